Context: an optimization exercise on an open-source flow, tuned for small area. The choices shown serve that exercise and are no tape-out recipe.
At most, simulation tests tie the RTL to the original design; equivalence was not proved.
Order is by start time. A run may have started before the one above it ended, and the first run may already hold edits.
Not every run is shown, and edits may drop behaviour that the tests do not exercise.
The RTL of runs 1, 3 and 15 was laid out without a check of its function.
The clock cells of runs 9 to 12 and 14 to 21 come from the design's own scripts or RTL, not from TritonCTS.
No driver is modelled on the clock port, so clock power and skew are understated where the tree is cut down; a real chip needs a root buffer or a tree.
Power is estimated from default activity; no workload was simulated.

### flow/config.mk
export PLATFORM = sky130hd
export DESIGN_NAME = flash_dri
export DESIGN_NICKNAME = flash_dri
export VERILOG_FILES = /design/flow/design.v
export SDC_FILE = /design/flow/constraint.sdc
export NUM_CORES = 4
export LEC_CHECK = 0
export CAP_MARGIN = 20
export CORE_MARGIN = 2
export CORE_UTILIZATION = 40
export PLACE_DENSITY = 0.6
export SLEW_MARGIN = 20
### flow/constraint.sdc
create_clock -name core_clock -period 5.0 [get_ports {clk}]
set_input_delay 1.0000 -clock core_clock [delete_from_list [all_inputs] [get_ports {clk}]]
set_output_delay 1.0000 -clock core_clock [all_outputs]
set_load 0.01 [all_outputs]
### flow/design.v
`timescale 1ns / 1ps
module flash_write_enable
(
    input   wire    clk,
    input   wire    rst_n,
    output  reg     fls_sck,
    output  reg     fls_ncs,
    output  reg     fls_sdo,
    input   wire    fls_sdi,
    input   wire    start,
    output  reg     busy
);
reg [9:0] cnt;
reg [6:0] cycle_cnt; 
reg [2:0] phase_cnt;
reg [7:0] tx_reg;
reg sft_wen;
reg byte_flag;
always@(posedge clk)
begin
    if(!rst_n) begin
        cnt <= 0;
    end else begin
        if(busy)
            cnt <= cnt + 1;
        else
            cnt <= 0;
    end
end
always@(posedge clk)
begin
    if(!rst_n) begin
        cycle_cnt <= 0;
    end else begin
        cycle_cnt <= cnt[9:3];
    end
end
always@(posedge clk)
begin
    if(!rst_n) begin
        phase_cnt <= 0;
    end else begin
        phase_cnt <= cnt[2:0];
    end
end
always@(posedge clk)
begin
    if(!rst_n) begin
        fls_sck <= 0;
    end else begin
        fls_sck <= cnt[2];
    end
end
always@(posedge clk)
begin
    if(!rst_n) begin
        fls_ncs <= 1;
    end else begin
        if(busy)
            fls_ncs <= 0;
        else
            fls_ncs <= 1;
    end
end
always@(posedge clk)
begin
    if(!rst_n) begin
        tx_reg <= 0;
    end else begin
        if(start)
            tx_reg <= {8'h06};  
        else if(sft_wen)
            tx_reg <= {tx_reg[6:0],1'b0};
    end
end
always@(posedge clk)
begin
    if(!rst_n) begin
        sft_wen <= 0;
    end else begin
        sft_wen <= (phase_cnt == 6);
    end
end
always@(posedge clk)
begin
    if(!rst_n) begin
        byte_flag <= 0;
    end else begin
        byte_flag <= (cycle_cnt[2:0] == 7) && (phase_cnt == 5);
    end
end
always@(posedge clk)
begin
    if(!rst_n) begin
        fls_sdo <= 0;
    end else begin
        fls_sdo <= tx_reg[7];
    end
end
always@(posedge clk)
begin
    if(!rst_n) begin
        busy <= 0;
    end else begin
        if(start)
            busy <= 1;
        else if(cycle_cnt == 8)
            busy <= 0;
    end
end
endmodule
`timescale 1ns / 1ps
module flash_wait_free
(
    input   wire    clk,
    input   wire    rst_n,
    output  reg     fls_sck,
    output  reg     fls_ncs,
    output  reg     fls_sdo,
    input   wire    fls_sdi,
    input   wire    start,
    output  reg     busy
);
reg [31:0] cnt;
reg [28:0] cycle_cnt; 
reg [2:0] phase_cnt;
reg [7:0] tx_reg;
reg [7:0] rx_reg;
reg sft_wen;
reg sft_ren;
reg byte_flag;
reg fls_busy;
always@(posedge clk)
begin
    if(!rst_n) begin
        cnt <= 0;
    end else begin
        if(busy)
            cnt <= cnt + 1;
        else
            cnt <= 0;
    end
end
always@(posedge clk)
begin
    if(!rst_n) begin
        cycle_cnt <= 0;
    end else begin
        cycle_cnt <= cnt[31:3];
    end
end
always@(posedge clk)
begin
    if(!rst_n) begin
        phase_cnt <= 0;
    end else begin
        phase_cnt <= cnt[2:0];
    end
end
always@(posedge clk)
begin
    if(!rst_n) begin
        fls_sck <= 0;
    end else begin
        fls_sck <= cnt[2];
    end
end
always@(posedge clk)
begin
    if(!rst_n) begin
        fls_ncs <= 1;
    end else begin
        if(busy)
            fls_ncs <= 0;
        else
            fls_ncs <= 1;
    end
end
always@(posedge clk)
begin
    if(!rst_n) begin
        tx_reg <= 0;
    end else begin
        if(start)
            tx_reg <= {8'h05};  
        else if(sft_wen)
            tx_reg <= {tx_reg[6:0],1'b0};
    end
end
always@(posedge clk)
begin
    if(!rst_n) begin
        sft_wen <= 0;
    end else begin
        sft_wen <= (phase_cnt == 6);
    end
end
always@(posedge clk)
begin
    if(!rst_n) begin
        sft_ren <= 0;
    end else begin
        sft_ren <= (phase_cnt == 3) && (cycle_cnt > 7);
    end
end
always@(posedge clk)
begin
    if(!rst_n) begin
        byte_flag <= 0;
    end else begin
        byte_flag <= (cycle_cnt > 7) && (cycle_cnt[2:0] == 7) && (phase_cnt == 5);
    end
end
always@(posedge clk)
begin
    if(!rst_n) begin
        fls_sdo <= 0;
    end else begin
        fls_sdo <= tx_reg[7];
    end
end
always@(posedge clk)
begin
    if(!rst_n) begin
        rx_reg <= 0;
    end else begin
        if(sft_ren)
            rx_reg <= {rx_reg[6:0],fls_sdi};
    end
end
always@(posedge clk)
begin
    if(!rst_n) begin
        fls_busy <= 1'b1;
    end else begin
        if(start)
            fls_busy <= 1;
        else if(byte_flag)
            fls_busy <= rx_reg[0];  
    end
end
always@(posedge clk)
begin
    if(!rst_n) begin
        busy <= 0;
    end else begin
        if(start)
            busy <= 1;
        else if((fls_busy == 0) && (phase_cnt == 0))
            busy <= 0;
    end
end
endmodule
`timescale 1ns / 1ps
module flash_erase
(
    input   wire    clk,
    input   wire    rst_n,
    output  reg     fls_sck,
    output  reg     fls_ncs,
    output  reg     fls_sdo,
    input   wire    fls_sdi,
    input   wire    start,
    output  reg     busy
);
reg [9:0] cnt;
reg [6:0] cycle_cnt; 
reg [2:0] phase_cnt;
reg [7:0] tx_reg;
reg sft_wen;
reg byte_flag;
always@(posedge clk)
begin
    if(!rst_n) begin
        cnt <= 0;
    end else begin
        if(busy)
            cnt <= cnt + 1;
        else
            cnt <= 0;
    end
end
always@(posedge clk)
begin
    if(!rst_n) begin
        cycle_cnt <= 0;
    end else begin
        cycle_cnt <= cnt[9:3];
    end
end
always@(posedge clk)
begin
    if(!rst_n) begin
        phase_cnt <= 0;
    end else begin
        phase_cnt <= cnt[2:0];
    end
end
always@(posedge clk)
begin
    if(!rst_n) begin
        fls_sck <= 0;
    end else begin
        fls_sck <= cnt[2];
    end
end
always@(posedge clk)
begin
    if(!rst_n) begin
        fls_ncs <= 1;
    end else begin
        if(busy)
            fls_ncs <= 0;
        else
            fls_ncs <= 1;
    end
end
always@(posedge clk)
begin
    if(!rst_n) begin
        tx_reg <= 0;
    end else begin
        if(start)
            tx_reg <= {8'hc7};  
        else if(sft_wen)
            tx_reg <= {tx_reg[6:0],1'b0};
    end
end
always@(posedge clk)
begin
    if(!rst_n) begin
        sft_wen <= 0;
    end else begin
        sft_wen <= (phase_cnt == 6);
    end
end
always@(posedge clk)
begin
    if(!rst_n) begin
        byte_flag <= 0;
    end else begin
        byte_flag <= (cycle_cnt[2:0] == 7) && (phase_cnt == 5);
    end
end
always@(posedge clk)
begin
    if(!rst_n) begin
        fls_sdo <= 0;
    end else begin
        fls_sdo <= tx_reg[7];
    end
end
always@(posedge clk)
begin
    if(!rst_n) begin
        busy <= 0;
    end else begin
        if(start)
            busy <= 1;
        else if(cycle_cnt == 8)
            busy <= 0;
    end
end
endmodule
`timescale 1ns / 1ps
module flash_sector_erase
(
    input   wire        clk,
    input   wire        rst_n,
    output  reg         fls_sck,
    output  reg         fls_ncs,
    output  reg         fls_sdo,
    input   wire        fls_sdi,
    input   wire        start,
    input   wire [23:0] addr,
    output  reg         busy
);
reg [9:0] cnt;
reg [6:0] cycle_cnt; 
reg [2:0] phase_cnt;
reg [31:0] tx_reg;
reg sft_wen;
always@(posedge clk)
begin
    if(!rst_n) begin
        cnt <= 0;
    end else begin
        if(busy)
            cnt <= cnt + 1;
        else
            cnt <= 0;
    end
end
always@(posedge clk)
begin
    if(!rst_n) begin
        cycle_cnt <= 0;
    end else begin
        cycle_cnt <= cnt[9:3];
    end
end
always@(posedge clk)
begin
    if(!rst_n) begin
        phase_cnt <= 0;
    end else begin
        phase_cnt <= cnt[2:0];
    end
end
always@(posedge clk)
begin
    if(!rst_n) begin
        fls_sck <= 0;
    end else begin
        fls_sck <= cnt[2];
    end
end
always@(posedge clk)
begin
    if(!rst_n) begin
        fls_ncs <= 1;
    end else begin
        if(busy)
            fls_ncs <= 0;
        else
            fls_ncs <= 1;
    end
end
always@(posedge clk)
begin
    if(!rst_n) begin
        tx_reg <= 0;
    end else begin
        if(start)
            tx_reg <= {8'h20,addr};  
        else if(sft_wen)
            tx_reg <= {tx_reg[30:0],1'b0};
    end
end
always@(posedge clk)
begin
    if(!rst_n) begin
        sft_wen <= 0;
    end else begin
        sft_wen <= (phase_cnt == 6);
    end
end
always@(posedge clk)
begin
    if(!rst_n) begin
        fls_sdo <= 0;
    end else begin
        fls_sdo <= tx_reg[31];
    end
end
always@(posedge clk)
begin
    if(!rst_n) begin
        busy <= 0;
    end else begin
        if(start)
            busy <= 1;
        else if(cycle_cnt == 32)
            busy <= 0;
    end
end
endmodule
`timescale 1ns / 1ps
module flash_write
(
    input   wire        clk,
    input   wire        rst_n,
    output  reg         fls_sck,
    output  reg         fls_ncs,
    output  reg         fls_sdo,
    input   wire        fls_sdi,
    input   wire        start,
    input   wire [23:0] addr,
    input   wire [7:0]  din,
    output  reg         busy
);
reg [9:0] cnt;
reg [6:0] cycle_cnt; 
reg [2:0] phase_cnt;
reg [39:0] tx_reg;
reg sft_wen;
reg byte_flag;
always@(posedge clk)
begin
    if(!rst_n) begin
        cnt <= 0;
    end else begin
        if(busy)
            cnt <= cnt + 1;
        else
            cnt <= 0;
    end
end
always@(posedge clk)
begin
    if(!rst_n) begin
        cycle_cnt <= 0;
    end else begin
        cycle_cnt <= cnt[9:3];
    end
end
always@(posedge clk)
begin
    if(!rst_n) begin
        phase_cnt <= 0;
    end else begin
        phase_cnt <= cnt[2:0];
    end
end
always@(posedge clk)
begin
    if(!rst_n) begin
        fls_sck <= 0;
    end else begin
        fls_sck <= cnt[2];
    end
end
always@(posedge clk)
begin
    if(!rst_n) begin
        fls_ncs <= 1;
    end else begin
        if(busy)
            fls_ncs <= 0;
        else
            fls_ncs <= 1;
    end
end
always@(posedge clk)
begin
    if(!rst_n) begin
        tx_reg <= 0;
    end else begin
        if(start)
            tx_reg <= {8'h02,addr,din};
        else if(sft_wen)
            tx_reg <= {tx_reg[38:0],1'b0};
    end
end
always@(posedge clk)
begin
    if(!rst_n) begin
        sft_wen <= 0;
    end else begin
        sft_wen <= (phase_cnt == 6);
    end
end
always@(posedge clk)
begin
    if(!rst_n) begin
        byte_flag <= 0;
    end else begin
        byte_flag <= (cycle_cnt[2:0] == 7) && (phase_cnt == 5);
    end
end
always@(posedge clk)
begin
    if(!rst_n) begin
        fls_sdo <= 0;
    end else begin
        fls_sdo <= tx_reg[39];
    end
end
always@(posedge clk)
begin
    if(!rst_n) begin
        busy <= 0;
    end else begin
        if(start)
            busy <= 1;
        else if(cycle_cnt == 40)
            busy <= 0;
    end
end
endmodule
`timescale 1ns / 1ps
module flash_read
(
    input   wire        clk,
    input   wire        rst_n,
    output  reg         fls_sck,
    output  reg         fls_ncs,
    output  reg         fls_sdo,
    input   wire        fls_sdi,
    input   wire        start,
    input   wire [23:0] addr,
    output  reg         dout_en,
    output  reg  [7:0]  dout,
    output  reg         busy
);
reg [9:0] cnt;
reg [6:0] cycle_cnt; 
reg [2:0] phase_cnt;
reg [31:0] tx_reg;
reg [7:0] rx_reg;
reg sft_wen;
reg sft_ren;
reg byte_flag;
always@(posedge clk)
begin
    if(!rst_n) begin
        cnt <= 0;
    end else begin
        if(busy)
            cnt <= cnt + 1;
        else
            cnt <= 0;
    end
end
always@(posedge clk)
begin
    if(!rst_n) begin
        cycle_cnt <= 0;
    end else begin
        cycle_cnt <= cnt[9:3];
    end
end
always@(posedge clk)
begin
    if(!rst_n) begin
        phase_cnt <= 0;
    end else begin
        phase_cnt <= cnt[2:0];
    end
end
always@(posedge clk)
begin
    if(!rst_n) begin
        fls_sck <= 0;
    end else begin
        fls_sck <= cnt[2];
    end
end
always@(posedge clk)
begin
    if(!rst_n) begin
        fls_ncs <= 1;
    end else begin
        if(busy)
            fls_ncs <= 0;
        else
            fls_ncs <= 1;
    end
end
always@(posedge clk)
begin
    if(!rst_n) begin
        tx_reg <= 0;
    end else begin
        if(start)
            tx_reg <= {8'h03,addr};  
        else if(sft_wen)
            tx_reg <= {tx_reg[30:0],1'b0};
    end
end
always@(posedge clk)
begin
    if(!rst_n) begin
        sft_wen <= 0;
    end else begin
        sft_wen <= (phase_cnt == 6);
    end
end
always@(posedge clk)
begin
    if(!rst_n) begin
        sft_ren <= 0;
    end else begin
        sft_ren <= (phase_cnt == 3) && (cycle_cnt > 31);
    end
end
always@(posedge clk)
begin
    if(!rst_n) begin
        byte_flag <= 0;
    end else begin
        byte_flag <= (cycle_cnt > 31) && (cycle_cnt[2:0] == 7) && (phase_cnt == 5);
    end
end
always@(posedge clk)
begin
    if(!rst_n) begin
        fls_sdo <= 0;
    end else begin
        fls_sdo <= tx_reg[31];
    end
end
always@(posedge clk)
begin
    if(!rst_n) begin
        rx_reg <= 0;
    end else begin
        if(sft_ren)
            rx_reg <= {rx_reg[6:0],fls_sdi};
    end
end
always@(posedge clk)
begin
    if(!rst_n) begin
        dout_en <= 0;
    end else begin
        dout_en <= byte_flag;
    end
end
always@(posedge clk)
begin
    if(!rst_n) begin
        dout <= 0;
    end else begin
        if(byte_flag)
            dout <= rx_reg;
    end
end
always@(posedge clk)
begin
    if(!rst_n) begin
        busy <= 0;
    end else begin
        if(start)
            busy <= 1;
        else if(cycle_cnt == 40)
            busy <= 0;
    end
end
endmodule
`timescale 1ns / 1ps
module flash_fast_read
(
    input   wire        clk,
    input   wire        rst_n,
    output  reg         fls_sck,
    output  reg         fls_ncs,
    output  reg         fls_sdo,
    input   wire        fls_sdi,
    input   wire        start,
    output  reg         dout_en,
    output  reg [23:0]  addr,
    output  reg [7:0]   dout,
    output  reg         busy
);
reg [31:0] cnt;
reg [28:0] cycle_cnt; 
reg [2:0] phase_cnt;
reg [31:0] tx_reg;
reg [7:0] rx_reg;
reg sft_wen;
reg sft_ren;
reg byte_flag;
always@(posedge clk)
begin
    if(!rst_n) begin
        cnt <= 0;
    end else begin
        if(busy)
            cnt <= cnt + 1;
        else
            cnt <= 0;
    end
end
always@(posedge clk)
begin
    if(!rst_n) begin
        cycle_cnt <= 0;
    end else begin
        cycle_cnt <= cnt[31:3];
    end
end
always@(posedge clk)
begin
    if(!rst_n) begin
        phase_cnt <= 0;
    end else begin
        phase_cnt <= cnt[2:0];
    end
end
always@(posedge clk)
begin
    if(!rst_n) begin
        fls_sck <= 0;
    end else begin
        fls_sck <= cnt[2];
    end
end
always@(posedge clk)
begin
    if(!rst_n) begin
        fls_ncs <= 1;
    end else begin
        if(busy)
            fls_ncs <= 0;
        else
            fls_ncs <= 1;
    end
end
always@(posedge clk)
begin
    if(!rst_n) begin
        tx_reg <= 0;
    end else begin
        if(start)
            tx_reg <= {8'h0b,8'h00,8'h00,8'h00};  
        else if(sft_wen)
            tx_reg <= {tx_reg[30:0],1'b0};
    end
end
always@(posedge clk)
begin
    if(!rst_n) begin
        sft_wen <= 0;
    end else begin
        sft_wen <= (phase_cnt == 6);
    end
end
always@(posedge clk)
begin
    if(!rst_n) begin
        sft_ren <= 0;
    end else begin
        sft_ren <= (phase_cnt == 3) && (cycle_cnt > 39);
    end
end
always@(posedge clk)
begin
    if(!rst_n) begin
        byte_flag <= 0;
    end else begin
        byte_flag <= (cycle_cnt > 39) && (cycle_cnt[2:0] == 7) && (phase_cnt == 5);
    end
end
always@(posedge clk)
begin
    if(!rst_n) begin
        fls_sdo <= 0;
    end else begin
        fls_sdo <= tx_reg[31];
    end
end
always@(posedge clk)
begin
    if(!rst_n) begin
        rx_reg <= 0;
    end else begin
        if(sft_ren)
            rx_reg <= {rx_reg[6:0],fls_sdi};
    end
end
always@(posedge clk)
begin
    if(!rst_n) begin
        dout_en <= 0;
    end else begin
        dout_en <= byte_flag;
    end
end
always@(posedge clk)
begin
    if(!rst_n) begin
        dout <= 0;
    end else begin
        if(byte_flag)
            dout <= rx_reg;
    end
end
always@(posedge clk)
begin
    if(!rst_n) begin
        addr <= 0;
    end else begin
        if(start)
            addr <= 24'hFF_FFFF;
        else if(byte_flag)
            addr <= addr + 1;
    end
end
always@(posedge clk)
begin
    if(!rst_n) begin
        busy <= 0;
    end else begin
        if(start)
            busy <= 1;
        else if(cycle_cnt == 28'h800_0028)
            busy <= 0;
    end
end
endmodule
`timescale 1ns / 1ps
module flash_id
(
    input   wire        clk,
    input   wire        rst_n,
    output  reg         fls_sck,
    output  reg         fls_ncs,
    output  reg         fls_sdo,
    input   wire        fls_sdi,
    input   wire        start,
    output  reg [15:0]  fls_id,
    output  reg         busy
);
reg [9:0] cnt;
reg [6:0] cycle_cnt; 
reg [2:0] phase_cnt;
reg [31:0] tx_reg;
reg [7:0] rx_reg;
reg sft_wen;
reg sft_ren;
reg byte_flag;
always@(posedge clk)
begin
    if(!rst_n) begin
        cnt <= 0;
    end else begin
        if(busy)
            cnt <= cnt + 1;
        else
            cnt <= 0;
    end
end
always@(posedge clk)
begin
    if(!rst_n) begin
        cycle_cnt <= 0;
    end else begin
        cycle_cnt <= cnt[9:3];
    end
end
always@(posedge clk)
begin
    if(!rst_n) begin
        phase_cnt <= 0;
    end else begin
        phase_cnt <= cnt[2:0];
    end
end
always@(posedge clk)
begin
    if(!rst_n) begin
        fls_sck <= 0;
    end else begin
        fls_sck <= cnt[2];
    end
end
always@(posedge clk)
begin
    if(!rst_n) begin
        fls_ncs <= 1;
    end else begin
        if(busy)
            fls_ncs <= 0;
        else
            fls_ncs <= 1;
    end
end
always@(posedge clk)
begin
    if(!rst_n) begin
        tx_reg <= 0;
    end else begin
        if(start)
            tx_reg <= {8'h90,8'h00,8'h00,8'h00};  
        else if(sft_wen)
            tx_reg <= {tx_reg[30:0],1'b0};
    end
end
always@(posedge clk)
begin
    if(!rst_n) begin
        sft_wen <= 0;
    end else begin
        sft_wen <= (phase_cnt == 6);
    end
end
always@(posedge clk)
begin
    if(!rst_n) begin
        sft_ren <= 0;
    end else begin
        sft_ren <= (phase_cnt == 3) && (cycle_cnt > 31) && (cycle_cnt < 48);
    end
end
always@(posedge clk)
begin
    if(!rst_n) begin
        byte_flag <= 0;
    end else begin
        byte_flag <= (cycle_cnt > 31) && (cycle_cnt[2:0] == 7) && (phase_cnt == 5);
    end
end
always@(posedge clk)
begin
    if(!rst_n) begin
        fls_sdo <= 0;
    end else begin
        fls_sdo <= tx_reg[31];
    end
end
always@(posedge clk)
begin
    if(!rst_n) begin
        rx_reg <= 0;
    end else begin
        if(sft_ren)
            rx_reg <= {rx_reg[6:0],fls_sdi};
    end
end
always@(posedge clk)
begin
    if(!rst_n) begin
        fls_id <= 0;
    end else begin
        if(byte_flag)
            fls_id <= {fls_id[7:0],rx_reg};
    end
end
always@(posedge clk)
begin
    if(!rst_n) begin
        busy <= 0;
    end else begin
        if(start)
            busy <= 1;
        else if(cycle_cnt == 48)
            busy <= 0;
    end
end
endmodule
`timescale 1ns / 1ps
module flash_dri
(
    input   wire        clk,
    input   wire        rst_n,
    output  reg         fls_sck,
    output  reg         fls_ncs,
    output  reg         fls_sdo,
    input   wire        fls_sdi,
    input   wire        start,
    input   wire [2:0]  mod_sel,  
    input   wire [23:0] fls_addr,
    input   wire [7:0]  fls_write,
    output  wire [7:0]  fls_read,
    output  wire        frd_en,
    output  wire [23:0] frd_addr,
    output  wire [7:0]  frd_data,
    output  wire [15:0] id,
    output  reg         busy
);
wire fls_sck_wen;
wire fls_sck_wfree;
wire fls_sck_erase;
wire fls_sck_sector;
wire fls_sck_wr;
wire fls_sck_rd;
wire fls_sck_frd;
wire fls_sck_id;
wire fls_ncs_wen;
wire fls_ncs_wfree;
wire fls_ncs_erase;
wire fls_ncs_sector;
wire fls_ncs_wr;
wire fls_ncs_rd;
wire fls_ncs_frd;
wire fls_ncs_id;
wire fls_sdo_wen;
wire fls_sdo_wfree;
wire fls_sdo_erase;
wire fls_sdo_sector;
wire fls_sdo_wr;
wire fls_sdo_rd;
wire fls_sdo_frd;
wire fls_sdo_id;
reg fls_sdi_wen;
reg fls_sdi_wfree;
reg fls_sdi_erase;
reg fls_sdi_sector;
reg fls_sdi_wr;
reg fls_sdi_rd;
reg fls_sdi_frd;
reg fls_sdi_id;
reg start_wen;
reg start_wfree;
reg start_erase;
reg start_sector;
reg start_wr;
reg start_rd;
reg start_frd;
reg start_id;
wire busy_wen;
wire busy_wfree;
wire busy_erase;
wire busy_sector;
wire busy_wr;
wire busy_rd;
wire busy_frd;
wire busy_id;
flash_write_enable u_flash_write_enable
(
    .clk        (clk            ),
    .rst_n      (rst_n            ),
    .fls_sck    (fls_sck_wen    ),
    .fls_ncs    (fls_ncs_wen    ),
    .fls_sdo    (fls_sdo_wen    ),
    .fls_sdi    (fls_sdi_wen    ),
    .start      (start_wen      ),
    .busy       (busy_wen       )
);
flash_wait_free u_flash_wait_free
(
    .clk        (clk            ),
    .rst_n      (rst_n            ),
    .fls_sck    (fls_sck_wfree  ),
    .fls_ncs    (fls_ncs_wfree  ),
    .fls_sdo    (fls_sdo_wfree  ),
    .fls_sdi    (fls_sdi_wfree  ),
    .start      (start_wfree    ),
    .busy       (busy_wfree     )
);
flash_erase u_flash_erase
(
    .clk        (clk            ),
    .rst_n      (rst_n            ),
    .fls_sck    (fls_sck_erase  ),
    .fls_ncs    (fls_ncs_erase  ),
    .fls_sdo    (fls_sdo_erase  ),
    .fls_sdi    (fls_sdi_erase  ),
    .start      (start_erase    ),
    .busy       (busy_erase     )
);
flash_sector_erase u_flash_sector_erase
(
    .clk        (clk            ),
    .rst_n      (rst_n            ),
    .fls_sck    (fls_sck_sector ),
    .fls_ncs    (fls_ncs_sector ),
    .fls_sdo    (fls_sdo_sector ),
    .fls_sdi    (fls_sdi_sector ),
    .start      (start_sector   ),
    .addr       (fls_addr       ),
    .busy       (busy_sector    )
);
flash_write u_flash_write
(
    .clk        (clk            ),
    .rst_n      (rst_n            ),
    .fls_sck    (fls_sck_wr     ),
    .fls_ncs    (fls_ncs_wr     ),
    .fls_sdo    (fls_sdo_wr     ),
    .fls_sdi    (fls_sdi_wr     ),
    .start      (start_wr       ),
    .addr       (fls_addr       ),
    .din        (fls_write      ),
    .busy       (busy_wr        )
);
flash_read u_flash_read
(
    .clk        (clk            ),
    .rst_n      (rst_n            ),
    .fls_sck    (fls_sck_rd     ),
    .fls_ncs    (fls_ncs_rd     ),
    .fls_sdo    (fls_sdo_rd     ),
    .fls_sdi    (fls_sdi_rd     ),
    .start      (start_rd       ),
    .addr       (fls_addr       ),
    .dout       (fls_read       ),
    .busy       (busy_rd        )
);
flash_fast_read u_flash_fast_read
(
    .clk        (clk            ),
    .rst_n      (rst_n            ),
    .fls_sck    (fls_sck_frd    ),
    .fls_ncs    (fls_ncs_frd    ),
    .fls_sdo    (fls_sdo_frd    ),
    .fls_sdi    (fls_sdi_frd    ),
    .start      (start_frd      ),
    .dout_en    (frd_en         ),
    .addr       (frd_addr       ),
    .dout       (frd_data       ),
    .busy       (busy_frd       )
);
flash_id u_flash_id
(
    .clk        (clk            ),
    .rst_n      (rst_n            ),
    .fls_sck    (fls_sck_id     ),
    .fls_ncs    (fls_ncs_id     ),
    .fls_sdo    (fls_sdo_id     ),
    .fls_sdi    (fls_sdi_id     ),
    .start      (start_id       ),
    .fls_id     (id             ),
    .busy       (busy_id        )
);
always@(posedge clk)
begin
    if(!rst_n) begin
        start_wfree <= 0;
        start_wen <= 0;
        start_erase <= 0;
        start_wr <= 0;
        start_rd <= 0;
        start_frd <= 0;
        start_id <= 0;
        start_sector <= 0;
    end else begin
        start_wfree  <= start && (mod_sel == 0);
        start_wen    <= start && (mod_sel == 1);
        start_erase  <= start && (mod_sel == 2);
        start_wr     <= start && (mod_sel == 3);
        start_rd     <= start && (mod_sel == 4);
        start_frd    <= start && (mod_sel == 5);
        start_id     <= start && (mod_sel == 6);
        start_sector <= start && (mod_sel == 7);
    end
end
always@(posedge clk)
begin
    if(!rst_n) begin
        fls_sdi_wfree <= 0;
        fls_sdi_wen <= 0;
        fls_sdi_erase <= 0;
        fls_sdi_wr <= 0;
        fls_sdi_rd <= 0;
        fls_sdi_frd <= 0;
        fls_sdi_id <= 0;
        fls_sdi_sector <= 0;
    end else begin
        fls_sdi_wfree <= fls_sdi && (mod_sel == 0);
        fls_sdi_wen   <= fls_sdi && (mod_sel == 1);
        fls_sdi_erase <= fls_sdi && (mod_sel == 2);
        fls_sdi_wr    <= fls_sdi && (mod_sel == 3);
        fls_sdi_rd    <= fls_sdi && (mod_sel == 4);
        fls_sdi_frd   <= fls_sdi && (mod_sel == 5);
        fls_sdi_id    <= fls_sdi && (mod_sel == 6);
        fls_sdi_sector<= fls_sdi && (mod_sel == 7);
    end
end
always@(posedge clk)
begin
    if(!rst_n) begin
        fls_sck <= 0;
    end else begin
        case(mod_sel)
         0: fls_sck <= fls_sck_wfree;
         1: fls_sck <= fls_sck_wen;
         2: fls_sck <= fls_sck_erase;
         3: fls_sck <= fls_sck_wr;
         4: fls_sck <= fls_sck_rd;
         5: fls_sck <= fls_sck_frd;
         6: fls_sck <= fls_sck_id;
         7: fls_sck <= fls_sck_sector;
        endcase
    end
end
always@(posedge clk)
begin
    if(!rst_n) begin
        fls_ncs <= 1;
    end else begin
        case(mod_sel)
         0: fls_ncs <= fls_ncs_wfree;
         1: fls_ncs <= fls_ncs_wen;
         2: fls_ncs <= fls_ncs_erase;
         3: fls_ncs <= fls_ncs_wr;
         4: fls_ncs <= fls_ncs_rd;
         5: fls_ncs <= fls_ncs_frd;
         6: fls_ncs <= fls_ncs_id;
         7: fls_ncs <= fls_ncs_sector;
        endcase
    end
end
always@(posedge clk)
begin
    if(!rst_n) begin
        fls_sdo <= 0;
    end else begin
        case(mod_sel)
         0: fls_sdo <= fls_sdo_wfree;
         1: fls_sdo <= fls_sdo_wen;
         2: fls_sdo <= fls_sdo_erase;
         3: fls_sdo <= fls_sdo_wr;
         4: fls_sdo <= fls_sdo_rd;
         5: fls_sdo <= fls_sdo_frd;
         6: fls_sdo <= fls_sdo_id;
         7: fls_sdo <= fls_sdo_sector;
        endcase
    end
end
always@(posedge clk)
begin
    if(!rst_n) begin
        busy <= 0;
    end else begin
        busy <= busy_wfree | busy_wen | busy_erase | busy_wr | busy_rd | busy_frd | busy_id | busy_sector;
    end
end
endmodule
### flow/run.sh
#!/bin/bash
# synth_recipe.tcl (not shown) runs the flow's synth.tcl, then flattens the netlist and writes it again
# the make line also repeats each setting of config.mk as NAME=value (left out here)
make -C /OpenROAD-flow-scripts/flow DESIGN_CONFIG=/design/flow/config.mk WORK_HOME=/design/flow/orfs CLKGATE_MAP_FILE= SYNTH_SCRIPT=/design/flow/synth_recipe.tcl finish
==> results of run 1 <==
[final timing paths]
kind | from | to | slack, ns | depth (start not counted)
max | u_flash_fast_read.addr[0]$_SDFFE_PN0P_ | frd_addr[0] | 2.33 | 1
min | u_flash_write_enable.phase_cnt[0]$_SDFF_PN0_ | u_flash_write_enable.sft_wen$_SDFF_PN0_ | 0.39 | 1
max reg2reg | u_flash_fast_read.byte_flag$_SDFF_PN0_ | u_flash_fast_read.addr[13]$_SDFFE_PN0P_ | 2.53 | 4
min reg2reg | u_flash_write_enable.phase_cnt[0]$_SDFF_PN0_ | u_flash_write_enable.sft_wen$_SDFF_PN0_ | 0.39 | 1
[cells by family after synthesis]
group,Yosys count,share of synthesized area (%)
xor+xnor,76,3.45
simple gates,813,21.3
fa+ha+maj,9,0.583
flops,526,54.5
buf+inv,133,2.68
mux,197,10.3
compound gates,249,7.18
[placed cells by master (no fill, tap or decap), types with 4 or more instances in the layout]
cell and n:
or3_1 24, a21oi_1 161, inv_1 19, buf_4 7
nand2_1 64, o41ai_1 6, clkdlybuf4s50_1 98, or4_1 33
and2_1 128, a31oi_1 13, xor2_1 52, dfxtp_1 522
bufinv_16 5, nor4_1 18, clkinv_2 7, nor2_1 353
and4b_1 6, nor3_1 15, ha_1 9, clkbuf_8 13
and3_1 23, xnor2_1 24, clkbuf_16 56, o21ai_0 28
nand2b_1 9, nand4b_1 4, o31ai_1 30, nand4_1 45
mux2i_1 195, and4_1 17, clkbuf_1 16, nand3_1 51
nor3b_1 5
[synth_stat cells, types with 2 or more instances]
library cell,instances,area [sq um]
dfxtp_1,526,10500
nor2_1,353,1330
mux2i_1,195,1950
a21oi_1,161,806
and2_1,128,801
clkbuf_1,87,327
nand2_1,65,244
xor2_1,52,455
nand3_1,51,255
nand4_1,45,282
or4_1,33,248
o31ai_1,30,225
o21ai_0,28,140
or3_1,24,150
xnor2_1,24,210
and3_1,23,144
buf_1,20,75.1
inv_1,19,71.3
nor4_1,18,113
and4_1,17,149
nor3_1,15,75.1
a31oi_1,13,81.3
ha_1,9,113
nand2b_1,9,56.3
and4b_1,6,60.1
o41ai_1,6,52.6
nor3b_1,5,37.5
nand4b_1,4,35.0
buf_2,3,15.0
nor2b_1,3,18.8
or2_2,3,18.8
or4b_2,3,30.0
a221oi_1,2,17.5
a22oi_1,2,15.0
buf_6,2,22.5
inv_2,2,7.51
nand4bb_1,2,22.5
nor4b_1,2,17.5
o21ai_1,2,10.0
[layout make-up]
| class | count | area share (%) |
|---|---|---|
| clock buffers | 85 | 7.26 |
| well taps | 615 | 3.41 |
| flip-flops and latches | 526 | 46.6 |
| repair buffers | 106 | 4.66 |
| inverters | 21 | 0.371 |
| multi-input cells | 1344 | 36.6 |
| clock inverters | 15 | 1.08 |
[power by group through the flow]
| stage | clock [mW] | combinational [mW] | sequential [mW] |
|---|---|---|---|
| global placement | 0 | 0.163 | 4.33 |
| detailed placement | 0 | 0.165 | 4.33 |
| global route | 4.44 | 0.183 | 4.23 |
| CTS | 4.27 | 0.166 | 4.23 |
| floorplan | 0 | 0.0880 | 4.32 |
| finish | 4.14 | 0.164 | 4.23 |
[stage by stage]
| step | std cells | total power, mW | setup slack (ns) | util (%) | cell area (sq um) |
|---|---|---|---|---|---|
| floorplan | 2003 | 4.41 | 2.95 | - | 19300 |
| global placement | 2612 | 4.49 | 1.93 | 43.4 | 20700 |
| detailed placement | 2612 | 4.49 | 1.89 | 43.4 | 20700 |
| CTS | 2712 | 8.67 | 2.28 | 47.3 | 22600 |
| global route | 2712 | 8.86 | 2.27 | 47.3 | 22600 |
| finish | 2712 | 8.54 | 2.33 | 47.3 | 22600 |
[layer usage]
layer	GRT usage [%]	vias to the layer above	part of all wire (%)
li1	-	7013	-
met1	19.7	6449	48
met2	25.2	164	46
met3	3.25	54	3.9
met4	4.26	4	1.9
met5	0	-	0.076
==> flow_summary.ini, run 1 <==
[yosys]
syn-cell-area_sq_mm = 0.0193
synth_edf_count = 0
yosys_warnings = 9
netlist_instances = 2003
avgSynthCellArea_sq_um = 9.64
synthDistinctLibCells = 50
synth_fp_nets = 2051
ys_ff_latch = 526
ys_async_sr_fraction_pct = 0
synth_flop_cell = dfxtp_1
ys_seq_area_share_pct = 54.5

[floorplanning]
ios = 100
core_sq_mm = 0.0477
die_area_sq_mm = 0.0501
rows = 80
die_w_um = 224
die_h_um = 224
start_util_pct = 40.5

[place]
routabilityCongestion = 0.759
place.detailed.hpwl_um = 24400
port_buffers = 99

[final_layout]
multiInputGateArea_sq_mm = 0.00827
antenna_cells = 0
syn_to_final_growth_pct = 17.0
drive_gt1_share_pct = 5.20
nets = 2102
ff_latch_area_sq_mm = 0.0105
n_fill_cell = 4472
largest_register_ffs = 40

[setup_path]
cp_slowest_cell = clkdlybuf4s50_1
critPathBufInv = 1
max_stage_delay_ns = 0.59
path_cells = clkdlybuf4s50_1
critPathTopFamily = buffers and inverters
timing_worst_setup_path_type = flop to output port
critPathLaunchType = flop
cp.required_ns = 4.00
arrival_ns = 1.67
worstSetupEndpointType = output port
crit_fanout = 6

[clocking]
clock_sinks = 526
postCtsSetupBuffers = 0
htree_levels = 2
clockRootBuffer = clkbuf_16
clk_latency_ns = 0.61
path_clk_slew_ns = 0.06
clockBufferDepth = 3
ctsHoldBuffers = 0
cts_resized = 0
cts_made_buffers = 55
tritoncts = done

[drt]
drtIter0Drc = 735
num_vias = 13700
wire_per_inst_um = 14.1
drt-total-wl_um = 38200
ant_nets = 0
route.detailed.drc = 0
drtPass1Iterations = 5
vias_per_cell = 5.05

[sta]
whs_ns = 0.389
tns_ns = 0
slew_headroom_pct = 34.3
fmax_ghz = 0.375
min_period_ns = 2.67
post-route-period-util_pct = 53.4
worstMarginPinSlew_ns = 0.984
fin_worst_skew_ns = 0.0242
hold_viol = 0
rsz0062_at_grt = false
drv_slew = 0
finalSetupViolCount = 0

[run_status]
outcome = no timing/DRC/antenna violations

[pwr]
p_leak_nw = 7.80
combPwrFrac_pct = 1.9
p_sw_share_pct = 20.5
peakVddDrop_mv = 0.268
power_switching_mw = 1.75
pwr_density_cell_mw_per_mm2 = 378
p_seq_share_pct = 49.6
clockPowerShare_pct = 48.5
p_int_mw = 6.79

[grt]
grt_max_degree = 106
antenna_found_initial = 2
grt_use_total_pct = 15.1
grt_pass1_vias = 13100
grt_pass1_wl_um = 63600
gr-total-overflow = 0

[min_path]
hold_class = flop to flop

[run]
maxCapViolCount = 0
==> run 2, diff against run 1 <==
==> flow/design.v (replaced) <==
module flash_dri
(
    input   wire        clk,
    input   wire        rst_n,
    output  reg         fls_sck,
    output  reg         fls_ncs,
    output  reg         fls_sdo,
    input   wire        fls_sdi,
    input   wire        start,
    input   wire [2:0]  mod_sel,
    input   wire [23:0] fls_addr,
    input   wire [7:0]  fls_write,
    output  reg  [7:0]  fls_read,
    output  reg         frd_en,
    output  reg  [23:0] frd_addr,
    output  reg  [7:0]  frd_data,
    output  reg  [15:0] id,
    output  reg         busy
);
localparam C_WFREE  = 3'd0;
localparam C_WEN    = 3'd1;
localparam C_ERASE  = 3'd2;
localparam C_WR     = 3'd3;
localparam C_RD     = 3'd4;
localparam C_FRD    = 3'd5;
localparam C_ID     = 3'd6;
localparam C_SECTOR = 3'd7;
reg  [8:0] f;
reg  [7:0] rx;
wire [2:0] fbyte = f[8:6];
wire [2:0] fbit  = f[5:3];
wire is_wfree = (mod_sel == C_WFREE);
wire is_frd   = (mod_sel == C_FRD);
wire is_rd    = (mod_sel == C_RD);
wire is_id    = (mod_sel == C_ID);
localparam [63:0] OPS   = {8'h20, 8'h90, 8'h0b, 8'h03, 8'h02, 8'hc7, 8'h06, 8'h05};
localparam [23:0] LASTS = {3'd5, 3'd7, 3'd7, 3'd6, 3'd6, 3'd2, 3'd2, 3'd3};
wire [7:0] op   = OPS[{mod_sel, 3'b000} +: 8];
wire [2:0] last = LASTS[mod_sel * 3 +: 3];
wire has_addr = (mod_sel == C_WR) | (mod_sel == C_RD) | (mod_sel == C_SECTOR);
wire has_data = (mod_sel == C_WR);
wire [7:0] addr_byte = (fbyte == 3'd2) ? fls_addr[23:16] :
                       (fbyte == 3'd3) ? fls_addr[15:8]  : fls_addr[7:0];
wire tx_bit = (fbyte == 3'd0) ? op[7] :
              (fbyte == 3'd1) ? op[~fbit] :
              (fbyte == 3'd5) ? (has_data & fls_write[~fbit]) :
              (fbyte[2:1] == 2'b11) ? 1'b0 :
              (has_addr & addr_byte[~fbit]);
wire idle    = (f == 9'd0);
wire f_pre   = (fbyte == 3'd0) & (f[5:0] == 6'd62);       
wire at_cap  = (f[5:0] == 6'd61);                        
wire at_end  = (f[5:0] == 6'd0) & (fbyte == last) &
               (is_wfree ? ~rx[0] : is_frd ? (&frd_addr) : 1'b1);
wire hold_hi = (is_wfree & (fbyte == 3'd3)) | (is_frd & (fbyte == 3'd7));
wire frd_load = is_frd & at_cap & (fbyte == 3'd0);
wire frd_cap  = is_frd & at_cap & fbyte[2] & fbyte[1];
wire rd_cap   = is_rd  & at_cap & (fbyte == 3'd5);
wire id_cap   = is_id  & at_cap & ((fbyte == 3'd5) | (fbyte == 3'd6));
always @(posedge clk) begin
    if (!rst_n)
        f <= 9'd0;
    else if (start)
        f <= 9'd61;
    else if (idle | at_end)
        f <= 9'd0;
    else begin
        f[5:0] <= f[5:0] + 6'd1;
        if ((&f[5:0]) & ~hold_hi)
            f[8:6] <= f[8:6] + 3'd1;
    end
end
always @(posedge clk) begin
    if (f[2:0] == 3'd2)
        rx <= {rx[6:0], fls_sdi};
end
always @(posedge clk) begin
    if (!rst_n) begin
        busy     <= 1'b0;
        fls_ncs  <= 1'b1;
        fls_sck  <= 1'b0;
        fls_sdo  <= 1'b0;
        frd_en   <= 1'b0;
        fls_read <= 8'd0;
        frd_data <= 8'd0;
        frd_addr <= 24'd0;
        id       <= 16'd0;
    end else begin
        busy    <= f_pre | (busy & ~at_end);
        fls_ncs <= ~busy;
        fls_sck <= busy & (f[2] ^ (f[1] & f[0]));
        fls_sdo <= busy & tx_bit;
        frd_en  <= frd_cap;
        if (rd_cap)
            fls_read <= rx;
        if (id_cap)
            id <= {id[7:0], rx};
        if (frd_cap)
            frd_data <= rx;
        if (frd_load)
            frd_addr <= 24'hff_ffff;
        else if (frd_cap)
            frd_addr <= frd_addr + 24'd1;
    end
end
endmodule
==> run 2 against run 1 <==
Setup slack worse by 0.39 ns. Final cell count shrank 76%. Largest power group unchanged. Sequential power shrank 85%. Highest routed layer is now met4.
==> flow_summary.ini, run 2 <==
[run_status]
outcome = no timing/DRC/antenna violations

[clocking]
tritoncts = done
clockBufferDepth = 2
path_clk_slew_ns = 0.08
htree_levels = 3
cts_made_buffers = 9
ctsHoldBuffers = 0
clk_latency_ns = 0.35
clockRootBuffer = clkbuf_8
clock_sinks = 78
cts_resized = 0
postCtsSetupBuffers = 0

[setup_path]
reg2reg_to = id[11]$_SDFFE_PN0P_
crit_fanout = 17
cp_slowest_cell = clkdlybuf4s50_1
path_depth = 6
arrival_ns = 3.26
reg2reg_depth = 5
critPathTopFamily = simple AND/OR/NAND/NOR gates
critPathBufInv = 1
max_stage_delay_ns = 0.70
critPathLaunchType = primary input
worstSetupEndpointType = flop
path_cells = clkdlybuf4s50_1, nand3b_2, nor3_1, nand3_1, xnor2_1, a21oi_1
worstReg2RegStart = f[3]$_SDFF_PN0_
crit_path_end = frd_addr[14]$_SDFFE_PN0P_
timing.reg2reg.setup_slack_ns = 2.08
cp.required_ns = 5.21
timing_worst_setup_path_type = primary input to flop
startpoint = mod_sel[1]

[pwr]
p_int_mw = 0.926
p_seq_share_pct = 52.4
power_switching_mw = 0.316
peakVddDrop_mv = 0.153
combPwrFrac_pct = 7.4
pwr_density_cell_mw_per_mm2 = 238
clockPowerShare_pct = 40.2
p_leak_nw = 1.79
p_sw_share_pct = 25.4

[sta]
hold_viol = 0
min_period_ns = 3.05
rsz0062_at_grt = false
drv_slew = 0
slew_headroom_pct = 35.4
whs_ns = 0.458
fmax_ghz = 0.327
fin_worst_skew_ns = 0.0111
tns_ns = 0
post-route-period-util_pct = 61.1
finalSetupViolCount = 0
worstMarginPinSlew_ns = 0.969

[yosys]
synth_fp_nets = 465
synthDistinctLibCells = 58
synth_top_area_share_pct = 35.1
yosys_warnings = 1
ys_ff_latch = 78
avgSynthCellArea_sq_um = 9.61
synth_xor_area_share_pct = 5.49
synth_common_cells = 70 x dfxtp_1, 38 x a21oi_1, 33 x nor2_1
ys_async_sr_fraction_pct = 0
yosys.area_share.simple_pct = 20.9
synth_top_cell_by_area = dfxtp_1
muxShareOfSynthArea_pct = 11.7
synthAdderAreaFrac_pct = 3.45
synth_flop_cell = dfxtp_1
synth_compound_area_share_pct = 13.0
synth_most_common_cell = dfxtp_1
synth_top_family_by_area = simple AND/OR/NAND/NOR gates
netlist_top_cells_area = dfxtp_1 35%, mux2i_1 7.5%, edfxtp_1 6.0%, a21oi_1 4.8%, ha_1 3.5%
synth_edf_count = 8
netlist_instances = 415
syn-cell-area_sq_mm = 0.00399
ys_seq_area_share_pct = 41.2

[grt]
gr-total-overflow = 0
grt_use_total_pct = 18.9
grt_max_degree = 61
grt_pass1_wl_um = 16800
grt_pass1_vias = 3299
antenna_found_initial = 0

[place]
routabilityCongestion = 0.765
place.detailed.hpwl_um = 7260
port_buffers = 99

[drt]
ant_nets = 0
wire_per_inst_um = 15.8
drtPass1Iterations = 4
vias_per_cell = 5.33
num_vias = 3405
drtIter0Drc = 176
drt-total-wl_um = 10100
route.detailed.drc = 0

[final_layout]
nets = 551
multiInputGateArea_sq_mm = 0.00217
utilization_pct = 53.7
ff_latch_area_sq_mm = 0.00164
largest_register_ffs = 24
syn_to_final_growth_pct = 31.0
layout_commonest_cell = clkdlybuf4s50_1
n_fill_cell = 899
drive_gt1_share_pct = 6.52
reg_top3 = frd_addr x24, id x16, f x9
layout_common_cells = 99 x clkdlybuf4s50_1, 70 x dfxtp_1, 38 x a21oi_1
antenna_cells = 0

[floorplanning]
die_w_um = 104
core_sq_mm = 0.00973
die_h_um = 104
start_util_pct = 41.0
die_area_sq_mm = 0.0108
ios = 100
rows = 36

[run]
maxCapViolCount = 0

[min_path]
hold_class = flop to flop
[run 2: worst min-delay path, stage by stage (launching register included)]
cell and delay, ns:
dfxtp_1 0.32, nand2_1 0.05, a21oi_1 0.05
[run 2: final cells by class]
| type | count | share of cell area, % |
|---|---|---|
| clock inverters | 7 | 1.53 |
| inverters | 10 | 0.718 |
| flip-flops and latches | 78 | 31.4 |
| repair buffers | 101 | 19.2 |
| multi-input cells | 301 | 41.5 |
| well taps | 133 | 3.18 |
| clock buffers | 9 | 2.37 |
[run 2: metrics by stage]
| stage | setup WS (ns) | area [sq um] | std cells | total power, mW |
|---|---|---|---|---|
| 5_1_grt | 1.74 | 5230 | 639 | 1.29 |
| 2_1_floorplan | 2.54 | 3990 | 415 | 0.715 |
| 6_report | 1.95 | 5230 | 639 | 1.24 |
| 3_3_place_gp | 1.64 | 5020 | 623 | 0.755 |
| 3_5_place_dp | 1.62 | 5020 | 623 | 0.757 |
| 4_1_cts | 2.00 | 5230 | 639 | 1.26 |
[run 2: cells by family after synthesis]
kind of cell / Yosys count
AND/OR/NAND/NOR: 146
buffers and inverters: 36
flip-flops: 78
AO/OA/AOI/OAI: 82
adder cells (fa/ha/maj): 11
multiplexers: 37
XOR/XNOR: 25
[run 2: worst min-delay path by stage]
stage                                        start                       end  slack [ns]  cells after the start
after global routing      frd_data[4]$_SDFFE_PN0P_  frd_data[4]$_SDFFE_PN0P_        0.47                      2
after detailed placement  frd_data[6]$_SDFFE_PN0P_  frd_data[6]$_SDFFE_PN0P_        0.45                      2
final                     frd_data[6]$_SDFFE_PN0P_  frd_data[6]$_SDFFE_PN0P_        0.46                      2
after global placement    frd_data[6]$_SDFFE_PN0P_  frd_data[6]$_SDFFE_PN0P_        0.44                      2
after floorplan                    busy$_SDFF_PN0_        fls_ncs$_SDFF_PN1_        0.45                      1
after CTS                 frd_data[6]$_SDFFE_PN0P_  frd_data[6]$_SDFFE_PN0P_        0.46                      2
[run 2: routing by layer]
layer | track usage (%) | up-vias | wire length [um]
met5 | 0 | - | 0
met4 | 5.79 | 0 | 121
met3 | 3.70 | 14 | 390
met2 | 31.3 | 76 | 4860
met1 | 25.0 | 1627 | 4700
li1 | - | 1688 | -
[run 2: power by group through the flow]
| stage | Clock (mW) | Combinational (mW) | Sequential, mW |
|---|---|---|---|
| after global placement | 0 | 0.0902 | 0.665 |
| after detailed placement | 0 | 0.0919 | 0.665 |
| after CTS | 0.514 | 0.0921 | 0.650 |
| after floorplan | 0 | 0.0603 | 0.655 |
| after global routing | 0.538 | 0.0995 | 0.652 |
| final | 0.500 | 0.0917 | 0.650 |
==> run 3, diff against run 2 <==
--- a/flow/design.v
+++ b/flow/design.v
@@ -40,11 +40,16 @@
 wire has_addr = (mod_sel == C_WR) | (mod_sel == C_RD) | (mod_sel == C_SECTOR);
 wire has_data = (mod_sel == C_WR);
-wire [7:0] addr_byte = (fbyte == 3'd2) ? fls_addr[23:16] :
-                       (fbyte == 3'd3) ? fls_addr[15:8]  : fls_addr[7:0];
-wire tx_bit = (fbyte == 3'd0) ? op[7] :
-              (fbyte == 3'd1) ? op[~fbit] :
-              (fbyte == 3'd5) ? (has_data & fls_write[~fbit]) :
-              (fbyte[2:1] == 2'b11) ? 1'b0 :
-              (has_addr & addr_byte[~fbit]);
+wire [7:0] pay_byte;
+genvar bi;
+generate
+    for (bi = 0; bi < 8; bi = bi + 1) begin : g_pay
+        wire [3:0] col = {fls_write[bi], fls_addr[bi], fls_addr[8+bi], fls_addr[16+bi]};
+        assign pay_byte[bi] = col[{fbyte[2], fbyte[0]}];
+    end
+endgenerate
+wire pay_bit = pay_byte[~fbit];
+wire pay_ok  = (fbyte[2] ? ~fbyte[1] : fbyte[1]) &
+               (fbyte[2] & fbyte[0] ? has_data : has_addr);
+wire tx_bit  = (fbyte[2:1] == 2'b00) ? op[fbyte[0] ? ~fbit : 3'd7] : (pay_ok & pay_bit);
 wire idle    = (f == 9'd0);
 wire f_pre   = (fbyte == 3'd0) & (f[5:0] == 6'd62);       
@@ -81,8 +86,4 @@
         fls_sdo  <= 1'b0;
         frd_en   <= 1'b0;
-        fls_read <= 8'd0;
-        frd_data <= 8'd0;
-        frd_addr <= 24'd0;
-        id       <= 16'd0;
     end else begin
         busy    <= f_pre | (busy & ~at_end);
@@ -91,15 +92,28 @@
         fls_sdo <= busy & tx_bit;
         frd_en  <= frd_cap;
-        if (rd_cap)
-            fls_read <= rx;
-        if (id_cap)
-            id <= {id[7:0], rx};
-        if (frd_cap)
-            frd_data <= rx;
-        if (frd_load)
-            frd_addr <= 24'hff_ffff;
-        else if (frd_cap)
-            frd_addr <= frd_addr + 24'd1;
     end
 end
+wire       rd_en  = rd_cap  | ~rst_n;
+wire       id_en  = id_cap  | ~rst_n;
+wire       frd_en_w = frd_cap | ~rst_n;
+wire [7:0] rx_r   = rx & {8{rst_n}};
+wire [7:0] idl_r  = id[7:0] & {8{rst_n}};
+always @(posedge clk) begin
+    if (rd_en)
+        fls_read <= rx_r;
+    if (frd_en_w)
+        frd_data <= rx_r;
+    if (id_en)
+        id <= {idl_r, rx_r};
+end
+wire [24:0] addr_c;
+assign addr_c[0] = frd_cap;
+genvar gi;
+generate
+    for (gi = 0; gi < 24; gi = gi + 1) begin : g_addr
+        assign addr_c[gi+1] = addr_c[gi] & frd_addr[gi];
+        always @(posedge clk)
+            frd_addr[gi] <= rst_n & (frd_load | (frd_addr[gi] ^ addr_c[gi]));
+    end
+endgenerate
 endmodule
==> flow/flow/run.sh (new file) <==
#!/bin/bash
# Own layout flow: the standard layout (standard.sh), with two changes:
#  - synthesis is the standard synthesis script, except that ABC maps the
#    logic with an area-oriented script (flow/abc_area.script);
#  - the port buffers that global placement inserts are buf_1 cells.
set -euo pipefail
W=$(pwd)
FL=$W/flow

# standard synthesis script, with the ABC mapping script swapped
{
  cat <<'TCL'
proc abc {args} {
  set i [lsearch -exact $args -script]
  if { $i >= 0 } { lset args [expr {$i + 1}] $::env(MY_ABC_SCRIPT) }
  yosys abc {*}$args
}
TCL
  cat "$W/synth_recipe.tcl"
} > "$W/own_synth.tcl"

export MY_ABC_SCRIPT="$FL/abc_area.script"
export BUFFER_PORTS_ARGS="-buffer_cell sky130_fd_sc_hd__buf_1"

bash "$W/standard.sh" SYNTH_SCRIPT="$W/own_synth.tcl" finish > "$W/flow_make.log" 2>&1
==> flow/flow/abc_area.script (new file) <==
strash
dch
amap
topo
==> flow/standard.sh (new file) <==
#!/bin/bash
# synth_recipe.tcl (not shown) runs the flow's synth.tcl, then flattens the netlist and writes it again
# the make line also repeats each setting of config.mk as NAME=value (left out here)
make -C /OpenROAD-flow-scripts/flow DESIGN_CONFIG=/design/flow/config.mk WORK_HOME=/design/flow/orfs CLKGATE_MAP_FILE= SYNTH_SCRIPT=/design/flow/synth_recipe.tcl "${@:-finish}"
removed: flow/run.sh
==> run 3 against run 2 <==
The layout now fails its checks (negative setup slack). Global-route usage down 1.9 points. Synthesized cell count down 22%. Count of clock-buffer cells in the layout unchanged. Cell area down 11%. Total power up 7.4%. Clock power up 5.6%. First-iteration DRC count down 28%. Critical endpoint is now frd_addr[23]$_DFF_P_. Largest power group unchanged. Highest routed layer unchanged.
==> flow_summary.ini, run 3 <==
[floorplanning]
core_sq_mm = 0.00830
die_area_sq_mm = 0.00941
die_w_um = 97
rows = 33
start_util_pct = 41.7
ios = 100
die_h_um = 97

[sta]
hold_viol = 0
drv_slew = 0
fin_worst_skew_ns = 0.00904
finalSetupViolCount = 1
worstMarginPinSlew_ns = 0.899
slew_headroom_pct = 40.0
rsz0062_at_grt = true
setup_slack_ns = -0.0244
post-route-period-util_pct = 100
min_period_ns = 5.02
fmax_ghz = 0.199
tns_ns = -0.0244

[final_layout]
multiInputGateArea_sq_mm = 0.00174
syn_to_final_growth_pct = 34.6
largest_register_ffs = 24
n_fill_cell = 745
reg_top3 = frd_addr x24, id x16, f x9
layout_common_cells = 97 x buf_1, 70 x nor2_1, 40 x edfxtp_1
antenna_cells = 0
layout_commonest_cell = buf_1
drive_gt1_share_pct = 13.6
nets = 517
postLayoutCellArea_sq_mm = 0.00466
ff_latch_area_sq_mm = 0.00196
stdcell_count = 554

[clocking]
tritoncts = done
clk_latency_ns = 0.35
clockBufferDepth = 2
clockRootBuffer = clkbuf_8
htree_levels = 3
clock_sinks = 78
cts_made_buffers = 9
path_clk_slew_ns = 0.08
ctsHoldBuffers = 0

[yosys]
ys_seq_area_share_pct = 56.7
synth_top_area_share_pct = 34.7
avgSynthCellArea_sq_um = 10.7
ys_async_sr_fraction_pct = 0
netlist_instances = 322
synth_common_cells = 71 x nor2_1, 40 x edfxtp_1, 38 x dfxtp_1
synth_most_common_cell = nor2_1
yosys_warnings = 1
syn-cell-area_sq_mm = 0.00346
netlist_top_cells_area = edfxtp_1 35%, dfxtp_1 22%, ha_1 12%, nor2_1 7.7%, a22oi_1 4.8%
ys_ff_latch = 78
synthDistinctLibCells = 30
synth_fp_nets = 395
synth_edf_count = 40
synth_flop_cell = edfxtp_1
synth_top_cell_by_area = edfxtp_1

[grt]
use_met1_pct = 20.9
grt_use_total_pct = 17.0
met3_usage_pct = 4.19
antenna_found_initial = 0
met2_usage_pct = 28.8
busiest_layer = met2
grt_pass1_wl_um = 13000
grt_max_degree = 44
grt_pass1_vias = 2742
gr-total-overflow = 0

[drt]
num_vias = 2813
ant_nets = 0
wire_per_inst_um = 14.0
vias_per_cell = 5.08
drtIter0Drc = 126
route.detailed.drc = 0
drt-total-wl_um = 7730
drtPass1Iterations = 4

[setup_path]
arrival_ns = 5.24
crit_fanout = 2
critPathBufInv = 3
cp_slowest_cell = ha_2
critPathLaunchType = primary input
timing_worst_setup_path_type = primary input to flop
max_stage_delay_ns = 0.19
cpMostUsedCell = ha_4
cp.required_ns = 5.22
critPathTopFamily = adder cells
worstSetupEndpointType = flop

[run_status]
outcome = complete, but fails checks
failed_checks = negative setup slack

[pwr]
peakVddDrop_mv = 0.152
pwr_density_cell_mw_per_mm2 = 286
p_leak_nw = 1.71
p_total_mw = 1.33

[min_path]
hold_class = flop to flop

[place]
place.detailed.hpwl_um = 5710
port_buffers = 99
dp.cells = 537
routabilityCongestion = 0.828
place_ws_ns = -0.588
place_area_sq_mm = 0.00438

[run]
maxCapViolCount = 0
==> run 3: area by class of cell <==
| cell class | count | area share (%) |
|---|---|---|
| well taps | 105 | 2.82 |
| clock inverters | 7 | 2.26 |
| repair buffers | 111 | 10.3 |
| multi-input cells | 221 | 37.3 |
| inverters | 23 | 2.47 |
| clock buffers | 9 | 2.66 |
| flip-flops and latches | 78 | 42.1 |
==> run 3: cells by family after synthesis <==
| family | Yosys count | synth area share [%] |
|---|---|---|
| AND/OR/NAND/NOR | 126 | 16.4 |
| flip-flops | 78 | 56.7 |
| AO/OA/AOI/OAI | 60 | 11.8 |
| adder cells (fa/ha/maj) | 34 | 12.3 |
| buffers and inverters | 23 | 2.50 |
| XOR/XNOR | 1 | 0.253 |
==> run 3: worst paths after layout <==
kind	start	to	slack, ns	depth (start not counted)
worst min-delay path	rx[5]$_DFFE_PN_	rx[6]$_DFFE_PN_	0.45	0
worst max-delay path	mod_sel[2]	frd_addr[23]$_DFF_P_	-0.02	33
worst min register to register	rx[5]$_DFFE_PN_	rx[6]$_DFFE_PN_	0.45	0
worst max register to register	f[1]$_SDFF_PP0_	frd_addr[23]$_DFF_P_	0.10	31
==> run 3: per-layer routing <==
| metal | vias to the layer above | wire length, um |
|---|---|---|
| met2 | 74 | 3810 |
| met5 | - | 0 |
| met3 | 18 | 344 |
| met4 | 0 | 156 |
| li1 | 1427 | - |
| met1 | 1294 | 3420 |
==> run 3: timing repair <==
action	CTS	global route
pin swaps	1	4
buffers inserted	1	0
gates resized for setup	4	8
setup endpoints to repair	2	2
==> run 3: through the flow <==
stage	hold slack (ns)	util [%]
final	0.454	56.1
after global routing	0.464	56.1
after CTS	0.455	55.8
after detailed placement	0.427	52.8
after global placement	0.425	52.8
after floorplan	0.418	-
==> run 3: where the power goes <==
group | internal, mW | switching (mW) | total, mW
sequential | 0.693 | 0.0111 | 0.704
combinational | 0.0395 | 0.0613 | 0.101
clock | 0.288 | 0.240 | 0.528
total | 1.02 | 0.313 | 1.33
==> run 4, diff against run 3 <==
--- a/flow/design.v
+++ b/flow/design.v
@@ -107,12 +107,21 @@
         id <= {idl_r, rx_r};
 end
+wire [2:0] blk_c;
+assign blk_c[0] = frd_cap;
+assign blk_c[1] = blk_c[0] & (&frd_addr[7:0]);
+assign blk_c[2] = blk_c[1] & (&frd_addr[15:8]);
 wire [24:0] addr_c;
-assign addr_c[0] = frd_cap;
 genvar gi;
 generate
     for (gi = 0; gi < 24; gi = gi + 1) begin : g_addr
-        assign addr_c[gi+1] = addr_c[gi] & frd_addr[gi];
-        always @(posedge clk)
-            frd_addr[gi] <= rst_n & (frd_load | (frd_addr[gi] ^ addr_c[gi]));
+        if (gi % 8 == 0) begin : g_blk
+            assign addr_c[gi+1] = blk_c[gi/8] & frd_addr[gi];
+            always @(posedge clk)
+                frd_addr[gi] <= rst_n & (frd_load | (frd_addr[gi] ^ blk_c[gi/8]));
+        end else begin : g_rip
+            assign addr_c[gi+1] = addr_c[gi] & frd_addr[gi];
+            always @(posedge clk)
+                frd_addr[gi] <= rst_n & (frd_load | (frd_addr[gi] ^ addr_c[gi]));
+        end
     end
 endgenerate
==> run 4 against run 3 <==
Cell area shrank 10%. Setup slack improved by 1.4 ns. Area after synthesis fell by 0.36%. Combinational power shrank 16%. Fmax up 40%. The run now finishes clean. Clock power decreased by 9.7%. Sequential power about the same. Global-route usage shrank 0.89 points. Largest power group unchanged. Clock skew barely moved.
==> flow_summary.ini, run 4 <==
[run_status]
outcome = no timing/DRC/antenna violations

[clocking]
cts_made_buffers = 9
htree_levels = 3
ctsHoldBuffers = 0
path_clk_slew_ns = 0.08
clockRootBuffer = clkbuf_8
clock_sinks = 78
tritoncts = done
postCtsSetupBuffers = 0
clk_latency_ns = 0.35
cts_resized = 0
clockBufferDepth = 2

[setup_path]
timing.reg2reg.setup_slack_ns = 1.90
cp_slowest_cell = nor3_1
timing_worst_setup_path_type = primary input to flop
critPathBufInv = 2
crit_fanout = 8
critPathLaunchType = primary input
cpMostUsedCell = ha_1
cp.required_ns = 5.28
worstSetupEndpointType = flop
critPathTopFamily = simple AND/OR/NAND/NOR gates
arrival_ns = 3.87
worstReg2RegStart = f[3]$_SDFF_PN0_
startpoint = mod_sel[2]
max_stage_delay_ns = 0.33
path_cells = buf_1, clkinv_1, nor2_1, and2_0, nand2_1, nor3_1, nand2_1, nor3_1, ha_1, ha_1, ha_1, ha_1, ha_1, ha_1, ha_1, xor2_1, nor2_1, nor2_1

[grt]
grt_use_total_pct = 16.1
grt_pass1_vias = 2594
antenna_found_initial = 0
gr-total-overflow = 0
grt_pass1_wl_um = 12100
grt_max_degree = 44

[final_layout]
antenna_cells = 0
reg_top3 = frd_addr x24, id x16, f x9
utilization_pct = 50.3
largest_register_ffs = 24
layout_commonest_cell = buf_1
postLayoutCellArea_sq_mm = 0.00418
layout_common_cells = 99 x buf_1, 75 x nor2_1, 40 x edfxtp_1
syn_to_final_growth_pct = 21.2
nets = 517
drive_gt1_share_pct = 4.21

[drt]
ant_nets = 0
drtPass1Iterations = 4
drtIter0Drc = 97
drt-total-wl_um = 7370
wire_per_inst_um = 13.3
route.detailed.drc = 0
num_vias = 2753
vias_per_cell = 4.95

[sta]
tns_ns = 0
finalSetupViolCount = 0
fmax_ghz = 0.279
min_period_ns = 3.58
worstMarginPinSlew_ns = 0.850
drv_slew = 0
fin_worst_skew_ns = 0.00904
setup_slack_ns = 1.42
post-route-period-util_pct = 71.7
rsz0062_at_grt = false
hold_viol = 0
slew_headroom_pct = 41.9

[floorplanning]
die_w_um = 96.8
core_sq_mm = 0.00830
start_util_pct = 41.5
ios = 100
die_h_um = 96.8
rows = 33
die_area_sq_mm = 0.00938

[pwr]
p_leak_nw = 1.62
pwr_density_cell_mw_per_mm2 = 303
p_total_mw = 1.27
peakVddDrop_mv = 0.113

[min_path]
hold_start = rx[2]$_DFFE_PN_
hold_class = flop to flop

[yosys]
synth_top_cell_by_area = edfxtp_1
synth_edf_count = 40
ys_async_sr_fraction_pct = 0
synthDistinctLibCells = 28
ys_ff_latch = 78
synth_most_common_cell = nor2_1
synth_common_cells = 75 x nor2_1, 40 x edfxtp_1, 38 x dfxtp_1
synth_fp_nets = 404
synth_top_area_share_pct = 34.8
yosys_warnings = 1
netlist_instances = 333
netlist_top_cells_area = edfxtp_1 35%, dfxtp_1 22%, ha_1 12%, nor2_1 8.2%, nand2_1 3.2%
avgSynthCellArea_sq_um = 10.4
syn-cell-area_sq_mm = 0.00345
ys_seq_area_share_pct = 56.9
synth_flop_cell = edfxtp_1

[place]
routabilityCongestion = 0.908
place_area_sq_mm = 0.00397
place_ws_ns = 1.07
port_buffers = 99
place.detailed.hpwl_um = 5410

[run]
maxCapViolCount = 0
## run 4: final cells by class
type,instances,area [sq um]
Clock inverter,7,81.3
Timing Repair Buffer,102,394
Inverter,23,86.3
Multi-Input combinational cell,232,1400
Sequential cell,78,1960
Tap cell,105,131
Fill cell,784,4120
Clock buffer,9,124
## run 4: power by group
part	switching [mW]	internal (mW)	total [mW]
Clock	0.241	0.236	0.477
Combinational	0.0540	0.0309	0.0849
Sequential	0.0114	0.693	0.704
## run 4: per-layer routing
layer,wire length [um],vias up,track usage [%]
met5,0,-,0
met2,3480,85,26.4
met1,3310,1237,19.7
met4,164,0,6.83
met3,412,14,4.77
li1,-,1417,-
## run 4: path summary, 6_finish.rpt
path	endpoint	cells past startpoint
worst max-delay path	frd_addr[23]$_DFF_P_	18
worst min-delay path	rx[3]$_DFFE_PN_	0
worst max register to register	frd_addr[23]$_DFF_P_	16
worst min register to register	rx[3]$_DFFE_PN_	0
## run 4: stage by stage
step	instances	hold slack, ns
floorplan	333	0.418
global placement	540	0.425
detailed placement	540	0.427
CTS	556	0.449
global route	556	0.460
finish	556	0.451
## run 4: worst register-to-register path, stage by stage, from the launching register on
cell and delay (ns):
dfxtp_1 0.49, nand4_1 0.24, nor2b_1 0.27, nand2_1 0.11, nor3_1 0.33, nand2_1 0.13
nor3_1 0.17, ha_1 0.18, ha_1 0.14, ha_1 0.14, ha_1 0.14, ha_1 0.15
ha_1 0.14, ha_1 0.15, xor2_1 0.14, nor2_1 0.05, nor2_1 0.08
## run 4: cells by family (layout without fill, tap and decap cells)
logic type               count (synthesis)  count (layout)  share of synthesized area [%]
AO/OA/AOI/OAI                           51              51                           9.66
flip-flops                              78              78                           56.9
adder cells (fa/ha/maj)                 32              32                           11.6
AND/OR/NAND/NOR                        146             146                           18.5
buffers and inverters                   23             141                           2.50
XOR/XNOR                                 3               3                          0.762
==> run 5, diff against run 4 <==
--- a/flow/flow/run.sh
+++ b/flow/flow/run.sh
@@ -22,4 +22,5 @@
 export MY_ABC_SCRIPT="$FL/abc_area.script"
 export BUFFER_PORTS_ARGS="-buffer_cell sky130_fd_sc_hd__buf_1"
+export CTS_ARGS="-sink_clustering_enable -repair_clock_nets -dont_use_dummy_load -buf_list sky130_fd_sc_hd__clkbuf_16 -sink_clustering_size 100 -sink_clustering_max_diameter 500"
 
 bash "$W/standard.sh" SYNTH_SCRIPT="$W/own_synth.tcl" finish > "$W/flow_make.log" 2>&1
==> run 5 against run 4 <==
Register-to-register slack barely moved. Hold slack got worse by 0.013 ns. Setup slack lost 0.026 ns. Clock skew rose by 0.0039 ns. Critical path depth is the same. Combinational power barely moved. Global-route usage fell by 0.15 points. Sequential share of layout area decreased by 0.22 points. Highest routed layer unchanged.
==> flow_summary.ini, run 5 <==
[run_status]
outcome = no timing/DRC/antenna violations

[clocking]
tritoncts = done
postCtsSetupBuffers = 0
clock_sinks = 78
cts_resized = 0
ctsHoldBuffers = 0
clockBufferDepth = 2
cts_made_buffers = 9
htree_levels = 3
clk_latency_ns = 0.33
clockRootBuffer = clkbuf_16
path_clk_slew_ns = 0.05

[sta]
setup_slack_ns = 1.39
min_period_ns = 3.61
slew_headroom_pct = 41.8
tns_ns = 0
whs_ns = 0.438
fmax_ghz = 0.277
post-route-period-util_pct = 72.2
rsz0062_at_grt = false
worstMarginPinSlew_ns = 0.851
hold_viol = 0
fin_worst_skew_ns = 0.0130
finalSetupViolCount = 0
drv_slew = 0

[setup_path]
arrival_ns = 3.86
worstSetupEndpointType = flop
crit_fanout = 8
cp.required_ns = 5.25
critPathLaunchType = primary input
timing_worst_setup_path_type = primary input to flop

[drt]
drt-total-wl_um = 7370
route.detailed.drc = 0
wire_per_inst_um = 13.4
drtIter0Drc = 98
vias_per_cell = 4.97
ant_nets = 0
route.met3.wl_um = 396
num_vias = 2727
drtPass1Iterations = 4
wl_met1_um = 3350
top_layer = met4
wl_met2_um = 3470

[final_layout]
layout_commonest_cell = buf_1
reg_top3 = frd_addr x24, id x16, f x9
largest_register_ffs = 24
antenna_cells = 0
drive_gt1_share_pct = 2.70
syn_to_final_growth_pct = 21.8
layout_common_cells = 99 x buf_1, 75 x nor2_1, 40 x edfxtp_1
nets = 517
utilization_pct = 50.6

[min_path]
hold_class = flop to flop

[run]
maxCapViolCount = 0

[yosys]
synth_common_cells = 75 x nor2_1, 40 x edfxtp_1, 38 x dfxtp_1
synth_top_cell_by_area = edfxtp_1
netlist_top_cells_area = edfxtp_1 35%, dfxtp_1 22%, ha_1 12%, nor2_1 8.2%, nand2_1 3.2%
ys_ff_latch = 78
synth_fp_nets = 404
synthDistinctLibCells = 28
avgSynthCellArea_sq_um = 10.4
ys_async_sr_fraction_pct = 0
synth_top_area_share_pct = 34.8
synth_edf_count = 40
yosys_warnings = 1
synth_most_common_cell = nor2_1
ys_seq_area_share_pct = 56.9
synth_flop_cell = edfxtp_1
syn-cell-area_sq_mm = 0.00345
netlist_instances = 333

[floorplanning]
die_h_um = 96.8
ios = 100
rows = 33
core_sq_mm = 0.00830
start_util_pct = 41.5
die_area_sq_mm = 0.00938
die_w_um = 96.8

[place]
routabilityCongestion = 0.908
place.detailed.hpwl_um = 5410
place_ws_ns = 1.07
port_buffers = 99

[grt]
grt_pass1_wl_um = 12000
antenna_found_initial = 0
grt_pass1_vias = 2592
grt_max_degree = 44
gr-total-overflow = 0
grt_use_total_pct = 15.9

[pwr]
peakVddDrop_mv = 0.162
p_total_mw = 1.31
p_leak_nw = 1.63
pwr_density_cell_mw_per_mm2 = 313
run 5: cell counts after synthesis:
No cell type changed its count.
run 5: power by group:
part           leakage [nW]  internal (mW)  switching, mW
registers             0.706          0.695         0.0114
logic                 0.811         0.0309         0.0542
clock network         0.111          0.315          0.207
total                  1.63           1.04          0.272
run 5: routing by layer:
metal	GRT usage (%)	up-vias
met3	4.55	12
met4	6.50	0
met1	19.5	1225
met2	26.5	80
li1	-	1410
met5	0	-
run 5: path summary, 6_finish.rpt:
| path | startpoint | endpoint | slack [ns] | cells after the start |
|---|---|---|---|---|
| worst max-delay path | mod_sel[2] | frd_addr[23]$_DFF_P_ | 1.39 | 18 |
| worst min-delay path | rx[2]$_DFFE_PN_ | rx[3]$_DFFE_PN_ | 0.44 | 0 |
| worst max register to register | f[3]$_SDFF_PN0_ | frd_addr[23]$_DFF_P_ | 1.91 | 16 |
| worst min register to register | rx[2]$_DFFE_PN_ | rx[3]$_DFFE_PN_ | 0.44 | 0 |
run 5: worst max-delay path, cell delays in order:
cell and delay (ns):
buf_1 0.16, clkinv_1 0.23, nor2_1 0.18, and2_0 0.25, nand2_1 0.10, nor3_1 0.33
nand2_1 0.13, nor3_1 0.17, ha_1 0.18, ha_1 0.14, ha_1 0.14, ha_1 0.14
ha_1 0.15, ha_1 0.14, ha_1 0.15, xor2_1 0.14, nor2_1 0.05, nor2_1 0.08
run 5: cell families after synthesis:
group           share of synthesized area (%)
fa+ha+maj                                11.6
xor+xnor                                0.762
simple gates                             18.5
buf+inv                                  2.50
compound gates                           9.66
flops                                    56.9
run 5: area by class of cell:
type | count | area [sq um]
Fill cell | 784 | 4100
Timing Repair Buffer | 102 | 394
Inverter | 23 | 86.3
Clock buffer | 9 | 225
Tap cell | 105 | 131
Sequential cell | 78 | 1960
Multi-Input combinational cell | 232 | 1400
run 5: stage by stage:
step,instances,instance area [sq um]
3_3_place_gp,540,3970
6_report,549,4200
2_1_floorplan,333,3450
5_1_grt,549,4200
3_5_place_dp,540,3970
4_1_cts,549,4200
==> run 6, diff against run 5 <==
--- a/flow/flow/run.sh
+++ b/flow/flow/run.sh
@@ -22,5 +22,5 @@
 export MY_ABC_SCRIPT="$FL/abc_area.script"
 export BUFFER_PORTS_ARGS="-buffer_cell sky130_fd_sc_hd__buf_1"
-export CTS_ARGS="-sink_clustering_enable -repair_clock_nets -dont_use_dummy_load -buf_list sky130_fd_sc_hd__clkbuf_16 -sink_clustering_size 100 -sink_clustering_max_diameter 500"
+export CTS_ARGS="-sink_clustering_enable -repair_clock_nets -dont_use_dummy_load"
 
 bash "$W/standard.sh" SYNTH_SCRIPT="$W/own_synth.tcl" finish > "$W/flow_make.log" 2>&1
==> run 6 against run 5 <==
Clock skew up 0.0079 ns. Register-to-register slack is essentially flat. Fmax up 0.42%. Sequential power is essentially flat. Combinational power about the same. First-iteration DRC count is 20% lower. Global-route usage is 0.12 points higher. Core utilization is 1.2 points lower. Area after synthesis unchanged.
==> flow_summary.ini, run 6 <==
[drt]
drt-total-wl_um = 7400
route.detailed.drc = 0
drtIter0Drc = 78
ant_nets = 0
vias_per_cell = 4.97
drtPass1Iterations = 5
num_vias = 2729
wire_per_inst_um = 13.5

[yosys]
ys_ff_latch = 78
yosys_warnings = 1
avgSynthCellArea_sq_um = 10.4
synthDistinctLibCells = 28
synth_top_cell_by_area = edfxtp_1
ys_seq_area_share_pct = 56.9
synth_most_common_cell = nor2_1
syn-cell-area_sq_mm = 0.00345
synth_edf_count = 40
synth_flop_cell = edfxtp_1
synth_fp_nets = 404
synth_common_cells = 75 x nor2_1, 40 x edfxtp_1, 38 x dfxtp_1
netlist_instances = 333
netlist_top_cells_area = edfxtp_1 35%, dfxtp_1 22%, ha_1 12%, nor2_1 8.2%, nand2_1 3.2%
ys_async_sr_fraction_pct = 0
synth_top_area_share_pct = 34.8

[clocking]
cts_made_buffers = 9
clockRootBuffer = clkbuf_8
clock_sinks = 78
postCtsSetupBuffers = 0
htree_levels = 3
clk_latency_ns = 0.35
tritoncts = done
clockBufferDepth = 2
cts_resized = 0
ctsHoldBuffers = 0
path_clk_slew_ns = 0.09

[final_layout]
syn_to_final_growth_pct = 18.8
n_fill_cell = 792
nets = 517
ff_latch_area_sq_mm = 0.00196
stdcell_count = 549
utilization_pct = 49.4
multiInputGateArea_sq_mm = 0.00140
drive_gt1_share_pct = 2.70
reg_top3 = frd_addr x24, id x16, f x9
largest_register_ffs = 24
antenna_cells = 0
layout_common_cells = 99 x buf_1, 75 x nor2_1, 40 x edfxtp_1
layout_commonest_cell = buf_1

[place]
port_buffers = 99
dp.cells = 540
place.detailed.hpwl_um = 5410
place_ws_ns = 1.07
routabilityCongestion = 0.908

[setup_path]
critPathLaunchType = primary input
worstSetupEndpointType = flop
timing_worst_setup_path_type = primary input to flop
arrival_ns = 3.86
crit_fanout = 8
cp.required_ns = 5.27

[sta]
finalSetupViolCount = 0
rsz0062_at_grt = false
slew_headroom_pct = 41.8
fmax_ghz = 0.278
worstMarginPinSlew_ns = 0.851
setup_slack_ns = 1.41
fin_worst_skew_ns = 0.0209
tns_ns = 0
drv_slew = 0
post-route-period-util_pct = 71.9
min_period_ns = 3.59
hold_viol = 0

[grt]
grt_max_degree = 44
grt_use_total_pct = 16.1
grt_pass1_wl_um = 12100
gr-total-overflow = 0
antenna_found_initial = 0
grt_pass1_vias = 2597

[min_path]
hold_class = flop to flop

[floorplanning]
die_area_sq_mm = 0.00938
rows = 33
ios = 100
die_h_um = 96.8
die_w_um = 96.8
start_util_pct = 41.5
core_sq_mm = 0.00830

[run]
maxCapViolCount = 0

[run_status]
outcome = no timing/DRC/antenna violations

[pwr]
p_leak_nw = 1.58
peakVddDrop_mv = 0.118
pwr_density_cell_mw_per_mm2 = 278
## run 6: cell counts after synthesis
No cell type changed its count.
## run 6: per-layer routing
metal,vias to the layer above,global-route usage [%],wire [um]
li1,1410,-,-
met5,-,0,0
met3,8,4.70,400
met2,82,26.9,3570
met4,0,6.28,110
met1,1229,19.5,3320
## run 6: report_power, final
group	switching [mW]	leakage, nW	internal [mW]	total (mW)
logic	0.0542	0.811	0.0309	0.0851
registers	0.0114	0.706	0.694	0.705
clock network	0.189	0.0647	0.161	0.349
## run 6: logic make-up (layout without fill, tap and decap cells)
logic type,after synthesis,after routing,share of synthesized area [%]
buffers and inverters,23,134,2.50
xor gates and xnor gates,3,3,0.762
DFF,78,78,56.9
and+or+nand+nor,146,146,18.5
adders and majority gates,32,32,11.6
AOI/OAI and AO/OA,51,51,9.66
## run 6: final cells by class
class                           count  area share (%)
Timing Repair Buffer              102            9.62
Inverter                           23            2.11
Sequential cell                    78            47.9
Tap cell                          105            3.21
Multi-Input combinational cell    232            34.1
Clock buffer                        9            3.02
## run 6: final timing paths
path | startpoint | cells past startpoint | slack (ns) | end
worst max register to register | f[3]$_SDFF_PN0_ | 16 | 1.91 | frd_addr[23]$_DFF_P_
worst min register to register | rx[3]$_DFFE_PN_ | 0 | 0.44 | rx[4]$_DFFE_PN_
worst max-delay path | mod_sel[2] | 18 | 1.41 | frd_addr[23]$_DFF_P_
worst min-delay path | rx[3]$_DFFE_PN_ | 0 | 0.44 | rx[4]$_DFFE_PN_
## run 6: critical path: stages
cell and delay, ns:
buf_1 0.16, clkinv_1 0.24, nor2_1 0.19, and2_0 0.25
nand2_1 0.10, nor3_1 0.33, nand2_1 0.13, nor3_1 0.17
ha_1 0.18, ha_1 0.14, ha_1 0.14, ha_1 0.14
ha_1 0.15, ha_1 0.14, ha_1 0.15, xor2_1 0.14
nor2_1 0.05, nor2_1 0.08
## run 6: metrics by stage
stage	area, sq um	hold WS, ns	power (mW)
2_1_floorplan	3450	0.418	0.767
3_3_place_gp	3970	0.425	0.804
3_5_place_dp	3970	0.427	0.805
4_1_cts	4100	0.431	1.16
5_1_grt	4100	0.449	1.20
6_report	4100	0.437	1.14
==> run 7, diff against run 6 <==
--- a/flow/config.mk
+++ b/flow/config.mk
@@ -6,7 +6,7 @@
 export NUM_CORES = 4
 export LEC_CHECK = 0
-export CAP_MARGIN = 20
+export CAP_MARGIN = 0
 export CORE_MARGIN = 2
 export CORE_UTILIZATION = 40
 export PLACE_DENSITY = 0.6
-export SLEW_MARGIN = 20
+export SLEW_MARGIN = 0
==> run 7 against run 6 <==
Clock skew stayed put. Register-to-register slack hardly changed. Area after synthesis stayed put. Via count stayed put. Synthesized cell count stayed put. Hold slack stayed put. Largest cell class unchanged. Still clean. Critical endpoint unchanged. Die area stayed put.
==> flow_summary.ini, run 7 <==
[run_status]
outcome = no timing/DRC/antenna violations

[final_layout]
utilization_pct = 49.4
drive_gt1_share_pct = 2.70
ff_latch_area_sq_mm = 0.00196
layout_common_cells = 99 x buf_1, 75 x nor2_1, 40 x edfxtp_1
n_fill_cell = 792
nets = 517
postLayoutCellArea_sq_mm = 0.00410
antenna_cells = 0
layout_commonest_cell = buf_1
largest_register_ffs = 24
multiInputGateArea_sq_mm = 0.00140
stdcell_count = 549
syn_to_final_growth_pct = 18.8
reg_top3 = frd_addr x24, id x16, f x9

[yosys]
synth_fp_nets = 404
ys_async_sr_fraction_pct = 0
synth_flop_cell = edfxtp_1
synth_top_area_share_pct = 34.8
synth_common_cells = 75 x nor2_1, 40 x edfxtp_1, 38 x dfxtp_1
synth_most_common_cell = nor2_1
yosys_warnings = 1
synth_edf_count = 40
ys_ff_latch = 78
synthDistinctLibCells = 28
synth_top_cell_by_area = edfxtp_1
syn-cell-area_sq_mm = 0.00345
netlist_top_cells_area = edfxtp_1 35%, dfxtp_1 22%, ha_1 12%, nor2_1 8.2%, nand2_1 3.2%
netlist_instances = 333
avgSynthCellArea_sq_um = 10.4
ys_seq_area_share_pct = 56.9

[sta]
setup_slack_ns = 1.41
rsz0062_at_grt = false
post-route-period-util_pct = 71.9
min_period_ns = 3.59
hold_viol = 0
worstMarginPinSlew_ns = 0.851
drv_slew = 0
tns_ns = 0
fmax_ghz = 0.278
finalSetupViolCount = 0
whs_ns = 0.437
fin_worst_skew_ns = 0.0209
slew_headroom_pct = 41.8

[grt]
grt_pass1_vias = 2597
antenna_found_initial = 0
grt_max_degree = 44
gr-total-overflow = 0
grt_use_total_pct = 16.1
grt_pass1_wl_um = 12100

[clocking]
cts_resized = 0
tritoncts = done
clock_sinks = 78
postCtsSetupBuffers = 0
ctsHoldBuffers = 0
path_clk_slew_ns = 0.09
clockRootBuffer = clkbuf_8
htree_levels = 3
cts_made_buffers = 9
clk_latency_ns = 0.35
clockBufferDepth = 2

[floorplanning]
ios = 100
die_h_um = 96.8
die_w_um = 96.8
die_area_sq_mm = 0.00938
rows = 33
core_sq_mm = 0.00830
start_util_pct = 41.5

[pwr]
p_int_mw = 0.885
p_total_mw = 1.14
p_sw_share_pct = 22.3
peakVddDrop_mv = 0.118
clockPowerShare_pct = 30.7
pwr_density_cell_mw_per_mm2 = 278
combPwrFrac_pct = 7.5
p_leak_nw = 1.58
power_switching_mw = 0.254
p_seq_share_pct = 61.9

[drt]
ant_nets = 0
num_vias = 2729
route.detailed.drc = 0
wire_per_inst_um = 13.5
vias_per_cell = 4.97
drtIter0Drc = 78
drtPass1Iterations = 5
drt-total-wl_um = 7400

[min_path]
hold_class = flop to flop

[setup_path]
timing_worst_setup_path_type = primary input to flop
reg2reg_depth = 16
critPathLaunchType = primary input
startpoint = mod_sel[2]
crit_fanout = 8
worstSetupEndpointType = flop
crit_path_end = frd_addr[23]$_DFF_P_
timing.reg2reg.setup_slack_ns = 1.91
cp.required_ns = 5.27
arrival_ns = 3.86
worstReg2RegStart = f[3]$_SDFF_PN0_
reg2reg_to = frd_addr[23]$_DFF_P_

[place]
place_ws_ns = 1.07
routabilityCongestion = 0.908
dp.cells = 540
port_buffers = 99
place_area_sq_mm = 0.00397
place.detailed.hpwl_um = 5410

[run]
maxCapViolCount = 0
run 7: cell counts in the layout (fill, tap and decap cells not counted):
No cell type changed its count.
run 7: final cells by class:
class,instances,area share [%]
clock buffers,9,3.02
inverters,23,2.11
multi-input cells,232,34.1
flip-flops and latches,78,47.9
well taps,105,3.21
repair buffers,102,9.62
run 7: logic make-up after synthesis:
family | Yosys count | synth area share, %
AO/OA/AOI/OAI | 51 | 9.66
XOR/XNOR | 3 | 0.762
adder cells (fa/ha/maj) | 32 | 11.6
buffers and inverters | 23 | 2.50
flip-flops | 78 | 56.9
AND/OR/NAND/NOR | 146 | 18.5
run 7: power groups by stage:
stage          clock network [mW]  logic (mW)  registers [mW]
4_1_cts                     0.368      0.0862           0.705
2_1_floorplan                   0      0.0420           0.725
5_1_grt                     0.394      0.0966           0.708
3_3_place_gp                    0      0.0846           0.719
6_report                    0.349      0.0851           0.705
3_5_place_dp                    0      0.0858           0.719
run 7: critical path, stage by stage:
cell and delay (ns):
buf_1 0.16, clkinv_1 0.24, nor2_1 0.19, and2_0 0.25, nand2_1 0.10, nor3_1 0.33, nand2_1 0.13, nor3_1 0.17
ha_1 0.18, ha_1 0.14, ha_1 0.14, ha_1 0.14, ha_1 0.15, ha_1 0.14, ha_1 0.15, xor2_1 0.14
nor2_1 0.05, nor2_1 0.08
run 7: routing by layer:
layer,part of all wire (%),global-route usage (%),up-vias
li1,-,-,1410
met1,45,19.5,1229
met2,48,26.9,82
met3,5.4,4.70,8
met4,1.5,6.28,0
met5,0,0,-
run 7: how the worst min path moves through the flow:
stage	slack, ns	startpoint	to	cells past startpoint
2_1_floorplan	0.42	rx[1]$_DFFE_PN_	rx[2]$_DFFE_PN_	0
4_1_cts	0.43	rx[3]$_DFFE_PN_	rx[4]$_DFFE_PN_	0
3_3_place_gp	0.43	rx[2]$_DFFE_PN_	rx[3]$_DFFE_PN_	0
6_report	0.44	rx[3]$_DFFE_PN_	rx[4]$_DFFE_PN_	0
5_1_grt	0.45	rx[3]$_DFFE_PN_	rx[4]$_DFFE_PN_	0
3_5_place_dp	0.43	rx[2]$_DFFE_PN_	rx[3]$_DFFE_PN_	0
==> run 8, diff against run 7 <==
--- a/flow/flow/run.sh
+++ b/flow/flow/run.sh
@@ -3,5 +3,6 @@
 #  - synthesis is the standard synthesis script, except that ABC maps the
 #    logic with an area-oriented script (flow/abc_area.script);
-#  - the port buffers that global placement inserts are buf_1 cells.
+#  - the port buffers that global placement inserts are buf_1 cells;
+#  - the clock tree is a single clock buffer (flow/cts_single_buffer.tcl).
 set -euo pipefail
 W=$(pwd)
@@ -22,5 +23,8 @@
 export MY_ABC_SCRIPT="$FL/abc_area.script"
 export BUFFER_PORTS_ARGS="-buffer_cell sky130_fd_sc_hd__buf_1"
-export CTS_ARGS="-sink_clustering_enable -repair_clock_nets -dont_use_dummy_load"
+# clock tree: one clock buffer from the clock port to all registers
+export PRE_CTS_TCL="$FL/cts_single_buffer.tcl"
+export SINGLE_CLKBUF=sky130_fd_sc_hd__clkbuf_16
+export CLOCK_PORT_NET=clk
 
 bash "$W/standard.sh" SYNTH_SCRIPT="$W/own_synth.tcl" finish > "$W/flow_make.log" 2>&1
==> flow/flow/cts_single_buffer.tcl (new file) <==
# PRE_CTS hook: the clock tree is a single clock buffer between the clock
# port and every register, placed at the registers' centroid.
proc clock_tree_synthesis {args} {
  set block [ord::get_db_block]
  set n 0
  set sx 0
  set sy 0
  foreach inst [$block getInsts] {
    set m [[$inst getMaster] getName]
    if { [string match "*df*" $m] } {
      set box [$inst getBBox]
      set sx [expr { $sx + ([$box xMin] + [$box xMax]) / 2.0 }]
      set sy [expr { $sy + ([$box yMin] + [$box yMax]) / 2.0 }]
      incr n
    }
  }
  set dbu [$block getDbUnitsPerMicron]
  set x [expr { $sx / $n / $dbu }]
  set y [expr { $sy / $n / $dbu }]
  puts "single clock buffer at ($x, $y) for $n registers"
  insert_buffer -buffer_cell $::env(SINGLE_CLKBUF) -net [get_nets $::env(CLOCK_PORT_NET)] \
    -location [list $x $y] -buffer_name clkbuf_0_clk -net_name clknet_0_clk
  set net [$block findNet clknet_0_clk]
  $net setSigType CLOCK
  set_propagated_clock [all_clocks]
}
--- a/flow/config.mk
+++ b/flow/config.mk
@@ -6,7 +6,7 @@
 export NUM_CORES = 4
 export LEC_CHECK = 0
-export CAP_MARGIN = 0
+export CAP_MARGIN = 20
 export CORE_MARGIN = 2
 export CORE_UTILIZATION = 40
 export PLACE_DENSITY = 0.6
-export SLEW_MARGIN = 0
+export SLEW_MARGIN = 20
==> run 8 against run 7 <==
The flow now stops in clock tree synthesis. Area after synthesis did not move. Synthesized cell count stayed put.
==> flow_summary.ini, run 8 <==
[yosys]
netlist_instances = 333
netlist_top_cells_area = edfxtp_1 35%, dfxtp_1 22%, ha_1 12%, nor2_1 8.2%, nand2_1 3.2%
synth_flop_cell = edfxtp_1
synth_top_cell_by_area = edfxtp_1
synth_common_cells = 75 x nor2_1, 40 x edfxtp_1, 38 x dfxtp_1
avgSynthCellArea_sq_um = 10.4
synth_top_area_share_pct = 34.8
yosys_warnings = 1
syn-cell-area_sq_mm = 0.00345
synthDistinctLibCells = 28
synth_fp_nets = 404
ys_seq_area_share_pct = 56.9
ys_async_sr_fraction_pct = 0
synth_most_common_cell = nor2_1
synth_edf_count = 40
ys_ff_latch = 78

[place]
place_area_sq_mm = 0.00397
place_ws_ns = 1.07
port_buffers = 99
place.detailed.hpwl_um = 5410
routabilityCongestion = 0.908
dp.cells = 540

[run_status]
error = Error: cts.tcl, 36 invalid command name "NULL"
outcome = did not finish
haltStage = clock tree synthesis

[floorplanning]
rows = 33
ios = 100
start_util_pct = 41.5
die_h_um = 96.8
die_w_um = 96.8
-- run 8: cell counts after synthesis --
No cell type changed its count.
-- run 8: worst max-delay path by stage --
stage,start,endpoint,slack (ns)
2_1_floorplan,mod_sel[2],frd_addr[23]$_DFF_P_,1.66
3_3_place_gp,mod_sel[2],frd_addr[22]$_DFF_P_,1.28
3_5_place_dp,mod_sel[2],frd_addr[22]$_DFF_P_,1.07
-- run 8: cells by family after synthesis --
group	synth area share, %
AOI/OAI and AO/OA	9.66
xor gates and xnor gates	0.762
buffers and inverters	2.50
and+or+nand+nor	18.5
DFF	56.9
adders and majority gates	11.6
-- run 8: power by group through the flow --
stage               registers, mW  clock network, mW  logic (mW)
detailed placement          0.719                  0      0.0858
global placement            0.719                  0      0.0846
floorplan                   0.725                  0      0.0420
==> run 9, diff against run 8 <==
--- a/flow/flow/run.sh
+++ b/flow/flow/run.sh
@@ -4,5 +4,6 @@
 #    logic with an area-oriented script (flow/abc_area.script);
 #  - the port buffers that global placement inserts are buf_1 cells;
-#  - the clock tree is a single clock buffer (flow/cts_single_buffer.tcl).
+#  - the clock tree is a few clock buffers fed by the clock port
+#    (flow/cts_groups.tcl).
 set -euo pipefail
 W=$(pwd)
@@ -23,7 +24,8 @@
 export MY_ABC_SCRIPT="$FL/abc_area.script"
 export BUFFER_PORTS_ARGS="-buffer_cell sky130_fd_sc_hd__buf_1"
-# clock tree: one clock buffer from the clock port to all registers
-export PRE_CTS_TCL="$FL/cts_single_buffer.tcl"
-export SINGLE_CLKBUF=sky130_fd_sc_hd__clkbuf_16
+# clock tree: a few clock buffers, each fed by the clock port
+export PRE_CTS_TCL="$FL/cts_groups.tcl"
+export CLKBUF_CELL=${CLKBUF_CELL:-sky130_fd_sc_hd__clkbuf_16}
+export CLKBUF_GROUPS=${CLKBUF_GROUPS:-3}
 export CLOCK_PORT_NET=clk
 
==> flow/flow/cts_groups.tcl (new file) <==
# PRE_CTS hook: the clock tree is CLKBUF_GROUPS clock buffers, each driven
# directly by the clock port and each driving one group of registers.  The
# groups are balanced: the registers are split recursively across their
# wider spread, in proportion to the number of groups on each side.  Each
# buffer sits at its group's centroid.
proc cts_groups { pts k } {
  if { $k <= 1 } { return [list $pts] }
  set xs [lsort -real [lmap p $pts { lindex $p 1 }]]
  set ys [lsort -real [lmap p $pts { lindex $p 2 }]]
  set axis [expr { ([lindex $xs end] - [lindex $xs 0]) >= ([lindex $ys end] - [lindex $ys 0]) ? 1 : 2 }]
  set pts [lsort -real -index $axis $pts]
  set k1 [expr { $k / 2 }]
  set n1 [expr { round([llength $pts] * double($k1) / $k) }]
  return [concat [cts_groups [lrange $pts 0 [expr { $n1 - 1 }]] $k1] \
    [cts_groups [lrange $pts $n1 end] [expr { $k - $k1 }]]]
}
proc clock_tree_synthesis {args} {
  set block [ord::get_db_block]
  set dbu [$block getDbUnitsPerMicron]
  set pts {}
  foreach inst [$block getInsts] {
    if { [string match "*df*" [[$inst getMaster] getName]] } {
      set box [$inst getBBox]
      lappend pts [list [$inst getName] [expr { ([$box xMin] + [$box xMax]) / 2.0 / $dbu }] \
        [expr { ([$box yMin] + [$box yMax]) / 2.0 / $dbu }]]
    }
  }
  set c 0
  foreach g [cts_groups $pts $::env(CLKBUF_GROUPS)] {
    set sx 0.0
    set sy 0.0
    set pins {}
    foreach p $g {
      set sx [expr { $sx + [lindex $p 1] }]
      set sy [expr { $sy + [lindex $p 2] }]
      lappend pins [get_pins "[lindex $p 0]/CLK"]
    }
    set x [expr { $sx / [llength $g] }]
    set y [expr { $sy / [llength $g] }]
    puts "clock buffer $c at ($x, $y) for [llength $g] registers"
    insert_buffer -buffer_cell $::env(CLKBUF_CELL) -net [get_nets $::env(CLOCK_PORT_NET)] \
      -load_pins $pins -location [list $x $y] -buffer_name clkbuf_${c}_clk -net_name clknet_${c}_clk
    incr c
  }
  set_propagated_clock [all_clocks]
}
removed: flow/flow/cts_single_buffer.tcl
==> run 9 against run 8 <==
Area after synthesis unchanged. Synthesized cell count unchanged. Now clean on timing, DRC and antenna.
==> flow_summary.ini, run 9 <==
[run_status]
outcome = no timing/DRC/antenna violations

[setup_path]
crit_fanout = 8
timing.reg2reg.setup_slack_ns = 1.92
reg2reg_depth = 16
arrival_ns = 3.85
critPathLaunchType = primary input
worstSetupEndpointType = flop
timing_worst_setup_path_type = primary input to flop
cp.required_ns = 5.11

[drt]
ant_nets = 0
drtPass1Iterations = 4
num_vias = 2738
vias_per_cell = 5.04
wire_per_inst_um = 13.4
drt-total-wl_um = 7260
drtIter0Drc = 113
route.detailed.drc = 0

[yosys]
synth_flop_cell = edfxtp_1
avgSynthCellArea_sq_um = 10.4
syn-cell-area_sq_mm = 0.00345
synth_edf_count = 40
synthDistinctLibCells = 28
ys_async_sr_fraction_pct = 0
ys_ff_latch = 78
yosys_warnings = 1
synth_common_cells = 75 x nor2_1, 40 x edfxtp_1, 38 x dfxtp_1
synth_top_cell_by_area = edfxtp_1
synth_fp_nets = 404
ys_seq_area_share_pct = 56.9
netlist_instances = 333
synth_top_area_share_pct = 34.8
netlist_top_cells_area = edfxtp_1 35%, dfxtp_1 22%, ha_1 12%, nor2_1 8.2%, nand2_1 3.2%
synth_most_common_cell = nor2_1

[floorplanning]
rows = 33
core_sq_mm = 0.00830
die_h_um = 96.8
die_area_sq_mm = 0.00938
die_w_um = 96.8
ios = 100
start_util_pct = 41.5

[grt]
grt_use_total_pct = 14.7
grt_pass1_vias = 2548
antenna_found_initial = 0
gr-total-overflow = 0
grt_max_degree = 44
grt_pass1_wl_um = 11900

[sta]
post-route-period-util_pct = 74.9
slew_headroom_pct = 42.0
fin_worst_skew_ns = 0.0113
setup_slack_ns = 1.25
hold_viol = 0
drv_slew = 0
rsz0062_at_grt = false
worstMarginPinSlew_ns = 0.848
tns_ns = 0
fmax_ghz = 0.267
min_period_ns = 3.75
finalSetupViolCount = 0

[final_layout]
reg_top3 = frd_addr x24, id x16, f x9
layout_commonest_cell = buf_1
postLayoutCellArea_sq_mm = 0.00405
layout_common_cells = 99 x buf_1, 75 x nor2_1, 40 x edfxtp_1
multiInputGateArea_sq_mm = 0.00140
n_fill_cell = 799
drive_gt1_share_pct = 1.37
nets = 511
antenna_cells = 0
largest_register_ffs = 24
ff_latch_area_sq_mm = 0.00196
utilization_pct = 48.8
syn_to_final_growth_pct = 17.4

[pwr]
p_int_mw = 0.834
power_switching_mw = 0.219
p_sw_share_pct = 20.8
combPwrFrac_pct = 8.1
peakVddDrop_mv = 0.138
p_total_mw = 1.05
pwr_density_cell_mw_per_mm2 = 260
p_seq_share_pct = 66.9
p_leak_nw = 1.55
clockPowerShare_pct = 25.1

[clocking]
ctsHoldBuffers = 0
postCtsSetupBuffers = 0
path_clk_slew_ns = 0.10
clk_latency_ns = 0.16
cts_resized = 0

[place]
port_buffers = 99
place.detailed.hpwl_um = 5410
place_ws_ns = 1.07
routabilityCongestion = 0.908
place_area_sq_mm = 0.00397

[min_path]
hold_class = flop to flop
hold_depth = 0

[run]
maxCapViolCount = 0
-- run 9: cell counts after synthesis --
Identical to the previous run, type by type.
-- run 9: path summary, 6_finish.rpt --
kind                                             end       startpoint
worst max-delay path            frd_addr[23]$_DFF_P_       mod_sel[2]
worst min-delay path                 rx[3]$_DFFE_PN_  rx[2]$_DFFE_PN_
worst max register to register  frd_addr[23]$_DFF_P_  f[3]$_SDFF_PN0_
worst min register to register       rx[3]$_DFFE_PN_  rx[2]$_DFFE_PN_
-- run 9: routing by layer --
layer | up-vias | track usage (%) | routed length [um]
li1 | 1398 | - | -
met1 | 1251 | 19.5 | 3320
met2 | 83 | 26.8 | 3480
met3 | 6 | 1.52 | 385
met4 | 0 | 1.73 | 87
met5 | - | 0 | 0
-- run 9: cell type report, clock buffers not listed --
type | instances | share of cell area [%]
Sequential cell | 78 | 48.5
Multi-Input combinational cell | 232 | 34.6
Timing Repair Buffer | 102 | 9.74
Tap cell | 105 | 3.25
Inverter | 23 | 2.13
-- run 9: power by group through the flow --
| stage | Combinational (mW) | Clock [mW] | Sequential, mW |
|---|---|---|---|
| 2_1_floorplan | 0.0420 | 0 | 0.725 |
| 3_3_place_gp | 0.0846 | 0 | 0.719 |
| 3_5_place_dp | 0.0858 | 0 | 0.719 |
| 4_1_cts | 0.0862 | 0.272 | 0.705 |
| 5_1_grt | 0.0966 | 0.296 | 0.708 |
| 6_report | 0.0851 | 0.264 | 0.704 |
-- run 9: per-stage QoR --
step	cells	hold WS, ns
finish	543	0.450
global route	543	0.465
CTS	543	0.452
detailed placement	540	0.427
global placement	540	0.425
floorplan	333	0.418
-- run 9: worst max-delay path: stages --
cell	delay, ns
buf_1	0.16
clkinv_1	0.23
nor2_1	0.19
and2_0	0.26
nand2_1	0.10
nor3_1	0.32
nand2_1	0.13
nor3_1	0.17
ha_1	0.18
ha_1	0.14
ha_1	0.14
ha_1	0.14
ha_1	0.15
ha_1	0.14
ha_1	0.15
xor2_1	0.14
nor2_1	0.05
nor2_1	0.08
-- run 9: cell families (layout without fill, tap and decap cells) --
family / after synthesis / in the layout / share of synthesized area, %
XOR/XNOR: 3 / 3 / 0.762
buffers and inverters: 23 / 128 / 2.50
AND/OR/NAND/NOR: 146 / 146 / 18.5
adder cells (fa/ha/maj): 32 / 32 / 11.6
AO/OA/AOI/OAI: 51 / 51 / 9.66
flip-flops: 78 / 78 / 56.9
==> run 10, diff against run 9 <==
--- a/flow/flow/run.sh
+++ b/flow/flow/run.sh
@@ -26,6 +26,6 @@
 # clock tree: a few clock buffers, each fed by the clock port
 export PRE_CTS_TCL="$FL/cts_groups.tcl"
-export CLKBUF_CELL=${CLKBUF_CELL:-sky130_fd_sc_hd__clkbuf_16}
-export CLKBUF_GROUPS=${CLKBUF_GROUPS:-3}
+export CLKBUF_CELL=${CLKBUF_CELL:-sky130_fd_sc_hd__clkbuf_8}
+export CLKBUF_GROUPS=${CLKBUF_GROUPS:-4}
 export CLOCK_PORT_NET=clk
 
--- a/flow/config.mk
+++ b/flow/config.mk
@@ -8,5 +8,5 @@
 export CAP_MARGIN = 20
 export CORE_MARGIN = 2
-export CORE_UTILIZATION = 40
-export PLACE_DENSITY = 0.6
+export CORE_UTILIZATION = 70
+export PLACE_DENSITY = 0.85
 export SLEW_MARGIN = 20
==> run 10 against run 9 <==
Synthesized cell count is the same. Fmax grew 1.9%. Sequential share of layout area grew 0.82 points. Combinational power grew 2%. Flip-flop and latch count is the same.
==> flow_summary.ini, run 10 <==
[setup_path]
worstReg2RegStart = f[3]$_SDFF_PN0_
critPathLaunchType = primary input
crit_fanout = 8
reg2reg_depth = 16
worstSetupEndpointType = flop
reg2reg_to = frd_addr[23]$_DFF_P_
cp.required_ns = 5.11
arrival_ns = 3.79
crit_path_end = frd_addr[23]$_DFF_P_
startpoint = mod_sel[2]
timing_worst_setup_path_type = primary input to flop
timing.reg2reg.setup_slack_ns = 1.94

[floorplanning]
core_sq_mm = 0.00472
start_util_pct = 73.0
die_h_um = 74.2
die_area_sq_mm = 0.00550
rows = 25
die_w_um = 74.2
ios = 100

[sta]
slew_headroom_pct = 41.4
fin_worst_skew_ns = 0.0159
min_period_ns = 3.68
finalSetupViolCount = 0
fmax_ghz = 0.272
whs_ns = 0.452
hold_viol = 0
drv_slew = 0
worstMarginPinSlew_ns = 0.858
tns_ns = 0
post-route-period-util_pct = 73.6
rsz0062_at_grt = false

[yosys]
synthDistinctLibCells = 28
synth_edf_count = 40
ys_ff_latch = 78
netlist_instances = 333
synth_top_area_share_pct = 34.8
synth_top_cell_by_area = edfxtp_1
ys_seq_area_share_pct = 56.9
synth_common_cells = 75 x nor2_1, 40 x edfxtp_1, 38 x dfxtp_1
avgSynthCellArea_sq_um = 10.4
synth_most_common_cell = nor2_1
yosys_warnings = 1
synth_flop_cell = edfxtp_1
netlist_top_cells_area = edfxtp_1 35%, dfxtp_1 22%, ha_1 12%, nor2_1 8.2%, nand2_1 3.2%
synth_fp_nets = 404
ys_async_sr_fraction_pct = 0
syn-cell-area_sq_mm = 0.00345

[clocking]
clk_latency_ns = 0.17
ctsHoldBuffers = 0
postCtsSetupBuffers = 0
path_clk_slew_ns = 0.11
cts_resized = 0

[final_layout]
antenna_cells = 0
syn_to_final_growth_pct = 15.5
reg_top3 = frd_addr x24, id x16, f x9
n_fill_cell = 284
utilization_pct = 84.3
nets = 512
layout_commonest_cell = buf_1
largest_register_ffs = 24
ff_latch_area_sq_mm = 0.00196
multiInputGateArea_sq_mm = 0.00140
drive_gt1_share_pct = 1.59
layout_common_cells = 99 x buf_1, 75 x nor2_1, 40 x edfxtp_1

[place]
place.detailed.hpwl_um = 5480
routabilityCongestion = 1.07
port_buffers = 99

[drt]
drtIter0Drc = 255
drtPass1Iterations = 4
route.detailed.drc = 0
num_vias = 2863
ant_nets = 0
vias_per_cell = 5.66
drt-total-wl_um = 7490
wire_per_inst_um = 14.8

[grt]
grt_max_degree = 44
use_met1_pct = 35.8
grt_pass1_vias = 2670
met3_usage_pct = 1.76
grt_use_total_pct = 27.4
grt_pass1_wl_um = 11800
met2_usage_pct = 50.1
gr-total-overflow = 0
antenna_found_initial = 0
busiest_layer = met2

[pwr]
p_leak_nw = 1.55
peakVddDrop_mv = 0.218
pwr_density_cell_mw_per_mm2 = 255

[min_path]
hold_depth = 0
hold_class = flop to flop

[run]
maxCapViolCount = 0

[run_status]
outcome = no timing/DRC/antenna violations
-- run 10: cell counts after synthesis --
Identical to the previous run, type by type.
-- run 10: how the worst min path moves through the flow --
stage	end	start
final	rx[4]$_DFFE_PN_	rx[3]$_DFFE_PN_
after global routing	rx[3]$_DFFE_PN_	rx[2]$_DFFE_PN_
after CTS	rx[4]$_DFFE_PN_	rx[3]$_DFFE_PN_
after detailed placement	rx[4]$_DFFE_PN_	rx[3]$_DFFE_PN_
after global placement	rx[3]$_DFFE_PN_	rx[2]$_DFFE_PN_
after floorplan	rx[2]$_DFFE_PN_	rx[1]$_DFFE_PN_
-- run 10: worst max-delay path, cell delays in order --
cell      delay [ns]
buf_1           0.14
clkinv_1        0.21
nor2_1          0.17
and2_0          0.25
nand2_1         0.10
nor3_1          0.29
nand2_1         0.13
nor3_1          0.16
ha_1            0.17
ha_1            0.14
ha_1            0.14
ha_1            0.14
ha_1            0.15
ha_1            0.16
ha_1            0.16
xor2_1          0.15
nor2_1          0.05
nor2_1          0.08
-- run 10: power breakdown --
part / total (mW) / internal [mW] / switching [mW]
Clock: 0.221 / 0.0748 / 0.146
Sequential: 0.706 / 0.693 / 0.0128
Combinational: 0.0867 / 0.0312 / 0.0555
Total: 1.01 / 0.799 / 0.214
-- run 10: kinds of logic (layout without fill, tap and decap cells) --
logic type / Yosys count / count (layout) / share of synthesized area [%]
simple gates: 146 / 146 / 18.5
fa+ha+maj: 32 / 32 / 11.6
compound gates: 51 / 51 / 9.66
buf+inv: 23 / 129 / 2.50
flops: 78 / 78 / 56.9
xor+xnor: 3 / 3 / 0.762
-- run 10: area by class of cell, clock buffers not listed --
cell class	instances	share of cell area [%]
Multi-Input combinational cell	232	35.1
Tap cell	67	2.11
Timing Repair Buffer	102	9.90
Sequential cell	78	49.3
Inverter	23	2.17
-- run 10: per-layer routing --
metal,routed length (um),share of wire [%],up-vias
met5,0,0,-
met4,165,2.2,0
met3,403,5.4,21
met2,3870,52,112
met1,3050,41,1336
li1,-,-,1394
-- run 10: stage by stage --
| stage | setup slack, ns | std cells | area (sq um) | total power [mW] |
|---|---|---|---|---|
| after floorplan | 1.66 | 333 | 3450 | 0.767 |
| after detailed placement | 1.21 | 502 | 3930 | 0.805 |
| after global routing | 1.01 | 506 | 3980 | 1.05 |
| after global placement | 1.35 | 502 | 3930 | 0.801 |
| final | 1.32 | 506 | 3980 | 1.01 |
| after CTS | 1.35 | 506 | 3980 | 1.01 |
==> run 11, diff against run 10 <==
--- a/flow/design.v
+++ b/flow/design.v
@@ -52,14 +52,14 @@
                (fbyte[2] & fbyte[0] ? has_data : has_addr);
 wire tx_bit  = (fbyte[2:1] == 2'b00) ? op[fbyte[0] ? ~fbit : 3'd7] : (pay_ok & pay_bit);
-wire idle    = (f == 9'd0);
-wire f_pre   = (fbyte == 3'd0) & (f[5:0] == 6'd62);       
+wire pre     = ~busy & f[5];
+wire f_pre   = pre & f[1];                                
 wire at_cap  = (f[5:0] == 6'd61);                        
-wire at_end  = (f[5:0] == 6'd0) & (fbyte == last) &
+wire at_end  = (f[5:0] == 6'd0) & (fbyte >= last) &
                (is_wfree ? ~rx[0] : is_frd ? (&frd_addr) : 1'b1);
-wire hold_hi = (is_wfree & (fbyte == 3'd3)) | (is_frd & (fbyte == 3'd7));
-wire frd_load = is_frd & at_cap & (fbyte == 3'd0);
+wire hold_hi = &fbyte;
+wire frd_load = is_frd & pre & f[0];                     
 wire frd_cap  = is_frd & at_cap & fbyte[2] & fbyte[1];
-wire rd_cap   = is_rd  & at_cap & (fbyte == 3'd5);
-wire id_cap   = is_id  & at_cap & ((fbyte == 3'd5) | (fbyte == 3'd6));
+wire rd_cap   = is_rd  & at_cap & fbyte[2] & fbyte[0];
+wire id_cap   = is_id  & at_cap & fbyte[2] & (fbyte[1] | fbyte[0]);
 always @(posedge clk) begin
     if (!rst_n)
@@ -67,5 +67,5 @@
     else if (start)
         f <= 9'd61;
-    else if (idle | at_end)
+    else if (at_end | ~(busy | f[5]))
         f <= 9'd0;
     else begin
--- a/flow/flow/run.sh
+++ b/flow/flow/run.sh
@@ -26,6 +26,6 @@
 # clock tree: a few clock buffers, each fed by the clock port
 export PRE_CTS_TCL="$FL/cts_groups.tcl"
-export CLKBUF_CELL=${CLKBUF_CELL:-sky130_fd_sc_hd__clkbuf_8}
-export CLKBUF_GROUPS=${CLKBUF_GROUPS:-4}
+export CLKBUF_CELL=${CLKBUF_CELL:-sky130_fd_sc_hd__clkbuf_16}
+export CLKBUF_GROUPS=${CLKBUF_GROUPS:-3}
 export CLOCK_PORT_NET=clk
 
==> flow/flow/abc_area.script (replaced) <==
strash
balance
rewrite
refactor
balance
rewrite
rewrite -z
balance
refactor -z
rewrite -z
balance
dch
amap
topo
==> run 11 against run 10 <==
First-iteration DRC count down 23%. Critical path depth down 9. Clock power up 16%. Fmax up 5.7%. Wire length down 3.3%. Setup slack better by 0.20 ns. Via count down 2.9%. Hold slack worse by 0.0045 ns. Critical path type is now flop to flop.
==> flow_summary.ini, run 11 <==
[run_status]
outcome = no timing/DRC/antenna violations

[clocking]
postCtsSetupBuffers = 0
clk_latency_ns = 0.16
cts_resized = 0
path_clk_slew_ns = 0.10
ctsHoldBuffers = 0

[final_layout]
syn_to_final_growth_pct = 16.1
n_fill_cell = 286
reg_top3 = frd_addr x24, id x16, f x9
multiInputGateArea_sq_mm = 0.00138
drive_gt1_share_pct = 1.92
largest_register_ffs = 24
nets = 490
ff_latch_area_sq_mm = 0.00196
postLayoutCellArea_sq_mm = 0.00395
layout_commonest_cell = buf_1
antenna_cells = 0
layout_common_cells = 99 x buf_1, 67 x nor2_1, 40 x edfxtp_1

[sta]
fin_worst_skew_ns = 0.0162
rsz0062_at_grt = false
fmax_ghz = 0.287
worstMarginPinSlew_ns = 0.683
tns_ns = 0
min_period_ns = 3.48
hold_viol = 0
slew_headroom_pct = 54.4
drv_slew = 0
finalSetupViolCount = 0
post-route-period-util_pct = 69.6

[min_path]
hold_class = flop to flop

[pwr]
p_int_mw = 0.831
p_leak_nw = 1.50
pwr_density_cell_mw_per_mm2 = 264
combPwrFrac_pct = 8.1
p_sw_share_pct = 20.3
p_seq_share_pct = 67.3
power_switching_mw = 0.212
clockPowerShare_pct = 24.6
peakVddDrop_mv = 0.277

[setup_path]
path_cells = clkinv_1, ha_1, o21a_1, o21a_1, o221a_1, nor2_1, o21ai_0, or2_0, a221oi_1
crit_fanout = 23
worstSetupEndpointType = flop
timing_worst_setup_path_type = flop to flop
cp_slowest_cell = dfxtp_1
max_stage_delay_ns = 0.72
cp.required_ns = 5.07
critPathTopFamily = compound AO/OA/AOI/OAI gates
arrival_ns = 3.56
critPathLaunchType = flop
cpMostUsedCell = o21a_1
critPathBufInv = 1

[yosys]
synthDistinctLibCells = 26
netlist_instances = 312
synth_most_common_cell = nor2_1
synth_top_area_share_pct = 35.3
ys_ff_latch = 78
syn-cell-area_sq_mm = 0.00340
synth_fp_nets = 383
synth_top_cell_by_area = edfxtp_1
yosys_warnings = 1
netlist_top_cells_area = edfxtp_1 35%, dfxtp_1 22%, ha_1 12%, nor2_1 7.4%, o221ai_1 4.1%
ys_async_sr_fraction_pct = 0
synth_common_cells = 67 x nor2_1, 40 x edfxtp_1, 38 x dfxtp_1
synth_flop_cell = edfxtp_1
ys_seq_area_share_pct = 57.6
synth_edf_count = 40
avgSynthCellArea_sq_um = 10.9

[drt]
drt-total-wl_um = 7240
route.detailed.drc = 0
drtIter0Drc = 196
wire_per_inst_um = 15.4
num_vias = 2780
ant_nets = 0
drtPass1Iterations = 4
vias_per_cell = 5.90

[floorplanning]
die_w_um = 73.7
core_sq_mm = 0.00469
ios = 100
rows = 25
start_util_pct = 72.5
die_area_sq_mm = 0.00544
die_h_um = 73.7

[place]
place_area_sq_mm = 0.00388
port_buffers = 99
routabilityCongestion = 0.961
place.detailed.hpwl_um = 5390

[grt]
antenna_found_initial = 0
grt_max_degree = 38
grt_use_total_pct = 25.9
grt_pass1_wl_um = 11200
grt_pass1_vias = 2446
gr-total-overflow = 0

[run]
maxCapViolCount = 0
==> run 11: cell types whose count changed in the layout (fill, tap and decap cells not counted), sizes merged, moves of 3 or more <==
cell / previous run / this run
nand2: 29 / 12
o22ai: 15 / 5
o221ai: 2 / 16
o21ai: 8 / 13
nand3: 3 / 9
a31oi: 9 / 3
or3: 3 / 0
nor2: 75 / 67
nor4: 0 / 3
==> run 11: cell families (layout without fill, tap and decap cells) <==
group	count (synthesis)	count (layout)	synth area share (%)
xor gates and xnor gates	3	3	0.772
DFF	78	78	57.6
adders and majority gates	32	32	11.8
AOI/OAI and AO/OA	50	50	10.4
buffers and inverters	21	126	2.32
and+or+nand+nor	128	128	17.1
==> run 11: path summary, 6_finish.rpt <==
check / from / to / slack, ns / cells after the start
hold / removal: rx[4]$_DFFE_PN_ / rx[5]$_DFFE_PN_ / 0.45 / 0
hold reg to reg: rx[4]$_DFFE_PN_ / rx[5]$_DFFE_PN_ / 0.45 / 0
setup reg to reg: f[6]$_SDFFE_PP0P_ / f[6]$_SDFFE_PP0P_ / 1.52 / 9
setup / recovery: f[6]$_SDFFE_PP0P_ / f[6]$_SDFFE_PP0P_ / 1.52 / 9
==> run 11: layout make-up, clock buffers not listed <==
| cell class | instances | share of cell area (%) |
|---|---|---|
| inverters | 21 | 1.99 |
| repair buffers | 102 | 9.97 |
| well taps | 54 | 1.71 |
| flip-flops and latches | 78 | 49.6 |
| multi-input cells | 213 | 34.8 |
==> run 11: worst reg2reg max path, cell delays in order, from the launching register on <==
cell and delay, ns:
dfxtp_1 0.72, clkinv_1 0.71, ha_1 0.52, o21a_1 0.18
o21a_1 0.16, o221a_1 0.25, nor2_1 0.11, o21ai_0 0.19
or2_0 0.34, a221oi_1 0.21
==> run 11: power by group through the flow <==
| stage | registers (mW) | clock network, mW | logic [mW] |
|---|---|---|---|
| after floorplan | 0.722 | 0 | 0.0389 |
| after global placement | 0.715 | 0 | 0.0811 |
| after detailed placement | 0.716 | 0 | 0.0838 |
| after CTS | 0.701 | 0.259 | 0.0845 |
| after global routing | 0.703 | 0.279 | 0.0939 |
| final | 0.701 | 0.257 | 0.0844 |
==> run 11: metrics by stage <==
stage	util (%)	power, mW	cells	hold slack (ns)	worst slack (ns)
finish	84.2	1.04	471	0.448	1.52
global route	84.2	1.08	471	0.468	1.23
CTS	84.2	1.04	471	0.448	1.55
detailed placement	82.6	0.800	468	0.431	1.46
global placement	82.6	0.796	468	0.426	1.56
floorplan	-	0.761	312	0.418	1.34
==> run 11: routing by layer <==
| metal | track usage (%) | part of all wire [%] | vias to the layer above |
|---|---|---|---|
| met2 | 49.0 | 53 | 90 |
| met5 | 0 | 0 | - |
| met3 | 1.51 | 4.4 | 8 |
| met4 | 3.64 | 1.1 | 0 |
| li1 | - | - | 1351 |
| met1 | 33.4 | 42 | 1331 |
==> run 12, diff against run 11 <==
--- a/flow/config.mk
+++ b/flow/config.mk
@@ -9,4 +9,5 @@
 export CORE_MARGIN = 2
 export CORE_UTILIZATION = 70
+export GPL_TIMING_DRIVEN = 0
 export PLACE_DENSITY = 0.85
 export SLEW_MARGIN = 20
==> run 12 against run 11 <==
Register-to-register slack about the same. Sequential share of layout area decreased by 0.078 points. Largest power group unchanged. Combinational power shrank 0.8%. Clock power about the same. Flip-flop and latch count is the same. Sequential power hardly changed. Critical path depth unchanged. Clock skew down 0.0052 ns. Die area unchanged. Total power is essentially flat. Critical endpoint unchanged. Global-route usage shrank 1.1 points.
==> flow_summary.ini, run 12 <==
[run]
maxCapViolCount = 0

[yosys]
synth_top_cell_by_area = edfxtp_1
yosys_warnings = 1
synth_edf_count = 40
synth_fp_nets = 383
ys_async_sr_fraction_pct = 0
ys_ff_latch = 78
synth_flop_cell = edfxtp_1
synth_top_area_share_pct = 35.3
netlist_instances = 312
netlist_top_cells_area = edfxtp_1 35%, dfxtp_1 22%, ha_1 12%, nor2_1 7.4%, o221ai_1 4.1%
avgSynthCellArea_sq_um = 10.9
synth_most_common_cell = nor2_1
ys_seq_area_share_pct = 57.6
synth_common_cells = 67 x nor2_1, 40 x edfxtp_1, 38 x dfxtp_1
synthDistinctLibCells = 26
syn-cell-area_sq_mm = 0.00340

[sta]
tns_ns = 0
finalSetupViolCount = 0
fin_worst_skew_ns = 0.0111
slew_headroom_pct = 49.3
hold_viol = 0
rsz0062_at_grt = false
post-route-period-util_pct = 69.8
whs_ns = 0.442
min_period_ns = 3.49
worstMarginPinSlew_ns = 0.759
drv_slew = 0
fmax_ghz = 0.287

[pwr]
peakVddDrop_mv = 0.207
p_leak_nw = 1.51
pwr_density_cell_mw_per_mm2 = 263

[final_layout]
antenna_cells = 0
layout_commonest_cell = buf_1
stdcell_count = 472
largest_register_ffs = 24
reg_top3 = frd_addr x24, id x16, f x9
layout_common_cells = 99 x buf_1, 67 x nor2_1, 40 x edfxtp_1
drive_gt1_share_pct = 2.39
nets = 491
syn_to_final_growth_pct = 16.3

[floorplanning]
rows = 25
die_h_um = 73.7
start_util_pct = 72.5
core_sq_mm = 0.00469
ios = 100
die_area_sq_mm = 0.00544
die_w_um = 73.7

[clocking]
postCtsSetupBuffers = 0
path_clk_slew_ns = 0.10
clk_latency_ns = 0.16
cts_resized = 0
ctsHoldBuffers = 0

[drt]
route.detailed.drc = 0
drtPass1Iterations = 4
ant_nets = 0
wire_per_inst_um = 15.0
drtIter0Drc = 169
num_vias = 2744
drt-total-wl_um = 7080
vias_per_cell = 5.81

[grt]
antenna_found_initial = 0
gr-total-overflow = 0
grt_pass1_wl_um = 10700
grt_max_degree = 43
grt_use_total_pct = 24.8
grt_pass1_vias = 2445

[min_path]
hold_class = flop to flop

[setup_path]
arrival_ns = 3.56
crit_fanout = 23
worstSetupEndpointType = flop
timing_worst_setup_path_type = flop to flop
cp.required_ns = 5.07
critPathLaunchType = flop

[place]
place.detailed.hpwl_um = 5290
routabilityCongestion = 0.890
dp.cells = 469
port_buffers = 99

[run_status]
outcome = no timing/DRC/antenna violations
-- run 12: cell type report, clock buffers not listed --
class / instances / area [sq um]
fill: 235 / 733
tap: 54 / 67.6
inverter: 21 / 80.1
timing repair buffer: 103 / 399
sequential: 78 / 1960
multi-input combinational: 213 / 1380
-- run 12: final timing paths --
path,slack [ns],start,cells past startpoint,to
worst min register to register,0.44,rx[6]$_DFFE_PN_,0,rx[7]$_DFFE_PN_
worst max-delay path,1.51,f[6]$_SDFFE_PP0P_,9,f[6]$_SDFFE_PP0P_
worst max register to register,1.51,f[6]$_SDFFE_PP0P_,9,f[6]$_SDFFE_PP0P_
worst min-delay path,0.44,rx[6]$_DFFE_PN_,0,rx[7]$_DFFE_PN_
-- run 12: where the power goes --
group | internal [mW] | leakage [nW] | switching (mW)
Combinational | 0.0298 | 0.767 | 0.0539
Clock | 0.110 | 0.0370 | 0.147
Sequential | 0.690 | 0.706 | 0.0104
Total | 0.831 | 1.51 | 0.212
-- run 12: kinds of logic (layout without fill, tap and decap cells) --
family	count (synthesis)	after routing	synth area share (%)
AOI/OAI and AO/OA	50	50	10.4
xor gates and xnor gates	3	3	0.772
adders and majority gates	32	32	11.8
buffers and inverters	21	127	2.32
DFF	78	78	57.6
and+or+nand+nor	128	128	17.1
-- run 12: worst max-delay path, stage by stage, from the launching register on --
cell      delay (ns)
dfxtp_1         0.71
clkinv_1        0.70
ha_1            0.50
o21a_1          0.18
o21a_1          0.16
o221a_1         0.26
nor2_1          0.09
o21ai_0         0.20
or2_0           0.36
a221oi_1        0.22
-- run 12: routing by layer --
layer	vias to the layer above	GRT usage, %	share of wire, %
met1	1280	32.1	42
li1	1353	-	-
met4	0	4.65	1.5
met2	99	45.9	52
met3	12	1.51	5.0
met5	-	0	0
-- run 12: stage by stage --
stage	setup slack [ns]	power [mW]	instance area [sq um]	utilization (%)
after global placement	0.138	0.794	3840	81.9
final	1.51	1.04	3960	84.4
after detailed placement	1.46	0.799	3880	82.8
after floorplan	1.34	0.761	3400	-
after CTS	1.57	1.04	3960	84.4
after global routing	1.19	1.08	3960	84.4
==> run 13, diff against run 12 <==
--- a/flow/flow/run.sh
+++ b/flow/flow/run.sh
@@ -26,6 +26,6 @@
 # clock tree: a few clock buffers, each fed by the clock port
 export PRE_CTS_TCL="$FL/cts_groups.tcl"
-export CLKBUF_CELL=${CLKBUF_CELL:-sky130_fd_sc_hd__clkbuf_16}
-export CLKBUF_GROUPS=${CLKBUF_GROUPS:-3}
+export CLKBUF_CELL=${CLKBUF_CELL:-sky130_fd_sc_hd__clkbuf_8}
+export CLKBUF_GROUPS=${CLKBUF_GROUPS:-4}
 export CLOCK_PORT_NET=clk
 
--- a/flow/config.mk
+++ b/flow/config.mk
@@ -8,6 +8,5 @@
 export CAP_MARGIN = 20
 export CORE_MARGIN = 2
-export CORE_UTILIZATION = 70
-export GPL_TIMING_DRIVEN = 0
-export PLACE_DENSITY = 0.85
+export CORE_UTILIZATION = 85
+export PLACE_DENSITY = 0.92
 export SLEW_MARGIN = 20
==> run 13 against run 12 <==
The run now fails in global placement. Synthesized cell count unchanged. Area after synthesis unchanged.
==> flow_summary.ini, run 13 <==
[run_status]
outcome = did not finish
haltStage = global placement
error = [ERROR GPL-0301] Utilization 107.195 % exceeds 100%.

[yosys]
synth_fp_nets = 383
netlist_top_cells_area = edfxtp_1 35%, dfxtp_1 22%, ha_1 12%, nor2_1 7.4%, o221ai_1 4.1%
ys_seq_area_share_pct = 57.6
yosys_warnings = 1
synth_edf_count = 40
synth_top_cell_by_area = edfxtp_1
synth_most_common_cell = nor2_1
synthDistinctLibCells = 26
synth_flop_cell = edfxtp_1
netlist_instances = 312
ys_ff_latch = 78
synth_common_cells = 67 x nor2_1, 40 x edfxtp_1, 38 x dfxtp_1
synth_top_area_share_pct = 35.3
syn-cell-area_sq_mm = 0.00340
ys_async_sr_fraction_pct = 0
avgSynthCellArea_sq_um = 10.9

[floorplanning]
die_h_um = 67.3
die_w_um = 67.3
start_util_pct = 90.9
ios = 100
rows = 22

[place]
port_buffers = 99
## run 13: cells by family after synthesis
group	Yosys count	synth area share [%]
flops	78	57.6
buf+inv	21	2.32
compound gates	50	10.4
simple gates	128	17.1
xor+xnor	3	0.772
fa+ha+maj	32	11.8
==> run 14, diff against run 13 <==
--- a/flow/config.mk
+++ b/flow/config.mk
@@ -8,5 +8,5 @@
 export CAP_MARGIN = 20
 export CORE_MARGIN = 2
-export CORE_UTILIZATION = 85
-export PLACE_DENSITY = 0.92
+export CORE_UTILIZATION = 75
+export PLACE_DENSITY = 0.88
 export SLEW_MARGIN = 20
==> run 14 against run 13 <==
Now clean on timing, DRC and antenna. Synthesized cell count stayed put. Area after synthesis unchanged.
==> flow_summary.ini, run 14 <==
[yosys]
avgSynthCellArea_sq_um = 10.9
synth_flop_cell = edfxtp_1
netlist_top_cells_area = edfxtp_1 35%, dfxtp_1 22%, ha_1 12%, nor2_1 7.4%, o221ai_1 4.1%
yosys.area_share.simple_pct = 17.1
synth_top_family_by_area = simple AND/OR/NAND/NOR gates
synth_top_cell_by_area = edfxtp_1
synth_xor_area_share_pct = 0.772
synth_edf_count = 40
ys_async_sr_fraction_pct = 0
syn-cell-area_sq_mm = 0.00340
synth_fp_nets = 383
synth_most_common_cell = nor2_1
yosys_warnings = 1
muxShareOfSynthArea_pct = 0
ys_seq_area_share_pct = 57.6
synthDistinctLibCells = 26
synthAdderAreaFrac_pct = 11.8
synth_compound_area_share_pct = 10.4
synth_common_cells = 67 x nor2_1, 40 x edfxtp_1, 38 x dfxtp_1
ys_ff_latch = 78
netlist_instances = 312
synth_top_area_share_pct = 35.3

[grt]
grt_pass1_wl_um = 12400
grt_use_total_pct = 30.2
gr-total-overflow = 0
grt_max_degree = 38
grt_pass1_vias = 2630
antenna_found_initial = 0

[clocking]
postCtsSetupBuffers = 0
ctsHoldBuffers = 0
clk_latency_ns = 0.17
path_clk_slew_ns = 0.11
cts_resized = 0

[floorplanning]
start_util_pct = 78.2
die_w_um = 71.4
core_sq_mm = 0.00435
ios = 100
rows = 24
die_h_um = 71.4
die_area_sq_mm = 0.00509

[sta]
drv_slew = 0
fmax_ghz = 0.284
setup_slack_ns = 1.48
post-route-period-util_pct = 70.4
tns_ns = 0
fin_worst_skew_ns = 0.0151
slew_headroom_pct = 52.5
min_period_ns = 3.52
finalSetupViolCount = 0
hold_viol = 0
worstMarginPinSlew_ns = 0.711
rsz0062_at_grt = false

[final_layout]
layout_commonest_cell = buf_1
reg_top3 = frd_addr x24, id x16, f x9
nets = 491
stdcell_count = 470
largest_register_ffs = 24
n_fill_cell = 202
postLayoutCellArea_sq_mm = 0.00393
drive_gt1_share_pct = 2.15
layout_common_cells = 99 x buf_1, 67 x nor2_1, 40 x edfxtp_1
antenna_cells = 0
syn_to_final_growth_pct = 15.5

[place]
port_buffers = 99
dp.cells = 466
place.detailed.hpwl_um = 5770
place_ws_ns = 1.40
place_area_sq_mm = 0.00387
routabilityCongestion = 0.982

[drt]
route.detailed.drc = 0
vias_per_cell = 6.08
ant_nets = 0
drtPass1Iterations = 5
num_vias = 2857
wire_per_inst_um = 16.8
drt-total-wl_um = 7880
drtIter0Drc = 240

[setup_path]
cp.required_ns = 5.11
path_cells = buf_1, nand3_1, nor3_1, nand2_1, nor3_1, ha_1, ha_1, ha_1, ha_1, ha_1, ha_1, ha_1, xor2_1, nor2_1, nor2_1
cp_slowest_cell = nor3_1
cpMostUsedCell = ha_1
critPathLaunchType = primary input
max_stage_delay_ns = 0.28
critPathBufInv = 1
timing_worst_setup_path_type = primary input to flop
crit_fanout = 5
critPathTopFamily = adder cells
arrival_ns = 3.63
worstSetupEndpointType = flop

[run_status]
outcome = no timing/DRC/antenna violations

[min_path]
hold_class = flop to flop

[pwr]
pwr_density_cell_mw_per_mm2 = 257
peakVddDrop_mv = 0.215
p_leak_nw = 1.49

[run]
maxCapViolCount = 0
[run 14: cell counts after synthesis]
No cell type changed its count.
[run 14: final timing paths]
check                    start              endpoint  slack (ns)  cells after the start
min reg2reg    rx[4]$_DFFE_PN_       rx[5]$_DFFE_PN_        0.45                      0
min            rx[4]$_DFFE_PN_       rx[5]$_DFFE_PN_        0.45                      0
max reg2reg  f[6]$_SDFFE_PP0P_     f[6]$_SDFFE_PP0P_        1.51                      9
max                 mod_sel[0]  frd_addr[23]$_DFF_P_        1.48                     15
[run 14: cell families after synthesis]
| group | count (synthesis) |
|---|---|
| AOI/OAI and AO/OA | 50 |
| xor gates and xnor gates | 3 |
| adders and majority gates | 32 |
| buffers and inverters | 21 |
| DFF | 78 |
| and+or+nand+nor | 128 |
[run 14: power by group]
| group | internal [mW] | leakage (nW) | switching (mW) | total, mW |
|---|---|---|---|---|
| sequential | 0.691 | 0.706 | 0.0108 | 0.701 |
| combinational | 0.0299 | 0.760 | 0.0560 | 0.0859 |
| clock | 0.0748 | 0.0288 | 0.148 | 0.222 |
| total | 0.795 | 1.49 | 0.214 | 1.01 |
[run 14: final cells by class, clock buffers not listed]
type                       count  area, sq um  area share [%]
inverter                      21         78.8            2.01
multi-input combinational    213         1380            35.0
sequential                    78         1960            49.9
tap                           52         65.1            1.66
timing repair buffer         102          394            10.0
[run 14: through the flow]
stage,total power [mW],util (%),hold slack [ns]
floorplan,0.761,-,0.418
global placement,0.795,89.0,0.423
detailed placement,0.799,89.0,0.432
CTS,1.01,90.3,0.457
global route,1.04,90.3,0.472
finish,1.01,90.3,0.452
[run 14: per-layer routing]
layer  GRT usage [%]  vias to the layer above  share of wire (%)  wire [um]
li1                -                     1353                  -          -
met1            37.4                     1308                 37       2900
met2            57.1                      161                 52       4120
met3            2.25                       35                7.0        554
met4            7.97                        0                3.9        306
met5               0                        -                  0          0
==> run 15, diff against run 14 <==
--- a/flow/design.v
+++ b/flow/design.v
@@ -35,7 +35,15 @@
 wire is_id    = (mod_sel == C_ID);
 localparam [63:0] OPS   = {8'h20, 8'h90, 8'h0b, 8'h03, 8'h02, 8'hc7, 8'h06, 8'h05};
-localparam [23:0] LASTS = {3'd5, 3'd7, 3'd7, 3'd6, 3'd6, 3'd2, 3'd2, 3'd3};
 wire [7:0] op   = OPS[{mod_sel, 3'b000} +: 8];
-wire [2:0] last = LASTS[mod_sel * 3 +: 3];
+wire [7:0] end_byte = {
+    fbyte[2] & fbyte[0],                 
+    &fbyte,                              
+    &fbyte,                              
+    fbyte[2] & fbyte[1],                 
+    fbyte[2] & fbyte[1],                 
+    fbyte[1],                            
+    fbyte[1],                            
+    fbyte[2] | (fbyte[1] & fbyte[0])     
+};
 wire has_addr = (mod_sel == C_WR) | (mod_sel == C_RD) | (mod_sel == C_SECTOR);
 wire has_data = (mod_sel == C_WR);
@@ -55,6 +63,9 @@
 wire f_pre   = pre & f[1];                                
 wire at_cap  = (f[5:0] == 6'd61);                        
-wire at_end  = (f[5:0] == 6'd0) & (fbyte >= last) &
-               (is_wfree ? ~rx[0] : is_frd ? (&frd_addr) : 1'b1);
+wire addr_g0 = &frd_addr[7:0];
+wire addr_g1 = &frd_addr[15:8];
+wire addr_g2 = &frd_addr[23:16];
+wire at_end  = (f[5:0] == 6'd0) & end_byte[mod_sel] &
+               (is_wfree ? ~rx[0] : is_frd ? (addr_g0 & addr_g1 & addr_g2) : 1'b1);
 wire hold_hi = &fbyte;
 wire frd_load = is_frd & pre & f[0];                     
@@ -94,21 +105,19 @@
     end
 end
-wire       rd_en  = rd_cap  | ~rst_n;
-wire       id_en  = id_cap  | ~rst_n;
-wire       frd_en_w = frd_cap | ~rst_n;
-wire [7:0] rx_r   = rx & {8{rst_n}};
-wire [7:0] idl_r  = id[7:0] & {8{rst_n}};
+wire       rd_ld  = rst_n & rd_cap;
+wire       rd_hd  = rst_n & ~rd_cap;
+wire       id_ld  = rst_n & id_cap;
+wire       id_hd  = rst_n & ~id_cap;
+wire       frd_ld = rst_n & frd_cap;
+wire       frd_hd = rst_n & ~frd_cap;
 always @(posedge clk) begin
-    if (rd_en)
-        fls_read <= rx_r;
-    if (frd_en_w)
-        frd_data <= rx_r;
-    if (id_en)
-        id <= {idl_r, rx_r};
+    fls_read <= ({8{rd_ld}}  & rx) | ({8{rd_hd}}  & fls_read);
+    frd_data <= ({8{frd_ld}} & rx) | ({8{frd_hd}} & frd_data);
+    id       <= ({16{id_ld}} & {id[7:0], rx}) | ({16{id_hd}} & id);
 end
 wire [2:0] blk_c;
 assign blk_c[0] = frd_cap;
-assign blk_c[1] = blk_c[0] & (&frd_addr[7:0]);
-assign blk_c[2] = blk_c[1] & (&frd_addr[15:8]);
+assign blk_c[1] = blk_c[0] & addr_g0;
+assign blk_c[2] = blk_c[1] & addr_g1;
 wire [24:0] addr_c;
 genvar gi;
==> flow/flow/abc_area.script (replaced) <==
&get -n
&st
&dch -x
&nf -R 1000 -C 32 -F 20 -A 20 -E 100 -Q 100 -p
&put
==> run 15 against run 14 <==
Hold slack better by 0.042 ns. Total power fell by 8.1%. Register-to-register slack better by 0.12 ns. Fmax shrank 2.4%. Synthesized cell count shrank 13%. Setup slack got worse by 0.086 ns. Clock skew barely moved. Die area decreased by 2.9%. Critical path type unchanged. Critical endpoint is now frd_addr[22]$_DFF_P_. Largest cell class unchanged. Highest routed layer unchanged.
==> flow_summary.ini, run 15 <==
[sta]
rsz0062_at_grt = false
post-route-period-util_pct = 72.2
setup_slack_ns = 1.39
finalSetupViolCount = 0
tns_ns = 0
min_period_ns = 3.61
fin_worst_skew_ns = 0.0153
worstMarginPinSlew_ns = 0.883
slew_headroom_pct = 41.1
fmax_ghz = 0.277
whs_ns = 0.494
hold_viol = 0
drv_slew = 0

[clocking]
path_clk_slew_ns = 0.12
clk_latency_ns = 0.17
cts_resized = 0
ctsHoldBuffers = 0
postCtsSetupBuffers = 0

[final_layout]
syn_to_final_growth_pct = 15.6
postLayoutCellArea_sq_mm = 0.00381
multiInputGateArea_sq_mm = 0.00163
largest_register_ffs = 24
n_fill_cell = 220
reg_top3 = frd_addr x24, id x16, f x9
ff_latch_area_sq_mm = 0.00164
nets = 449
antenna_cells = 0
stdcell_count = 429
utilization_pct = 88.8
layout_common_cells = 99 x buf_1, 70 x dfxtp_1, 32 x a22o_1
layout_commonest_cell = buf_1
drive_gt1_share_pct = 4.77

[setup_path]
timing.reg2reg.setup_slack_ns = 1.63
worstReg2RegStart = f[8]$_SDFFE_PP0P_
reg2reg_to = frd_addr[22]$_DFF_P_
crit_fanout = 10
startpoint = mod_sel[2]
timing_worst_setup_path_type = primary input to flop
reg2reg_depth = 11
worstSetupEndpointType = flop
critPathLaunchType = primary input
arrival_ns = 3.69
cp.required_ns = 5.08

[yosys]
yosys_warnings = 1
synth_top_cell_by_area = dfxtp_1
ys_async_sr_fraction_pct = 0
synth_most_common_cell = dfxtp_1
synth_fp_nets = 342
netlist_top_cells_area = dfxtp_1 43%, ha_1 12%, a22o_1 8.5%, edfxtp_1 7.3%, mux4_2 6.8%
synth_top_area_share_pct = 42.5
netlist_instances = 272
avgSynthCellArea_sq_um = 12.1
syn-cell-area_sq_mm = 0.00330
synthDistinctLibCells = 38
synth_flop_cell = dfxtp_1
ys_ff_latch = 78
synth_common_cells = 70 x dfxtp_1, 32 x a22o_1, 31 x ha_1
ys_seq_area_share_pct = 49.8
synth_edf_count = 8

[place]
place_area_sq_mm = 0.00375
dp.cells = 425
port_buffers = 99
routabilityCongestion = 0.912
place.detailed.hpwl_um = 5370
place_ws_ns = 1.24

[min_path]
whs_endpoint = id[8]$_DFF_P_
hold_class = flop to flop
hold_depth = 1
hold_start = id[8]$_DFF_P_

[grt]
grt_pass1_wl_um = 11700
grt_max_degree = 35
gr-total-overflow = 0
antenna_found_initial = 0
grt_pass1_vias = 2539
grt_use_total_pct = 28.7

[pwr]
p_total_mw = 0.928
pwr_density_cell_mw_per_mm2 = 243
peakVddDrop_mv = 0.221
p_leak_nw = 1.51

[drt]
drtPass1Iterations = 5
drt-total-wl_um = 7210
drtIter0Drc = 154
num_vias = 2638
route.detailed.drc = 0
vias_per_cell = 6.15
ant_nets = 0
wire_per_inst_um = 16.8

[floorplanning]
rows = 24
die_h_um = 70.3
start_util_pct = 76.8
die_w_um = 70.3
ios = 100
die_area_sq_mm = 0.00494
core_sq_mm = 0.00429

[run]
maxCapViolCount = 0

[run_status]
outcome = no timing/DRC/antenna violations
==> run 15: routing by layer <==
layer	wire (um)	track usage, %	vias up
met5	0	0	-
met4	133	6.20	0
met3	402	3.32	14
met2	3710	51.6	112
met1	2960	37.2	1250
li1	-	-	1262
==> run 15: worst max path at each step <==
stage / depth (start not counted) / end
after global routing: 13 / frd_addr[23]$_DFF_P_
after detailed placement: 12 / frd_addr[22]$_DFF_P_
after global placement: 12 / frd_addr[22]$_DFF_P_
final: 12 / frd_addr[22]$_DFF_P_
after CTS: 12 / frd_addr[22]$_DFF_P_
after floorplan: 4 / frd_addr[15]$_DFF_P_
==> run 15: layout make-up, clock buffers not listed <==
class	count	share of cell area, %
Multi-Input combinational cell	186	42.9
Timing Repair Buffer	101	10.1
Tap cell	52	1.71
Sequential cell	78	43.1
Inverter	8	0.788
==> run 15: kinds of logic (layout without fill, tap and decap cells) <==
kind of cell	count (synthesis)	count (layout)	share of synthesized area [%]
AO/OA/AOI/OAI	80	80	18.7
XOR/XNOR	9	9	2.39
adder cells (fa/ha/maj)	31	31	11.8
flip-flops	78	78	49.8
AND/OR/NAND/NOR	53	53	8.65
multiplexers	13	13	7.78
buffers and inverters	8	113	0.911
==> run 15: worst max-delay path: stages <==
cell,delay [ns]
buf_1,0.30
nand3_1,0.24
nor4_1,0.56
and3_1,0.28
ha_1,0.15
ha_1,0.15
ha_1,0.16
ha_1,0.15
ha_1,0.14
ha_1,0.16
ha_1,0.23
o21a_1,0.18
==> run 15: where the power goes <==
part	switching, mW	total, mW	internal, mW
logic	0.0307	0.0573	0.0266
clock network	0.150	0.225	0.0748
registers	0.00975	0.646	0.636
total	0.190	0.928	0.737
==> run 16, diff against run 15 <==
--- a/flow/design.v
+++ b/flow/design.v
@@ -48,16 +48,14 @@
 wire has_addr = (mod_sel == C_WR) | (mod_sel == C_RD) | (mod_sel == C_SECTOR);
 wire has_data = (mod_sel == C_WR);
-wire [7:0] pay_byte;
-genvar bi;
-generate
-    for (bi = 0; bi < 8; bi = bi + 1) begin : g_pay
-        wire [3:0] col = {fls_write[bi], fls_addr[bi], fls_addr[8+bi], fls_addr[16+bi]};
-        assign pay_byte[bi] = col[{fbyte[2], fbyte[0]}];
-    end
-endgenerate
-wire pay_bit = pay_byte[~fbit];
-wire pay_ok  = (fbyte[2] ? ~fbyte[1] : fbyte[1]) &
-               (fbyte[2] & fbyte[0] ? has_data : has_addr);
-wire tx_bit  = (fbyte[2:1] == 2'b00) ? op[fbyte[0] ? ~fbit : 3'd7] : (pay_ok & pay_bit);
+wire [7:0] bsel = 8'd1 << (~fbit);
+wire y_f  = (fbyte == 3'd0);
+wire y_op = (fbyte == 3'd1);
+wire y_a2 = (fbyte == 3'd2) & has_addr;
+wire y_a1 = (fbyte == 3'd3) & has_addr;
+wire y_a0 = (fbyte == 3'd4) & has_addr;
+wire y_d  = (fbyte == 3'd5) & has_data;
+wire [7:0] col = ({8{y_op}} & op) | ({8{y_a2}} & fls_addr[23:16]) | ({8{y_a1}} & fls_addr[15:8]) |
+                 ({8{y_a0}} & fls_addr[7:0]) | ({8{y_d}} & fls_write);
+wire tx_bit = (y_f & op[7]) | (|(bsel & col));
 wire pre     = ~busy & f[5];
 wire f_pre   = pre & f[1];                                
@@ -73,17 +71,10 @@
 wire rd_cap   = is_rd  & at_cap & fbyte[2] & fbyte[0];
 wire id_cap   = is_id  & at_cap & fbyte[2] & (fbyte[1] | fbyte[0]);
-always @(posedge clk) begin
-    if (!rst_n)
-        f <= 9'd0;
-    else if (start)
-        f <= 9'd61;
-    else if (at_end | ~(busy | f[5]))
-        f <= 9'd0;
-    else begin
-        f[5:0] <= f[5:0] + 6'd1;
-        if ((&f[5:0]) & ~hold_hi)
-            f[8:6] <= f[8:6] + 3'd1;
-    end
-end
+wire       f_ld   = rst_n & start;
+wire       f_keep = rst_n & ~start & ~at_end & (busy | f[5]);
+wire [5:0] f_lo   = f[5:0] + 6'd1;
+wire [2:0] f_hi   = f[8:6] + {2'd0, (&f[5:0]) & ~hold_hi};
+always @(posedge clk)
+    f <= ({9{f_keep}} & {f_hi, f_lo}) | ({9{f_ld}} & 9'd61);
 always @(posedge clk) begin
     if (f[2:0] == 3'd2)
@@ -91,17 +82,9 @@
 end
 always @(posedge clk) begin
-    if (!rst_n) begin
-        busy     <= 1'b0;
-        fls_ncs  <= 1'b1;
-        fls_sck  <= 1'b0;
-        fls_sdo  <= 1'b0;
-        frd_en   <= 1'b0;
-    end else begin
-        busy    <= f_pre | (busy & ~at_end);
-        fls_ncs <= ~busy;
-        fls_sck <= busy & (f[2] ^ (f[1] & f[0]));
-        fls_sdo <= busy & tx_bit;
-        frd_en  <= frd_cap;
-    end
+    busy    <= rst_n & (f_pre | (busy & ~at_end));
+    fls_ncs <= ~(rst_n & busy);
+    fls_sck <= rst_n & busy & (f[2] ^ (f[1] & f[0]));
+    fls_sdo <= rst_n & busy & tx_bit;
+    frd_en  <= rst_n & frd_cap;
 end
 wire       rd_ld  = rst_n & rd_cap;
==> run 16 against run 15 <==
Largest cell class unchanged. Cell area down 1.8%. Register-to-register slack better by 0.18 ns. Fmax up 1.4%. Still clean. Clock skew fell by 0.0046 ns. Critical path depth unchanged. Hold slack worse by 0.0042 ns. Final cell count up 3.0%.
==> flow_summary.ini, run 16 <==
[pwr]
p_seq_share_pct = 70.3
peakVddDrop_mv = 0.249
p_sw_share_pct = 20.5
clockPowerShare_pct = 24.7
pwr_density_cell_mw_per_mm2 = 244
p_leak_nw = 1.44
power_switching_mw = 0.188
combPwrFrac_pct = 5.0
p_total_mw = 0.916
p_int_mw = 0.728

[yosys]
synth_top_area_share_pct = 43.5
synth_top_cell_by_area = dfxtp_1
synth_compound_area_share_pct = 22.6
synthAdderAreaFrac_pct = 10.5
ys_ff_latch = 78
netlist_top_cells_area = dfxtp_1 44%, ha_1 10%, a22o_1 8.7%, edfxtp_1 7.5%, o21a_1 5.6%
synth_flop_cell = dfxtp_1
synth_fp_nets = 352
yosys.area_share.simple_pct = 13.3
yosys_warnings = 1
synth_xor_area_share_pct = 2.18
netlist_instances = 286
synth_most_common_cell = dfxtp_1
synth_edf_count = 8
ys_async_sr_fraction_pct = 0
avgSynthCellArea_sq_um = 11.3
synth_common_cells = 70 x dfxtp_1, 32 x a22o_1, 27 x ha_1
synthDistinctLibCells = 35
syn-cell-area_sq_mm = 0.00322
muxShareOfSynthArea_pct = 0
ys_seq_area_share_pct = 51.0
synth_top_family_by_area = compound AO/OA/AOI/OAI gates

[clocking]
cts_resized = 0
ctsHoldBuffers = 0
path_clk_slew_ns = 0.11
clk_latency_ns = 0.17
postCtsSetupBuffers = 0

[floorplanning]
die_h_um = 69.5
core_sq_mm = 0.00406
ios = 100
start_util_pct = 79.4
die_w_um = 69.5
die_area_sq_mm = 0.00483
rows = 23

[final_layout]
ff_latch_area_sq_mm = 0.00164
postLayoutCellArea_sq_mm = 0.00374
layout_common_cells = 99 x buf_1, 70 x dfxtp_1, 32 x a22o_1
n_fill_cell = 155
nets = 460
largest_register_ffs = 24
layout_commonest_cell = buf_1
antenna_cells = 0
multiInputGateArea_sq_mm = 0.00158
stdcell_count = 442
syn_to_final_growth_pct = 16.3
reg_top3 = frd_addr x24, id x16, f x9
drive_gt1_share_pct = 2.30

[setup_path]
worstReg2RegStart = f[5]$_DFF_P_
worstSetupEndpointType = flop
arrival_ns = 3.63
cp.required_ns = 5.07
cp_slowest_cell = nor3_1
path_depth = 12
crit_fanout = 11
critPathBufInv = 1
reg2reg_to = frd_addr[22]$_DFF_P_
critPathLaunchType = primary input
critPathTopFamily = adder cells
max_stage_delay_ns = 0.45
timing.reg2reg.setup_slack_ns = 1.81
crit_path_end = frd_addr[22]$_DFF_P_
timing_worst_setup_path_type = primary input to flop
cpMostUsedCell = ha_1
path_cells = buf_1, nand3b_1, nor3_1, and3_1, ha_1, ha_1, ha_1, ha_1, ha_1, ha_1, ha_1, o21a_1
startpoint = mod_sel[2]
reg2reg_depth = 12

[drt]
drtPass1Iterations = 5
route.detailed.drc = 0
drt-total-wl_um = 8300
vias_per_cell = 6.50
ant_nets = 0
wire_per_inst_um = 18.8
drtIter0Drc = 294
num_vias = 2875

[sta]
fmax_ghz = 0.281
finalSetupViolCount = 0
drv_slew = 0
post-route-period-util_pct = 71.2
tns_ns = 0
rsz0062_at_grt = false
hold_viol = 0
whs_ns = 0.490
worstMarginPinSlew_ns = 1.08
slew_headroom_pct = 28.2
min_period_ns = 3.56
fin_worst_skew_ns = 0.0107

[grt]
antenna_found_initial = 0
gr-total-overflow = 0
grt_pass1_vias = 2834
grt_max_degree = 33
grt_use_total_pct = 33.8
grt_pass1_wl_um = 13600

[place]
place_area_sq_mm = 0.00368
place.detailed.hpwl_um = 6110
routabilityCongestion = 0.952
dp.cells = 438
port_buffers = 99

[min_path]
hold_class = flop to flop

[run_status]
outcome = no timing/DRC/antenna violations

[run]
maxCapViolCount = 0
-- run 16: changes by cell type after synthesis, moves of 3 or more --
cell / delta
clkinv_1: -4
mux4_2: -10
nor2b_1: +3
nor3_1: +7
ha_1: -4
nor2_1: +4
a221oi_1: +5
a221o_1: +5
nor4b_1: +4
-- run 16: power groups by stage --
stage               clock network [mW]  registers, mW  logic, mW
floorplan                            0          0.656     0.0186
global placement                     0          0.657     0.0415
detailed placement                   0          0.657     0.0441
CTS                              0.223          0.643     0.0444
global route                     0.245          0.644     0.0500
finish                           0.226          0.643     0.0461
-- run 16: per-layer routing --
metal | track usage (%) | share of wire (%) | up-vias | wire [um]
met5 | 0 | 0 | - | 0
met4 | 6.75 | 2.2 | 0 | 181
met3 | 3.05 | 6.6 | 22 | 550
met2 | 64.9 | 53 | 157 | 4400
met1 | 41.1 | 38 | 1362 | 3170
li1 | - | - | 1334 | -
-- run 16: final cells by class, clock buffers not listed --
type / count / share of cell area [%]
repair buffers: 102 / 10.5
multi-input cells: 204 / 42.1
flip-flops and latches: 78 / 43.8
well taps: 50 / 1.67
inverters: 4 / 0.401
-- run 16: kinds of logic (layout without fill, tap and decap cells) --
logic type / count (synthesis) / after routing
AND/OR/NAND/NOR: 76 / 76
adder cells (fa/ha/maj): 27 / 27
AO/OA/AOI/OAI: 93 / 93
XOR/XNOR: 8 / 8
flip-flops: 78 / 78
buffers and inverters: 4 / 110
-- run 16: how the worst min path moves through the flow --
stage          slack [ns]  depth (start not counted)                  end                 from
2_1_floorplan        0.48                          0      rx[2]$_DFFE_PN_      rx[1]$_DFFE_PN_
3_3_place_gp         0.45                          1  frd_data[5]$_DFF_P_  frd_data[5]$_DFF_P_
3_5_place_dp         0.46                          1  frd_data[4]$_DFF_P_  frd_data[4]$_DFF_P_
4_1_cts              0.49                          1  frd_data[4]$_DFF_P_  frd_data[4]$_DFF_P_
5_1_grt              0.50                          1  frd_data[5]$_DFF_P_  frd_data[5]$_DFF_P_
6_report             0.49                          1  frd_data[4]$_DFF_P_  frd_data[4]$_DFF_P_
-- run 16: stage by stage --
step                worst slack, ns  utilization, %
floorplan                      1.48               -
global placement               1.52            90.8
detailed placement             1.28            90.8
CTS                            1.47            92.1
global route                   1.21            92.3
finish                         1.44            92.3
==> run 17, diff against run 16 <==
==> flow/flow/abc_area.script (replaced) <==
&get -n
&st
&b
&dch -x
&nf -R 1000 -C 32 -F 20 -A 20 -E 100 -Q 100 -p
&st
&dch -x
&nf -R 1000 -C 32 -F 20 -A 20 -E 100 -Q 100 -p
&put
==> run 17 against run 16 <==
Still clean on timing, DRC and antenna. Global-route usage up 0.63 points. Via count down 0.10%. Clock power about the same. Critical path type unchanged. Largest power group unchanged.
==> flow_summary.ini, run 17 <==
[floorplanning]
start_util_pct = 78.6
ios = 100
die_h_um = 69.2
die_w_um = 69.2
core_sq_mm = 0.00406
die_area_sq_mm = 0.00479
rows = 23

[sta]
post-route-period-util_pct = 75.3
tns_ns = 0
worstMarginPinSlew_ns = 0.916
slew_headroom_pct = 38.5
whs_ns = 0.495
hold_viol = 0
fin_worst_skew_ns = 0.0103
drv_slew = 0
finalSetupViolCount = 0
rsz0062_at_grt = false
min_period_ns = 3.77
fmax_ghz = 0.265
setup_slack_ns = 1.23

[yosys]
ys_async_sr_fraction_pct = 0
netlist_top_cells_area = dfxtp_1 44%, ha_1 11%, a22o_1 8.8%, edfxtp_1 7.5%, o21a_1 5.6%
synth_flop_cell = dfxtp_1
avgSynthCellArea_sq_um = 11.2
ys_seq_area_share_pct = 51.5
synth_common_cells = 70 x dfxtp_1, 32 x a22o_1, 27 x ha_1
synth_fp_nets = 351
syn-cell-area_sq_mm = 0.00319
yosys_warnings = 1
synth_most_common_cell = dfxtp_1
synth_top_area_share_pct = 43.9
netlist_instances = 285
synthDistinctLibCells = 34
synth_top_cell_by_area = dfxtp_1
ys_ff_latch = 78
synth_edf_count = 8

[pwr]
p_sw_share_pct = 20.6
p_seq_share_pct = 70.1
p_total_mw = 0.918
peakVddDrop_mv = 0.217
p_leak_nw = 1.45
pwr_density_cell_mw_per_mm2 = 248
clockPowerShare_pct = 24.7
p_int_mw = 0.729
combPwrFrac_pct = 5.2
power_switching_mw = 0.189

[clocking]
postCtsSetupBuffers = 0
clk_latency_ns = 0.17
ctsHoldBuffers = 0
cts_resized = 0
path_clk_slew_ns = 0.12

[min_path]
hold_class = flop to flop
hold_depth = 1

[drt]
num_vias = 2872
drtIter0Drc = 304
vias_per_cell = 6.53
drt-total-wl_um = 8450
route.detailed.drc = 0
drtPass1Iterations = 5
ant_nets = 0
wire_per_inst_um = 19.2

[final_layout]
layout_common_cells = 99 x buf_1, 70 x dfxtp_1, 32 x a22o_1
nets = 458
largest_register_ffs = 24
layout_commonest_cell = buf_1
reg_top3 = frd_addr x24, id x16, f x9
antenna_cells = 0
syn_to_final_growth_pct = 15.9
drive_gt1_share_pct = 1.79

[grt]
grt_max_degree = 34
grt_use_total_pct = 34.5
grt_pass1_wl_um = 13600
grt_pass1_vias = 2819
gr-total-overflow = 0
antenna_found_initial = 0

[setup_path]
path_cells = buf_1, nand2_1, nor2_1, nand3_1, nor3_1, nor3b_1, ha_1, ha_1, ha_1, ha_1, ha_1, ha_1, ha_1, xor2_1, o21a_1
arrival_ns = 3.89
cp.required_ns = 5.12
cp_slowest_cell = buf_1
reg2reg_depth = 14
max_stage_delay_ns = 0.33
timing_worst_setup_path_type = primary input to flop
crit_fanout = 9
worstSetupEndpointType = flop
critPathLaunchType = primary input
cpMostUsedCell = ha_1

[run]
maxCapViolCount = 0

[place]
place_ws_ns = 1.14
routabilityCongestion = 1.04
place.detailed.hpwl_um = 6330
port_buffers = 99

[run_status]
outcome = no timing/DRC/antenna violations
run 17: cell types whose count changed in the layout (fill, tap and decap cells not counted), sizes merged, moves of 3 or more:
cell,change
nor3,-5
nand2,+10
nand3,+3
nor4,-3
nand3b,-3
nor4b,-3
o21ai,-3
run 17: metal layers:
metal	vias up	GRT usage, %	share of wire [%]
li1	1316	-	-
met1	1349	41.3	38
met2	174	64.5	52
met3	33	3.63	6.6
met4	0	10.7	3.7
met5	-	0	0
run 17: final cells by class, clock buffers not listed:
type | count | area [sq um]
inverter | 4 | 15.0
timing repair buffer | 101 | 387
fill | 178 | 362
sequential | 78 | 1640
multi-input combinational | 203 | 1540
tap | 50 | 62.6
run 17: power by group through the flow:
stage / clock network (mW) / logic [mW] / registers, mW
floorplan: 0 / 0.0206 / 0.656
global placement: 0 / 0.0437 / 0.657
detailed placement: 0 / 0.0462 / 0.657
CTS: 0.222 / 0.0464 / 0.643
global route: 0.247 / 0.0517 / 0.644
finish: 0.227 / 0.0477 / 0.643
run 17: cell families after synthesis:
| family | synth area share, % |
|---|---|
| and+or+nand+nor | 13.0 |
| xor gates and xnor gates | 2.20 |
| adders and majority gates | 10.6 |
| DFF | 51.5 |
| buffers and inverters | 0.471 |
| AOI/OAI and AO/OA | 22.3 |
run 17: worst max-delay path: cells and delay by family:
family | cells | cell delay [ns]
adders and majority gates | 7 | 1.13
and+or+nand+nor | 5 | 1.09
buffers and inverters | 1 | 0.33
AOI/OAI and AO/OA | 1 | 0.14
xor gates and xnor gates | 1 | 0.19
run 17: per-stage QoR:
stage | instances | area [sq um] | util (%)
final | 440 | 3700 | 91.1
after global routing | 440 | 3700 | 91.1
after CTS | 440 | 3690 | 91.0
after detailed placement | 436 | 3640 | 89.7
after global placement | 436 | 3640 | 89.7
after floorplan | 285 | 3190 | -
run 17: final timing paths:
kind,startpoint,end,slack [ns]
worst max-delay path,mod_sel[2],frd_addr[23]$_DFF_P_,1.23
worst min-delay path,frd_data[0]$_DFF_P_,frd_data[0]$_DFF_P_,0.49
worst max register to register,f[5]$_DFF_P_,frd_addr[23]$_DFF_P_,1.75
worst min register to register,frd_data[0]$_DFF_P_,frd_data[0]$_DFF_P_,0.49
==> run 18, diff against run 17 <==
--- a/flow/design.v
+++ b/flow/design.v
@@ -72,5 +72,5 @@
 wire id_cap   = is_id  & at_cap & fbyte[2] & (fbyte[1] | fbyte[0]);
 wire       f_ld   = rst_n & start;
-wire       f_keep = rst_n & ~start & ~at_end & (busy | f[5]);
+wire       f_keep = rst_n & ~at_end & (busy | f[5]);       
 wire [5:0] f_lo   = f[5:0] + 6'd1;
 wire [2:0] f_hi   = f[8:6] + {2'd0, (&f[5:0]) & ~hold_hi};
--- a/flow/flow/abc_area.script
+++ b/flow/flow/abc_area.script
@@ -1,4 +1,5 @@
 &get -n
 &st
+&deepsyn -I 20 -J 50
 &b
 &dch -x
==> run 18 against run 17 <==
Still clean on timing, DRC and antenna. Sequential share of layout area is 0.17 points higher. Clock skew down 0.0038 ns. Cell area shrank 0.37%. Die area is 0.71% lower. Synthesized cell count is 0.70% lower. Global-route usage grew 0.86 points. Register-to-register slack worse by 0.17 ns. Total power up 1.0%. Area after synthesis fell by 0.75%. Critical endpoint unchanged. Largest power group unchanged. Highest routed layer unchanged.
==> flow_summary.ini, run 18 <==
[sta]
fmax_ghz = 0.241
rsz0062_at_grt = false
worstMarginPinSlew_ns = 1.07
tns_ns = 0
drv_slew = 0
fin_worst_skew_ns = 0.00655
slew_headroom_pct = 28.4
whs_ns = 0.488
finalSetupViolCount = 0
hold_viol = 0
setup_slack_ns = 0.851
min_period_ns = 4.15
post-route-period-util_pct = 83.0

[yosys]
syn-cell-area_sq_mm = 0.00317
netlist_instances = 283
synth_flop_cell = dfxtp_1
synthDistinctLibCells = 41
netlist_top_cells_area = dfxtp_1 44%, ha_1 11%, a22o_1 8.9%, edfxtp_1 7.6%, o21a_1 5.9%
synth_edf_count = 8
synth_top_cell_by_area = dfxtp_1
avgSynthCellArea_sq_um = 11.2
synth_fp_nets = 349
synth_top_area_share_pct = 44.3
synth_most_common_cell = dfxtp_1
yosys_warnings = 1
synth_common_cells = 70 x dfxtp_1, 32 x a22o_1, 27 x ha_1
ys_ff_latch = 78
ys_seq_area_share_pct = 51.9
ys_async_sr_fraction_pct = 0

[place]
port_buffers = 99
place_ws_ns = 0.987
dp.cells = 435
routabilityCongestion = 0.969
place.detailed.hpwl_um = 6000

[pwr]
p_leak_nw = 1.43
peakVddDrop_mv = 0.293
pwr_density_cell_mw_per_mm2 = 252

[clocking]
ctsHoldBuffers = 0
clk_latency_ns = 0.17
cts_resized = 0
postCtsSetupBuffers = 0
path_clk_slew_ns = 0.11

[final_layout]
nets = 457
ff_latch_area_sq_mm = 0.00164
layout_commonest_cell = buf_1
multiInputGateArea_sq_mm = 0.00151
syn_to_final_growth_pct = 16.3
largest_register_ffs = 24
antenna_cells = 0
drive_gt1_share_pct = 2.06
reg_top3 = frd_addr x24, id x16, f x9
layout_common_cells = 99 x buf_1, 70 x dfxtp_1, 32 x a22o_1
stdcell_count = 439
n_fill_cell = 169
utilization_pct = 91.4

[setup_path]
critPathTopFamily = simple AND/OR/NAND/NOR gates
worstSetupEndpointType = flop
path_cells = buf_1, nand2_1, nor2_1, nand2_1, nor4_1, nor3b_1, ha_1, ha_1, ha_1, ha_1, ha_1, ha_1, ha_1, xor2_1, o21a_1
critPathLaunchType = primary input
critPathBufInv = 1
timing_worst_setup_path_type = primary input to flop
max_stage_delay_ns = 0.46
cp_slowest_cell = nor4_1
crit_fanout = 13
cpMostUsedCell = ha_1
arrival_ns = 4.26
cp.required_ns = 5.11

[floorplanning]
ios = 100
die_area_sq_mm = 0.00476
start_util_pct = 78.6
die_w_um = 69.0
rows = 23
core_sq_mm = 0.00403
die_h_um = 69.0

[drt]
vias_per_cell = 6.52
wire_per_inst_um = 19.3
drt-total-wl_um = 8460
drtPass1Iterations = 5
num_vias = 2863
drtIter0Drc = 337
ant_nets = 0
route.detailed.drc = 0

[grt]
gr-total-overflow = 0
grt_max_degree = 32
grt_pass1_wl_um = 12600
grt_pass1_vias = 2590
antenna_found_initial = 0
grt_use_total_pct = 35.3

[run]
maxCapViolCount = 0

[run_status]
outcome = no timing/DRC/antenna violations

[min_path]
hold_class = flop to flop
## run 18: final timing paths
| check | startpoint | endpoint | slack (ns) | cells past startpoint |
|---|---|---|---|---|
| max | mod_sel[2] | frd_addr[23]$_DFF_P_ | 0.85 | 15 |
| min | id[8]$_DFF_P_ | id[8]$_DFF_P_ | 0.49 | 1 |
| max reg2reg | f[5]$_DFF_P_ | frd_addr[23]$_DFF_P_ | 1.58 | 13 |
| min reg2reg | id[8]$_DFF_P_ | id[8]$_DFF_P_ | 0.49 | 1 |
## run 18: final cells by class, clock buffers not listed
cell class                 count  share of cell area, %
tap                           50                   1.70
timing repair buffer         102                   10.7
multi-input combinational    201                   41.1
inverter                       4                  0.408
sequential                    78                   44.6
## run 18: per-layer routing
metal  up-vias  wire length, um  share of wire (%)  global-route usage (%)
li1       1314                -                  -                       -
met1      1339             3240                 38                    44.0
met2       180             4300                 51                    64.9
met3        30              664                7.9                    3.25
met4         0              249                2.9                    10.3
met5         -                0                  0                       0
## run 18: kinds of logic (layout without fill, tap and decap cells)
kind of cell / Yosys count / in the layout / synth area share [%]
and+or+nand+nor: 71 / 71 / 11.6
AOI/OAI and AO/OA: 96 / 96 / 23.4
DFF: 78 / 78 / 51.9
adders and majority gates: 27 / 27 / 10.7
buffers and inverters: 4 / 110 / 0.474
xor gates and xnor gates: 7 / 7 / 1.94
## run 18: per-stage QoR
stage | power (mW) | cell area, sq um
2_1_floorplan | 0.684 | 3170
3_3_place_gp | 0.709 | 3630
3_5_place_dp | 0.713 | 3630
4_1_cts | 0.921 | 3680
5_1_grt | 0.949 | 3680
6_report | 0.928 | 3680
## run 18: power by group
group / internal (mW) / switching [mW] / leakage (nW) / total, mW
clock: 0.0749 / 0.151 / 0.0288 / 0.226
combinational: 0.0217 / 0.0328 / 0.764 / 0.0545
sequential: 0.637 / 0.0101 / 0.638 / 0.647
## run 18: worst reg2reg max path: stages, from the launching register on
cell,delay (ns)
dfxtp_1,0.54
nand3_1,0.20
nand4b_1,0.33
nor4_1,0.51
nor3b_1,0.25
ha_1,0.19
ha_1,0.15
ha_1,0.15
ha_1,0.14
ha_1,0.15
ha_1,0.14
ha_1,0.22
xor2_1,0.24
o21a_1,0.16
==> run 19, diff against run 18 <==
--- a/flow/flow/run.sh
+++ b/flow/flow/run.sh
@@ -1,6 +1,8 @@
 #!/bin/bash
-# Own layout flow: the standard layout (standard.sh), with two changes:
+# Own layout flow: the standard layout (standard.sh), with these changes:
 #  - synthesis is the standard synthesis script, except that ABC maps the
-#    logic with an area-oriented script (flow/abc_area.script);
+#    logic with an area-oriented script (flow/abc_area.script), and the
+#    half- and full-adder cells are not used (Yosys's adder extraction would
+#    otherwise fix them before ABC; ABC maps that logic smaller);
 #  - the port buffers that global placement inserts are buf_1 cells;
 #  - the clock tree is a few clock buffers fed by the clock port
@@ -23,4 +25,6 @@
 
 export MY_ABC_SCRIPT="$FL/abc_area.script"
+# the platform's config adds its own don't-use cells to these
+export DONT_USE_CELLS="sky130_fd_sc_hd__ha_1 sky130_fd_sc_hd__ha_2 sky130_fd_sc_hd__ha_4 sky130_fd_sc_hd__fa_1 sky130_fd_sc_hd__fa_2 sky130_fd_sc_hd__fa_4"
 export BUFFER_PORTS_ARGS="-buffer_cell sky130_fd_sc_hd__buf_1"
 # clock tree: a few clock buffers, each fed by the clock port
--- a/flow/flow/abc_area.script
+++ b/flow/flow/abc_area.script
@@ -1,5 +1,4 @@
 &get -n
 &st
-&deepsyn -I 20 -J 50
 &b
 &dch -x
==> run 19 against run 18 <==
Core utilization barely moved. Wire length is 7.3% lower. Still clean. Highest routed layer unchanged. First-iteration DRC count shrank 26%. Synthesized cell count is 0.71% higher.
==> flow_summary.ini, run 19 <==
[yosys]
synth_top_area_share_pct = 43.9
synth_top_cell_by_area = dfxtp_1
synth_most_common_cell = dfxtp_1
synthAdderAreaFrac_pct = 10.6
ys_ff_latch = 78
synth_fp_nets = 351
synthDistinctLibCells = 36
synth_top_family_by_area = compound AO/OA/AOI/OAI gates
synth_common_cells = 70 x dfxtp_1, 32 x a22o_1, 27 x ha_1
avgSynthCellArea_sq_um = 11.2
syn-cell-area_sq_mm = 0.00319
netlist_top_cells_area = dfxtp_1 44%, ha_1 11%, a22o_1 8.8%, edfxtp_1 7.5%, o21a_1 5.6%
yosys_warnings = 1
yosys.area_share.simple_pct = 12.4
synth_edf_count = 8
ys_async_sr_fraction_pct = 0
synth_flop_cell = dfxtp_1
synth_xor_area_share_pct = 2.19
netlist_instances = 285
ys_seq_area_share_pct = 51.4
muxShareOfSynthArea_pct = 0
synth_compound_area_share_pct = 22.9

[floorplanning]
die_h_um = 69.3
rows = 23
die_w_um = 69.3
ios = 100
die_area_sq_mm = 0.00480
core_sq_mm = 0.00406
start_util_pct = 78.7

[run_status]
outcome = no timing/DRC/antenna violations

[grt]
grt_pass1_wl_um = 13000
grt_use_total_pct = 32.1
grt_max_degree = 35
grt_pass1_vias = 2723
antenna_found_initial = 0
gr-total-overflow = 0

[pwr]
peakVddDrop_mv = 0.240
p_seq_share_pct = 70.3
p_sw_share_pct = 20.4
pwr_density_cell_mw_per_mm2 = 248
p_leak_nw = 1.44
p_int_mw = 0.733
power_switching_mw = 0.188
combPwrFrac_pct = 5.8
clockPowerShare_pct = 23.9

[place]
dp.cells = 437
place.detailed.hpwl_um = 5840
routabilityCongestion = 0.941
port_buffers = 99

[drt]
route.detailed.drc = 0
num_vias = 2874
drtIter0Drc = 251
drt-total-wl_um = 7840
wl_met2_um = 3980
wire_per_inst_um = 17.8
wl_met1_um = 3050
top_layer = met4
vias_per_cell = 6.52
route.met3.wl_um = 519
ant_nets = 0
drtPass1Iterations = 5

[sta]
slew_headroom_pct = 38.3
finalSetupViolCount = 0
fmax_ghz = 0.265
worstMarginPinSlew_ns = 0.925
rsz0062_at_grt = false
tns_ns = 0
hold_viol = 0
fin_worst_skew_ns = 0.00799
min_period_ns = 3.77
post-route-period-util_pct = 75.5
drv_slew = 0

[setup_path]
critPathLaunchType = primary input
path_cells = buf_1, nand2_1, nor2_1, nand3_1, nor3_1, nor3b_1, ha_1, ha_1, ha_1, ha_1, ha_1, ha_1, ha_1, o21a_1
worstSetupEndpointType = flop
timing_worst_setup_path_type = primary input to flop
crit_fanout = 12
cp_slowest_cell = buf_1
cpMostUsedCell = ha_1
max_stage_delay_ns = 0.40
arrival_ns = 3.84
cp.required_ns = 5.07

[min_path]
hold_class = flop to flop

[final_layout]
layout_commonest_cell = buf_1
syn_to_final_growth_pct = 16.1
nets = 459
layout_common_cells = 99 x buf_1, 70 x dfxtp_1, 32 x a22o_1
reg_top3 = frd_addr x24, id x16, f x9
antenna_cells = 0
drive_gt1_share_pct = 2.05
largest_register_ffs = 24
stdcell_count = 441

[clocking]
cts_resized = 0
clk_latency_ns = 0.17
path_clk_slew_ns = 0.11
ctsHoldBuffers = 0
postCtsSetupBuffers = 0

[run]
maxCapViolCount = 0
==> run 19: cell families (layout without fill, tap and decap cells) <==
group	after synthesis	after routing
AND/OR/NAND/NOR	75	75
AO/OA/AOI/OAI	92	92
XOR/XNOR	8	8
adder cells (fa/ha/maj)	27	27
buffers and inverters	5	111
flip-flops	78	78
==> run 19: through the flow <==
stage,hold WS (ns),cell area (sq um),setup slack [ns],utilization [%],power [mW]
3_5_place_dp,0.455,3650,1.12,90.0,0.712
5_1_grt,0.497,3710,0.901,91.4,0.949
6_report,0.483,3710,1.23,91.4,0.921
2_1_floorplan,0.476,3190,1.91,-,0.684
3_3_place_gp,0.456,3650,1.32,90.0,0.709
4_1_cts,0.486,3710,1.28,91.3,0.917
==> run 19: worst max-delay path, delay by kind of cell <==
family | cells | cell delay (ns)
AOI/OAI and AO/OA | 1 | 0.18
buffers and inverters | 1 | 0.40
adders and majority gates | 7 | 1.15
and+or+nand+nor | 5 | 1.10
==> run 19: path summary, 6_finish.rpt <==
path / cells after the start / to / startpoint / slack, ns
worst max-delay path: 14 / frd_addr[22]$_DFF_P_ / mod_sel[2] / 1.23
worst min-delay path: 1 / frd_data[0]$_DFF_P_ / frd_data[0]$_DFF_P_ / 0.48
worst max register to register: 13 / frd_addr[22]$_DFF_P_ / f[5]$_DFF_P_ / 1.84
worst min register to register: 1 / frd_data[0]$_DFF_P_ / frd_data[0]$_DFF_P_ / 0.48
==> run 19: layout make-up, clock buffers not listed <==
class | instances | area, sq um
flip-flops and latches | 78 | 1640
multi-input cells | 202 | 1540
repair buffers | 102 | 394
fillers | 170 | 349
well taps | 50 | 62.6
inverters | 5 | 18.8
==> run 19: power groups by stage <==
stage	registers [mW]	logic, mW	clock network (mW)
floorplan	0.660	0.0243	0
global placement	0.661	0.0483	0
detailed placement	0.661	0.0510	0
CTS	0.647	0.0520	0.218
global route	0.649	0.0593	0.241
finish	0.648	0.0531	0.220
==> run 19: layer usage <==
layer	vias up	global-route usage (%)
li1	1320	-
met5	-	0
met2	153	58.7
met3	33	3.20
met4	0	11.5
met1	1368	39.2
==> run 20, diff against run 19 <==
--- a/flow/flow/run.sh
+++ b/flow/flow/run.sh
@@ -25,6 +25,11 @@
 
 export MY_ABC_SCRIPT="$FL/abc_area.script"
-# the platform's config adds its own don't-use cells to these
-export DONT_USE_CELLS="sky130_fd_sc_hd__ha_1 sky130_fd_sc_hd__ha_2 sky130_fd_sc_hd__ha_4 sky130_fd_sc_hd__fa_1 sky130_fd_sc_hd__fa_2 sky130_fd_sc_hd__fa_4"
+# The standard flow's config.mk, plus the adder cells as don't-use (the platform's config
+# adds its own don't-use cells to these)
+{
+  echo "include $W/config.mk"
+  echo "export DONT_USE_CELLS += sky130_fd_sc_hd__ha_1 sky130_fd_sc_hd__ha_2 sky130_fd_sc_hd__ha_4"
+  echo "export DONT_USE_CELLS += sky130_fd_sc_hd__fa_1 sky130_fd_sc_hd__fa_2 sky130_fd_sc_hd__fa_4"
+} > "$W/own_config.mk"
 export BUFFER_PORTS_ARGS="-buffer_cell sky130_fd_sc_hd__buf_1"
 # clock tree: a few clock buffers, each fed by the clock port
@@ -34,3 +39,3 @@
 export CLOCK_PORT_NET=clk
 
-bash "$W/standard.sh" SYNTH_SCRIPT="$W/own_synth.tcl" finish > "$W/flow_make.log" 2>&1
+bash "$W/standard.sh" DESIGN_CONFIG="$W/own_config.mk" SYNTH_SCRIPT="$W/own_synth.tcl" finish > "$W/flow_make.log" 2>&1
==> run 20 against run 19 <==
Still clean. Flip-flop and latch count unchanged. Wire length up 3.3%. Sequential power about the same. Synthesized cell count up 10%. Fmax up 6.6%. Clock skew up 0.0085 ns. Critical endpoint is now frd_addr[17]$_DFF_P_. Largest power group unchanged.
==> flow_summary.ini, run 20 <==
[run_status]
outcome = no timing/DRC/antenna violations

[grt]
antenna_found_initial = 0
grt_max_degree = 36
grt_use_total_pct = 32.3
grt_pass1_vias = 2526
grt_pass1_wl_um = 11800
gr-total-overflow = 0

[pwr]
p_total_mw = 0.923
p_leak_nw = 1.19
clockPowerShare_pct = 24.4
p_seq_share_pct = 70.3
p_int_mw = 0.733
power_switching_mw = 0.190
peakVddDrop_mv = 0.225
pwr_density_cell_mw_per_mm2 = 250
p_sw_share_pct = 20.6
combPwrFrac_pct = 5.3

[final_layout]
layout_common_cells = 99 x buf_1, 70 x dfxtp_1, 32 x a22o_1
syn_to_final_growth_pct = 16.4
nets = 461
largest_register_ffs = 24
drive_gt1_share_pct = 2.14
n_fill_cell = 188
postLayoutCellArea_sq_mm = 0.00369
reg_top3 = frd_addr x24, id x16, f x9
antenna_cells = 0
layout_commonest_cell = buf_1

[yosys]
synth_top_area_share_pct = 44.2
ys_ff_latch = 78
synth_edf_count = 8
syn-cell-area_sq_mm = 0.00317
synthDistinctLibCells = 42
synth_fp_nets = 353
ys_seq_area_share_pct = 51.8
avgSynthCellArea_sq_um = 10.1
synth_most_common_cell = dfxtp_1
netlist_top_cells_area = dfxtp_1 44%, a22o_1 8.8%, edfxtp_1 7.6%, a21boi_0 4.3%, nand2_1 3.7%
synth_top_cell_by_area = dfxtp_1
synth_flop_cell = dfxtp_1
ys_async_sr_fraction_pct = 0
synth_common_cells = 70 x dfxtp_1, 32 x a22o_1, 31 x nand2_1
netlist_instances = 314
yosys_warnings = 1

[place]
place.detailed.hpwl_um = 5500
port_buffers = 99
place_area_sq_mm = 0.00363
routabilityCongestion = 0.869

[sta]
hold_viol = 0
post-route-period-util_pct = 70.8
fin_worst_skew_ns = 0.0165
slew_headroom_pct = 37.9
min_period_ns = 3.54
rsz0062_at_grt = false
drv_slew = 0
fmax_ghz = 0.282
finalSetupViolCount = 0
worstMarginPinSlew_ns = 0.931
tns_ns = 0

[clocking]
cts_resized = 0
ctsHoldBuffers = 0
path_clk_slew_ns = 0.11
clk_latency_ns = 0.17
postCtsSetupBuffers = 0

[floorplanning]
ios = 100
start_util_pct = 78.6
die_h_um = 69.0
rows = 23
die_w_um = 69.0
die_area_sq_mm = 0.00476
core_sq_mm = 0.00403

[drt]
drt-total-wl_um = 8100
drtPass1Iterations = 7
route.detailed.drc = 0
drtIter0Drc = 247
vias_per_cell = 6.57
ant_nets = 0
wire_per_inst_um = 17.2
num_vias = 3087

[setup_path]
critPathLaunchType = primary input
worstSetupEndpointType = flop
arrival_ns = 3.66
cp.required_ns = 5.12
timing_worst_setup_path_type = primary input to flop
crit_fanout = 12

[min_path]
hold_class = flop to flop

[run]
maxCapViolCount = 0
## run 20: logic make-up after synthesis
logic type | Yosys count | share of synthesized area (%)
AND/OR/NAND/NOR | 113 | 18.6
AO/OA/AOI/OAI | 106 | 25.0
flip-flops | 78 | 51.8
XOR/XNOR | 16 | 4.42
buffers and inverters | 1 | 0.118
## run 20: path summary, 6_finish.rpt
check,cells after the start,to,startpoint,slack [ns]
min,1,fls_read[4]$_DFF_P_,fls_read[4]$_DFF_P_,0.49
min reg2reg,1,fls_read[4]$_DFF_P_,fls_read[4]$_DFF_P_,0.49
max reg2reg,11,frd_addr[17]$_DFF_P_,f[3]$_DFF_P_,2.01
max,13,frd_addr[17]$_DFF_P_,mod_sel[2],1.46
## run 20: stage by stage
step / setup slack (ns) / utilization [%] / cells / hold WS, ns
6_report: 1.46 / 91.5 / 470 / 0.490
5_1_grt: 1.26 / 91.5 / 470 / 0.510
4_1_cts: 1.59 / 91.5 / 470 / 0.491
3_5_place_dp: 1.52 / 90.1 / 466 / 0.464
3_3_place_gp: 1.74 / 90.0 / 466 / 0.460
2_1_floorplan: 2.25 / - / 314 / 0.476
## run 20: cell type report, clock buffers not listed
type / instances / area, sq um / area share, %
tap: 50 / 62.6 / 1.70
inverter: 1 / 3.75 / 0.102
sequential: 78 / 1640 / 44.5
multi-input combinational: 235 / 1530 / 41.5
timing repair buffer: 102 / 394 / 10.7
## run 20: critical path: stages
cell and delay [ns]:
buf_1 0.40, nand2_1 0.15, nor2_1 0.26, nand3_1 0.17, nor3_1 0.38, nand2_1 0.17
nor2_1 0.21, nand2_1 0.12, nor2_1 0.17, nand2_1 0.12, o21ai_0 0.27, a21oi_1 0.13
nor2b_1 0.11
## run 20: metal layers
layer  share of wire [%]  track usage, %  vias up
met2                  50            54.9      169
li1                    -               -     1429
met3                 7.2            5.03       25
met5                   0               0        -
met1                  41            41.8     1464
met4                 2.4            11.3        0
## run 20: power groups by stage
stage,combinational [mW],sequential (mW),clock (mW)
final,0.0487,0.649,0.225
after global routing,0.0535,0.650,0.241
after CTS,0.0476,0.648,0.223
after detailed placement,0.0472,0.663,0
after global placement,0.0458,0.662,0
after floorplan,0.0228,0.661,0
==> run 21, diff against run 20 <==
--- a/flow/design.v
+++ b/flow/design.v
@@ -99,4 +99,5 @@
     id       <= ({16{id_ld}} & {id[7:0], rx}) | ({16{id_hd}} & id);
 end
+wire a_ld = rst_n & frd_load;
 wire [2:0] blk_c;
 assign blk_c[0] = frd_cap;
@@ -110,9 +111,9 @@
             assign addr_c[gi+1] = blk_c[gi/8] & frd_addr[gi];
             always @(posedge clk)
-                frd_addr[gi] <= rst_n & (frd_load | (frd_addr[gi] ^ blk_c[gi/8]));
+                frd_addr[gi] <= (rst_n & (frd_addr[gi] ^ blk_c[gi/8])) | a_ld;
         end else begin : g_rip
             assign addr_c[gi+1] = addr_c[gi] & frd_addr[gi];
             always @(posedge clk)
-                frd_addr[gi] <= rst_n & (frd_load | (frd_addr[gi] ^ addr_c[gi]));
+                frd_addr[gi] <= (rst_n & (frd_addr[gi] ^ addr_c[gi])) | a_ld;
         end
     end
==> flow/flow/abc_area.script (replaced) <==
&get -n
&st
&dch -x
&nf -R 1000 -C 32 -F 20 -A 20 -E 100 -Q 100 -p
&put
==> run 21 against run 20 <==
Cell area decreased by 3.7%. Global-route usage increased by 2.8 points. Largest power group unchanged. Largest cell class unchanged. Flip-flop and latch count unchanged. Still clean on timing, DRC and antenna. Combinational power decreased by 1%. Clock skew decreased by 0.0098 ns.
==> flow_summary.ini, run 21 <==
[run_status]
outcome = no timing/DRC/antenna violations

[pwr]
p_total_mw = 0.918
p_leak_nw = 1.20
pwr_density_cell_mw_per_mm2 = 259
peakVddDrop_mv = 0.195

[sta]
worstMarginPinSlew_ns = 0.984
rsz0062_at_grt = false
fin_worst_skew_ns = 0.00670
whs_ns = 0.491
drv_slew = 0
fmax_ghz = 0.265
finalSetupViolCount = 0
tns_ns = 0
slew_headroom_pct = 34.2
setup_slack_ns = 1.23
post-route-period-util_pct = 75.4
min_period_ns = 3.77
hold_viol = 0

[grt]
grt_use_total_pct = 35.1
grt_pass1_vias = 2636
grt_pass1_wl_um = 12400
grt_max_degree = 25
met3_usage_pct = 3.33
antenna_found_initial = 0
use_met1_pct = 44.0
busiest_layer = met2
met2_usage_pct = 64.2
gr-total-overflow = 0

[final_layout]
syn_to_final_growth_pct = 17.0
stdcell_count = 454
postLayoutCellArea_sq_mm = 0.00355
utilization_pct = 90.1
reg_top3 = frd_addr x24, id x16, f x9
largest_register_ffs = 24
ff_latch_area_sq_mm = 0.00164
multiInputGateArea_sq_mm = 0.00138
antenna_cells = 0
nets = 445
n_fill_cell = 187
layout_commonest_cell = buf_1
drive_gt1_share_pct = 1.98
layout_common_cells = 99 x buf_1, 70 x dfxtp_1, 32 x a22o_1

[yosys]
synthDistinctLibCells = 37
avgSynthCellArea_sq_um = 10.2
yosys_warnings = 1
synth_most_common_cell = dfxtp_1
syn-cell-area_sq_mm = 0.00304
synth_flop_cell = dfxtp_1
ys_async_sr_fraction_pct = 0
netlist_instances = 299
ys_seq_area_share_pct = 54.1
synth_edf_count = 8
ys_ff_latch = 78
synth_top_cell_by_area = dfxtp_1
netlist_top_cells_area = dfxtp_1 46%, a22o_1 9.2%, edfxtp_1 7.9%, o21ai_0 5.1%, nand2_1 2.8%
synth_top_area_share_pct = 46.2
synth_fp_nets = 338
synth_common_cells = 70 x dfxtp_1, 32 x a22o_1, 31 x o21ai_0

[floorplanning]
start_util_pct = 77.0
die_w_um = 67.6
rows = 23
die_h_um = 67.6
core_sq_mm = 0.00394
die_area_sq_mm = 0.00457
ios = 100

[clocking]
clk_latency_ns = 0.17
ctsHoldBuffers = 0
postCtsSetupBuffers = 0
path_clk_slew_ns = 0.11
cts_resized = 0

[setup_path]
arrival_ns = 3.86
critPathLaunchType = primary input
cp_slowest_cell = nor4_1
cp.required_ns = 5.09
timing_worst_setup_path_type = primary input to flop
path_cells = buf_1, nand2_1, nor4_1, and2_0, and3_1, nand2_1, nor3_1, and2_0, and3_1, o21ai_0, o21ai_0
crit_fanout = 10
max_stage_delay_ns = 0.69
worstSetupEndpointType = flop

[min_path]
hold_class = flop to flop

[place]
place_ws_ns = 1.21
routabilityCongestion = 0.975
place_area_sq_mm = 0.00349
dp.cells = 450
place.detailed.hpwl_um = 5920
port_buffers = 99

[drt]
ant_nets = 0
drtPass1Iterations = 6
num_vias = 2984
vias_per_cell = 6.57
route.detailed.drc = 0
drtIter0Drc = 394
wire_per_inst_um = 17.9
drt-total-wl_um = 8110

[run]
maxCapViolCount = 0
[run 21: changes by cell type after synthesis, sizes merged, moves of 8 or more]
cell	before	now
nor2b	12	4
nand3	12	4
o21ai	14	31
a21boi	18	0
nand2	31	23
o31ai	1	9
[run 21: cell families after synthesis]
family	count (synthesis)	synth area share, %
simple gates	83	14.1
xor+xnor	12	3.46
compound gates	119	27.5
buf+inv	7	0.866
flops	78	54.1
[run 21: power by group]
part | internal (mW) | leakage [nW] | switching (mW)
Combinational | 0.0170 | 0.531 | 0.0312
Sequential | 0.637 | 0.638 | 0.0113
Clock | 0.0748 | 0.0288 | 0.147
Total | 0.729 | 1.20 | 0.190
[run 21: layer usage]
metal,part of all wire [%],vias to the layer above
li1,-,1375
met3,7.5,22
met1,39,1410
met4,2.3,0
met2,51,177
met5,0,-
[run 21: final cells by class, clock buffers not listed]
| class | instances | share of cell area [%] |
|---|---|---|
| flip-flops and latches | 78 | 46.2 |
| multi-input cells | 214 | 38.8 |
| repair buffers | 101 | 10.9 |
| well taps | 50 | 1.76 |
| inverters | 7 | 0.740 |
[run 21: worst paths after layout]
check	startpoint	to	slack, ns	cells past startpoint
worst min-delay path	frd_data[7]$_DFF_P_	frd_data[7]$_DFF_P_	0.49	1
worst max-delay path	mod_sel[2]	frd_addr[15]$_DFF_P_	1.23	11
worst max register to register	f[4]$_DFF_P_	frd_addr[15]$_DFF_P_	1.37	11
worst min register to register	frd_data[7]$_DFF_P_	frd_data[7]$_DFF_P_	0.49	1
[run 21: worst max-delay path: cells and delay by family]
kind,cells,cell delay [ns]
compound gates,2,0.22
buf+inv,1,0.32
simple gates,8,2.32

## what the ideal ports hide
No port has a modelled driver above. Below, the same layouts with a new extraction and two added sets of constraints. Step 1 sets driving cells, clkbuf_16 on the clock port and buf_2 on the other inputs (assumed; they add their load-dependent delay and slew). Step 2 times the ports against the registers' clock, not the clock port: input delays grow and output delays shrink by t, the midpoint of the rising clock arrivals with the driver on. Three values: ideal, step 1, step 2; two values: the first two.
run | t (ns) | slack for setup (ns) | worst setup path at the end | worst data-port slew with drivers (ns)
run 1 | 0.654 | 2.332 / 2.279 / 1.885 | input to register | 0.09
run 2 | 0.381 | 1.946 / 1.955 / 1.574 | input to register | 0.04
run 3 | 0.372 | -0.024 / -0.040 / -0.412 | input to register | 0.06
run 4 | 0.372 | 1.416 / 1.406 / 1.034 | input to register | 0.06
run 5 | 0.350 | 1.390 / 1.384 / 1.034 | input to register | 0.06
run 6 | 0.365 | 1.405 / 1.396 / 1.030 | input to register | 0.05
run 7 | 0.365 | 1.405 / 1.396 / 1.030 | input to register | 0.05
run 9 | 0.217 | 1.253 / 1.274 / 1.057 | input to register | 0.05
run 10 | 0.222 | 1.321 / 1.346 / 1.124 | input to register | 0.04
run 11 | 0.214 | 1.518 / 1.518 / 1.409 | input to register | 0.05
run 12 | 0.214 | 1.510 / 1.510 / 1.392 | input to register | 0.05
run 14 | 0.226 | 1.478 / 1.502 / 1.276 | input to register | 0.04
run 15 | 0.224 | 1.392 / 1.427 / 1.203 | input to register | 0.04
run 16 | 0.227 | 1.441 / 1.457 / 1.231 | input to register | 0.05
run 17 | 0.226 | 1.233 / 1.272 / 1.047 | input to register | 0.04
run 18 | 0.226 | 0.851 / 0.885 / 0.659 | input to register | 0.03
run 19 | 0.223 | 1.225 / 1.263 / 1.040 | input to register | 0.04
run 20 | 0.226 | 1.458 / 1.488 / 1.262 | input to register | 0.04
run 21 | 0.220 | 1.232 / 1.267 / 1.048 | input to register | 0.04
The setup slack of run 1, which loses most, moves by -0.053 ns with the drivers and by -0.447 ns with both steps.
